From an optimization exercise on the open Yosys and OpenROAD flow, aimed at small area, a short achievable clock period and few clock cycles per item; shortcuts taken in it are not production practice. Where RTL was checked, it was by simulation tests only, not by an equivalence proof against the original. Order is by start time. A run may have started before the one above it ended, and the first run may already hold edits. The series may have gaps, and a smaller design here may also do less where the tests do not look. For runs 4, 5 and 11, only the layout was checked, not whether the RTL still works. The flow treats the clock pin as an ideal source, which a real chip does not have. No activity file was given, so power comes from the tool's default toggle rates.

### design/flow/config.mk
export PLATFORM = sky130hd
export DESIGN_NAME = MD5
export DESIGN_NICKNAME = MD5
export VERILOG_FILES = /design/flow/design.v
export SDC_FILE = /design/flow/constraint.sdc
export NUM_CORES = 4
export LEC_CHECK = 0
export CAP_MARGIN = 20
export CORE_MARGIN = 2
export CORE_UTILIZATION = 40
export SLEW_MARGIN = 20
### design/flow/constraint.sdc
create_clock -name core_clock -period 12.0 [get_ports {clk}]
set_input_delay 2.4000 -clock core_clock [delete_from_list [all_inputs] [get_ports {clk}]]
set_output_delay 2.4000 -clock core_clock [all_outputs]
set_load 0.01 [all_outputs]
### design/flow/design.v
`timescale 1ns / 1ps
module MD5(
    input clk,
    input rst_n,
    input hash_en,
    input rst_en,
    input w_en,
    input [2:0] w_addr,
    input [63:0] w_data,
    input r_addr,
    output wire [63:0] r_data,
    output wire hash_rdy
);
    wire [31:0] F_bcd;
    wire [31:0] G_bcd;
    wire [31:0] H_bcd;
    wire [31:0] I_bcd;
    wire [31:0] f_sum;
    reg [31:0] f;
    reg [3:0] g;
    reg [1:0] state;
    reg [31:0] A;
    reg [31:0] B;
    reg [31:0] C;
    reg [31:0] D;
    reg [5:0] cnt;
    reg [31:0] M [15:0];
    reg [31:0] hash [3:0];
    integer i;
    localparam IDLE = 2'b00;
    localparam COMPUTE = 2'b01;
    localparam ADD = 2'b10;
    function [31:0] k;
        input [5:0] idx;
        begin
            case (idx)
                6'd0:  k = 32'hd76aa478; 6'd1:  k = 32'he8c7b756; 6'd2:  k = 32'h242070db; 6'd3:  k = 32'hc1bdceee;
                6'd4:  k = 32'hf57c0faf; 6'd5:  k = 32'h4787c62a; 6'd6:  k = 32'ha8304613; 6'd7:  k = 32'hfd469501;
                6'd8:  k = 32'h698098d8; 6'd9:  k = 32'h8b44f7af; 6'd10: k = 32'hffff5bb1; 6'd11: k = 32'h895cd7be;
                6'd12: k = 32'h6b901122; 6'd13: k = 32'hfd987193; 6'd14: k = 32'ha679438e; 6'd15: k = 32'h49b40821;
                6'd16: k = 32'hf61e2562; 6'd17: k = 32'hc040b340; 6'd18: k = 32'h265e5a51; 6'd19: k = 32'he9b6c7aa;
                6'd20: k = 32'hd62f105d; 6'd21: k = 32'h02441453; 6'd22: k = 32'hd8a1e681; 6'd23: k = 32'he7d3fbc8;
                6'd24: k = 32'h21e1cde6; 6'd25: k = 32'hc33707d6; 6'd26: k = 32'hf4d50d87; 6'd27: k = 32'h455a14ed;
                6'd28: k = 32'ha9e3e905; 6'd29: k = 32'hfcefa3f8; 6'd30: k = 32'h676f02d9; 6'd31: k = 32'h8d2a4c8a;
                6'd32: k = 32'hfffa3942; 6'd33: k = 32'h8771f681; 6'd34: k = 32'h6d9d6122; 6'd35: k = 32'hfde5380c;
                6'd36: k = 32'ha4beea44; 6'd37: k = 32'h4bdecfa9; 6'd38: k = 32'hf6bb4b60; 6'd39: k = 32'hbebfbc70;
                6'd40: k = 32'h289b7ec6; 6'd41: k = 32'heaa127fa; 6'd42: k = 32'hd4ef3085; 6'd43: k = 32'h04881d05;
                6'd44: k = 32'hd9d4d039; 6'd45: k = 32'he6db99e5; 6'd46: k = 32'h1fa27cf8; 6'd47: k = 32'hc4ac5665;
                6'd48: k = 32'hf4292244; 6'd49: k = 32'h432aff97; 6'd50: k = 32'hab9423a7; 6'd51: k = 32'hfc93a039;
                6'd52: k = 32'h655b59c3; 6'd53: k = 32'h8f0ccc92; 6'd54: k = 32'hffeff47d; 6'd55: k = 32'h85845dd1;
                6'd56: k = 32'h6fa87e4f; 6'd57: k = 32'hfe2ce6e0; 6'd58: k = 32'ha3014314; 6'd59: k = 32'h4e0811a1;
                6'd60: k = 32'hf7537e82; 6'd61: k = 32'hbd3af235; 6'd62: k = 32'h2ad7d2bb; default: k = 32'heb86d391;
            endcase
        end
    endfunction
    function [4:0] s;
        input [5:0] idx;
        begin
            case ({idx[5:4], idx[1:0]})
                4'b0000: s = 5'd7;  4'b0001: s = 5'd12; 4'b0010: s = 5'd17; 4'b0011: s = 5'd22;
                4'b0100: s = 5'd5;  4'b0101: s = 5'd9;  4'b0110: s = 5'd14; 4'b0111: s = 5'd20;
                4'b1000: s = 5'd4;  4'b1001: s = 5'd11; 4'b1010: s = 5'd16; 4'b1011: s = 5'd23;
                4'b1100: s = 5'd6;  4'b1101: s = 5'd10; 4'b1110: s = 5'd15; default: s = 5'd21;
            endcase
        end
    endfunction
    always @ (posedge clk, negedge rst_n) begin
        if (~rst_n) begin
            state <= IDLE;
            cnt <= 6'b000000;
            for (i = 0; i < 16; i = i + 1)
                M[i] <= 32'd0;
            hash[3] <= 32'h67452301;
            hash[2] <= 32'hefcdab89;
            hash[1] <= 32'h98badcfe;
            hash[0] <= 32'h10325476;
            A <= 0;
            B <= 0;
            C <= 0;
            D <= 0;
        end
        else begin
            case(state)
                IDLE:
                begin
                    if (w_en) begin
                        {M[{w_addr, 1'b1}], M[{w_addr, 1'b0}]} <= {w_data[7:0], w_data[15:8], w_data[23:16], w_data[31:24], w_data[39:32], w_data[47:40], w_data[55:48], w_data[63:56]};
                    end
                    if (hash_en) begin
                        state <= COMPUTE;
                        A <= rst_en ? 32'h67452301 : hash[3];
                        B <= rst_en ? 32'hefcdab89 : hash[2];
                        C <= rst_en ? 32'h98badcfe : hash[1];
                        D <= rst_en ? 32'h10325476 : hash[0];
                        if (rst_en) begin
                            hash[3] <= 32'h67452301;
                            hash[2] <= 32'hefcdab89;
                            hash[1] <= 32'h98badcfe;
                            hash[0] <= 32'h10325476;
                        end
                    end
                end
                COMPUTE:
                begin
                    cnt <= cnt + 1;
                    if (cnt == 63) begin
                        state <= ADD;
                    end
                    A <= D;
                    D <= C;
                    C <= B;
                    B <= B + ((f_sum << s(cnt)) | (f_sum >> (32 - s(cnt))));  
                end
                ADD:
                begin
                    state <= IDLE;
                    hash[3] <= A + hash[3];
                    hash[2] <= B + hash[2];
                    hash[1] <= C + hash[1];
                    hash[0] <= D + hash[0];
                end
                default:
                    state <= IDLE;
            endcase
        end
    end
    assign F_bcd = ((B & C) | ((~B) & D));
    assign G_bcd = ((B & D) | (C & (~D)));
    assign H_bcd = (B ^ C ^ D);
    assign I_bcd = (C ^ (B | (~D)));
    always @ (*) begin
        if (cnt < 16) begin
            f = F_bcd;
            g = cnt;
        end
        else if (cnt < 32) begin
            f = G_bcd;
            g = 5 * cnt + 1;
        end
        else if (cnt < 48) begin
            f = H_bcd;
            g = 3 * cnt + 5;
        end
        else begin
            f = I_bcd;
            g = 7 * cnt;
        end
    end
    assign f_sum = (f + A + k(cnt) + M[g]);
    assign hash_rdy = (state == IDLE);
    assign r_data = r_addr ? {hash[3], hash[2]} : {hash[1], hash[0]};
endmodule
### design/flow/run.sh
#!/bin/bash
# synth_recipe.tcl (not shown) runs the flow's synth.tcl, then flattens the netlist and writes it again
# the make line also repeats each setting of config.mk as NAME=value (left out here)
make -C /OpenROAD-flow-scripts/flow DESIGN_CONFIG=/design/flow/config.mk WORK_HOME=/design/flow/orfs CLKGATE_MAP_FILE= SYNTH_SCRIPT=/design/flow/synth_recipe.tcl finish
==> results of run 1 <==
## timing repair
item / CTS / global route
endpoints found under the setup margin: 0 / 8
hold endpoints to repair: 0 / 0
setup buffers: 0 / 8
gates resized for setup: 0 / 4
## state kept, by name (all words and copies together) (netlist names)
signal  cells
D          32
state       2
cnt         6
B          32
C          32
A          32
M         512
hash      128
## worst paths after layout
check                      depth (start not counted)     endpoint  slack, ns      from
setup reg to reg                                  40        B[26]       0.71    cnt[0]
hold reg to reg                                    1     M[0][30]       0.50  M[0][30]
min in group asynchronous                          1  hash[0][25]       1.72     rst_n
hold / removal                                     1     M[0][30]       0.50  M[0][30]
setup / recovery                                  40        B[26]       0.71    cnt[0]
max in group asynchronous                          3     M[14][4]       7.91     rst_n
## cell usage in the layout (no fill, tap or decap), types with 21 or more instances in the layout
master	synthesis	routed
xnor2_1	122	120
nand2_1	429	422
a221o_1	21	21
fa_1	72	72
nor2b_1	33	31
nand2b_1	51	48
or2_2	44	44
nand4_1	21	21
buf_4	2	110
xor2_1	82	81
or3_1	35	34
a211oi_1	75	75
inv_1	130	129
a22oi_1	56	56
mux2_2	587	587
dfrtp_1	712	708
clkdlybuf4s50_1	0	134
nor2_1	364	351
a21o_1	76	76
a31oi_1	55	55
and3_1	31	29
nand3_1	98	98
clkbuf_16	0	91
a221oi_1	79	79
a21oi_1	411	411
o211ai_1	71	71
a22o_1	50	50
a41oi_1	23	23
o21a_1	42	42
o221ai_1	22	22
o21ai_0	435	435
o22ai_1	25	25
mux2i_1	103	103
nor3_1	128	127
nor3b_1	63	63
ha_1	225	224
o31ai_1	54	54
dfstp_2	64	64
## area by class of cell
cell class / instances / area (sq um)
antenna: 6 / 15.01
clock buffer: 122 / 2594
clock inverter: 37 / 639.4
fill: 12430 / 71730
inverter: 136 / 510.5
multi-input combinational: 4243 / 31720
sequential: 776 / 19510
tap: 1755 / 2196
timing repair buffer: 256 / 2386
## worst register-to-register path: cells and delay by family, from the launching register on
family	cells	cell delay, ns
AO/OA/AOI/OAI	17	3.85
buffers and inverters	4	1.13
multiplexers	4	1.07
flip-flops	1	0.34
AND/OR/NAND/NOR	7	2.02
XOR/XNOR	2	0.35
adder cells (fa/ha/maj)	6	2.37
## metrics by stage
stage          hold slack [ns]  cell area, sq um
2_1_floorplan           0.4737             52830
3_3_place_gp            0.4828             56150
3_5_place_dp            0.4902             56180
4_1_cts                 0.5033             59420
5_1_grt                 0.5103             59550
6_report                0.5029             59570
## cell families (layout without fill, tap and decap cells)
family                   Yosys count  after routing
AO/OA/AOI/OAI                   1673           1673
XOR/XNOR                         209            209
adder cells (fa/ha/maj)          298            298
buffers and inverters            487            551
flip-flops                       776            776
multiplexers                     710            710
other                              0              6
AND/OR/NAND/NOR                 1352           1353
## metal layers
layer	global-route usage, %	up-vias
met4	12.86	12
met1	40.93	23090
met2	44.99	1849
li1	-	20410
met3	4.572	427
met5	0	-
## power by group
part           switching [mW]  internal, mW
combinational           0.104        0.0389
sequential                  0          2.62
clock                    1.24          1.77
total                    1.34          4.42
==> notes.md, run 1 <==
* Nets at 5873
* Routed wl met3 at 14130 microns
* CTS Buf Count at 90
* Adder-Cell Fraction of Synth Area at 8.075%
* Routed via count at 45790
* Tot GR Track Use at 29.36%
* Die Wd at 367.4 microns
* Syn Area/Cell at 9.598 sq um
* CTS tree: built
* Post-route insts no fill at 7331
* DIE AREA at 135000 sq um
* Initial antenna violation count at 11
* Area delta synth->final at 12.75%
* Post-layout util at 45.37%
* # DRC at 0
* WL met2 at 89410 microns
* Final hold vios at 0
* Fmax at 0.08859 GHz
* Number of global-route vias before repair at 44520
* Vias/cell at 6.246
* Hold_buf cts at 0
* Top cells by area, synth: dfrtp_1, mux2_2, ha_1
* Ys Warns at 3
* Max-cap viol count at 0
* Critical Path Source Type: register
* Asr flop ratio synth at 100.0%
* Root Buffer: clkbuf_16
* Starting Density at 40.24%
* Worst EP required at 12.54 ns
* I/O Buffers at 137
* Largest family of logic cells by synthesized area: compound AO/OA/AOI/OAI gates
* Post-Syn Area at 52830 sq um
* Syn Inst Count at 5505
* Simple-Gate Fraction of Synth Area at 12.00%
* Syn Nets at 5875
* Placed cells at 7157
* Num rows at 133
* Max H-tree Level at 3
* Pwr Density at 96.80 nW/um^2
* Most common cell in the synthesized netlist: dfrtp_1
* Commonest cells post-synth: dfrtp_1, mux2_2, o21ai_0
* Worst setup margin at 0.7124 ns
* Global placer's final weighted congestion at 1.003
* Fin crit period at 11.29 ns
* Slowest stage cell, crit path: nor2_4
* Slew Limit Fails at 0
* Slew margin rel. at 22.90%
* Drt total wl at 202100 microns
* Period utilization at 94.06%
* Clock latency on the worst-skew pair at 0.74 ns
* Status: no timing/DRC/antenna violations
* Clock Pin Slew Worst Setup and Hold Paths at 0.06 ns
* Worst-path fanout max at 39
* Pleak at 26.59 nW
* Xor/xnor share of the synthesized area at 3.576%
* CP Buf/Inv Count at 4
* Post-synth top area cell: dfrtp_1
* Min-Delay Path Class: reg2reg
* Yosys reg bits at 776
* Proportion of synthesized area in mux cells at 15.30%
* Complex-gate fraction of the synthesized area at 20.59%
* Starting DRT DRC Count at 4629
* Tot Pwr at 5.767 mW
* Top Ports at 138
* Area share of the largest cell type after synthesis at 33.72%
* DR pass1 iterations at 7
* Worst VDD drop at 0.0001184 V
* Final ANT Viol Nets at 0
* RSZ-0062 raised after global routing: false
* Height of the die at 367.4 microns
* CP delay by family, top: compound AO/OA/AOI/OAI gates
* Worst Path Arrival at 11.83 ns
* DP Wirelength at 142400 microns
* Critical Path Most Common Cell: a21oi_1
* Top_reg_cell synth: dfrtp_1
* Crit path kind: reg2reg
* Crit end category: register
* Largest net degree at the start of global routing at 165
* Total negative slack at 0 ns
* Share of cells above drive strength 1 at 18.87%
* Post-synth EDFFs at 0
* Max layer used: met5
* Max Root-Sink Buffers at 3
* Final setup fails at 0
* Metal-1 WL at 88790 microns
* Clock tree sinks at 776
* First-pass GRT wire length at 300400 microns
* Wire per inst at 27.57 microns
* Grt total ovfl at 0
* Slowest stage delay, CP at 0.68 ns
* Place WS at 0.7113 ns
* Skew final at 0.07245 ns
* Worst-margin pin slew at 1.153 ns
* Synth unique cells at 96
* Core region area at 131300 sq um
* Post-synthesis sequential area ratio at 36.91%
Testbench counts, summed over its fixed seeds: cycles 28,032, blocks 384.
==> run 2: changes to the inputs <==
==> design/flow/design.v (replaced) <==
`timescale 1ns / 1ps
module MD5(
    input clk,
    input rst_n,
    input hash_en,
    input rst_en,
    input w_en,
    input [2:0] w_addr,
    input [63:0] w_data,
    input r_addr,
    output wire [63:0] r_data,
    output wire hash_rdy
);
    localparam [31:0] IV_A = 32'h67452301;
    localparam [31:0] IV_B = 32'hefcdab89;
    localparam [31:0] IV_C = 32'h98badcfe;
    localparam [31:0] IV_D = 32'h10325476;
    function [31:0] k;
        input [5:0] idx;
        begin
            case (idx)
                6'd0:  k = 32'hd76aa478; 6'd1:  k = 32'he8c7b756; 6'd2:  k = 32'h242070db; 6'd3:  k = 32'hc1bdceee;
                6'd4:  k = 32'hf57c0faf; 6'd5:  k = 32'h4787c62a; 6'd6:  k = 32'ha8304613; 6'd7:  k = 32'hfd469501;
                6'd8:  k = 32'h698098d8; 6'd9:  k = 32'h8b44f7af; 6'd10: k = 32'hffff5bb1; 6'd11: k = 32'h895cd7be;
                6'd12: k = 32'h6b901122; 6'd13: k = 32'hfd987193; 6'd14: k = 32'ha679438e; 6'd15: k = 32'h49b40821;
                6'd16: k = 32'hf61e2562; 6'd17: k = 32'hc040b340; 6'd18: k = 32'h265e5a51; 6'd19: k = 32'he9b6c7aa;
                6'd20: k = 32'hd62f105d; 6'd21: k = 32'h02441453; 6'd22: k = 32'hd8a1e681; 6'd23: k = 32'he7d3fbc8;
                6'd24: k = 32'h21e1cde6; 6'd25: k = 32'hc33707d6; 6'd26: k = 32'hf4d50d87; 6'd27: k = 32'h455a14ed;
                6'd28: k = 32'ha9e3e905; 6'd29: k = 32'hfcefa3f8; 6'd30: k = 32'h676f02d9; 6'd31: k = 32'h8d2a4c8a;
                6'd32: k = 32'hfffa3942; 6'd33: k = 32'h8771f681; 6'd34: k = 32'h6d9d6122; 6'd35: k = 32'hfde5380c;
                6'd36: k = 32'ha4beea44; 6'd37: k = 32'h4bdecfa9; 6'd38: k = 32'hf6bb4b60; 6'd39: k = 32'hbebfbc70;
                6'd40: k = 32'h289b7ec6; 6'd41: k = 32'heaa127fa; 6'd42: k = 32'hd4ef3085; 6'd43: k = 32'h04881d05;
                6'd44: k = 32'hd9d4d039; 6'd45: k = 32'he6db99e5; 6'd46: k = 32'h1fa27cf8; 6'd47: k = 32'hc4ac5665;
                6'd48: k = 32'hf4292244; 6'd49: k = 32'h432aff97; 6'd50: k = 32'hab9423a7; 6'd51: k = 32'hfc93a039;
                6'd52: k = 32'h655b59c3; 6'd53: k = 32'h8f0ccc92; 6'd54: k = 32'hffeff47d; 6'd55: k = 32'h85845dd1;
                6'd56: k = 32'h6fa87e4f; 6'd57: k = 32'hfe2ce6e0; 6'd58: k = 32'ha3014314; 6'd59: k = 32'h4e0811a1;
                6'd60: k = 32'hf7537e82; 6'd61: k = 32'hbd3af235; 6'd62: k = 32'h2ad7d2bb; default: k = 32'heb86d391;
            endcase
        end
    endfunction
    function [3:0] g;
        input [5:0] idx;
        begin
            case (idx[5:4])
                2'd0: g = idx[3:0];
                2'd1: g = 5 * idx[3:0] + 1;
                2'd2: g = 3 * idx[3:0] + 5;
                default: g = 7 * idx[3:0];
            endcase
        end
    endfunction
    function [31:0] fn;
        input [1:0] grp;
        input [31:0] b, c, d;
        begin
            case (grp)
                2'd0: fn = (b & c) | (~b & d);
                2'd1: fn = (b & d) | (c & ~d);
                2'd2: fn = b ^ c ^ d;
                default: fn = c ^ (b | ~d);
            endcase
        end
    endfunction
    function [31:0] rotl;
        input [31:0] x;
        input [4:0] n;
        begin
            rotl = (x << n) | (x >> (6'd32 - {1'b0, n}));
        end
    endfunction
    function [31:0] rot;
        input [3:0] sel;
        input [31:0] x;
        begin
            case (sel)
                4'd0:  rot = rotl(x, 5'd7);
                4'd1:  rot = rotl(x, 5'd12);
                4'd2:  rot = rotl(x, 5'd17);
                4'd3:  rot = rotl(x, 5'd22);
                4'd4:  rot = rotl(x, 5'd5);
                4'd5:  rot = rotl(x, 5'd9);
                4'd6:  rot = rotl(x, 5'd14);
                4'd7:  rot = rotl(x, 5'd20);
                4'd8:  rot = rotl(x, 5'd4);
                4'd9:  rot = rotl(x, 5'd11);
                4'd10: rot = rotl(x, 5'd16);
                4'd11: rot = rotl(x, 5'd23);
                4'd12: rot = rotl(x, 5'd6);
                4'd13: rot = rotl(x, 5'd10);
                4'd14: rot = rotl(x, 5'd15);
                default: rot = rotl(x, 5'd21);
            endcase
        end
    endfunction
    function [31:0] bswap;
        input [31:0] x;
        begin
            bswap = {x[7:0], x[15:8], x[23:16], x[31:24]};
        end
    endfunction
    reg busy;
    reg r61, r62, fin;        
    reg [3:0] fsel;           
    reg [15:0] rsel;          
    reg [5:0] rn;             
    reg [3:0] gn;             
    reg [31:0] B, C, D;
    reg [31:0] P;             
    reg [31:0] ha, hb, hc, hd;
    reg [63:0] slot [0:7];
    wire [31:0] Z1 = (r61 ? ha : r62 ? hd : hc) + B;
    wire [31:0] Z2 = hb + B;
    wire [31:0] f = ({32{fsel[0]}} & ((B & C) | (~B & D)))
                  | ({32{fsel[1]}} & ((B & D) | (C & ~D)))
                  | ({32{fsel[2]}} & (B ^ C ^ D))
                  | ({32{fsel[3]}} & (C ^ (B | ~D)));
    wire [31:0] t = f + P;
    reg [31:0] rt;
    integer j;
    always @(*) begin
        rt = 32'd0;
        for (j = 0; j < 16; j = j + 1)
            if (rsel[j])
                rt = rt | rot(j, t);
    end
    wire [31:0] Bn = (fin ? Z2 : B) + rt;
    wire byp = ~busy & w_en & (w_addr == 3'd0);
    wire [63:0] sl = slot[gn[3:1]];
    wire [31:0] w_raw = byp ? w_data[63:32] : (gn[0] ? sl[31:0] : sl[63:32]);
    wire [31:0] An = busy ? D : (rst_en ? IV_A : ha);
    wire [31:0] Pn = An + k(rn) + bswap(w_raw);
    wire [5:0] rn1 = rn + 6'd1;
    wire [3:0] gstep = (rn[5:4] == 2'd0) ? 4'd1 : (rn[5:4] == 2'd1) ? 4'd5 :
                       (rn[5:4] == 2'd2) ? 4'd3 : 4'd7;
    wire [3:0] gn1 = (rn[3:0] == 4'd15) ? g(rn1) : gn + gstep;
    always @(posedge clk) begin
        for (j = 0; j < 8; j = j + 1)
            if (~busy & w_en & (w_addr == j))
                slot[j] <= w_data;
        P <= Pn;
        if (busy) begin
            B <= Bn;
            C <= B;
            D <= C;
        end else begin
            B <= rst_en ? IV_B : hb;
            C <= rst_en ? IV_C : hc;
            D <= rst_en ? IV_D : hd;
        end
    end
    always @(posedge clk or negedge rst_n) begin
        if (~rst_n) begin
            busy <= 1'b0;
            r61 <= 1'b0;
            r62 <= 1'b0;
            fin <= 1'b0;
            fsel <= 4'b0001;
            rsel <= 16'd1;
            rn <= 6'd0;
            gn <= 4'd0;
            ha <= IV_A;
            hb <= IV_B;
            hc <= IV_C;
            hd <= IV_D;
        end else if (busy) begin
            r61 <= (rn == 6'd61);
            r62 <= (rn == 6'd62);
            fin <= (rn == 6'd63);
            fsel <= 4'b0001 << rn[5:4];
            rsel <= 16'd1 << {rn[5:4], rn[1:0]};
            rn <= rn1;
            gn <= gn1;
            if (r61)
                ha <= Z1;
            if (r62)
                hd <= Z1;
            if (fin) begin
                hc <= Z1;
                hb <= Bn;
                busy <= 1'b0;
                rn <= 6'd0;
                gn <= 4'd0;
            end
        end else if (hash_en) begin
            busy <= 1'b1;
            fsel <= 4'b0001;
            rsel <= 16'd1;
            rn <= 6'd1;
            gn <= 4'd1;
            if (rst_en) begin
                ha <= IV_A;
                hb <= IV_B;
                hc <= IV_C;
                hd <= IV_D;
            end
        end
    end
    assign hash_rdy = ~busy;
    assign r_data = r_addr ? {ha, hb} : {hc, hd};
endmodule
--- a/design/flow/config.mk
+++ b/design/flow/config.mk
@@ -8,4 +8,5 @@
 export CAP_MARGIN = 20
 export CORE_MARGIN = 2
 export CORE_UTILIZATION = 40
+export SETUP_SLACK_MARGIN = 5
 export SLEW_MARGIN = 20
==> notes.md, run 2 <==
* CP delay by family, top: compound AO/OA/AOI/OAI gates
* First-pass GRT wire length at 264900 microns (-12%)
* Most common cell in the synthesized netlist: edfxtp_1
* Total negative slack at 0 ns (unchanged)
* Slowest stage cell, crit path: ha_2
* CP Buf/Inv Count at 6 (+2)
* DIE AREA at 121700 sq um (-9.8%)
* Final setup fails at 0 (unchanged)
* Global placer's final weighted congestion at 0.9794 (-2.3%)
* Area share of the largest cell type after synthesis at 32.31% (-1.4 points)
* Starting Density at 40.29% (+0.054 points)
* Status: no timing/DRC/antenna violations
* Most flops, register: slot
* Ant. Diodes at 0 (-6)
* Hold Path Stages at 2 (+1)
* I/O Buffers at 137 (unchanged)
* Hold_buf cts at 0 (unchanged)
* Initial antenna violation count at 11 (unchanged)
* Number of global-route vias before repair at 38250 (-14%)
* Max reg flops at 512 (unchanged)
* Root Buffer: clkbuf_16
* Max H-tree Level at 3 (unchanged)
* Hold path endpoint: rsel[6]
* Crit end category: register
* # DRC at 0 (unchanged)
* Clock Pin Slew Worst Setup and Hold Paths at 0.06 ns (about the same)
* Synth unique cells at 79 (-18%)
* Top_reg_cell synth: edfxtp_1
* Syn Inst Count at 4646 (-16%)
* Critical Path Source Type: register
* Slowest stage delay, CP at 0.43 ns (-0.25 ns)
* Top cells by area, synth: edfxtp_1, dfxtp_1, dfrtp_1
* Worst Path Arrival at 7.63 ns (-4.20 ns)
* Min-Delay Path Class: reg2reg
* Slew margin rel. at 22.21% (-0.70 points)
* Syn Nets at 4949 (-16%)
* Most frequent cells in the layout: edfxtp_1, nand2_1, a21oi_1
* Area of the multi-input gates at 24690 sq um (-22%)
* Nets at 5005 (-15%)
* Final ANT Viol Nets at 0 (unchanged)
* DP Wirelength at 119900 microns (-16%)
* RSZ-0062 raised after global routing: true
* Grt total ovfl at 0 (unchanged)
* CTS tree: built
* Syn Area/Cell at 10.24 sq um (+6.7%)
* Share of cells above drive strength 1 at 14.61% (-4.3 points)
* Tot GR Track Use at 28.92% (-0.44 points)
* Post-synth top area cell: edfxtp_1
* R2r endpoint: B[31]
* Worst EP required at 12.60 ns (+0.06 ns)
* Period utilization at 58.56% (-36 points)
* Max Root-Sink Buffers at 3 (unchanged)
* Top Ports at 138 (unchanged)
* Hold_sp: rsel[6]
* Most common cell after layout, fill and taps aside: edfxtp_1
* Wire per inst at 28.69 microns (+4.1%)
* Clock latency on the worst-skew pair at 0.71 ns (-0.03 ns)
* Area delta synth->final at 15.72%
* Worst reg2reg setup slack at 4.97 ns (+4.26 ns)
* Max-cap viol count at 0 (unchanged)
* Post-synthesis sequential area ratio at 46.39% (+9.5 points)
* Post-synth EDFFs at 512 (+512)
* Ys Warns at 2 (-1)
* Skew final at 0.07446 ns (+0.002011 ns)
* Drt total wl at 181100 microns (-10%)
* Post-Syn Area at 47580 sq um (-9.9%)
* Height of the die at 348.9 microns (-5.0%)
* Core region area at 118100 sq um (-10%)
* Crit Reg-Reg Startpoint: fsel[1]
* Routed via count at 40490 (-12%)
* Crit path kind: reg2reg
* Final hold vios at 0 (unchanged)
* Reg area at 22100 sq um (+13%)
* Slew Limit Fails at 0 (unchanged)
* Fin crit period at 7.027 ns (-4.260 ns)
* Starting DRT DRC Count at 5405 (+17%)
* Cells on worst reg2reg path at 32 (-20%)
* Worst-margin pin slew at 1.164 ns (+0.01136 ns)
* Asr flop ratio synth at 20.20% (-80 points)
* DR pass1 iterations at 12 (+5)
* Clock tree sinks at 802 (+3.4%)
* Commonest cells post-synth: edfxtp_1, nand2_1, a21oi_1
* Yosys reg bits at 802 (+3.4%)
* Die Wd at 348.9 microns (-5.0%)
* # fillers at 10910 (-12%)
* Fmax at 0.1423 GHz (+61%)
* Largest net degree at the start of global routing at 97 (-41%)
* Num rows at 126 (-5.3%)
* CTS Buf Count at 88 (-2.2%)
* Worst-path fanout max at 17 (-56%)
* Vias/cell at 6.415 (+2.7%)
run 2: cell count changes after synthesis, moves of 45 or more:
cell,delta
a22o_1,+88
a22oi_1,+77
dfrtp_1,-616
dfxtp_1,+128
edfxtp_1,+512
mux2_2,-482
nor2_1,-83
nor3_1,-46
o21ai_0,-167
xnor2_1,+45
run 2: final cells by class:
type / instances / share of cell area [%]
Inverter: 94 / 0.7136
Sequential cell: 802 / 40.14
Clock inverter: 42 / 0.7863
Multi-Input combinational cell: 3384 / 44.84
Tap cell: 1536 / 3.491
Timing Repair Buffer: 332 / 5.602
Clock buffer: 122 / 4.434
run 2: timing repair:
| action | CTS | global route |
|---|---|---|
| pin swaps | 28 | 46 |
| gates cloned | 7 | 3 |
| resized for setup | 91 | 110 |
| setup buffers | 38 | 26 |
| setup endpoints to repair | 60 | 39 |
run 2: how the worst max path moves through the flow:
| stage | endpoint | cells after the start | startpoint | slack, ns |
|---|---|---|---|---|
| floorplan | B[30] | 36 | fsel[3] | 5.00 |
| global placement | hb[31] | 33 | fsel[1] | 3.59 |
| detailed placement | hb[31] | 33 | fsel[1] | 3.41 |
| CTS | hb[31] | 32 | fsel[3] | 5.01 |
| global route | B[31] | 31 | fsel[3] | 4.73 |
| finish | B[31] | 32 | fsel[1] | 4.97 |
run 2: worst reg2reg max path: cells and delay by family (launching register included):
family / cells / cell delay (ns)
flip-flops: 1 / 0.39
adder cells (fa/ha/maj): 2 / 0.70
AO/OA/AOI/OAI: 17 / 3.35
XOR/XNOR: 1 / 0.15
AND/OR/NAND/NOR: 6 / 1.34
buffers and inverters: 6 / 1.02
run 2: logic make-up after synthesis:
family	share of synthesized area (%)
AND/OR/NAND/NOR	10.51
multiplexers	5.267
adder cells (fa/ha/maj)	6.711
AO/OA/AOI/OAI	23.38
flip-flops	46.39
buffers and inverters	3.831
XOR/XNOR	3.902
run 2: routing by layer:
layer  share of wire [%]  up-vias  wire length, microns  track usage, %
met5               0.031        -                    57               0
met4                 4.6        8                  8275           12.03
met3                 8.7      374                 15670           4.700
met2                  45     2126                 81430           44.95
met1                  42    20090                 75630           40.02
li1                    -    17890                     -               -
run 2: stage by stage:
stage               hold WS (ns)  util [%]  std cells  setup slack, ns  instance area, sq um
floorplan                 0.4539         -       4646            5.004                 47620
global placement          0.4639     42.81       6073            3.590                 50550
detailed placement        0.4721     42.82       6074            3.411                 50560
CTS                       0.4864     45.99       6283            5.011                 54310
global route              0.5289     46.63       6312            4.731                 55060
finish                    0.4803     46.63       6312            4.973                 55060
Testbench counts for the RTL of run 2, summed over its fixed seeds: cycles 27,648, blocks 384.
Power of run 2 is left out: the tool's default activity adds up to more than one toggle a clock period on the data nets, which glitch-free logic cannot reach.
==> run 3: changes to the inputs <==
--- a/design/flow/config.mk
+++ b/design/flow/config.mk
@@ -5,6 +5,7 @@
 export SDC_FILE = /design/flow/constraint.sdc
 export NUM_CORES = 4
 export LEC_CHECK = 0
+export ABC_AREA = 1
 export CAP_MARGIN = 20
 export CORE_MARGIN = 2
 export CORE_UTILIZATION = 40
==> notes.md, run 3 <==
* Fin crit period at 6.948 ns (-0.07991 ns)
* Nets at 6022 (+20%)
* Worst Path Arrival at 4.55 ns (-3.08 ns)
* Drt total wl at 191400 microns (+5.7%)
* Crit path kind: in2out
* Crit-path cells: buf_4, buf_8, nor2_1, a21oi_1, clkdlybuf4s50_1
* DP Wirelength at 134100 microns (+12%)
* Initial antenna violation count at 9 (-2)
* Num rows at 127 (+0.79%)
* Post-CTS Setup Bufs at 0 (-100%)
* Critical Path Source Type: input port
* Skew final at 0.04951 ns (-0.02495 ns)
* Clock Pin Slew Worst Setup and Hold Paths at 0.05 ns (about the same)
* Top cells by area, synth: edfxtp_1, nand2_1, dfxtp_1
* Most flops, register: slot
* First-pass GRT wire length at 279000 microns (+5.3%)
* Number of global-route vias before repair at 41540 (+8.6%)
* Max H-tree Level at 3 (unchanged)
* Ys Warns at 2 (unchanged)
* Final ANT Viol Nets at 0 (unchanged)
* Met1 usage at 42.77% (+2.8 points)
* Slew Limit Fails at 0 (unchanged)
* Area share of the largest cell type after synthesis at 31.87% (-0.44 points)
* Met3 usage at 5.780% (+1.1 points)
* Routed via count at 44580 (+10%)
* Gr busiest metal: met2
* Max-cap viol count at 0 (unchanged)
* GR Util met2 at 46.22% (+1.3 points)
* Hold_buf cts at 0 (unchanged)
* Post-synthesis sequential area ratio at 45.76% (-0.63 points)
* Asr flop ratio synth at 20.20% (unchanged)
* # fillers at 11780 (+8.0%)
* Grt total ovfl at 0 (unchanged)
* Commonest cells post-synth: nand2_1, inv_1, edfxtp_1
* Slowest stage cell, crit path: clkdlybuf4s50_1
* CTS Buf Count at 87 (-1.1%)
* Clock tree sinks at 802 (unchanged)
* Die Wd at 351.3 microns (+0.68%)
* Min-Delay Path Class: reg2reg
* Area of the multi-input gates at 22720 sq um (-8.0%)
* Max reg flops at 512 (unchanged)
* Post-synth top area cell: edfxtp_1
* Height of the die at 351.3 microns (+0.68%)
* Largest net degree at the start of global routing at 69 (-29%)
* Starting Density at 40.26% (about the same)
* DIE AREA at 123400 sq um (+1.4%)
* Global placer's final weighted congestion at 0.9780 (-0.14%)
* Tot GR Track Use at 30.38% (+1.5 points)
* Most frequent cells in the layout: nand2_1, inv_1, edfxtp_1
* Area delta synth->final at 12.33%
* Wire per inst at 25.84 microns (-9.9%)
* CTS tree: built
* Final hold vios at 0 (unchanged)
* Reg area at 22080 sq um (about the same)
* Slowest stage delay, CP at 0.65 ns (+0.22 ns)
* DR pass1 iterations at 7 (-5)
* # DRC at 0 (unchanged)
* Synth unique cells at 74 (-6.3%)
* Status: no timing/DRC/antenna violations
* Syn Nets at 5989 (+21%)
* Root Buffer: clkbuf_16
* Slew margin rel. at 26.06% (+3.9 points)
* Fmax at 0.1439 GHz (+1.2%)
* Worst-margin pin slew at 1.108 ns (-0.05622 ns)
* Core region area at 119800 sq um (+1.5%)
* Share of cells above drive strength 1 at 7.026% (-7.6 points)
* Worst EP required at 9.60 ns (-3.00 ns)
* Syn Inst Count at 5686 (+22%)
* Vias/cell at 6.019 (-6.2%)
* Yosys reg bits at 802 (unchanged)
* Top Ports at 138 (unchanged)
* Crit end category: output port
* Max Root-Sink Buffers at 3 (unchanged)
* Most common cell after layout, fill and taps aside: nand2_1
* Period utilization at 57.90% (-0.67 points)
* Most common cell in the synthesized netlist: nand2_1
* I/O Buffers at 137 (unchanged)
* Worst-path fanout max at 66 (+49)
* Post-Syn Area at 48240 sq um (+1.4%)
* RSZ-0062 raised after global routing: true
* Syn Area/Cell at 8.484 sq um (-17%)
* Clock latency on the worst-skew pair at 0.70 ns (about the same)
* Final setup fails at 0 (unchanged)
* Post-synth EDFFs at 512 (unchanged)
* Starting DRT DRC Count at 5374 (-0.57%)
* Final hold slack at 0.5059 ns (+0.02560 ns)
* Top_reg_cell synth: edfxtp_1
* Total negative slack at 0 ns (unchanged)
## run 3: cell types whose count changed after synthesis, moves of 56 or more
cell	change
a22o_1	-98
clkbuf_1	-103
inv_1	+525
mux2_2	-105
mux2i_1	-94
nand2_1	+625
nand3_1	+111
nor2_1	+156
o2111ai_1	+56
o21ai_0	+220
o22ai_1	+197
xnor2_1	-125
## run 3: area by class of cell
cell class | instances | share of cell area [%]
Multi-Input combinational cell | 3959 | 41.93
Inverter | 645 | 4.480
Sequential cell | 802 | 40.76
Timing Repair Buffer | 224 | 3.778
Tap cell | 1612 | 3.722
Clock inverter | 48 | 0.9675
Antenna cell | 1 | 0.004618
Clock buffer | 115 | 4.362
## run 3: metal layers
layer,vias up,wire [microns]
met5,-,79
met1,21600,81840
li1,20210,-
met4,12,8262
met2,2326,83340
met3,438,17870
## run 3: path summary, 6_finish.rpt
check                             endpoint  slack (ns)  cells after the start   start
worst max-delay path            r_data[63]        5.05                      5  r_addr
worst min-delay path                 hd[1]        0.51                      2   hd[1]
worst max register to register      hb[28]        5.33                     30    B[9]
worst min register to register       hd[1]        0.51                      2   hd[1]
max in group asynchronous             busy        8.97                      2   rst_n
min in group asynchronous           hb[14]        1.67                      1   rst_n
## run 3: cell families after synthesis
kind of cell	after synthesis	share of synthesized area, %
AOI/OAI and AO/OA	1706	21.86
xor gates and xnor gates	88	1.598
adders and majority gates	230	6.619
buffers and inverters	925	7.408
DFF	802	45.76
and+or+nand+nor	1935	16.76
## run 3: critical path: cells and delay by family
family	cells	cell delay (ns)
AOI/OAI and AO/OA	1	0.43
buffers and inverters	3	1.55
and+or+nand+nor	1	0.11
## run 3: what timing repair did
| item | CTS | global route |
|---|---|---|
| pin swaps | 0 | 0 |
| setup endpoints to repair | 10 | 26 |
| gates resized for setup | 1 | 15 |
## run 3: per-stage QoR
stage / utilization (%) / instances / setup WS (ns) / area [sq um]
floorplan: - / 5686 / 5.260 / 48250
global placement: 42.77 / 7242 / 4.763 / 51240
detailed placement: 42.77 / 7242 / 4.693 / 51240
CTS: 45.18 / 7405 / 5.058 / 54130
global route: 45.22 / 7405 / 4.949 / 54180
finish: 45.22 / 7406 / 5.053 / 54180
Power of run 3 is left out for the same reason.
==> run 4: changes to the inputs <==
--- a/design/flow/design.v
+++ b/design/flow/design.v
@@ -68,71 +68,84 @@
             rotl = (x << n) | (x >> (6'd32 - {1'b0, n}));
         end
     endfunction
-    function [31:0] rot;
-        input [3:0] sel;
-        input [31:0] x;
-        begin
-            case (sel)
-                4'd0:  rot = rotl(x, 5'd7);
-                4'd1:  rot = rotl(x, 5'd12);
-                4'd2:  rot = rotl(x, 5'd17);
-                4'd3:  rot = rotl(x, 5'd22);
-                4'd4:  rot = rotl(x, 5'd5);
-                4'd5:  rot = rotl(x, 5'd9);
-                4'd6:  rot = rotl(x, 5'd14);
-                4'd7:  rot = rotl(x, 5'd20);
-                4'd8:  rot = rotl(x, 5'd4);
-                4'd9:  rot = rotl(x, 5'd11);
-                4'd10: rot = rotl(x, 5'd16);
-                4'd11: rot = rotl(x, 5'd23);
-                4'd12: rot = rotl(x, 5'd6);
-                4'd13: rot = rotl(x, 5'd10);
-                4'd14: rot = rotl(x, 5'd15);
-                default: rot = rotl(x, 5'd21);
-            endcase
-        end
-    endfunction
     function [31:0] bswap;
         input [31:0] x;
         begin
             bswap = {x[7:0], x[15:8], x[23:16], x[31:24]};
         end
     endfunction
+    localparam [7:0] TT_F = 8'hca;
+    localparam [7:0] TT_G = 8'he4;
+    localparam [7:0] TT_H = 8'h96;
+    localparam [7:0] TT_I = 8'h39;
+    function [7:0] rsel_of;             
+        input [5:0] idx;
+        begin
+            case ({idx[5:4], idx[1:0]})
+                4'd0:  rsel_of = {4'b0001, 4'b1000};    
+                4'd1:  rsel_of = {4'b0010, 4'b1000};    
+                4'd2:  rsel_of = {4'b0100, 4'b1000};    
+                4'd3:  rsel_of = {4'b1000, 4'b0100};    
+                4'd4:  rsel_of = {4'b0001, 4'b0010};    
+                4'd5:  rsel_of = {4'b0010, 4'b0001};    
+                4'd6:  rsel_of = {4'b0100, 4'b0001};    
+                4'd7:  rsel_of = {4'b1000, 4'b0001};    
+                4'd8:  rsel_of = {4'b0001, 4'b0001};    
+                4'd9:  rsel_of = {4'b0010, 4'b0100};    
+                4'd10: rsel_of = {4'b0100, 4'b0100};    
+                4'd11: rsel_of = {4'b1000, 4'b1000};    
+                4'd12: rsel_of = {4'b0001, 4'b0100};    
+                4'd13: rsel_of = {4'b0010, 4'b0010};    
+                4'd14: rsel_of = {4'b0100, 4'b0010};    
+                default: rsel_of = {4'b1000, 4'b0010};  
+            endcase
+        end
+    endfunction
     reg busy;
     reg r61, r62, fin;        
-    reg [3:0] fsel;           
-    reg [15:0] rsel;          
+    reg [7:0] tt;             
+    reg [3:0] rfine, rcoarse;
     reg [5:0] rn;             
-    reg [3:0] gn;             
+    reg [15:0] gn;            
     reg [31:0] B, C, D;
     reg [31:0] P;             
     reg [31:0] ha, hb, hc, hd;
     reg [63:0] slot [0:7];
     wire [31:0] Z1 = (r61 ? ha : r62 ? hd : hc) + B;
     wire [31:0] Z2 = hb + B;
-    wire [31:0] f = ({32{fsel[0]}} & ((B & C) | (~B & D)))
-                  | ({32{fsel[1]}} & ((B & D) | (C & ~D)))
-                  | ({32{fsel[2]}} & (B ^ C ^ D))
-                  | ({32{fsel[3]}} & (C ^ (B | ~D)));
+    reg [31:0] f;
+    integer j;
+    always @(*)
+        for (j = 0; j < 32; j = j + 1)
+            f[j] = tt[{B[j], C[j], D[j]}];
     wire [31:0] t = f + P;
-    reg [31:0] rt;
-    integer j;
-    always @(*) begin
-        rt = 32'd0;
-        for (j = 0; j < 16; j = j + 1)
-            if (rsel[j])
-                rt = rt | rot(j, t);
-    end
+    wire [31:0] r1 = ({32{rfine[0]}} & rotl(t, 5'd4)) | ({32{rfine[1]}} & rotl(t, 5'd5))
+                   | ({32{rfine[2]}} & rotl(t, 5'd6)) | ({32{rfine[3]}} & rotl(t, 5'd7));
+    wire [31:0] rt = ({32{rcoarse[0]}} & r1) | ({32{rcoarse[1]}} & rotl(r1, 5'd5))
+                   | ({32{rcoarse[2]}} & rotl(r1, 5'd10)) | ({32{rcoarse[3]}} & rotl(r1, 5'd16));
     wire [31:0] Bn = (fin ? Z2 : B) + rt;
     wire byp = ~busy & w_en & (w_addr == 3'd0);
-    wire [63:0] sl = slot[gn[3:1]];
-    wire [31:0] w_raw = byp ? w_data[63:32] : (gn[0] ? sl[31:0] : sl[63:32]);
+    reg [31:0] wsel;
+    always @(*) begin
+        wsel = 32'd0;
+        for (j = 0; j < 8; j = j + 1)
+            wsel = wsel | ({32{gn[2*j]}} & slot[j][63:32]) | ({32{gn[2*j+1]}} & slot[j][31:0]);
+    end
+    wire [31:0] w_raw = byp ? w_data[63:32] : wsel;
     wire [31:0] An = busy ? D : (rst_en ? IV_A : ha);
     wire [31:0] Pn = An + k(rn) + bswap(w_raw);
     wire [5:0] rn1 = rn + 6'd1;
-    wire [3:0] gstep = (rn[5:4] == 2'd0) ? 4'd1 : (rn[5:4] == 2'd1) ? 4'd5 :
-                       (rn[5:4] == 2'd2) ? 4'd3 : 4'd7;
-    wire [3:0] gn1 = (rn[3:0] == 4'd15) ? g(rn1) : gn + gstep;
+    reg [15:0] gn1;
+    always @(*) begin
+        if (rn[3:0] == 4'd15)
+            gn1 = (rn[5:4] == 2'd0) ? 16'h0002 : (rn[5:4] == 2'd1) ? 16'h0020 : 16'h0001;
+        else case (rn[5:4])
+            2'd0: gn1 = {gn[14:0], gn[15]};
+            2'd1: gn1 = {gn[10:0], gn[15:11]};
+            2'd2: gn1 = {gn[12:0], gn[15:13]};
+            default: gn1 = {gn[8:0], gn[15:9]};
+        endcase
+    end
     always @(posedge clk) begin
         for (j = 0; j < 8; j = j + 1)
             if (~busy & w_en & (w_addr == j))
@@ -154,10 +167,10 @@
             r61 <= 1'b0;
             r62 <= 1'b0;
             fin <= 1'b0;
-            fsel <= 4'b0001;
-            rsel <= 16'd1;
+            tt <= TT_F;
+            {rcoarse, rfine} <= rsel_of(6'd0);
             rn <= 6'd0;
-            gn <= 4'd0;
+            gn <= 16'h0001;
             ha <= IV_A;
             hb <= IV_B;
             hc <= IV_C;
@@ -166,8 +179,13 @@
             r61 <= (rn == 6'd61);
             r62 <= (rn == 6'd62);
             fin <= (rn == 6'd63);
-            fsel <= 4'b0001 << rn[5:4];
-            rsel <= 16'd1 << {rn[5:4], rn[1:0]};
+            case (rn[5:4])
+                2'd0: tt <= TT_F;
+                2'd1: tt <= TT_G;
+                2'd2: tt <= TT_H;
+                default: tt <= TT_I;
+            endcase
+            {rcoarse, rfine} <= rsel_of(rn);
             rn <= rn1;
             gn <= gn1;
             if (r61)
@@ -179,14 +197,14 @@
                 hb <= Bn;
                 busy <= 1'b0;
                 rn <= 6'd0;
-                gn <= 4'd0;
+                gn <= 16'h0001;
             end
         end else if (hash_en) begin
             busy <= 1'b1;
-            fsel <= 4'b0001;
-            rsel <= 16'd1;
+            tt <= TT_F;
+            {rcoarse, rfine} <= rsel_of(6'd0);
             rn <= 6'd1;
-            gn <= 4'd1;
+            gn <= 16'h0002;
             if (rst_en) begin
                 ha <= IV_A;
                 hb <= IV_B;
==> design/flow/flow/run.sh (new file) <==
#!/bin/bash
# The standard layout (standard.sh, unchanged synthesis and steps), with a
# larger setup margin for the resizer's timing repair so that it keeps
# working below the 12 ns clock. The SDC and everything else are the standard flow's.
set -euo pipefail
MARGIN=6.3
sed "s/SETUP_SLACK_MARGIN=[0-9.]*/SETUP_SLACK_MARGIN=${MARGIN}/" standard.sh > standard_margin.sh
bash standard_margin.sh > standard.log 2>&1
==> design/flow/standard.sh (new file) <==
#!/bin/bash
# synth_recipe.tcl (not shown) runs the flow's synth.tcl, then flattens the netlist and writes it again
# the make line also repeats each setting of config.mk as NAME=value (left out here)
make -C /OpenROAD-flow-scripts/flow DESIGN_CONFIG=/design/flow/config.mk WORK_HOME=/design/flow/orfs CLKGATE_MAP_FILE= SYNTH_SCRIPT=/design/flow/synth_recipe.tcl "${@:-finish}"
removed: design/flow/run.sh
==> notes.md, run 4 <==
* Clock Pin Slew Worst Setup and Hold Paths at 0.07 ns (+0.02 ns)
* Most flops, register: slot
* Core region area at 115900 sq um (-3.3%)
* Crit end category: register
* Clock tree sinks at 810 (+1.0%)
* Most common cell in the synthesized netlist: nand2_1
* Initial antenna violation count at 6 (-3)
* RSZ-0062 raised after global routing: true
* Skew final at 0.05048 ns (+0.0009749 ns)
* Hold_buf cts at 0 (unchanged)
* Commonest cells post-synth: nand2_1, inv_1, o21ai_0
* Global placer's final weighted congestion at 0.9838 (+0.59%)
* Final ANT Viol Nets at 0 (unchanged)
* WL met2 at 84170 microns (+1.0%)
* Post-synth EDFFs at 512 (unchanged)
* Xor/xnor share of the synthesized area at 1.705% (+0.11 points)
* DR pass1 iterations at 9 (+2)
* Period utilization at 49.78% (-8.1 points)
* Worst EP required at 12.63 ns (+3.03 ns)
* Asr flop ratio synth at 20.99% (+0.79 points)
* Proportion of synthesized area in mux cells at 0% (unchanged)
* Area share of the largest cell type after synthesis at 33.00% (+1.1 points)
* I/O Buffers at 137 (unchanged)
* Adder-Cell Fraction of Synth Area at 6.741% (+0.12 points)
* Post-Syn Area at 46590 sq um (-3.4%)
* Largest family of logic cells by synthesized area: compound AO/OA/AOI/OAI gates
* Max-cap viol count at 0 (unchanged)
* Top cells by area, synth: edfxtp_1, nand2_1, o21ai_0
* Slowest stage delay, CP at 0.73 ns (+0.08 ns)
* Slowest stage cell, crit path: dfstp_4
* Most frequent cells in the layout: nand2_1, edfxtp_1, inv_1
* Final hold slack at 0.5085 ns (+0.002522 ns)
* Grt total ovfl at 0 (unchanged)
* Share of cells above drive strength 1 at 17.69% (+11 points)
* Max reg flops at 512 (unchanged)
* Top_reg_cell synth: edfxtp_1
* Number of global-route vias before repair at 40160 (-3.3%)
* Post-synthesis sequential area ratio at 47.82% (+2.1 points)
* Wire per inst at 26.21 microns (+1.4%)
* CP Buf/Inv Count at 8 (+5)
* Fin crit period at 5.974 ns (-0.9740 ns)
* Top Ports at 138 (unchanged)
* Area delta synth->final at 22.35%
* Complex-gate fraction of the synthesized area at 20.58% (-1.3 points)
* Ys Warns at 2 (unchanged)
* Fmax at 0.1674 GHz (+16%)
* Final hold vios at 0 (unchanged)
* Syn Inst Count at 5413 (-4.8%)
* Total negative slack at 0 ns (unchanged)
* Root Buffer: clkbuf_16
* Most common cell after layout, fill and taps aside: nand2_1
* Syn Nets at 5713 (-4.6%)
* CTS Buf Count at 87 (unchanged)
* Max Root-Sink Buffers at 3 (unchanged)
* Critical Path Most Common Cell: nand2_2
* Die Wd at 345.3 microns (-1.7%)
* CP delay by family, top: compound AO/OA/AOI/OAI gates
* Yosys reg bits at 810 (+1.0%)
* Height of the die at 345.3 microns (-1.7%)
* Post-synth top area cell: edfxtp_1
* DP Wirelength at 128600 microns (-4.1%)
* Clock latency on the worst-skew pair at 0.70 ns (about the same)
* Worst-path fanout max at 5 (-92%)
* Worst Path Arrival at 6.60 ns (+2.05 ns)
* Status: no timing/DRC/antenna violations
* Tot GR Track Use at 30.43% (+0.051 points)
* Vias/cell at 5.989 (-0.50%)
* Worst-margin pin slew at 1.168 ns (+0.06038 ns)
* Starting Density at 40.20% (-0.059 points)
* Metal-1 WL at 77970 microns (-4.7%)
* Crit path kind: reg2reg
* Final setup fails at 0 (unchanged)
* # DRC at 0 (unchanged)
* Num rows at 125 (-1.6%)
* Routed wl met3 at 17470 microns (-2.2%)
* Nets at 5923 (-1.6%)
* Min-Delay Path Class: reg2reg
* Syn Area/Cell at 8.607 sq um (+1.5%)
* Simple-Gate Fraction of Synth Area at 16.48% (-0.28 points)
* Max H-tree Level at 3 (unchanged)
* Largest net degree at the start of global routing at 107 (+55%)
* Starting DRT DRC Count at 5285 (-1.7%)
* Slew margin rel. at 21.76% (-4.3 points)
* Critical Path Source Type: register
* Drt total wl at 189200 microns (-1.1%)
* Slew Limit Fails at 0 (unchanged)
* Max layer used: met5
* First-pass GRT wire length at 273000 microns (-2.2%)
* DIE AREA at 119200 sq um (-3.4%)
* CTS tree: built
* Synth unique cells at 73 (-1.4%)
* Routed via count at 43240 (-3.0%)
## run 4: final timing paths
kind	start	end	slack [ns]	cells after the start
max in group asynchronous	rst_n	ha[6]	8.88	2
worst max-delay path	tt[6]	hb[22]	6.03	39
worst min register to register	hd[21]	hd[21]	0.51	2
min in group asynchronous	rst_n	hd[29]	1.71	1
worst max register to register	tt[6]	hb[22]	6.03	39
worst min-delay path	hd[21]	hd[21]	0.51	2
## run 4: per-layer routing
layer	up-vias	global-route usage, %
met5	-	0
met3	466	5.212
met2	2312	47.28
li1	19490	-
met1	20960	41.78
met4	8	13.34
## run 4: through the flow
stage | cell area [sq um] | util, % | worst slack (ns) | cells
finish | 57000 | 49.19 | 6.026 | 7219
global route | 57000 | 49.19 | 5.883 | 7218
CTS | 54870 | 47.34 | 6.089 | 7132
detailed placement | 49580 | 42.78 | 4.369 | 6892
global placement | 49580 | 42.78 | 4.429 | 6891
floorplan | 46640 | - | 6.217 | 5413
## run 4: cells by family (layout without fill, tap and decap cells)
logic type	after synthesis	count (layout)
simple gates	1843	1843
other cells	0	1
fa+ha+maj	227	227
buf+inv	822	1103
flops	810	810
xor+xnor	89	89
compound gates	1622	1622
## run 4: layout make-up
| type | count | area, sq um |
|---|---|---|
| fill | 10840 | 58890 |
| multi-input combinational | 3781 | 23930 |
| sequential | 810 | 22320 |
| timing repair buffer | 380 | 3829 |
| clock buffer | 106 | 2288 |
| inverter | 562 | 2177 |
| tap | 1524 | 1907 |
| clock inverter | 54 | 540.5 |
| timing repair inverter | 1 | 11.26 |
| antenna | 1 | 2.502 |
## run 4: worst min-delay path, delay by kind of cell (launching register included)
kind,cells,cell delay (ns)
DFF,1,0.37
AOI/OAI and AO/OA,1,0.05
and+or+nand+nor,1,0.09
## run 4: repair_timing
action	in CTS	in global routing
setup buffers	71	82
pin swaps	88	189
cloned	9	4
setup endpoints to repair	146	88
resized for setup	424	416
Power of run 4 is left out for the same reason.
==> run 5: changes to the inputs <==
--- a/design/flow/design.v
+++ b/design/flow/design.v
@@ -68,6 +68,27 @@
             rotl = (x << n) | (x >> (6'd32 - {1'b0, n}));
         end
     endfunction
+    function [31:0] add_bk;
+        input [31:0] a, b;
+        reg [31:0] p, G, P;
+        integer l, i;
+        begin
+            p = a ^ b;
+            G = a & b;
+            P = p;
+            for (l = 0; l < 5; l = l + 1)
+                for (i = (2 << l) - 1; i < 32; i = i + (2 << l)) begin
+                    G[i] = G[i] | (P[i] & G[i - (1 << l)]);
+                    P[i] = P[i] & P[i - (1 << l)];
+                end
+            for (l = 3; l >= 0; l = l - 1)
+                for (i = (3 << l) - 1; i < 32; i = i + (2 << l)) begin
+                    G[i] = G[i] | (P[i] & G[i - (1 << l)]);
+                    P[i] = P[i] & P[i - (1 << l)];
+                end
+            add_bk = p ^ {G[30:0], 1'b0};
+        end
+    endfunction
     function [31:0] bswap;
         input [31:0] x;
         begin
@@ -103,27 +124,41 @@
     endfunction
     reg busy;
     reg r61, r62, fin;        
-    reg [7:0] tt;             
+    reg [31:0] fr;            
     reg [3:0] rfine, rcoarse;
     reg [5:0] rn;             
     reg [15:0] gn;            
     reg [31:0] B, C, D;
     reg [31:0] P;             
     reg [31:0] ha, hb, hc, hd;
+    reg iv;                   
     reg [63:0] slot [0:7];
-    wire [31:0] Z1 = (r61 ? ha : r62 ? hd : hc) + B;
-    wire [31:0] Z2 = hb + B;
-    reg [31:0] f;
-    integer j;
-    always @(*)
-        for (j = 0; j < 32; j = j + 1)
-            f[j] = tt[{B[j], C[j], D[j]}];
-    wire [31:0] t = f + P;
+    wire [31:0] Ha = iv ? IV_A : ha;
+    wire [31:0] Hb = iv ? IV_B : hb;
+    wire [31:0] Hc = iv ? IV_C : hc;
+    wire [31:0] Hd = iv ? IV_D : hd;
+    wire [31:0] Z1 = add_bk(r61 ? Ha : r62 ? Hd : Hc, B);
+    wire [31:0] Z2 = Hb + B;
+    wire [31:0] t = fr + P;
     wire [31:0] r1 = ({32{rfine[0]}} & rotl(t, 5'd4)) | ({32{rfine[1]}} & rotl(t, 5'd5))
                    | ({32{rfine[2]}} & rotl(t, 5'd6)) | ({32{rfine[3]}} & rotl(t, 5'd7));
     wire [31:0] rt = ({32{rcoarse[0]}} & r1) | ({32{rcoarse[1]}} & rotl(r1, 5'd5))
                    | ({32{rcoarse[2]}} & rotl(r1, 5'd10)) | ({32{rcoarse[3]}} & rotl(r1, 5'd16));
     wire [31:0] Bn = (fin ? Z2 : B) + rt;
+    wire [7:0] ttn = (rn[5:4] == 2'd0) ? TT_F : (rn[5:4] == 2'd1) ? TT_G :
+                     (rn[5:4] == 2'd2) ? TT_H : TT_I;
+    reg [31:0] x1, x0;
+    integer j;
+    always @(*)
+        for (j = 0; j < 32; j = j + 1) begin
+            x1[j] = ttn[{1'b1, B[j], C[j]}];
+            x0[j] = ttn[{1'b0, B[j], C[j]}];
+        end
+    wire [31:0] fn_busy = (Bn & x1) | (~Bn & x0);
+    wire [31:0] B0 = rst_en ? IV_B : Hb;
+    wire [31:0] C0 = rst_en ? IV_C : Hc;
+    wire [31:0] D0 = rst_en ? IV_D : Hd;
+    wire [31:0] fn_start = (B0 & C0) | (~B0 & D0);
     wire byp = ~busy & w_en & (w_addr == 3'd0);
     reg [31:0] wsel;
     always @(*) begin
@@ -132,8 +167,12 @@
             wsel = wsel | ({32{gn[2*j]}} & slot[j][63:32]) | ({32{gn[2*j+1]}} & slot[j][31:0]);
     end
     wire [31:0] w_raw = byp ? w_data[63:32] : wsel;
-    wire [31:0] An = busy ? D : (rst_en ? IV_A : ha);
-    wire [31:0] Pn = An + k(rn) + bswap(w_raw);
+    wire [31:0] An = busy ? D : (rst_en ? IV_A : Ha);
+    wire [31:0] Kn = k(rn);
+    wire [31:0] Wn = bswap(w_raw);
+    wire [31:0] Ps = An ^ Kn ^ Wn;
+    wire [31:0] Pc = (An & Kn) | (An & Wn) | (Kn & Wn);
+    wire [31:0] Pn = add_bk(Ps, {Pc[30:0], 1'b0});
     wire [5:0] rn1 = rn + 6'd1;
     reg [15:0] gn1;
     always @(*) begin
@@ -151,68 +190,59 @@
             if (~busy & w_en & (w_addr == j))
                 slot[j] <= w_data;
         P <= Pn;
+        fr <= busy ? fn_busy : fn_start;
         if (busy) begin
             B <= Bn;
             C <= B;
             D <= C;
         end else begin
-            B <= rst_en ? IV_B : hb;
-            C <= rst_en ? IV_C : hc;
-            D <= rst_en ? IV_D : hd;
+            B <= B0;
+            C <= C0;
+            D <= D0;
+        end
+    end
+    always @(posedge clk) begin
+        if (r61)
+            ha <= Z1;
+        if (r62)
+            hd <= Z1;
+        if (fin) begin
+            hc <= Z1;
+            hb <= Bn;
         end
     end
     always @(posedge clk or negedge rst_n) begin
         if (~rst_n) begin
             busy <= 1'b0;
+            iv <= 1'b1;
             r61 <= 1'b0;
             r62 <= 1'b0;
             fin <= 1'b0;
-            tt <= TT_F;
             {rcoarse, rfine} <= rsel_of(6'd0);
             rn <= 6'd0;
             gn <= 16'h0001;
-            ha <= IV_A;
-            hb <= IV_B;
-            hc <= IV_C;
-            hd <= IV_D;
         end else if (busy) begin
             r61 <= (rn == 6'd61);
             r62 <= (rn == 6'd62);
             fin <= (rn == 6'd63);
-            case (rn[5:4])
-                2'd0: tt <= TT_F;
-                2'd1: tt <= TT_G;
-                2'd2: tt <= TT_H;
-                default: tt <= TT_I;
-            endcase
             {rcoarse, rfine} <= rsel_of(rn);
             rn <= rn1;
             gn <= gn1;
-            if (r61)
-                ha <= Z1;
-            if (r62)
-                hd <= Z1;
             if (fin) begin
-                hc <= Z1;
-                hb <= Bn;
                 busy <= 1'b0;
+                iv <= 1'b0;
                 rn <= 6'd0;
                 gn <= 16'h0001;
             end
         end else if (hash_en) begin
             busy <= 1'b1;
-            tt <= TT_F;
             {rcoarse, rfine} <= rsel_of(6'd0);
             rn <= 6'd1;
             gn <= 16'h0002;
-            if (rst_en) begin
-                ha <= IV_A;
-                hb <= IV_B;
-                hc <= IV_C;
-                hd <= IV_D;
-            end
+            if (rst_en)
+                iv <= 1'b1;
         end
     end
     assign hash_rdy = ~busy;
-    assign r_data = r_addr ? {ha, hb} : {hc, hd};
+    assign r_data = r_addr ? {Ha, Hb} : {Hc, Hd};
 endmodule
==> notes.md, run 5 <==
* I/O Buffers at 137 (unchanged)
* Worst reg2reg setup slack at 6.03 ns (about the same)
* Post-synth EDFFs at 640 (+25%)
* Slew margin rel. at 24.13% (+2.4 points)
* Tot GR Track Use at 29.71% (-0.72 points)
* Nets at 5639 (-4.8%)
* Synth unique cells at 66 (-9.6%)
* Share of cells above drive strength 1 at 12.19% (-5.5 points)
* Max Root-Sink Buffers at 3 (unchanged)
* CTS Buf Count at 90 (+3.4%)
* Final ANT Viol Nets at 0 (unchanged)
* Drt total wl at 183000 microns (-3.3%)
* Post-synth top area cell: edfxtp_1
* Ys Warns at 2 (unchanged)
* Most frequent cells in the layout: nand2_1, edfxtp_1, inv_1
* Fin crit period at 6.040 ns (+0.06696 ns)
* Global placer's final weighted congestion at 0.9799 (-0.40%)
* Commonest cells post-synth: nand2_1, edfxtp_1, inv_1
* Most flops, register: slot
* Post-synthesis sequential area ratio at 49.88% (+2.1 points)
* Asr flop ratio synth at 4.192% (-17 points)
* Largest net degree at the start of global routing at 84 (-21%)
* Syn Inst Count at 5201 (-3.9%)
* Crit-path cells: clkdlybuf4s50_1, buf_12, nor2_4, buf_12, buf_4, inv_8, buf_4, o21ai_0, fa_1, ha_1, a21oi_1, nand2_2, fa_2, xor2_2, xor2_1, xor2_1, inv_1
* Clock tree sinks at 835 (+3.1%)
* Num rows at 125 (unchanged)
* Worst-margin pin slew at 1.138 ns (-0.03013 ns)
* Worst Path Arrival at 6.60 ns (about the same)
* DP Wirelength at 126500 microns (-1.7%)
* CTS tree: built
* Die Wd at 345.7 microns (+0.13%)
* Top cells by area, synth: edfxtp_1, nand2_1, dfxtp_1
* Starting Density at 40.25% (+0.050 points)
* Top Ports at 138 (unchanged)
* Worst-path fanout max at 38 (+33)
* Crit path kind: in2reg
* Status: no timing/DRC/antenna violations
* Core region area at 116000 sq um (+0.14%)
* Crit Reg-Reg Startpoint: rn[1]
* Number of global-route vias before repair at 37840 (-5.8%)
* Hold Path Stages at 1 (-1)
* Period utilization at 50.34% (+0.56 points)
* Max reg flops at 512 (unchanged)
* Max H-tree Level at 3 (unchanged)
* Placed cells at 6678 (-3.1%)
* CP delay by family, top: buffers and inverters
* Critical Path Source Type: input port
* Post-Syn Area at 46710 sq um (+0.26%)
* # DRC at 0 (unchanged)
* Hold_buf cts at 0 (unchanged)
* Syn Area/Cell at 8.981 sq um (+4.3%)
* Area delta synth->final at 18.08%
* Height of the die at 345.7 microns (+0.13%)
* Starting DRT DRC Count at 5399 (+2.2%)
* Cells on worst reg2reg path at 23 (-41%)
* R2r endpoint: P[31]
* Final hold vios at 0 (unchanged)
* Clock latency on the worst-skew pair at 0.68 ns (-0.02 ns)
* DR pass1 iterations at 6 (-3)
* Top_reg_cell synth: edfxtp_1
* Hold_sp: hb[27]
* Most common cell in the synthesized netlist: nand2_1
* Clock Pin Slew Worst Setup and Hold Paths at 0.06 ns (about the same)
* Root Buffer: clkbuf_16
* Final hold slack at 0.5429 ns (+0.03448 ns)
* DIE AREA at 119500 sq um (+0.26%)
* Hold path endpoint: fr[27]
* First-pass GRT wire length at 264800 microns (-3.0%)
* Initial antenna violation count at 7 (+1)
* Slowest stage delay, CP at 0.52 ns (-0.21 ns)
* Area share of the largest cell type after synthesis at 41.14% (+8.1 points)
* Worst EP required at 12.56 ns (-0.07 ns)
* Routed via count at 41180 (-4.8%)
* Wire per inst at 26.46 microns (+0.96%)
* Post-route insts no fill at 6915 (-4.2%)
* Grt total ovfl at 0 (unchanged)
* RSZ-0062 raised after global routing: true
* Syn Nets at 5516 (-3.4%)
* Min-Delay Path Class: reg2reg
* Vias/cell at 5.955 (-0.57%)
* Max-cap viol count at 0 (unchanged)
* Most common cell after layout, fill and taps aside: nand2_1
* Slowest stage cell, crit path: buf_4
* Slew Limit Fails at 0 (unchanged)
* Crit end category: register
* Final setup fails at 0 (unchanged)
* Skew final at 0.03297 ns (-0.01751 ns)
* Yosys reg bits at 835 (+3.1%)
* Fmax at 0.1655 GHz (-1.1%)
* CP Buf/Inv Count at 7 (-1)
* Total negative slack at 0 ns (unchanged)
## run 5: changes by cell type after synthesis, moves of 23 or more
cell      before  now
a21oi_1      487  306
a31oi_1      106   57
dfrtp_1       99   31
dfstp_2       71    4
dfxtp_1      128  160
edfxtp_1     512  640
fa_1          40   65
nand3_1      187  243
nor2_1       358  381
o21ai_0      534  473
o22ai_1      135   62
## run 5: kinds of logic after synthesis
kind of cell	after synthesis	synth area share, %
AO/OA/AOI/OAI	1299	16.97
flip-flops	835	49.88
adder cells (fa/ha/maj)	242	7.527
buffers and inverters	797	6.431
AND/OR/NAND/NOR	1928	17.32
XOR/XNOR	100	1.875
## run 5: metal layers
metal | track usage (%) | wire length, microns
met1 | 41.62 | 75720
met2 | 45.68 | 80260
met3 | 5.933 | 19590
met4 | 10.52 | 7369
met5 | 0 | 27
## run 5: worst max-delay path by stage
stage | from | to | slack [ns] | cells after the start
after floorplan | w_en | P[31] | 4.60 | 29
after global placement | w_en | P[31] | 3.99 | 27
after detailed placement | w_en | P[31] | 4.05 | 27
after CTS | w_en | P[31] | 6.04 | 32
after global routing | w_en | P[31] | 5.79 | 32
final | rst_en | P[31] | 5.96 | 17
## run 5: cell type report
type | count | area, sq um
repair inverters | 2 | 17.52
well taps | 1524 | 1907
flip-flops and latches | 835 | 23350
clock inverters | 29 | 265.3
repair buffers | 288 | 3072
fillers | 11060 | 60890
clock buffers | 129 | 2552
multi-input cells | 3569 | 21930
diodes | 1 | 2.502
inverters | 538 | 2056
## run 5: through the flow
step                      util [%]  setup WS, ns  cell area, sq um
final                        47.53         5.960             55160
after global routing         47.53         5.791             55160
after CTS                    46.74         6.038             54240
after detailed placement     42.94         4.048             49830
after global placement       42.94         3.993             49830
after floorplan                  -         4.598             46910
## run 5: repair_timing
action,in CTS,in global routing
resized for setup,475,121
setup buffers,23,37
cloned,14,4
setup endpoints to repair,190,99
pin swaps,55,29
## run 5: worst register-to-register path, stage by stage (launching register included)
cell and delay (ns):
dfrtp_4 0.61, inv_1 0.38, ha_2 0.44, nor2_1 0.10
nor2_1 0.37, inv_1 0.11, nand3_1 0.21, nand2_1 0.10
nand2_1 0.07, o21ai_0 0.15, a21oi_1 0.86, fa_1 0.63
ha_1 0.21, a21oi_1 0.19, nor2_1 0.07, a211oi_1 0.22
nand2_2 0.10, nand3_2 0.07, nand2_2 0.05, fa_2 0.36
xor2_2 0.17, xor2_1 0.18, xor2_1 0.16, inv_1 0.06
Power of run 5 is left out for the same reason.
==> run 6: changes to the inputs <==
==> design/flow/design.v: back to that of run 2 <==
==> design/flow/flow/run.sh (replaced) <==
#!/bin/bash
# The standard layout (standard.sh, unchanged synthesis and steps), with a
# larger setup margin for the resizer's timing repair so that it keeps
# working below the 12 ns clock. The SDC and everything else are the standard flow's.
set -euo pipefail
MARGIN=6.5
sed "s/SETUP_SLACK_MARGIN=[0-9.]*/SETUP_SLACK_MARGIN=${MARGIN}/" standard.sh > standard_margin.sh
bash standard_margin.sh > standard.log 2>&1
==> notes.md, run 6 <==
* Max-cap viol count at 0 (unchanged)
* Area delta synth->final at 24.91%
* DIE AREA at 123400 sq um (+3.2%)
* Worst reg2reg setup slack at 6.47 ns (+0.44 ns)
* Clock tree sinks at 802 (-4.0%)
* Worst EP required at 9.60 ns (-2.96 ns)
* Global placer's final weighted congestion at 1.036 (+5.7%)
* Most common cell after layout, fill and taps aside: nand2_1
* Final hold vios at 0 (unchanged)
* Starting DRT DRC Count at 6352 (+18%)
* DP Wirelength at 133500 microns (+5.6%)
* Worst Path Arrival at 3.27 ns (-3.33 ns)
* Final setup fails at 0 (unchanged)
* Slew margin rel. at 25.06% (+0.94 points)
* DR pass1 iterations at 9 (+3)
* Die Wd at 351.3 microns (+1.6%)
* Syn Area/Cell at 8.484 sq um (-5.5%)
* Post-synth top area cell: edfxtp_1
* Hold path endpoint: hd[6]
* Post-synthesis sequential area ratio at 45.76% (-4.1 points)
* # fillers at 11100 (+0.29%)
* Tot GR Track Use at 31.94% (+2.2 points)
* Clock latency on the worst-skew pair at 0.70 ns (+0.02 ns)
* Min-Delay Path Class: reg2reg
* CTS Buf Count at 88 (-2.2%)
* Skew final at 0.03722 ns (+0.004247 ns)
* Post-synth EDFFs at 512 (-20%)
* Vias/cell at 6.118 (+2.7%)
* Cells on worst reg2reg path at 36 (+57%)
* Hold Path Stages at 2 (+1)
* Syn Nets at 5989 (+8.6%)
* Crit path kind: in2out
* Worst-path fanout max at 5 (-87%)
* Max reg flops at 512 (unchanged)
* Top Ports at 138 (unchanged)
* Fmax at 0.1763 GHz (+6.5%)
* Syn Inst Count at 5686 (+9.3%)
* Number of global-route vias before repair at 43130 (+14%)
* Routed via count at 46950 (+14%)
* Root Buffer: clkbuf_16
* Starting Density at 40.26% (about the same)
* Commonest cells post-synth: nand2_1, inv_1, edfxtp_1
* Most flops, register: slot
* Total negative slack at 0 ns (unchanged)
* Share of cells above drive strength 1 at 19.87% (+7.7 points)
* Area share of the largest cell type after synthesis at 31.87% (-9.3 points)
* Hold_buf cts at 0 (unchanged)
* Post-layout util at 50.29% (+2.8 points)
* # DRC at 0 (unchanged)
* CTS tree: built
* Final ANT Viol Nets at 0 (unchanged)
* Crit Reg-Reg Startpoint: fsel[1]
* Fin crit period at 5.673 ns (-0.3671 ns)
* Synth unique cells at 74 (+12%)
* Crit end category: output port
* Ys Warns at 2 (unchanged)
* Period utilization at 47.28% (-3.1 points)
* Yosys reg bits at 802 (-4.0%)
* First-pass GRT wire length at 292200 microns (+10%)
* Top cells by area, synth: edfxtp_1, nand2_1, dfxtp_1
* R2r endpoint: hb[21]
* Height of the die at 351.3 microns (+1.6%)
* Clock Pin Slew Worst Setup and Hold Paths at 0.06 ns (about the same)
* Nets at 6290 (+12%)
* Worst-margin pin slew at 1.123 ns (-0.01527 ns)
* Drt total wl at 205900 microns (+13%)
* Wire per inst at 26.83 microns (+1.4%)
* Max Root-Sink Buffers at 3 (unchanged)
* Num rows at 127 (+1.6%)
* Top_reg_cell synth: edfxtp_1
* Grt total ovfl at 0 (unchanged)
* Most frequent cells in the layout: nand2_1, inv_1, edfxtp_1
* Status: no timing/DRC/antenna violations
* I/O Buffers at 137 (unchanged)
* RSZ-0062 raised after global routing: true
* Critical Path Source Type: input port
* Hold_sp: hd[6]
* Core region area at 119800 sq um (+3.2%)
* Max H-tree Level at 3 (unchanged)
* Largest net degree at the start of global routing at 76 (-9.5%)
* Slew Limit Fails at 0 (unchanged)
* Initial antenna violation count at 8 (+1)
* Asr flop ratio synth at 20.20% (+16 points)
* Post-Syn Area at 48240 sq um (+3.3%)
* Most common cell in the synthesized netlist: nand2_1
## run 6: cell types whose count changed in the layout (fill, tap and decap cells not counted), moves of 38 or more
| cell | delta |
|---|---|
| o22ai_1 | +153 |
| buf_4 | +145 |
| nand2_1 | -135 |
| edfxtp_1 | -128 |
| dfrtp_1 | +82 |
| inv_1 | +77 |
| dfstp_2 | +63 |
| a22oi_1 | +56 |
| a21oi_1 | +55 |
| nand2_2 | +43 |
| nand2_4 | +43 |
| a221oi_1 | -38 |
| dfxtp_1 | -38 |
## run 6: how the worst max path moves through the flow
| stage | cells after the start | start | end | slack [ns] |
|---|---|---|---|---|
| finish | 6 | r_addr | r_data[40] | 6.33 |
| floorplan | 20 | w_en | P[24] | 5.50 |
| global placement | 19 | w_en | P[29] | 4.68 |
| CTS | 6 | r_addr | r_data[3] | 6.31 |
| detailed placement | 21 | w_en | P[26] | 4.63 |
| global route | 6 | r_addr | r_data[3] | 6.33 |
## run 6: what timing repair did
action,in CTS,in global routing
setup endpoints to repair,148,112
gates resized for setup,649,455
pin swaps,69,181
setup buffers,83,156
gates cloned,23,11
## run 6: area by class of cell
class	instances	area, sq um	area share [%]
Timing Repair inverter	2	27.53	0.04569
Antenna cell	2	5.005	0.008307
Sequential cell	802	22120	36.72
Tap cell	1612	2017	3.348
Timing Repair Buffer	483	4870	8.082
Multi-Input combinational cell	3965	25560	42.43
Clock buffer	108	2379	3.948
Inverter	645	2506	4.159
Clock inverter	55	760.7	1.263
## run 6: routing by layer
metal | global-route usage (%) | routed length (microns) | share of wire, %
met5 | 0 | 37 | 0.018
met4 | 15.01 | 12350 | 6.0
met3 | 7.498 | 23680 | 11
met2 | 47.74 | 87490 | 42
met1 | 43.65 | 82340 | 40
## run 6: per-stage QoR
step                      instance area [sq um]  setup slack [ns]  std cells  hold slack, ns
after floorplan                           48490             5.503       5686          0.4628
after global placement                    51360             4.675       7236          0.4956
after detailed placement                  51360             4.634       7236          0.4988
after CTS                                 57240             6.312       7505          0.5075
after global routing                      60250             6.334       7673          0.5287
final                                     60250             6.327       7674          0.5098
## run 6: kinds of logic (layout without fill, tap and decap cells)
family,Yosys count,count (layout),share of synthesized area (%)
AO/OA/AOI/OAI,1706,1706,21.86
XOR/XNOR,88,88,1.598
adder cells (fa/ha/maj),230,230,6.619
buffers and inverters,925,1293,7.408
flip-flops,802,802,45.76
other,0,2,0
AND/OR/NAND/NOR,1935,1941,16.76
## run 6: critical path, stage by stage
cell and delay, ns:
buf_16 0.12, buf_16 0.13, buf_12 0.13, buf_12 0.13, o21ai_4 0.21, buf_6 0.13
Testbench counts for the RTL of run 6, summed over its fixed seeds: cycles 27,648, blocks 384.
Power of run 6 is left out for the same reason.
==> run 7: changes to the inputs <==
--- a/design/flow/design.v
+++ b/design/flow/design.v
@@ -68,28 +68,25 @@
             rotl = (x << n) | (x >> (6'd32 - {1'b0, n}));
         end
     endfunction
-    function [31:0] rot;
-        input [3:0] sel;
-        input [31:0] x;
-        begin
-            case (sel)
-                4'd0:  rot = rotl(x, 5'd7);
-                4'd1:  rot = rotl(x, 5'd12);
-                4'd2:  rot = rotl(x, 5'd17);
-                4'd3:  rot = rotl(x, 5'd22);
-                4'd4:  rot = rotl(x, 5'd5);
-                4'd5:  rot = rotl(x, 5'd9);
-                4'd6:  rot = rotl(x, 5'd14);
-                4'd7:  rot = rotl(x, 5'd20);
-                4'd8:  rot = rotl(x, 5'd4);
-                4'd9:  rot = rotl(x, 5'd11);
-                4'd10: rot = rotl(x, 5'd16);
-                4'd11: rot = rotl(x, 5'd23);
-                4'd12: rot = rotl(x, 5'd6);
-                4'd13: rot = rotl(x, 5'd10);
-                4'd14: rot = rotl(x, 5'd15);
-                default: rot = rotl(x, 5'd21);
-            endcase
+    function [31:0] add_bk;
+        input [31:0] a, b;
+        reg [31:0] p, G, P;
+        integer l, i;
+        begin
+            p = a ^ b;
+            G = a & b;
+            P = p;
+            for (l = 0; l < 5; l = l + 1)
+                for (i = (2 << l) - 1; i < 32; i = i + (2 << l)) begin
+                    G[i] = G[i] | (P[i] & G[i - (1 << l)]);
+                    P[i] = P[i] & P[i - (1 << l)];
+                end
+            for (l = 3; l >= 0; l = l - 1)
+                for (i = (3 << l) - 1; i < 32; i = i + (2 << l)) begin
+                    G[i] = G[i] | (P[i] & G[i - (1 << l)]);
+                    P[i] = P[i] & P[i - (1 << l)];
+                end
+            add_bk = p ^ {G[30:0], 1'b0};
         end
     endfunction
     function [31:0] bswap;
@@ -98,103 +95,154 @@
             bswap = {x[7:0], x[15:8], x[23:16], x[31:24]};
         end
     endfunction
+    localparam [7:0] TT_F = 8'hca;
+    localparam [7:0] TT_G = 8'he4;
+    localparam [7:0] TT_H = 8'h96;
+    localparam [7:0] TT_I = 8'h39;
+    function [7:0] rsel_of;             
+        input [5:0] idx;
+        begin
+            case ({idx[5:4], idx[1:0]})
+                4'd0:  rsel_of = {4'b0001, 4'b1000};    
+                4'd1:  rsel_of = {4'b0010, 4'b1000};    
+                4'd2:  rsel_of = {4'b0100, 4'b1000};    
+                4'd3:  rsel_of = {4'b1000, 4'b0100};    
+                4'd4:  rsel_of = {4'b0001, 4'b0010};    
+                4'd5:  rsel_of = {4'b0010, 4'b0001};    
+                4'd6:  rsel_of = {4'b0100, 4'b0001};    
+                4'd7:  rsel_of = {4'b1000, 4'b0001};    
+                4'd8:  rsel_of = {4'b0001, 4'b0001};    
+                4'd9:  rsel_of = {4'b0010, 4'b0100};    
+                4'd10: rsel_of = {4'b0100, 4'b0100};    
+                4'd11: rsel_of = {4'b1000, 4'b1000};    
+                4'd12: rsel_of = {4'b0001, 4'b0100};    
+                4'd13: rsel_of = {4'b0010, 4'b0010};    
+                4'd14: rsel_of = {4'b0100, 4'b0010};    
+                default: rsel_of = {4'b1000, 4'b0010};  
+            endcase
+        end
+    endfunction
     reg busy;
     reg r61, r62, fin;        
-    reg [3:0] fsel;           
-    reg [15:0] rsel;          
+    reg [31:0] fr;            
+    reg [3:0] rfine, rcoarse;
     reg [5:0] rn;             
-    reg [3:0] gn;             
+    reg [15:0] gn;            
     reg [31:0] B, C, D;
     reg [31:0] P;             
     reg [31:0] ha, hb, hc, hd;
+    reg iv;                   
     reg [63:0] slot [0:7];
-    wire [31:0] Z1 = (r61 ? ha : r62 ? hd : hc) + B;
-    wire [31:0] Z2 = hb + B;
-    wire [31:0] f = ({32{fsel[0]}} & ((B & C) | (~B & D)))
-                  | ({32{fsel[1]}} & ((B & D) | (C & ~D)))
-                  | ({32{fsel[2]}} & (B ^ C ^ D))
-                  | ({32{fsel[3]}} & (C ^ (B | ~D)));
-    wire [31:0] t = f + P;
-    reg [31:0] rt;
+    wire [31:0] Ha = iv ? IV_A : ha;
+    wire [31:0] Hb = iv ? IV_B : hb;
+    wire [31:0] Hc = iv ? IV_C : hc;
+    wire [31:0] Hd = iv ? IV_D : hd;
+    wire [31:0] Z1 = add_bk(r61 ? Ha : r62 ? Hd : Hc, B);
+    wire [31:0] Z2 = Hb + B;
+    wire [31:0] t = fr + P;
+    wire [31:0] r1 = ({32{rfine[0]}} & rotl(t, 5'd4)) | ({32{rfine[1]}} & rotl(t, 5'd5))
+                   | ({32{rfine[2]}} & rotl(t, 5'd6)) | ({32{rfine[3]}} & rotl(t, 5'd7));
+    wire [31:0] rt = ({32{rcoarse[0]}} & r1) | ({32{rcoarse[1]}} & rotl(r1, 5'd5))
+                   | ({32{rcoarse[2]}} & rotl(r1, 5'd10)) | ({32{rcoarse[3]}} & rotl(r1, 5'd16));
+    wire [31:0] Bn = (fin ? Z2 : B) + rt;
+    wire [7:0] ttn = (rn[5:4] == 2'd0) ? TT_F : (rn[5:4] == 2'd1) ? TT_G :
+                     (rn[5:4] == 2'd2) ? TT_H : TT_I;
+    reg [31:0] x1, x0;
     integer j;
+    always @(*)
+        for (j = 0; j < 32; j = j + 1) begin
+            x1[j] = ttn[{1'b1, B[j], C[j]}];
+            x0[j] = ttn[{1'b0, B[j], C[j]}];
+        end
+    wire [31:0] fn_busy = (Bn & x1) | (~Bn & x0);
+    wire [31:0] B0 = rst_en ? IV_B : Hb;
+    wire [31:0] C0 = rst_en ? IV_C : Hc;
+    wire [31:0] D0 = rst_en ? IV_D : Hd;
+    wire [31:0] fn_start = (B0 & C0) | (~B0 & D0);
+    wire byp = ~busy & w_en & (w_addr == 3'd0);
+    reg [31:0] wsel;
     always @(*) begin
-        rt = 32'd0;
-        for (j = 0; j < 16; j = j + 1)
-            if (rsel[j])
-                rt = rt | rot(j, t);
-    end
-    wire [31:0] Bn = (fin ? Z2 : B) + rt;
-    wire byp = ~busy & w_en & (w_addr == 3'd0);
-    wire [63:0] sl = slot[gn[3:1]];
-    wire [31:0] w_raw = byp ? w_data[63:32] : (gn[0] ? sl[31:0] : sl[63:32]);
-    wire [31:0] An = busy ? D : (rst_en ? IV_A : ha);
-    wire [31:0] Pn = An + k(rn) + bswap(w_raw);
+        wsel = 32'd0;
+        for (j = 0; j < 8; j = j + 1)
+            wsel = wsel | ({32{gn[2*j]}} & slot[j][63:32]) | ({32{gn[2*j+1]}} & slot[j][31:0]);
+    end
+    wire [31:0] w_raw = byp ? w_data[63:32] : wsel;
+    wire [31:0] An = busy ? D : (rst_en ? IV_A : Ha);
+    wire [31:0] Kn = k(rn);
+    wire [31:0] Wn = bswap(w_raw);
+    wire [31:0] Ps = An ^ Kn ^ Wn;
+    wire [31:0] Pc = (An & Kn) | (An & Wn) | (Kn & Wn);
+    wire [31:0] Pn = Ps + {Pc[30:0], 1'b0};
     wire [5:0] rn1 = rn + 6'd1;
-    wire [3:0] gstep = (rn[5:4] == 2'd0) ? 4'd1 : (rn[5:4] == 2'd1) ? 4'd5 :
-                       (rn[5:4] == 2'd2) ? 4'd3 : 4'd7;
-    wire [3:0] gn1 = (rn[3:0] == 4'd15) ? g(rn1) : gn + gstep;
+    reg [15:0] gn1;
+    always @(*) begin
+        if (rn[3:0] == 4'd15)
+            gn1 = (rn[5:4] == 2'd0) ? 16'h0002 : (rn[5:4] == 2'd1) ? 16'h0020 : 16'h0001;
+        else case (rn[5:4])
+            2'd0: gn1 = {gn[14:0], gn[15]};
+            2'd1: gn1 = {gn[10:0], gn[15:11]};
+            2'd2: gn1 = {gn[12:0], gn[15:13]};
+            default: gn1 = {gn[8:0], gn[15:9]};
+        endcase
+    end
     always @(posedge clk) begin
         for (j = 0; j < 8; j = j + 1)
             if (~busy & w_en & (w_addr == j))
                 slot[j] <= w_data;
         P <= Pn;
+        fr <= busy ? fn_busy : fn_start;
         if (busy) begin
             B <= Bn;
             C <= B;
             D <= C;
         end else begin
-            B <= rst_en ? IV_B : hb;
-            C <= rst_en ? IV_C : hc;
-            D <= rst_en ? IV_D : hd;
+            B <= B0;
+            C <= C0;
+            D <= D0;
+        end
+    end
+    always @(posedge clk) begin
+        if (r61)
+            ha <= Z1;
+        if (r62)
+            hd <= Z1;
+        if (fin) begin
+            hc <= Z1;
+            hb <= Bn;
         end
     end
     always @(posedge clk or negedge rst_n) begin
         if (~rst_n) begin
             busy <= 1'b0;
+            iv <= 1'b1;
             r61 <= 1'b0;
             r62 <= 1'b0;
             fin <= 1'b0;
-            fsel <= 4'b0001;
-            rsel <= 16'd1;
+            {rcoarse, rfine} <= rsel_of(6'd0);
             rn <= 6'd0;
-            gn <= 4'd0;
-            ha <= IV_A;
-            hb <= IV_B;
-            hc <= IV_C;
-            hd <= IV_D;
+            gn <= 16'h0001;
         end else if (busy) begin
             r61 <= (rn == 6'd61);
             r62 <= (rn == 6'd62);
             fin <= (rn == 6'd63);
-            fsel <= 4'b0001 << rn[5:4];
-            rsel <= 16'd1 << {rn[5:4], rn[1:0]};
+            {rcoarse, rfine} <= rsel_of(rn);
             rn <= rn1;
             gn <= gn1;
-            if (r61)
-                ha <= Z1;
-            if (r62)
-                hd <= Z1;
             if (fin) begin
-                hc <= Z1;
-                hb <= Bn;
                 busy <= 1'b0;
+                iv <= 1'b0;
                 rn <= 6'd0;
-                gn <= 4'd0;
+                gn <= 16'h0001;
             end
         end else if (hash_en) begin
             busy <= 1'b1;
-            fsel <= 4'b0001;
-            rsel <= 16'd1;
+            {rcoarse, rfine} <= rsel_of(6'd0);
             rn <= 6'd1;
-            gn <= 4'd1;
-            if (rst_en) begin
-                ha <= IV_A;
-                hb <= IV_B;
-                hc <= IV_C;
-                hd <= IV_D;
-            end
+            gn <= 16'h0002;
+            if (rst_en)
+                iv <= 1'b1;
         end
     end
     assign hash_rdy = ~busy;
-    assign r_data = r_addr ? {ha, hb} : {hc, hd};
+    assign r_data = r_addr ? {Ha, Hb} : {Hc, Hd};
 endmodule
==> design/flow/flow/run.sh (replaced) <==
#!/bin/bash
# The standard layout (standard.sh, unchanged synthesis and steps), with a
# larger setup margin for the resizer's timing repair so that it keeps
# working below the 12 ns clock. The SDC and everything else are the standard flow's.
set -euo pipefail
MARGIN=6.3
sed "s/SETUP_SLACK_MARGIN=[0-9.]*/SETUP_SLACK_MARGIN=${MARGIN}/" standard.sh > standard_margin.sh
bash standard_margin.sh > standard.log 2>&1
==> notes.md, run 7 <==
* Critical Path Source Type: input port
* Post-layout util at 47.21% (-3.1 points)
* RSZ-0062 raised after global routing: true
* Hold_sp: hd[22]
* Post-Syn Area at 46800 sq um (-3.0%)
* Share of cells above drive strength 1 at 10.77% (-9.1 points)
* Nets at 5673 (-9.8%)
* Crit path kind: in2out
* Syn Area/Cell at 8.923 sq um (+5.2%)
* DIE AREA at 119800 sq um (-2.9%)
* Final ANT Viol Nets at 0 (unchanged)
* Wire per inst at 26.94 microns (+0.41%)
* Place WS at 4.583 ns (-0.05163 ns)
* Syn Nets at 5552 (-7.3%)
* Max H-tree Level at 3 (unchanged)
* Crit end category: output port
* Drt total wl at 187700 microns (-8.9%)
* Post-synth top area cell: edfxtp_1
* Placed cells at 6725 (-7.1%)
* Commonest cells post-synth: nand2_1, edfxtp_1, inv_1
* Worst-margin pin slew at 1.207 ns (+0.08455 ns)
* Final hold vios at 0 (unchanged)
* Clock tree sinks at 835 (+4.1%)
* Status: no timing/DRC/antenna violations
* Global placer's final weighted congestion at 1.020 (-1.6%)
* Slew margin rel. at 18.66% (-6.4 points)
* Root Buffer: clkbuf_16
* Die Wd at 346.1 microns (-1.5%)
* Fmax at 0.1738 GHz (-1.4%)
* Syn Inst Count at 5245 (-7.8%)
* Num rows at 125 (-1.6%)
* Synth unique cells at 65 (-12%)
* Post-synth EDFFs at 640 (+25%)
* Slew Limit Fails at 0 (unchanged)
* Crit-path cells: buf_16, buf_8, clkbuf_16, nand2_1, o21ai_4, dlygate4sd2_1
* Top_reg_cell synth: edfxtp_1
* Period utilization at 47.95% (+0.67 points)
* Final setup fails at 0 (unchanged)
* Max-cap viol count at 0 (unchanged)
* DP Wirelength at 128000 microns (-4.2%)
* Total negative slack at 0 ns (unchanged)
* Top cells by area, synth: edfxtp_1, nand2_1, dfxtp_1
* Hold_buf cts at 0 (unchanged)
* Number of global-route vias before repair at 38680 (-10%)
* Max Root-Sink Buffers at 3 (unchanged)
* Slowest stage cell, crit path: dlygate4sd2_1
* Slowest stage delay, CP at 0.31 ns (+0.10 ns)
* Most flops, register: slot
* Clock latency on the worst-skew pair at 0.71 ns (about the same)
* Worst Path Arrival at 3.35 ns (+0.08 ns)
* Ys Warns at 2 (unchanged)
* DR pass1 iterations at 9 (unchanged)
* Worst setup margin at 6.246 ns (-0.08015 ns)
* Most common cell in the synthesized netlist: nand2_1
* Skew final at 0.06030 ns (+0.02308 ns)
* Post-synthesis sequential area ratio at 49.79% (+4.0 points)
* Asr flop ratio synth at 4.192% (-16 points)
* CTS Buf Count at 90 (+2.3%)
* First-pass GRT wire length at 268200 microns (-8.2%)
* Grt total ovfl at 0 (unchanged)
* Setup crit start: r_addr
* Area share of the largest cell type after synthesis at 41.07% (+9.2 points)
* Starting Density at 40.33% (+0.067 points)
* Post-route insts no fill at 6966 (-9.2%)
* Vias/cell at 6.005 (-1.8%)
* Height of the die at 346.1 microns (-1.5%)
* Min-Delay Path Class: reg2reg
* Worst EP required at 9.60 ns (about the same)
* Largest net degree at the start of global routing at 109 (+43%)
* Core region area at 116000 sq um (-3.1%)
* Clock Pin Slew Worst Setup and Hold Paths at 0.07 ns (about the same)
* Crit Reg-Reg Startpoint: rn[1]
* # DRC at 0 (unchanged)
* Tot GR Track Use at 30.20% (-1.7 points)
* I/O Buffers at 137 (unchanged)
* Routed via count at 41830 (-11%)
* Starting DRT DRC Count at 5857 (-7.8%)
* Initial antenna violation count at 7 (-1)
* Most frequent cells in the layout: nand2_1, edfxtp_1, inv_1
* Fin crit period at 5.754 ns (+0.08015 ns)
* Worst-path fanout max at 6 (+1)
* Yosys reg bits at 835 (+4.1%)
* Area delta synth->final at 17.07%
* Top Ports at 138 (unchanged)
* CTS tree: built
* Most common cell after layout, fill and taps aside: nand2_1
* Max reg flops at 512 (unchanged)
[run 7: cell count changes in the layout (fill, tap and decap cells not counted), moves of 63 or more]
cell	delta
inv_1	-72
dfstp_2	-63
buf_4	-138
o22ai_1	-159
o21ai_0	+66
edfxtp_1	+128
nand2_1	+152
dfrtp_1	-82
[run 7: cell families (layout without fill, tap and decap cells)]
family,count (synthesis),count (layout),share of synthesized area (%)
XOR/XNOR,116,116,2.187
adder cells (fa/ha/maj),234,234,7.074
flip-flops,835,835,49.79
AND/OR/NAND/NOR,1907,1908,16.95
AO/OA/AOI/OAI,1360,1360,17.63
other,0,3,0
buffers and inverters,793,986,6.374
[run 7: worst max-delay path: cells and delay by family]
kind | cells | cell delay (ns)
AOI/OAI and AO/OA | 1 | 0.09
buffers and inverters | 4 | 0.75
and+or+nand+nor | 1 | 0.10
[run 7: cell type report]
class / instances / area [sq um]
timing repair buffer: 284 / 2865
clock buffer: 114 / 2434
inverter: 536 / 2036
tap: 1524 / 1907
antenna: 3 / 7.507
multi-input combinational: 3618 / 21680
sequential: 835 / 23340
timing repair inverter: 1 / 7.507
fill: 11080 / 61260
clock inverter: 51 / 518.0
[run 7: metal layers]
layer,vias up,track usage [%],wire length [microns]
li1,18680,-,-
met1,20050,41.35,76040
met2,2601,45.63,81300
met3,494,6.177,19940
met4,8,14.66,10330
met5,-,0,55
[run 7: metrics by stage]
stage	hold slack (ns)	cell area (sq um)
detailed placement	0.4872	50040
global placement	0.4877	50040
floorplan	0.4603	47090
global route	0.5520	54780
CTS	0.4997	53930
finish	0.5022	54790
[run 7: repair_timing]
action	in CTS	in global routing
hold endpoints to repair	0	0
pin swaps	17	30
setup endpoints to repair	159	103
resized for setup	251	180
cloned	10	5
buffers inserted	30	27
[run 7: final timing paths]
| kind | to | slack [ns] | depth (start not counted) |
|---|---|---|---|
| max in group asynchronous | fin | 9.68 | 2 |
| max reg2reg | P[28] | 6.51 | 19 |
| max | r_data[12] | 6.25 | 6 |
| min reg2reg | fr[22] | 0.50 | 2 |
| min in group asynchronous | rcoarse[2] | 1.78 | 2 |
| min | fr[22] | 0.50 | 2 |
Testbench counts for the RTL of run 7, summed over its fixed seeds: cycles 27,648, blocks 384.
Power of run 7 is left out for the same reason.
==> run 8: changes to the inputs <==
--- a/design/flow/config.mk
+++ b/design/flow/config.mk
@@ -8,6 +8,9 @@
 export ABC_AREA = 1
 export CAP_MARGIN = 20
 export CORE_MARGIN = 2
-export CORE_UTILIZATION = 40
+export CORE_UTILIZATION = 55
+export CTS_BUF_LIST = sky130_fd_sc_hd__clkbuf_16
+export CTS_CLUSTER_DIAMETER = 100
+export CTS_CLUSTER_SIZE = 20
 export SETUP_SLACK_MARGIN = 5
 export SLEW_MARGIN = 20
==> notes.md, run 8 <==
* Final hold slack at 0.5470 ns (+0.04477 ns)
* CTS Buf Count at 50 (-44%)
* Post-synth EDFFs at 640 (unchanged)
* Worst-margin pin slew at 1.126 ns (-0.08148 ns)
* Total negative slack at 0 ns (unchanged)
* Max H-tree Level at 2 (-1)
* Most frequent cells in the layout: nand2_1, edfxtp_1, inv_1
* Proportion of synthesized area in mux cells at 0% (unchanged)
* Cells on worst reg2reg path at 17 (-2)
* Most flops, register: slot
* Global placer's final weighted congestion at 1.001 (-1.8%)
* Syn Nets at 5552 (unchanged)
* Most common cell after layout, fill and taps aside: nand2_1
* Max reg flops at 512 (unchanged)
* Complex-gate fraction of the synthesized area at 17.63% (unchanged)
* Max-cap viol count at 0 (unchanged)
* Top Ports at 138 (unchanged)
* Die Wd at 295.7 microns (-15%)
* Yosys reg bits at 835 (unchanged)
* Number of global-route vias before repair at 38160 (-1.3%)
* CTS tree: built
* Root Buffer: clkbuf_16
* DR pass1 iterations at 9 (unchanged)
* Starting DRT DRC Count at 5103 (-13%)
* Setup crit start: r_addr
* Post-Syn Area at 46800 sq um (unchanged)
* DP Wirelength at 120100 microns (-6.1%)
* Xor/xnor share of the synthesized area at 2.187% (unchanged)
* Worst-path fanout max at 13 (+7)
* Core region area at 83950 sq um (-28%)
* Tot GR Track Use at 39.13% (+8.9 points)
* Min-Delay Path Class: reg2reg
* Period utilization at 49.31% (+1.4 points)
* I/O Buffers at 137 (unchanged)
* Status: no timing/DRC/antenna violations
* Largest net degree at the start of global routing at 102 (-6.4%)
* Asr flop ratio synth at 4.192% (unchanged)
* Commonest cells post-synth: nand2_1, edfxtp_1, inv_1
* Wire per inst at 27.11 microns (+0.62%)
* Nets at 5633 (-0.71%)
* Final hold vios at 0 (unchanged)
* Starting Density at 55.75% (+15 points)
* Most common cell in the synthesized netlist: nand2_1
* Hold_sp: hc[6]
* RSZ-0062 raised after global routing: true
* Vias/cell at 6.368 (+6.0%)
* Crit Reg-Reg Startpoint: rn[5]
* Slew margin rel. at 24.15% (+5.5 points)
* Max Root-Sink Buffers at 3 (unchanged)
* Final setup fails at 0 (unchanged)
* Clock tree sinks at 835 (unchanged)
* Hold Path Stages at 2 (unchanged)
* # DRC at 0 (unchanged)
* Adder-Cell Fraction of Synth Area at 7.074% (unchanged)
* Slew Limit Fails at 0 (unchanged)
* Synth unique cells at 65 (unchanged)
* Post-synthesis sequential area ratio at 49.79% (unchanged)
* Largest family of logic cells by synthesized area: compound AO/OA/AOI/OAI gates
* Worst EP required at 9.60 ns (about the same)
* Area delta synth->final at 12.63%
* Syn Inst Count at 5245 (unchanged)
* Ys Warns at 2 (unchanged)
* Worst Path Arrival at 3.52 ns (+0.17 ns)
* First-pass GRT wire length at 252400 microns (-5.9%)
* Top cells by area, synth: edfxtp_1, nand2_1, dfxtp_1
* Num rows at 106 (-15%)
* Height of the die at 295.7 microns (-15%)
* Crit end category: output port
* Clock Pin Slew Worst Setup and Hold Paths at 0.09 ns (+0.02 ns)
* Area share of the largest cell type after synthesis at 41.07% (unchanged)
* DIE AREA at 87440 sq um (-27%)
* Final ANT Viol Nets at 0 (unchanged)
* Initial antenna violation count at 6 (-1)
* Share of cells above drive strength 1 at 9.817% (-0.96 points)
* Fin crit period at 5.917 ns (+0.1633 ns)
* Drt total wl at 176400 microns (-6.0%)
* Fmax at 0.1690 GHz (-2.8%)
* Syn Area/Cell at 8.923 sq um (unchanged)
* Critical Path Source Type: input port
* Routed via count at 41430 (-0.95%)
* Simple-Gate Fraction of Synth Area at 16.95% (unchanged)
* Crit path kind: in2out
* Top_reg_cell synth: edfxtp_1
* Grt total ovfl at 0 (unchanged)
* Post-synth top area cell: edfxtp_1
* Clock latency on the worst-skew pair at 0.68 ns (-0.03 ns)
* Skew final at 0.05564 ns (-0.004653 ns)
-- run 8: cell types whose count changed in the layout (fill, tap and decap cells not counted), sizes merged --
cell and delta:
clkinv -40, clkdlybuf4s15 -4, nor2 -1, diode +1, bufbuf -2, clkinvlp -1, dlygate4sd2 -13, buf +6
bufinv -4, inv +37, clkbuf -50, clkdlybuf4s50 +1
-- run 8: kinds of logic (layout without fill, tap and decap cells) --
family / count (synthesis) / count (layout)
other cells: 0 / 4
simple gates: 1907 / 1907
buf+inv: 793 / 916
fa+ha+maj: 234 / 234
xor+xnor: 116 / 116
compound gates: 1360 / 1360
flops: 835 / 835
-- run 8: final timing paths --
check	to	slack, ns
max	r_data[50]	6.08
min in group asynchronous	busy	1.91
max in group asynchronous	fin	9.38
min reg2reg	fr[6]	0.55
min	fr[6]	0.55
max reg2reg	P[28]	6.38
-- run 8: final cells by class --
cell class | instances | area (sq um)
Fill cell | 7161 | 31240
Sequential cell | 835 | 23340
Multi-Input combinational cell | 3617 | 21510
Timing Repair Buffer | 286 | 2846
Inverter | 536 | 2056
Tap cell | 1134 | 1419
Clock buffer | 50 | 1251
Clock inverter | 44 | 276.5
Antenna cell | 4 | 10.01
-- run 8: through the flow --
step | cell area, sq um | setup WS [ns] | std cells | util [%]
5_1_grt | 52700 | 6.076 | 6502 | 62.77
4_1_cts | 51880 | 6.049 | 6458 | 61.79
6_report | 52710 | 6.083 | 6506 | 62.78
3_5_place_dp | 49560 | 4.546 | 6336 | 59.03
3_3_place_gp | 49540 | 4.610 | 6334 | 59.01
2_1_floorplan | 47090 | 5.354 | 5245 | -
-- run 8: metal layers --
metal,vias up,share of wire [%],global-route usage (%)
met5,-,0.035,0
met1,19870,39,52.25
li1,18570,-,-
met4,10,5.8,19.78
met2,2530,44,60.63
met3,452,11,8.117
-- run 8: critical path: stages --
cell and delay (ns):
buf_16 0.15, o21ai_0 0.35, clkdlybuf4s50_1 0.62
-- run 8: what timing repair did --
item                                    4_1_cts  5_1_grt
cloned                                        6        8
resized for setup                           267      214
hold buffers                                  0        0
endpoints found under the setup margin      140      128
pin swaps                                    26       36
buffers inserted                             22       36
Power of run 8 is left out for the same reason.
==> run 9: changes to the inputs <==
--- a/design/flow/config.mk
+++ b/design/flow/config.mk
@@ -9,8 +9,5 @@
 export CAP_MARGIN = 20
 export CORE_MARGIN = 2
 export CORE_UTILIZATION = 55
-export CTS_BUF_LIST = sky130_fd_sc_hd__clkbuf_16
-export CTS_CLUSTER_DIAMETER = 100
-export CTS_CLUSTER_SIZE = 20
 export SETUP_SLACK_MARGIN = 5
 export SLEW_MARGIN = 20
==> notes.md, run 9 <==
* Wire per inst at 27.11 microns (about the same)
* Tot GR Track Use at 39.82% (+0.69 points)
* Xor/xnor share of the synthesized area at 2.187% (unchanged)
* Complex-gate fraction of the synthesized area at 17.63% (unchanged)
* Max H-tree Level at 3 (+1)
* Max Root-Sink Buffers at 3 (unchanged)
* Synth unique cells at 65 (unchanged)
* Post-synth top area cell: edfxtp_1
* Critical Path Source Type: input port
* Clock latency on the worst-skew pair at 0.68 ns (about the same)
* CTS Buf Count at 87 (+74%)
* Most common cell in the synthesized netlist: nand2_1
* Post-synthesis sequential area ratio at 49.79% (unchanged)
* Worst-path fanout max at 25 (+12)
* I/O Buffers at 137 (unchanged)
* Most frequent cells in the layout: nand2_1, edfxtp_1, inv_1
* Min-Delay Path Class: reg2reg
* Final hold slack at 0.5368 ns (-0.01019 ns)
* Post-Syn Area at 46800 sq um (unchanged)
* Simple-Gate Fraction of Synth Area at 16.95% (unchanged)
* Starting DRT DRC Count at 5040 (-1.2%)
* Fin area at 53830 sq um (+2.1%)
* Drt total wl at 178000 microns (+0.94%)
* Syn Nets at 5552 (unchanged)
* Area delta synth->final at 15.03%
* Hold_buf cts at 0 (unchanged)
* CTS tree: built
* Crit path kind: in2out
* Crit end category: output port
* Max-cap viol count at 0 (unchanged)
* Top_reg_cell synth: edfxtp_1
* DP Wirelength at 120100 microns (unchanged)
* First-pass GRT wire length at 256100 microns (+1.5%)
* Max reg flops at 512 (unchanged)
* Grt total ovfl at 0 (unchanged)
* Period utilization at 48.21% (-1.1 points)
* Worst Path Arrival at 3.39 ns (-0.13 ns)
* Largest net degree at the start of global routing at 102 (unchanged)
* Placement Cell Area at 49560 sq um (unchanged)
* Area share of the largest cell type after synthesis at 41.07% (unchanged)
* Core region area at 83950 sq um (unchanged)
* Fmax at 0.1729 GHz (+2.3%)
* Global placer's final weighted congestion at 1.001 (unchanged)
* Asr flop ratio synth at 4.192% (unchanged)
* Starting Density at 55.75% (unchanged)
* Number of global-route vias before repair at 38690 (+1.4%)
* Root Buffer: clkbuf_16
* Fin crit period at 5.785 ns (-0.1317 ns)
* Largest family of logic cells by synthesized area: compound AO/OA/AOI/OAI gates
* Die Wd at 295.7 microns (unchanged)
* Nets at 5663 (+0.53%)
* Slew margin rel. at 24.15% (about the same)
* Ys Warns at 2 (unchanged)
* Proportion of synthesized area in mux cells at 0% (unchanged)
* Routed via count at 41610 (+0.43%)
* Initial antenna violation count at 3 (-3)
* Yosys reg bits at 835 (unchanged)
* Commonest cells post-synth: nand2_1, edfxtp_1, inv_1
* Status: no timing/DRC/antenna violations
* Top Ports at 138 (unchanged)
* RSZ-0062 raised after global routing: true
* Total negative slack at 0 ns (unchanged)
* Cells on worst reg2reg path at 29 (+12)
* Worst EP required at 9.60 ns (about the same)
* Share of cells above drive strength 1 at 10.59% (+0.77 points)
* Clock tree sinks at 835 (unchanged)
* Hold Path Stages at 2 (unchanged)
* Num rows at 106 (unchanged)
* Vias/cell at 6.336 (-0.51%)
* Final ANT Viol Nets at 0 (unchanged)
* Post-layout util at 64.12% (+1.3 points)
* Syn Area/Cell at 8.923 sq um (unchanged)
* Most flops, register: slot
* Adder-Cell Fraction of Synth Area at 7.074% (unchanged)
* DIE AREA at 87440 sq um (unchanged)
* DR pass1 iterations at 8 (-1)
* Final hold vios at 0 (unchanged)
* Height of the die at 295.7 microns (unchanged)
* Syn Inst Count at 5245 (unchanged)
* # DRC at 0 (unchanged)
* Clock Pin Slew Worst Setup and Hold Paths at 0.06 ns (-0.03 ns)
* Final setup fails at 0 (unchanged)
* Most common cell after layout, fill and taps aside: nand2_1
* Slew Limit Fails at 0 (unchanged)
* Worst-margin pin slew at 1.126 ns (+0.000006676 ns)
* Skew final at 0.02941 ns (-0.02623 ns)
* Top cells by area, synth: edfxtp_1, nand2_1, dfxtp_1
* Post-synth EDFFs at 640 (unchanged)
-- run 9: cell counts after synthesis --
No cell type changed its count.
-- run 9: stage by stage --
stage | worst slack, ns | std cells
after CTS | 6.038 | 6539
final | 6.215 | 6567
after floorplan | 5.354 | 5245
after global placement | 4.610 | 6334
after detailed placement | 4.546 | 6336
after global routing | 6.199 | 6563
-- run 9: path summary, 6_finish.rpt --
| check | from | end | slack [ns] |
|---|---|---|---|
| worst max-delay path | r_addr | r_data[45] | 6.21 |
| worst min-delay path | hc[6] | fr[6] | 0.54 |
| worst max register to register | fr[0] | fr[14] | 6.44 |
| worst min register to register | hc[6] | fr[6] | 0.54 |
| max in group asynchronous | rst_n | busy | 9.37 |
| min in group asynchronous | rst_n | rn[2] | 1.90 |
-- run 9: what timing repair did --
item | CTS | global route
buffers inserted | 34 | 17
gates resized for setup | 277 | 183
pin swaps | 19 | 29
gates cloned | 7 | 7
endpoints found under the setup margin | 142 | 106
-- run 9: kinds of logic after synthesis --
| logic type | Yosys count |
|---|---|
| adders and majority gates | 234 |
| DFF | 835 |
| xor gates and xnor gates | 116 |
| AOI/OAI and AO/OA | 1360 |
| buffers and inverters | 793 |
| and+or+nand+nor | 1907 |
-- run 9: worst max-delay path, stage by stage --
cell and delay [ns]:
buf_16 0.15, clkinvlp_4 0.12, buf_12 0.18, nand2_1 0.13, o21ai_4 0.08, dlygate4sd2_1 0.31
-- run 9: routing by layer --
metal	share of wire, %	GRT usage (%)	up-vias
li1	-	-	18640
met1	39	52.91	19880
met2	44	60.98	2543
met3	11	8.694	538
met4	6.3	21.69	4
met5	0.015	0	-
-- run 9: final cells by class --
| cell class | count | area [sq um] |
|---|---|---|
| fillers | 7033 | 30120 |
| flip-flops and latches | 835 | 23340 |
| multi-input cells | 3617 | 21450 |
| repair buffers | 278 | 2745 |
| clock buffers | 119 | 2370 |
| inverters | 536 | 2053 |
| well taps | 1134 | 1419 |
| clock inverters | 43 | 445.4 |
| diodes | 4 | 10.01 |
| repair inverters | 1 | 5.005 |
Power of run 9 is left out for the same reason.
==> run 10: changes to the inputs <==
--- a/design/flow/design.v
+++ b/design/flow/design.v
@@ -38,29 +38,6 @@
             endcase
         end
     endfunction
-    function [3:0] g;
-        input [5:0] idx;
-        begin
-            case (idx[5:4])
-                2'd0: g = idx[3:0];
-                2'd1: g = 5 * idx[3:0] + 1;
-                2'd2: g = 3 * idx[3:0] + 5;
-                default: g = 7 * idx[3:0];
-            endcase
-        end
-    endfunction
-    function [31:0] fn;
-        input [1:0] grp;
-        input [31:0] b, c, d;
-        begin
-            case (grp)
-                2'd0: fn = (b & c) | (~b & d);
-                2'd1: fn = (b & d) | (c & ~d);
-                2'd2: fn = b ^ c ^ d;
-                default: fn = c ^ (b | ~d);
-            endcase
-        end
-    endfunction
     function [31:0] rotl;
         input [31:0] x;
         input [4:0] n;
@@ -124,6 +101,7 @@
     endfunction
     reg busy;
     reg r61, r62, fin;        
+    reg last;                 
     reg [31:0] fr;            
     reg [3:0] rfine, rcoarse;
     reg [5:0] rn;             
@@ -137,14 +115,13 @@
     wire [31:0] Hb = iv ? IV_B : hb;
     wire [31:0] Hc = iv ? IV_C : hc;
     wire [31:0] Hd = iv ? IV_D : hd;
-    wire [31:0] Z1 = add_bk(r61 ? Ha : r62 ? Hd : Hc, B);
-    wire [31:0] Z2 = Hb + B;
+    wire [31:0] Z1 = add_bk(r61 ? Ha : r62 ? Hd : fin ? Hc : Hb, B);
     wire [31:0] t = fr + P;
     wire [31:0] r1 = ({32{rfine[0]}} & rotl(t, 5'd4)) | ({32{rfine[1]}} & rotl(t, 5'd5))
                    | ({32{rfine[2]}} & rotl(t, 5'd6)) | ({32{rfine[3]}} & rotl(t, 5'd7));
     wire [31:0] rt = ({32{rcoarse[0]}} & r1) | ({32{rcoarse[1]}} & rotl(r1, 5'd5))
                    | ({32{rcoarse[2]}} & rotl(r1, 5'd10)) | ({32{rcoarse[3]}} & rotl(r1, 5'd16));
-    wire [31:0] Bn = (fin ? Z2 : B) + rt;
+    wire [31:0] Bn = B + rt;
     wire [7:0] ttn = (rn[5:4] == 2'd0) ? TT_F : (rn[5:4] == 2'd1) ? TT_G :
                      (rn[5:4] == 2'd2) ? TT_H : TT_I;
     reg [31:0] x1, x0;
@@ -154,11 +131,13 @@
             x1[j] = ttn[{1'b1, B[j], C[j]}];
             x0[j] = ttn[{1'b0, B[j], C[j]}];
         end
-    wire [31:0] fn_busy = (Bn & x1) | (~Bn & x0);
     wire [31:0] B0 = rst_en ? IV_B : Hb;
     wire [31:0] C0 = rst_en ? IV_C : Hc;
     wire [31:0] D0 = rst_en ? IV_D : Hd;
     wire [31:0] fn_start = (B0 & C0) | (~B0 & D0);
+    wire [31:0] y1 = busy ? x1 : fn_start;
+    wire [31:0] y0 = busy ? x0 : fn_start;
+    wire [31:0] frd = (Bn & y1) | (~Bn & y0);
     wire byp = ~busy & w_en & (w_addr == 3'd0);
     reg [31:0] wsel;
     always @(*) begin
@@ -190,7 +169,7 @@
             if (~busy & w_en & (w_addr == j))
                 slot[j] <= w_data;
         P <= Pn;
-        fr <= busy ? fn_busy : fn_start;
+        fr <= frd;
         if (busy) begin
             B <= Bn;
             C <= B;
@@ -206,10 +185,10 @@
             ha <= Z1;
         if (r62)
             hd <= Z1;
-        if (fin) begin
+        if (fin)
             hc <= Z1;
-            hb <= Bn;
-        end
+        if (last)
+            hb <= Z1;
     end
     always @(posedge clk or negedge rst_n) begin
         if (~rst_n) begin
@@ -218,6 +197,7 @@
             r61 <= 1'b0;
             r62 <= 1'b0;
             fin <= 1'b0;
+            last <= 1'b0;
             {rcoarse, rfine} <= rsel_of(6'd0);
             rn <= 6'd0;
             gn <= 16'h0001;
@@ -228,7 +208,8 @@
             {rcoarse, rfine} <= rsel_of(rn);
             rn <= rn1;
             gn <= gn1;
-            if (fin) begin
+            last <= fin;
+            if (last) begin
                 busy <= 1'b0;
                 iv <= 1'b0;
                 rn <= 6'd0;
==> design/flow/flow/run.sh (replaced) <==
#!/bin/bash
# The standard layout (standard.sh, unchanged synthesis and steps), with a
# larger setup margin for the resizer's timing repair so that it keeps
# working below the 12 ns clock, and plain buffers (buf_2) as the port
# buffers that buffer_ports inserts. The SDC and everything else are the standard flow's.
set -euo pipefail
MARGIN=6.3
export BUFFER_PORTS_ARGS="-buffer_cell sky130_fd_sc_hd__buf_2"
sed "s/SETUP_SLACK_MARGIN=[0-9.]*/SETUP_SLACK_MARGIN=${MARGIN}/" standard.sh > standard_margin.sh
bash standard_margin.sh > standard.log 2>&1
--- a/design/flow/config.mk
+++ b/design/flow/config.mk
@@ -9,5 +9,8 @@
 export CAP_MARGIN = 20
 export CORE_MARGIN = 2
 export CORE_UTILIZATION = 55
+export CTS_BUF_LIST = sky130_fd_sc_hd__clkbuf_16
+export CTS_CLUSTER_DIAMETER = 100
+export CTS_CLUSTER_SIZE = 20
 export SETUP_SLACK_MARGIN = 5
 export SLEW_MARGIN = 20
==> notes.md, run 10 <==
* Status: no timing/DRC/antenna violations
* Most common cell after layout, fill and taps aside: nand2_1
* Clock tree sinks at 836 (+0.12%)
* Crit Reg-Reg Startpoint: rn[2]
* Worst EP required at 9.60 ns (about the same)
* Global placer's final weighted congestion at 1.013 (+1.2%)
* Max Root-Sink Buffers at 3 (unchanged)
* Crit path kind: in2out
* Clock latency on the worst-skew pair at 0.68 ns (about the same)
* Final hold vios at 0 (unchanged)
* Post-synthesis sequential area ratio at 51.19% (+1.4 points)
* Number of global-route vias before repair at 36340 (-6.1%)
* R2r endpoint: P[25]
* Top_reg_cell synth: edfxtp_1
* Critical Path Source Type: input port
* Post-synth top area cell: edfxtp_1
* Post-Syn Area at 45570 sq um (-2.6%)
* Height of the die at 291.8 microns (-1.3%)
* Most common cell in the synthesized netlist: nand2_1
* Asr flop ratio synth at 4.306% (+0.11 points)
* DP Wirelength at 118600 microns (-1.3%)
* Worst reg2reg setup slack at 6.31 ns (-0.13 ns)
* Drt total wl at 172700 microns (-3.0%)
* Wire per inst at 27.81 microns (+2.6%)
* Root Buffer: clkbuf_16
* Metal-1 WL at 69120 microns (+0.58%)
* Starting DRT DRC Count at 5916 (+17%)
* Yosys reg bits at 836 (+0.12%)
* Grt total ovfl at 0 (unchanged)
* Critical Path End: r_data[4]
* Die Wd at 291.8 microns (-1.3%)
* Cells on worst reg2reg path at 24 (-17%)
* Max-cap viol count at 0 (unchanged)
* Ys Warns at 2 (unchanged)
* Most frequent cells in the layout: nand2_1, edfxtp_1, inv_1
* Fin crit period at 5.771 ns (-0.01421 ns)
* Final ANT Viol Nets at 0 (unchanged)
* Routed wl met3 at 23050 microns (+21%)
* Share of cells above drive strength 1 at 11.57% (+0.98 points)
* WL met2 at 72830 microns (-7.8%)
* Worst-path fanout max at 10 (-60%)
* Max reg flops at 512 (unchanged)
* Fmax at 0.1733 GHz (+0.25%)
* Initial antenna violation count at 18 (+15)
* Num rows at 105 (-0.94%)
* Post-route insts no fill at 6208 (-5.5%)
* Worst Path Arrival at 3.37 ns (-0.02 ns)
* Max H-tree Level at 2 (-1)
* Crit end category: output port
* Routed via count at 39950 (-4.0%)
* Synth unique cells at 69 (+6.2%)
* RSZ-0062 raised after global routing: true
* Commonest cells post-synth: nand2_1, edfxtp_1, inv_1
* Final setup fails at 0 (unchanged)
* Area delta synth->final at 10.66%
* Setup crit start: r_addr
* Syn Inst Count at 5035 (-4.0%)
* Clock Pin Slew Worst Setup and Hold Paths at 0.09 ns (+0.03 ns)
* Skew final at 0.06832 ns (+0.03891 ns)
* Final hold slack at 0.5365 ns (-0.0003340 ns)
* Largest net degree at the start of global routing at 65 (-36%)
* Vias/cell at 6.435 (+1.6%)
* Nets at 5365 (-5.3%)
* Total negative slack at 0 ns (unchanged)
* Placed cells at 6062 (-4.3%)
* Starting Density at 55.50% (-0.25 points)
* Top Ports at 138 (unchanged)
* Top cells by area, synth: edfxtp_1, nand2_1, dfxtp_1
* Worst-margin pin slew at 1.160 ns (+0.03402 ns)
* CTS Buf Count at 50 (-43%)
* Slew Limit Fails at 0 (unchanged)
* I/O Buffers at 137 (unchanged)
* Post-layout util at 61.41% (-2.7 points)
* Post-synth EDFFs at 640 (unchanged)
* Slew margin rel. at 21.85% (-2.3 points)
* First-pass GRT wire length at 248500 microns (-3.0%)
* DR pass1 iterations at 7 (-1)
* Tot GR Track Use at 39.64% (-0.18 points)
* DIE AREA at 85170 sq um (-2.6%)
* Area share of the largest cell type after synthesis at 42.18% (+1.1 points)
* # DRC at 0 (unchanged)
* CTS tree: built
* Min-Delay Path Class: reg2reg
* Syn Area/Cell at 9.050 sq um (+1.4%)
* Syn Nets at 5310 (-4.4%)
* Period utilization at 48.09% (-0.12 points)
* Core region area at 82110 sq um (-2.2%)
* Most flops, register: slot
* Max layer used: met5
-- run 10: cell count changes after synthesis, moves of 8 or more --
cell and change:
nand2_1 -29, nand3_1 -33, ha_1 -31, o22ai_1 +24, xor2_1 -10, inv_1 -42, nand2_2 +18, a211oi_1 +16
a221oi_1 -21, o21ai_1 -8, nor3_1 -8, xnor2_1 -14, o21ai_0 -65
-- run 10: per-layer routing --
metal | vias to the layer above | global-route usage, %
li1 | 17760 | -
met1 | 19110 | 57.01
met2 | 2641 | 57.94
met3 | 424 | 10.33
met4 | 14 | 14.01
met5 | - | 1.021
-- run 10: logic make-up after synthesis --
kind of cell	count (synthesis)	synth area share [%]
AOI/OAI and AO/OA	1305	17.54
adders and majority gates	202	6.370
muxes	2	0.04393
buffers and inverters	750	6.195
DFF	836	51.19
xor gates and xnor gates	92	1.785
and+or+nand+nor	1848	16.87
-- run 10: worst max-delay path, cell delays in order --
cell and delay, ns:
bufbuf_16 0.26, o21ai_1 0.46, buf_2 0.24
-- run 10: layout make-up --
type	instances	area [sq um]
repair inverters	1	16.27
multi-input cells	3449	20310
well taps	1070	1339
diodes	6	15.01
inverters	493	1894
fillers	7010	31690
repair buffers	259	1919
clock buffers	50	1251
flip-flops and latches	836	23370
clock inverters	44	310.3
-- run 10: through the flow --
| step | setup slack (ns) | instance area (sq um) |
|---|---|---|
| after floorplan | 6.112 | 45610 |
| after global placement | 4.517 | 47300 |
| after detailed placement | 4.432 | 47300 |
| after CTS | 6.300 | 49550 |
| after global routing | 6.206 | 50410 |
| final | 6.229 | 50420 |
-- run 10: worst min path at each step --
stage	from	to	slack (ns)	cells after the start
2_1_floorplan	hc[17]	fr[17]	0.48	2
3_3_place_gp	hc[29]	C[29]	0.52	2
3_5_place_dp	hc[29]	C[29]	0.52	2
4_1_cts	hc[26]	C[26]	0.53	2
5_1_grt	hc[29]	C[29]	0.57	2
6_report	hc[26]	C[26]	0.54	2
-- run 10: timing repair --
action / CTS / global route
endpoints found under the setup margin: 110 / 89
resized for setup: 127 / 131
endpoints found under the hold margin: 0 / 0
pin swaps: 15 / 32
cloned: 6 / 2
setup buffers: 16 / 22
hold buffers: 0 / 0
Testbench counts for the RTL of run 10, summed over its fixed seeds: cycles 28,032, blocks 384.
Power of run 10 is left out for the same reason.
==> run 11: changes to the inputs <==
--- a/design/flow/design.v
+++ b/design/flow/design.v
@@ -101,7 +101,6 @@
     endfunction
     reg busy;
     reg r61, r62, fin;        
-    reg last;                 
     reg [31:0] fr;            
     reg [3:0] rfine, rcoarse;
     reg [5:0] rn;             
@@ -115,7 +114,7 @@
     wire [31:0] Hb = iv ? IV_B : hb;
     wire [31:0] Hc = iv ? IV_C : hc;
     wire [31:0] Hd = iv ? IV_D : hd;
-    wire [31:0] Z1 = add_bk(r61 ? Ha : r62 ? Hd : fin ? Hc : Hb, B);
+    wire [31:0] Z1 = add_bk(r61 ? Ha : r62 ? Hd : Hc, B);
     wire [31:0] t = fr + P;
     wire [31:0] r1 = ({32{rfine[0]}} & rotl(t, 5'd4)) | ({32{rfine[1]}} & rotl(t, 5'd5))
                    | ({32{rfine[2]}} & rotl(t, 5'd6)) | ({32{rfine[3]}} & rotl(t, 5'd7));
@@ -146,9 +145,9 @@
             wsel = wsel | ({32{gn[2*j]}} & slot[j][63:32]) | ({32{gn[2*j+1]}} & slot[j][31:0]);
     end
     wire [31:0] w_raw = byp ? w_data[63:32] : wsel;
-    wire [31:0] An = busy ? D : (rst_en ? IV_A : Ha);
-    wire [31:0] Kn = k(rn);
-    wire [31:0] Wn = bswap(w_raw);
+    wire [31:0] An = busy ? (fin ? Hb : D) : (rst_en ? IV_A : Ha);
+    wire [31:0] Kn = fin ? B : k(rn);
+    wire [31:0] Wn = fin ? rt : bswap(w_raw);
     wire [31:0] Ps = An ^ Kn ^ Wn;
     wire [31:0] Pc = (An & Kn) | (An & Wn) | (Kn & Wn);
     wire [31:0] Pn = Ps + {Pc[30:0], 1'b0};
@@ -185,10 +184,10 @@
             ha <= Z1;
         if (r62)
             hd <= Z1;
-        if (fin)
+        if (fin) begin
             hc <= Z1;
-        if (last)
-            hb <= Z1;
+            hb <= Pn;
+        end
     end
     always @(posedge clk or negedge rst_n) begin
         if (~rst_n) begin
@@ -197,7 +196,6 @@
             r61 <= 1'b0;
             r62 <= 1'b0;
             fin <= 1'b0;
-            last <= 1'b0;
             {rcoarse, rfine} <= rsel_of(6'd0);
             rn <= 6'd0;
             gn <= 16'h0001;
@@ -208,8 +206,7 @@
             {rcoarse, rfine} <= rsel_of(rn);
             rn <= rn1;
             gn <= gn1;
-            last <= fin;
-            if (last) begin
+            if (fin) begin
                 busy <= 1'b0;
                 iv <= 1'b0;
                 rn <= 6'd0;
==> notes.md, run 11 <==
* Height of the die at 293 microns (+0.40%)
* Final ANT Viol Nets at 0 (unchanged)
* Root Buffer: clkbuf_16
* Vias/cell at 6.573 (+2.1%)
* Max Root-Sink Buffers at 3 (unchanged)
* Placement Cell Area at 47690 sq um (+0.82%)
* Fin crit period at 5.891 ns (+0.1202 ns)
* Slew margin rel. at 25.96% (+4.1 points)
* Post-synth EDFFs at 640 (unchanged)
* Routed via count at 40920 (+2.4%)
* Top cells by area, synth: edfxtp_1, nand2_1, dfxtp_1
* Wire per inst at 29.41 microns (+5.7%)
* Gr busiest metal: met2
* Core region area at 82370 sq um (+0.32%)
* Synth unique cells at 68 (-1.4%)
* Crit end category: register
* Max reg flops at 512 (unchanged)
* RSZ-0062 raised after global routing: true
* DP Wirelength at 127100 microns (+7.2%)
* Share of cells above drive strength 1 at 11.31% (-0.27 points)
* Most frequent cells in the layout: nand2_1, edfxtp_1, inv_1
* Min-Delay Path Class: reg2reg
* Met3 usage at 7.784% (-2.5 points)
* Worst-path fanout max at 10 (unchanged)
* DR pass1 iterations at 9 (+2)
* Max H-tree Level at 2 (unchanged)
* Starting DRT DRC Count at 5495 (-7.1%)
* Post-synth top area cell: edfxtp_1
* Most common cell after layout, fill and taps aside: nand2_1
* Nets at 5388 (+0.43%)
* Tot GR Track Use at 41.74% (+2.1 points)
* Clock latency on the worst-skew pair at 0.68 ns (about the same)
* Grt total ovfl at 0 (unchanged)
* Yosys reg bits at 835 (-0.12%)
* Status: no timing/DRC/antenna violations
* Syn Area/Cell at 9.084 sq um (+0.37%)
* Slew Limit Fails at 0 (unchanged)
* Final hold vios at 0 (unchanged)
* Most flops, register: slot
* Worst-margin pin slew at 1.109 ns (-0.05058 ns)
* Met1 usage at 52.43% (-4.6 points)
* Worst EP required at 12.41 ns (+2.81 ns)
* Total negative slack at 0 ns (unchanged)
* CTS Buf Count at 50 (unchanged)
* Top Ports at 138 (unchanged)
* Fmax at 0.1697 GHz (-2.0%)
* CTS tree: built
* Fin area at 50670 sq um (+0.48%)
* I/O Buffers at 137 (unchanged)
* Top_reg_cell synth: edfxtp_1
* Post-route insts no fill at 6226 (+0.29%)
* DIE AREA at 85850 sq um (+0.80%)
* Most common cell in the synthesized netlist: nand2_1
* Initial antenna violation count at 6 (-12)
* Asr flop ratio synth at 4.192% (-0.11 points)
* Area share of the largest cell type after synthesis at 41.84% (-0.34 points)
* Area delta synth->final at 10.30%
* Period utilization at 49.09% (+1.0 points)
* Crit path kind: reg2reg
* Placed cells at 6067 (+0.082%)
* Drt total wl at 183100 microns (+6.0%)
* Worst Path Arrival at 6.30 ns (+2.93 ns)
* Starting Density at 55.77% (+0.27 points)
* Clock Pin Slew Worst Setup and Hold Paths at 0.10 ns (about the same)
* Commonest cells post-synth: nand2_1, edfxtp_1, inv_1
* Clock tree sinks at 835 (-0.12%)
* Global placer's final weighted congestion at 1.041 (+2.7%)
* # DRC at 0 (unchanged)
* GR Util met2 at 65.57% (+7.6 points)
* Post-synthesis sequential area ratio at 50.73% (-0.47 points)
* Max-cap viol count at 0 (unchanged)
* Num rows at 105 (unchanged)
* First-pass GRT wire length at 261200 microns (+5.1%)
* Ys Warns at 2 (unchanged)
* Syn Nets at 5332 (+0.41%)
* Die Wd at 293 microns (+0.40%)
* Number of global-route vias before repair at 37920 (+4.3%)
* Critical Path Source Type: register
* Skew final at 0.05432 ns (-0.01400 ns)
* Syn Inst Count at 5057 (+0.44%)
* Final setup fails at 0 (unchanged)
* Largest net degree at the start of global routing at 64 (-1.5%)
* Post-Syn Area at 45940 sq um (+0.81%)
-- run 11: cell count changes after synthesis, sizes merged, moves of 19 or more --
cell,change
a21oi,-48
nand3,+46
o21ai,+20
a22o,+34
nand2,-53
o221ai,+38
inv,-19
-- run 11: final cells by class --
type                            instances  area, sq um
Fill cell                            7011        31700
Sequential cell                       835        23340
Multi-Input combinational cell       3480        20710
Timing Repair Buffer                  270         1933
Inverter                              475         1803
Tap cell                             1070         1339
Clock buffer                           51         1276
Clock inverter                         43        262.8
Timing Repair inverter                  1        7.507
Antenna cell                            1        2.502
-- run 11: through the flow --
step	hold WS, ns	setup WS, ns	utilization, %
global placement	0.5083	4.430	57.89
finish	0.5432	6.109	61.51
global route	0.5899	6.042	61.51
floorplan	0.4792	5.157	-
CTS	0.5442	6.198	60.72
detailed placement	0.5232	4.425	57.89
-- run 11: kinds of logic after synthesis --
kind of cell / count (synthesis) / share of synthesized area, %
multiplexers: 2 / 0.04630
buffers and inverters: 743 / 6.096
AND/OR/NAND/NOR: 1830 / 16.71
XOR/XNOR: 85 / 1.621
AO/OA/AOI/OAI: 1360 / 18.48
flip-flops: 835 / 50.73
adder cells (fa/ha/maj): 202 / 6.319
-- run 11: critical path, stage by stage (launching register included) --
cell	delay [ns]
dfrtp_2	0.54
inv_1	0.43
ha_2	0.44
nand2_2	0.23
inv_1	0.21
nor2_2	0.27
o21ai_0	0.32
a21oi_1	0.24
a31oi_1	0.08
mux2i_2	0.42
o21ai_0	0.18
fa_1	0.50
ha_1	0.37
nand2_1	0.09
inv_1	0.05
a21oi_2	0.18
o21ai_2	0.07
nand2_1	0.09
nand2_2	0.09
nand3_2	0.11
nand2_1	0.11
a21boi_2	0.22
o21ai_2	0.09
nand2_1	0.07
nand2_1	0.07
xor2_2	0.16
-- run 11: what timing repair did --
item	CTS	global route
hold buffers	0	0
cloned	7	1
gates resized for setup	134	102
setup endpoints to repair	143	85
pin swaps	24	36
buffers inserted	29	27
-- run 11: final timing paths --
kind | cells after the start | endpoint | start | slack [ns]
hold / removal | 2 | C[9] | hc[9] | 0.54
setup reg to reg | 25 | hb[27] | rn[0] | 6.11
max in group asynchronous | 1 | fin | rst_n | 9.72
setup / recovery | 25 | hb[27] | rn[0] | 6.11
hold reg to reg | 2 | C[9] | hc[9] | 0.54
min in group asynchronous | 1 | gn[14] | rst_n | 1.77
-- run 11: per-layer routing --
layer / wire, microns / vias to the layer above
li1: - / 18040
met1: 67190 / 19580
met2: 83020 / 2630
met3: 17740 / 669
met4: 15120 / 6
met5: 43 / -
Power of run 11 is left out for the same reason.
==> run 12: changes to the inputs <==
--- a/design/flow/design.v
+++ b/design/flow/design.v
@@ -101,6 +101,7 @@
     endfunction
     reg busy;
     reg r61, r62, fin;        
+    reg last;                 
     reg [31:0] fr;            
     reg [3:0] rfine, rcoarse;
     reg [5:0] rn;             
@@ -114,7 +115,7 @@
     wire [31:0] Hb = iv ? IV_B : hb;
     wire [31:0] Hc = iv ? IV_C : hc;
     wire [31:0] Hd = iv ? IV_D : hd;
-    wire [31:0] Z1 = add_bk(r61 ? Ha : r62 ? Hd : Hc, B);
+    wire [31:0] Z1 = add_bk(r61 ? Ha : r62 ? Hd : fin ? Hc : Hb, B);
     wire [31:0] t = fr + P;
     wire [31:0] r1 = ({32{rfine[0]}} & rotl(t, 5'd4)) | ({32{rfine[1]}} & rotl(t, 5'd5))
                    | ({32{rfine[2]}} & rotl(t, 5'd6)) | ({32{rfine[3]}} & rotl(t, 5'd7));
@@ -145,9 +146,9 @@
             wsel = wsel | ({32{gn[2*j]}} & slot[j][63:32]) | ({32{gn[2*j+1]}} & slot[j][31:0]);
     end
     wire [31:0] w_raw = byp ? w_data[63:32] : wsel;
-    wire [31:0] An = busy ? (fin ? Hb : D) : (rst_en ? IV_A : Ha);
-    wire [31:0] Kn = fin ? B : k(rn);
-    wire [31:0] Wn = fin ? rt : bswap(w_raw);
+    wire [31:0] An = busy ? D : (rst_en ? IV_A : Ha);
+    wire [31:0] Kn = k(rn);
+    wire [31:0] Wn = bswap(w_raw);
     wire [31:0] Ps = An ^ Kn ^ Wn;
     wire [31:0] Pc = (An & Kn) | (An & Wn) | (Kn & Wn);
     wire [31:0] Pn = Ps + {Pc[30:0], 1'b0};
@@ -184,10 +185,10 @@
             ha <= Z1;
         if (r62)
             hd <= Z1;
-        if (fin) begin
+        if (fin)
             hc <= Z1;
-            hb <= Pn;
-        end
+        if (last)
+            hb <= Z1;
     end
     always @(posedge clk or negedge rst_n) begin
         if (~rst_n) begin
@@ -196,6 +197,7 @@
             r61 <= 1'b0;
             r62 <= 1'b0;
             fin <= 1'b0;
+            last <= 1'b0;
             {rcoarse, rfine} <= rsel_of(6'd0);
             rn <= 6'd0;
             gn <= 16'h0001;
@@ -206,7 +208,8 @@
             {rcoarse, rfine} <= rsel_of(rn);
             rn <= rn1;
             gn <= gn1;
-            if (fin) begin
+            last <= fin;
+            if (last) begin
                 busy <= 1'b0;
                 iv <= 1'b0;
                 rn <= 6'd0;
--- a/design/flow/config.mk
+++ b/design/flow/config.mk
@@ -11,6 +11,6 @@
 export CORE_UTILIZATION = 55
 export CTS_BUF_LIST = sky130_fd_sc_hd__clkbuf_16
 export CTS_CLUSTER_DIAMETER = 100
-export CTS_CLUSTER_SIZE = 20
+export CTS_CLUSTER_SIZE = 24
 export SETUP_SLACK_MARGIN = 5
 export SLEW_MARGIN = 20
==> notes.md, run 12 <==
* Largest net degree at the start of global routing at 65 (+1.6%)
* Worst Path Arrival at 3.38 ns (-2.92 ns)
* Final setup fails at 0 (unchanged)
* Area delta synth->final at 9.932%
* # DRC at 0 (unchanged)
* Most common cell in the synthesized netlist: nand2_1
* Slew Limit Fails at 0 (unchanged)
* DR pass1 iterations at 6 (-3)
* RSZ-0062 raised after global routing: true
* Nets at 5352 (-0.67%)
* Yosys reg bits at 836 (+0.12%)
* Period utilization at 48.15% (-0.94 points)
* Die Wd at 291.8 microns (-0.40%)
* CTS Buf Count at 43 (-14%)
* DP Wirelength at 118600 microns (-6.7%)
* Post-Syn Area at 45570 sq um (-0.80%)
* Syn Nets at 5310 (-0.41%)
* Drt total wl at 172400 microns (-5.9%)
* Status: no timing/DRC/antenna violations
* Final ANT Viol Nets at 0 (unchanged)
* Max Root-Sink Buffers at 3 (unchanged)
* Share of cells above drive strength 1 at 11.29% (-0.022 points)
* Height of the die at 291.8 microns (-0.40%)
* Post-synth EDFFs at 640 (unchanged)
* Starting Density at 55.50% (-0.27 points)
* Grt total ovfl at 0 (unchanged)
* Slew margin rel. at 18.68% (-7.3 points)
* Top cells by area, synth: edfxtp_1, nand2_1, dfxtp_1
* Fmax at 0.1731 GHz (+1.9%)
* Most flops, register: slot
* Syn Inst Count at 5035 (-0.44%)
* First-pass GRT wire length at 247700 microns (-5.2%)
* Fin crit period at 5.779 ns (-0.1125 ns)
* Max-cap viol count at 0 (unchanged)
* Min-Delay Path Class: reg2reg
* Num rows at 105 (unchanged)
* Clock tree sinks at 836 (+0.12%)
* Critical Path Source Type: input port
* Syn Area/Cell at 9.050 sq um (-0.37%)
* Crit end category: output port
* Max H-tree Level at 2 (unchanged)
* Worst-margin pin slew at 1.207 ns (+0.09768 ns)
* Clock Pin Slew Worst Setup and Hold Paths at 0.10 ns (about the same)
* Vias/cell at 6.434 (-2.1%)
* CTS tree: built
* Worst-path fanout max at 10 (unchanged)
* Global placer's final weighted congestion at 1.013 (-2.7%)
* Final hold vios at 0 (unchanged)
* DIE AREA at 85170 sq um (-0.79%)
* Most frequent cells in the layout: nand2_1, edfxtp_1, inv_1
* Starting DRT DRC Count at 5755 (+4.7%)
* Synth unique cells at 69 (+1.5%)
* Post-synthesis sequential area ratio at 51.19% (+0.47 points)
* Initial antenna violation count at 21 (+15)
* Worst EP required at 9.60 ns (-2.81 ns)
* Skew final at 0.03494 ns (-0.01938 ns)
* Commonest cells post-synth: nand2_1, edfxtp_1, inv_1
* Core region area at 82110 sq um (-0.32%)
* Area share of the largest cell type after synthesis at 42.18% (+0.34 points)
* Hold_buf cts at 0 (unchanged)
* Tot GR Track Use at 39.50% (-2.2 points)
* Clock latency on the worst-skew pair at 0.66 ns (-0.02 ns)
* Total negative slack at 0 ns (unchanged)
* Most common cell after layout, fill and taps aside: nand2_1
* Routed via count at 39820 (-2.7%)
* Crit path kind: in2out
* I/O Buffers at 137 (unchanged)
* Max reg flops at 512 (unchanged)
* Top Ports at 138 (unchanged)
* Root Buffer: clkbuf_16
* Top_reg_cell synth: edfxtp_1
* Ys Warns at 2 (unchanged)
* Wire per inst at 27.85 microns (-5.3%)
* Asr flop ratio synth at 4.306% (+0.11 points)
* Number of global-route vias before repair at 36250 (-4.4%)
* Post-synth top area cell: edfxtp_1
==> run 12: cell types whose count changed after synthesis, sizes merged, moves of 10 or more <==
cell / change
o221ai: -38
nand3: -46
a41oi: +10
inv: +19
nor2: +15
buf: -10
o32ai: +13
o22ai: -10
o21ai: -20
nand2: +53
xor2: +13
a221oi: -13
a21oi: +48
a22o: -34
==> run 12: critical path, cell delays in order <==
cell	delay [ns]
bufbuf_16	0.26
o21ai_1	0.47
buf_2	0.24
==> run 12: layout make-up <==
type / count / area (sq um)
Fill cell: 7033 / 32020
Sequential cell: 836 / 23370
Multi-Input combinational cell: 3449 / 20270
Inverter: 493 / 1893
Timing Repair Buffer: 253 / 1828
Tap cell: 1070 / 1339
Clock buffer: 43 / 1076
Clock inverter: 37 / 276.5
Antenna cell: 7 / 17.52
Timing Repair inverter: 1 / 16.27
==> run 12: final timing paths <==
check                      startpoint        end  slack (ns)  cells after the start
max                            r_addr  r_data[4]        6.22                      3
min                            hc[29]      C[29]        0.55                      2
max reg2reg                     rn[0]      P[22]        6.33                     21
min reg2reg                    hc[29]      C[29]        0.55                      2
max in group asynchronous       rst_n       busy        9.68                      2
min in group asynchronous       rst_n   rfine[0]        1.83                      2
==> run 12: through the flow <==
step	worst slack [ns]	instance area [sq um]	util, %	instances	hold WS, ns
final	6.221	50090	61.01	6189	0.5453
after global routing	6.144	50080	60.99	6183	0.5686
after CTS	6.300	49320	60.07	6164	0.5390
after detailed placement	4.432	47300	57.61	6062	0.5169
after global placement	4.517	47300	57.61	6062	0.5159
after floorplan	6.112	45610	-	5035	0.4792
==> run 12: logic make-up (layout without fill, tap and decap cells) <==
| family | count (synthesis) | after routing | share of synthesized area [%] |
|---|---|---|---|
| compound gates | 1305 | 1305 | 17.54 |
| xor+xnor | 92 | 92 | 1.785 |
| fa+ha+maj | 202 | 202 | 6.370 |
| buf+inv | 750 | 827 | 6.195 |
| flops | 836 | 836 | 51.19 |
| mux | 2 | 2 | 0.04393 |
| other cells | 0 | 7 | 0 |
| simple gates | 1848 | 1848 | 16.87 |
==> run 12: timing repair <==
action,CTS,global route
pin swaps,14,22
endpoints found under the hold margin,0,0
gates resized for setup,120,131
setup buffers,16,17
cloned,6,1
endpoints found under the setup margin,112,95
==> run 12: layer usage <==
layer	GRT usage [%]	part of all wire (%)	vias to the layer above
met5	0	0.073	-
met4	14.29	4.3	20
met3	10.69	13	421
met2	57.72	42	2540
met1	56.53	41	19090
li1	-	-	17750
Testbench counts for the RTL of run 12, summed over its fixed seeds: cycles 28,032, blocks 384.
Power of run 12 is left out for the same reason.
==> run 13: changes to the inputs <==
--- a/design/flow/design.v
+++ b/design/flow/design.v
@@ -102,7 +102,7 @@
     reg busy;
     reg r61, r62, fin;        
     reg last;                 
-    reg [31:0] fr;            
+    reg [7:0] tt;             
     reg [3:0] rfine, rcoarse;
     reg [5:0] rn;             
     reg [15:0] gn;            
@@ -116,28 +116,20 @@
     wire [31:0] Hc = iv ? IV_C : hc;
     wire [31:0] Hd = iv ? IV_D : hd;
     wire [31:0] Z1 = add_bk(r61 ? Ha : r62 ? Hd : fin ? Hc : Hb, B);
-    wire [31:0] t = fr + P;
+    reg [31:0] f;
+    integer j;
+    always @(*)
+        for (j = 0; j < 32; j = j + 1)
+            f[j] = tt[{B[j], C[j], D[j]}];
+    wire [31:0] t = f + P;
     wire [31:0] r1 = ({32{rfine[0]}} & rotl(t, 5'd4)) | ({32{rfine[1]}} & rotl(t, 5'd5))
                    | ({32{rfine[2]}} & rotl(t, 5'd6)) | ({32{rfine[3]}} & rotl(t, 5'd7));
     wire [31:0] rt = ({32{rcoarse[0]}} & r1) | ({32{rcoarse[1]}} & rotl(r1, 5'd5))
                    | ({32{rcoarse[2]}} & rotl(r1, 5'd10)) | ({32{rcoarse[3]}} & rotl(r1, 5'd16));
     wire [31:0] Bn = B + rt;
-    wire [7:0] ttn = (rn[5:4] == 2'd0) ? TT_F : (rn[5:4] == 2'd1) ? TT_G :
-                     (rn[5:4] == 2'd2) ? TT_H : TT_I;
-    reg [31:0] x1, x0;
-    integer j;
-    always @(*)
-        for (j = 0; j < 32; j = j + 1) begin
-            x1[j] = ttn[{1'b1, B[j], C[j]}];
-            x0[j] = ttn[{1'b0, B[j], C[j]}];
-        end
     wire [31:0] B0 = rst_en ? IV_B : Hb;
     wire [31:0] C0 = rst_en ? IV_C : Hc;
     wire [31:0] D0 = rst_en ? IV_D : Hd;
-    wire [31:0] fn_start = (B0 & C0) | (~B0 & D0);
-    wire [31:0] y1 = busy ? x1 : fn_start;
-    wire [31:0] y0 = busy ? x0 : fn_start;
-    wire [31:0] frd = (Bn & y1) | (~Bn & y0);
     wire byp = ~busy & w_en & (w_addr == 3'd0);
     reg [31:0] wsel;
     always @(*) begin
@@ -169,7 +161,6 @@
             if (~busy & w_en & (w_addr == j))
                 slot[j] <= w_data;
         P <= Pn;
-        fr <= frd;
         if (busy) begin
             B <= Bn;
             C <= B;
@@ -199,6 +190,7 @@
             fin <= 1'b0;
             last <= 1'b0;
             {rcoarse, rfine} <= rsel_of(6'd0);
+            tt <= TT_F;
             rn <= 6'd0;
             gn <= 16'h0001;
         end else if (busy) begin
@@ -206,6 +198,12 @@
             r62 <= (rn == 6'd62);
             fin <= (rn == 6'd63);
             {rcoarse, rfine} <= rsel_of(rn);
+            case (rn[5:4])
+                2'd0: tt <= TT_F;
+                2'd1: tt <= TT_G;
+                2'd2: tt <= TT_H;
+                default: tt <= TT_I;
+            endcase
             rn <= rn1;
             gn <= gn1;
             last <= fin;
@@ -218,6 +216,7 @@
         end else if (hash_en) begin
             busy <= 1'b1;
             {rcoarse, rfine} <= rsel_of(6'd0);
+            tt <= TT_F;
             rn <= 6'd1;
             gn <= 16'h0002;
             if (rst_en)
--- a/design/flow/config.mk
+++ b/design/flow/config.mk
@@ -11,6 +11,6 @@
 export CORE_UTILIZATION = 55
 export CTS_BUF_LIST = sky130_fd_sc_hd__clkbuf_16
 export CTS_CLUSTER_DIAMETER = 100
-export CTS_CLUSTER_SIZE = 24
+export CTS_CLUSTER_SIZE = 20
 export SETUP_SLACK_MARGIN = 5
 export SLEW_MARGIN = 20
==> notes.md, run 13 <==
* Final hold vios at 0 (unchanged)
* Most frequent cells in the layout: nand2_1, edfxtp_1, inv_1
* Number of global-route vias before repair at 35110 (-3.1%)
* Post-Syn Area at 44240 sq um (-2.9%)
* Total negative slack at 0 ns (unchanged)
* DIE AREA at 82720 sq um (-2.9%)
* Yosys reg bits at 812 (-2.9%)
* Max-cap viol count at 0 (unchanged)
* Height of the die at 287.6 microns (-1.4%)
* DR pass1 iterations at 9 (+3)
* Period utilization at 48.46% (+0.30 points)
* Top cells by area, synth: edfxtp_1, nand2_1, dfxtp_1
* Asr flop ratio synth at 5.419% (+1.1 points)
* # DRC at 0 (unchanged)
* Num rows at 104 (-0.95%)
* Ys Warns at 2 (unchanged)
* Fin crit period at 5.815 ns (+0.03638 ns)
* Worst EP required at 9.60 ns (about the same)
* Met3 usage at 7.781% (-2.9 points)
* Post-synth EDFFs at 640 (unchanged)
* Final setup fails at 0 (unchanged)
* Max H-tree Level at 2 (unchanged)
* Setup crit start: r_addr
* Gr busiest metal: met2
* Clock tree sinks at 812 (-2.9%)
* CTS tree: built
* Post-synthesis sequential area ratio at 51.75% (+0.55 points)
* Hold_sp: C[24]
* Worst setup margin at 6.185 ns (-0.03638 ns)
* Fmax at 0.1720 GHz (-0.63%)
* Routed via count at 38260 (-3.9%)
* RSZ-0062 raised after global routing: true
* Share of cells above drive strength 1 at 14.36% (+3.1 points)
* Top Ports at 138 (unchanged)
* DP Wirelength at 114200 microns (-3.7%)
* Global placer's final weighted congestion at 1.020 (+0.64%)
* Crit path kind: in2out
* I/O Buffers at 137 (unchanged)
* First-pass GRT wire length at 236800 microns (-4.4%)
* Most common cell after layout, fill and taps aside: nand2_1
* Tot GR Track Use at 39.02% (-0.48 points)
* Syn Inst Count at 4786 (-4.9%)
* Final ANT Viol Nets at 0 (unchanged)
* Most flops, register: slot
* Die Wd at 287.6 microns (-1.4%)
* Synth unique cells at 67 (-2.9%)
* Status: no timing/DRC/antenna violations
* Critical Path End: r_data[10]
* Area delta synth->final at 12.71%
* Initial antenna violation count at 5 (-76%)
* Crit end category: output port
* Most common cell in the synthesized netlist: nand2_1
* Post-synth top area cell: edfxtp_1
* Core region area at 80030 sq um (-2.5%)
* Worst-path fanout max at 28 (+18)
* GR Util met2 at 60.24% (+2.5 points)
* Drt total wl at 166100 microns (-3.6%)
* Clock Pin Slew Worst Setup and Hold Paths at 0.09 ns (about the same)
* Skew final at 0.04295 ns (+0.008014 ns)
* Place WS at 5.042 ns (+0.6094 ns)
* Wire per inst at 27.94 microns (+0.32%)
* Cells on worst reg2reg path at 33 (+57%)
* Slew Limit Fails at 0 (unchanged)
* Vias/cell at 6.434 (about the same)
* Nets at 5130 (-4.1%)
* Worst-margin pin slew at 1.067 ns (-0.1404 ns)
* Slew margin rel. at 28.89% (+10 points)
* Area share of the largest cell type after synthesis at 43.44% (+1.3 points)
* R2r endpoint: B[30]
* Top_reg_cell synth: edfxtp_1
* Worst Path Arrival at 3.41 ns (+0.03 ns)
* Crit Reg-Reg Startpoint: tt[3]
* CTS Buf Count at 47 (+9.3%)
* Largest net degree at the start of global routing at 70 (+7.7%)
* Clock latency on the worst-skew pair at 0.65 ns (about the same)
* Syn Nets at 5062 (-4.7%)
* Max reg flops at 512 (unchanged)
* Met1 usage at 51.48% (-5.1 points)
* Min-Delay Path Class: reg2reg
* Grt total ovfl at 0 (unchanged)
* Max Root-Sink Buffers at 3 (unchanged)
* Starting DRT DRC Count at 5068 (-12%)
* Starting Density at 55.28% (-0.22 points)
* Critical Path Source Type: input port
* Commonest cells post-synth: nand2_1, edfxtp_1, inv_1
* Root Buffer: clkbuf_16
* Syn Area/Cell at 9.243 sq um (+2.1%)
* Worst reg2reg setup slack at 6.32 ns (about the same)
-- run 13: cell count changes in the layout (fill, tap and decap cells not counted), sizes merged, moves of 11 or more --
cell / change
dfxtp: -32
nand2: -77
o21ai: -73
o211ai: -24
xor2: -15
a22oi: +17
a221oi: +21
nor2: -93
a31oi: +23
o22ai: +36
a211oi: -11
-- run 13: layer usage --
layer / routed length [microns] / vias up
met5: 13 / -
met4: 11710 / 2
met3: 17260 / 514
met2: 74050 / 2317
met1: 63120 / 18340
li1: - / 17090
-- run 13: worst min path at each step --
stage | end | slack, ns | cells after the start
2_1_floorplan | D[31] | 0.49 | 2
4_1_cts | D[27] | 0.54 | 2
5_1_grt | B[5] | 0.57 | 2
6_report | D[24] | 0.55 | 2
3_5_place_dp | D[27] | 0.53 | 2
3_3_place_gp | B[10] | 0.51 | 2
-- run 13: final cells by class --
cell class / count / area [sq um]
Clock buffer: 48 / 1201
Inverter: 500 / 1899
Fill cell: 6832 / 30160
Sequential cell: 812 / 22930
Antenna cell: 5 / 12.51
Clock inverter: 29 / 186.4
Tap cell: 1060 / 1326
Timing Repair Buffer: 264 / 2033
Multi-Input combinational cell: 3229 / 20270
-- run 13: worst max-delay path, cell delays in order --
cell	delay [ns]
buf_16	0.16
clkbuf_16	0.20
o21ai_0	0.42
buf_2	0.22
-- run 13: metrics by stage --
| step | cells | hold WS [ns] | instance area [sq um] | util, % |
|---|---|---|---|---|
| finish | 5947 | 0.5475 | 49860 | 62.31 |
| CTS | 5892 | 0.5416 | 48390 | 60.46 |
| detailed placement | 5806 | 0.5291 | 46090 | 57.59 |
| floorplan | 4786 | 0.4928 | 44450 | - |
| global placement | 5805 | 0.5145 | 46080 | 57.58 |
| global route | 5943 | 0.5692 | 49850 | 62.30 |
-- run 13: kinds of logic after synthesis --
kind of cell,Yosys count,synth area share [%]
flops,812,51.75
buf+inv,745,6.335
compound gates,1285,18.02
xor+xnor,68,1.363
fa+ha+maj,203,6.590
simple gates,1673,15.94
-- run 13: what timing repair did --
item	CTS	global route
hold buffers	0	0
buffers inserted	5	47
gates cloned	4	3
endpoints found under the setup margin	98	64
resized for setup	154	222
pin swaps	13	85
Testbench counts for the RTL of run 13, summed over its fixed seeds: cycles 28,032, blocks 384.
Power of run 13 is left out for the same reason.
==> run 14: changes to the inputs <==
==> design/flow/flow/run.sh (replaced) <==
#!/bin/bash
# The standard layout (standard.sh, unchanged synthesis and steps), with:
# - a larger setup margin for the resizer's timing repair, so that it keeps
#   working below the 12 ns clock;
# - plain buffers (buf_2) as the port buffers that buffer_ports inserts;
# - after CTS, io_eco.tcl: stronger sizes for the gates and port buffers
#   that drive r_data (the r_addr -> r_data paths are the slowest).
# The SDC and everything else are the standard flow's.
set -euo pipefail
MARGIN=6.3
export BUFFER_PORTS_ARGS="-buffer_cell sky130_fd_sc_hd__buf_2"
export POST_CTS_TCL="$PWD/flow/io_eco.tcl"
sed "s/SETUP_SLACK_MARGIN=[0-9.]*/SETUP_SLACK_MARGIN=${MARGIN}/" standard.sh > standard_margin.sh
bash standard_margin.sh > standard.log 2>&1
==> design/flow/flow/io_eco.tcl (new file) <==
# Hook run after CTS (POST_CTS_TCL): the r_addr -> r_data paths, the
# slowest in the layout, end in a small mux gate driving each r_data port
# buffer. Give each of those gates, and the port buffers, a stronger size
# of the same cell, then legalise the placement again.
proc io_eco_bigger { inst sizes } {
  set m [[$inst getMaster] getName]
  if { ![regexp {^(.*)_([0-9]+)$} $m -> base size] } { return }
  foreach sz $sizes {
    if { $sz <= $size } { continue }
    set cand "${base}_$sz"
    if { [[ord::get_db] findMaster $cand] != "NULL" } {
      replace_cell [$inst getName] $cand
      puts "io_eco: [$inst getName] $m -> $cand"
      return
    }
  }
}
set block [ord::get_db_block]
foreach bterm [$block getBTerms] {
  if { ![string match "r_data*" [$bterm getName]] } { continue }
  set net [$bterm getNet]
  set buf ""
  foreach it [$net getITerms] {
    if { [$it isOutputSignal] } { set buf [$it getInst] }
  }
  if { $buf == "" } { continue }
  set gate ""
  foreach it [$buf getITerms] {
    if { [$it isInputSignal] } {
      foreach it2 [[$it getNet] getITerms] {
        if { [$it2 isOutputSignal] } { set gate [$it2 getInst] }
      }
    }
  }
  if { $gate != "" } { io_eco_bigger $gate {2 4} }
  io_eco_bigger $buf {4}
}
detailed_placement
check_placement -verbose
==> notes.md, run 14 <==
* Status: no timing/DRC/antenna violations
* Ys Warns at 2 (unchanged)
* Wire per inst at 28.11 microns (+0.62%)
* Synth unique cells at 67 (unchanged)
* Initial antenna violation count at 6 (+1)
* Skew final at 0.04714 ns (+0.004187 ns)
* Min-Delay Path Class: reg2reg
* Crit path kind: reg2reg
* DR pass1 iterations at 9 (unchanged)
* Top Ports at 138 (unchanged)
* Slowest stage delay, CP at 0.88 ns (+0.46 ns)
* Clock tree sinks at 812 (unchanged)
* Starting Density at 55.28% (unchanged)
* Most flops, register: slot
* Starting DRT DRC Count at 4858 (-4.1%)
* Critical Path Most Common Cell: nand2_1
* # fillers at 6778 (-0.79%)
* Area share of the largest cell type after synthesis at 43.44% (unchanged)
* Worst reg2reg setup slack at 6.30 ns (-0.02 ns)
* Post-synth top area cell: edfxtp_1
* Hold path endpoint: D[24]
* Largest net degree at the start of global routing at 70 (unchanged)
* Clock Pin Slew Worst Setup and Hold Paths at 0.10 ns (about the same)
* Most common cell after layout, fill and taps aside: nand2_1
* Hold Path Stages at 2 (unchanged)
* Routed via count at 38300 (+0.10%)
* Fin crit period at 5.701 ns (-0.1135 ns)
* Global placer's final weighted congestion at 1.020 (unchanged)
* Drt total wl at 167100 microns (+0.55%)
* Max-cap viol count at 0 (unchanged)
* Cells on worst reg2reg path at 33 (unchanged)
* Slew margin rel. at 19.55% (-9.3 points)
* Core region area at 80030 sq um (unchanged)
* Worst-path fanout max at 20 (-29%)
* Final hold vios at 0 (unchanged)
* Final ANT Viol Nets at 0 (unchanged)
* Post-synthesis sequential area ratio at 51.75% (unchanged)
* Crit Reg-Reg Startpoint: tt[3]
* Post-synth EDFFs at 640 (unchanged)
* R2r endpoint: B[30]
* Top cells by area, synth: edfxtp_1, nand2_1, dfxtp_1
* Die Wd at 287.6 microns (unchanged)
* Period utilization at 47.51% (-0.95 points)
* Slew Limit Fails at 0 (unchanged)
* CTS tree: built
* Fmax at 0.1754 GHz (+2.0%)
* Max reg flops at 512 (unchanged)
* Syn Nets at 5062 (unchanged)
* Post-Syn Area at 44240 sq um (unchanged)
* Tot GR Track Use at 39.11% (+0.087 points)
* Area delta synth->final at 13.70%
* Syn Area/Cell at 9.243 sq um (unchanged)
* Commonest cells post-synth: nand2_1, edfxtp_1, inv_1
* Top_reg_cell synth: edfxtp_1
* Clock latency on the worst-skew pair at 0.65 ns (about the same)
* Height of the die at 287.6 microns (unchanged)
* RSZ-0062 raised after global routing: true
* Hold_sp: C[24]
* Vias/cell at 6.445 (+0.17%)
* Number of global-route vias before repair at 35140 (+0.094%)
* Yosys reg bits at 812 (unchanged)
* Crit end category: register
* Share of cells above drive strength 1 at 15.44% (+1.1 points)
* Num rows at 104 (unchanged)
* First-pass GRT wire length at 237500 microns (+0.29%)
* Worst-margin pin slew at 1.207 ns (+0.1401 ns)
* Slowest stage cell, crit path: dfstp_4
* Nets at 5126 (-0.078%)
* Grt total ovfl at 0 (unchanged)
* Syn Inst Count at 4786 (unchanged)
* Total negative slack at 0 ns (unchanged)
* Asr flop ratio synth at 5.419% (unchanged)
* Final setup fails at 0 (unchanged)
* Worst EP required at 12.59 ns (+2.99 ns)
* DIE AREA at 82720 sq um (unchanged)
* # DRC at 0 (unchanged)
* I/O Buffers at 137 (unchanged)
* Most common cell in the synthesized netlist: nand2_1
* Worst Path Arrival at 6.29 ns (+2.88 ns)
* DP Wirelength at 114200 microns (unchanged)
* Critical Path Source Type: register
* Most frequent cells in the layout: nand2_1, edfxtp_1, inv_1
==> run 14: worst max-delay path, delay by kind of cell, from the launching register on <==
kind / cells / cell delay (ns)
compound gates: 10 / 1.91
fa+ha+maj: 2 / 0.68
buf+inv: 3 / 0.36
flops: 1 / 0.88
simple gates: 18 / 1.80
==> run 14: final cells by class <==
cell class | count | area, sq um | area share [%]
flip-flops and latches | 812 | 22930 | 45.59
clock inverters | 29 | 186.4 | 0.3706
multi-input cells | 3229 | 20580 | 40.92
well taps | 1060 | 1326 | 2.637
diodes | 5 | 12.51 | 0.02487
clock buffers | 48 | 1201 | 2.388
inverters | 500 | 1902 | 3.781
repair buffers | 260 | 2157 | 4.288
==> run 14: kinds of logic after synthesis <==
logic type                 after synthesis  synth area share, %
AOI/OAI and AO/OA                     1285                18.02
xor gates and xnor gates                68                1.363
adders and majority gates              203                6.590
buffers and inverters                  745                6.335
DFF                                    812                51.75
and+or+nand+nor                       1673                15.94
==> run 14: how the worst max path moves through the flow <==
stage | from | endpoint | slack (ns) | cells after the start
6_report | tt[3] | B[30] | 6.30 | 33
5_1_grt | tt[6] | B[30] | 6.11 | 36
3_5_place_dp | w_en | P[18] | 5.04 | 24
3_3_place_gp | w_en | P[30] | 5.08 | 25
2_1_floorplan | w_en | P[25] | 5.54 | 25
==> run 14: metal layers <==
metal  global-route usage, %  vias to the layer above  share of wire [%]
met4                   22.45                        6                6.9
li1                        -                    17100                  -
met3                   8.177                      507                 10
met5                       0                        -              0.024
met1                   51.30                    18330                 38
met2                   60.41                     2355                 45
==> run 14: per-stage QoR <==
stage / utilization, % / setup WS [ns] / hold WS [ns] / cells / cell area (sq um)
5_1_grt: 62.85 / 6.105 / 0.5665 / 5940 / 50290
2_1_floorplan: - / 5.541 / 0.4928 / 4786 / 44450
6_report: 62.85 / 6.299 / 0.5451 / 5943 / 50300
3_5_place_dp: 57.59 / 5.042 / 0.5291 / 5806 / 46090
3_3_place_gp: 57.58 / 5.080 / 0.5145 / 5805 / 46080
Power of run 14 is left out for the same reason.
==> run 15: changes to the inputs <==
==> design/flow/flow/run.sh (replaced) <==
#!/bin/bash
# The standard layout (standard.sh, unchanged synthesis and steps), with a
# larger setup margin for the resizer's timing repair so that it keeps
# working below the 12 ns clock, and plain buffers (buf_2) as the port
# buffers that buffer_ports inserts. The SDC and everything else are the standard flow's.
set -euo pipefail
MARGIN=6.4
export BUFFER_PORTS_ARGS="-buffer_cell sky130_fd_sc_hd__buf_2"
sed "s/SETUP_SLACK_MARGIN=[0-9.]*/SETUP_SLACK_MARGIN=${MARGIN}/" standard.sh > standard_margin.sh
bash standard_margin.sh > standard.log 2>&1
removed: design/flow/flow/io_eco.tcl
==> notes.md, run 15 <==
* Status: no timing/DRC/antenna violations
* Max reg flops at 512 (unchanged)
* Worst-path fanout max at 6 (-70%)
* Wire per inst at 28.18 microns (+0.24%)
* Most common cell in the synthesized netlist: nand2_1
* Hold_buf cts at 0
* Most common cell after layout, fill and taps aside: nand2_1
* Period utilization at 47.34% (-0.17 points)
* DP Wirelength at 112000 microns (-1.9%)
* Metal-1 WL at 64740 microns (+1.5%)
* Min-Delay Path Class: reg2reg
* Syn Area/Cell at 9.243 sq um (unchanged)
* CTS Buf Count at 49
* Root Buffer: clkbuf_16
* Height of the die at 287.6 microns (unchanged)
* Die Wd at 287.6 microns (unchanged)
* Global placer's final weighted congestion at 1.011 (-0.89%)
* Worst Path Arrival at 3.28 ns (-3.01 ns)
* Post-Syn Area at 44240 sq um (unchanged)
* Asr flop ratio synth at 5.419% (unchanged)
* Area delta synth->final at 14.61%
* Starting Density at 55.28% (unchanged)
* Max Root-Sink Buffers at 3
* Drt total wl at 168300 microns (+0.76%)
* Fmax at 0.1760 GHz (+0.36%)
* Number of global-route vias before repair at 35180 (+0.11%)
* Crit-path cells: buf_16, buf_4, nand3_1, o21ai_1, buf_2
* DR pass1 iterations at 9 (unchanged)
* Slew Limit Fails at 0 (unchanged)
* Grt total ovfl at 0 (unchanged)
* Final hold vios at 0 (unchanged)
* Area share of the largest cell type after synthesis at 43.44% (unchanged)
* Routed wl met3 at 18420 microns (+6.5%)
* Core region area at 80030 sq um (unchanged)
* # DRC at 0 (unchanged)
* Worst-margin pin slew at 1.149 ns (-0.05778 ns)
* DIE AREA at 82720 sq um (unchanged)
* Critical Path Source Type: input port
* Syn Inst Count at 4786 (unchanged)
* Largest net degree at the start of global routing at 65 (-7.1%)
* Crit end category: output port
* # fillers at 6684 (-1.4%)
* Total negative slack at 0 ns (unchanged)
* Most frequent cells in the layout: nand2_1, edfxtp_1, inv_1
* CTS tree: built
* Max H-tree Level at 2
* First-pass GRT wire length at 237000 microns (-0.19%)
* Nets at 5158 (+0.62%)
* Initial antenna violation count at 4 (-2)
* Most flops, register: slot
* Syn Nets at 5062 (unchanged)
* Max-cap viol count at 0 (unchanged)
* Share of cells above drive strength 1 at 15.88% (+0.44 points)
* Clock tree sinks at 812 (unchanged)
* WL met2 at 74200 microns (-0.34%)
* Clock latency on the worst-skew pair at 0.66 ns (about the same)
* Top cells by area, synth: edfxtp_1, nand2_1, dfxtp_1
* Slowest stage cell, crit path: o21ai_1
* Clock Pin Slew Worst Setup and Hold Paths at 0.10 ns (about the same)
* Post-synthesis sequential area ratio at 51.75% (unchanged)
* Skew final at 0.06825 ns (+0.02112 ns)
* Yosys reg bits at 812 (unchanged)
* Max layer used: met5
* Worst EP required at 9.60 ns (-2.99 ns)
* Num rows at 104 (unchanged)
* Synth unique cells at 67 (unchanged)
* Routed via count at 38570 (+0.69%)
* Final setup fails at 0 (unchanged)
* Starting DRT DRC Count at 5326 (+9.6%)
* Hold Path Stages at 2 (unchanged)
* Slew margin rel. at 23.40% (+3.9 points)
* Slowest stage delay, CP at 0.26 ns (-0.62 ns)
* Top_reg_cell synth: edfxtp_1
* Tot GR Track Use at 39.07% (-0.041 points)
* Vias/cell at 6.455 (+0.17%)
* Post-synth top area cell: edfxtp_1
* Post-synth EDFFs at 640 (unchanged)
* Final ANT Viol Nets at 0 (unchanged)
* RSZ-0062 raised after global routing: true
* Crit path kind: in2out
* Top Ports at 138 (unchanged)
* Ys Warns at 2 (unchanged)
* I/O Buffers at 137 (unchanged)
* Commonest cells post-synth: nand2_1, edfxtp_1, inv_1
* Cells on worst reg2reg path at 30 (-9.1%)
* Fin crit period at 5.681 ns (-0.02051 ns)
-- run 15: cell counts after synthesis --
No cell type changed its count.
-- run 15: kinds of logic (layout without fill, tap and decap cells) --
logic type / Yosys count / in the layout / synth area share, %
buf+inv: 745 / 872 / 6.335
other cells: 0 / 1 / 0
fa+ha+maj: 203 / 203 / 6.590
simple gates: 1673 / 1673 / 15.94
xor+xnor: 68 / 68 / 1.363
compound gates: 1285 / 1285 / 18.02
flops: 812 / 812 / 51.75
-- run 15: area by class of cell --
| class | instances | area [sq um] | share of cell area (%) |
|---|---|---|---|
| Sequential cell | 812 | 22930 | 45.22 |
| Multi-Input combinational cell | 3229 | 20630 | 40.68 |
| Timing Repair Buffer | 289 | 2376 | 4.686 |
| Inverter | 500 | 1958 | 3.862 |
| Tap cell | 1060 | 1326 | 2.616 |
| Clock buffer | 49 | 1226 | 2.418 |
| Clock inverter | 33 | 246.5 | 0.4861 |
| Timing Repair inverter | 1 | 11.26 | 0.02221 |
| Antenna cell | 1 | 2.502 | 0.004935 |
-- run 15: path summary, 6_finish.rpt --
check / startpoint / endpoint / slack [ns]
worst max register to register: tt[0] / B[28] / 6.44
max in group asynchronous: rst_n / tt[0] / 9.57
worst min-delay path: C[7] / D[7] / 0.54
min in group asynchronous: rst_n / gn[11] / 1.90
worst min register to register: C[7] / D[7] / 0.54
worst max-delay path: r_addr / r_data[37] / 6.32
-- run 15: metrics by stage --
stage	instances	setup slack [ns]	utilization, %	area (sq um)	hold WS, ns
floorplan	4786	5.541	-	44450	0.4928
global placement	5802	5.034	57.55	46060	0.5191
detailed placement	5802	4.977	57.55	46060	0.5247
CTS	5901	6.337	60.74	48610	0.5312
global route	5973	6.284	63.36	50700	0.5648
finish	5974	6.319	63.36	50700	0.5398
-- run 15: critical path: cells and delay by family --
family	cells	cell delay, ns
AO/OA/AOI/OAI	1	0.26
buffers and inverters	3	0.54
AND/OR/NAND/NOR	1	0.08
-- run 15: what timing repair did --
item | CTS | global route
endpoints found under the setup margin | 116 | 79
gates cloned | 8 | 9
resized for setup | 185 | 297
pin swaps | 10 | 97
buffers inserted | 9 | 63
-- run 15: layer usage --
metal	track usage (%)	vias up
li1	-	17160
met3	9.247	505
met2	59.75	2270
met5	0	-
met1	52.03	18620
met4	20.03	4
Power of run 15 is left out for the same reason.

[afterwards: timing with drivers on the ports]
How much do the figures lean on ideal ports? The routed layouts below were timed once more, with nothing changed but the port constraints.
Step 1 assumes that a clkbuf_16 drives the clock port and a buf_2 every other input.
Step 2, shift: input delay + t, output delay - t, t = (earliest + latest rising clock arrival at the registers) / 2. This alone moves slack from input paths to output paths.
a / b / c = ideal ports / drivers / drivers and shift; a / b = the first two.
| run | t (ns) | slack for setup (ns) | hold WS [ns] | worst setup path after step 2 | worst data-port slew with drivers (ns) |
|---|---|---|---|---|---|
| run 1 | 0.787 | 0.712 / 0.712 / 0.712 | 0.503 / 0.503 / 0.503 | register to register | 0.12 |
| run 2 | 0.754 | 4.973 / 4.973 / 4.575 | 0.480 / 0.480 / 0.480 | input to register | 0.11 |
| run 3 | 0.744 | 5.053 / 5.028 / 4.481 | 0.506 / 0.506 / 0.506 | input to register | 0.13 |
| run 4 | 0.757 | 6.026 / 6.026 / 5.683 | 0.508 / 0.508 / 0.508 | input to register | 0.27 |
| run 5 | 0.732 | 5.960 / 5.871 / 5.260 | 0.543 / 0.543 / 0.543 | input to register | 0.41 |
| run 6 | 0.758 | 6.327 / 6.066 / 5.938 | 0.510 / 0.510 / 0.510 | input to register | 0.36 |
| run 7 | 0.760 | 6.246 / 5.937 / 5.695 | 0.502 / 0.502 / 0.502 | input to register | 0.36 |
| run 8 | 0.725 | 6.083 / 5.975 / 5.793 | 0.547 / 0.547 / 0.547 | input to register | 0.17 |
| run 9 | 0.738 | 6.215 / 6.080 / 5.758 | 0.537 / 0.537 / 0.537 | input to register | 0.13 |
| run 10 | 0.722 | 6.229 / 6.092 / 5.704 | 0.536 / 0.536 / 0.536 | input to register | 0.22 |
| run 11 | 0.727 | 6.109 / 6.109 / 5.517 | 0.543 / 0.543 / 0.543 | input to register | 0.18 |
| run 12 | 0.715 | 6.221 / 6.076 / 5.680 | 0.545 / 0.545 / 0.545 | input to register | 0.23 |
| run 13 | 0.696 | 6.185 / 6.078 / 5.754 | 0.547 / 0.547 / 0.547 | input to register | 0.16 |
| run 14 | 0.695 | 6.299 / 6.110 / 5.755 | 0.545 / 0.545 / 0.545 | input to register | 0.24 |
| run 15 | 0.699 | 6.319 / 6.115 / 5.822 | 0.540 / 0.540 / 0.540 | input to register | 0.21 |
After both steps setup and hold are still met in every run listed. For run 5, which loses most, drivers alone change the setup slack by -0.089 ns; drivers and shift together by -0.700 ns.
